Source: an optimization exercise on an open RTL-to-GDS flow (aim: small area). Production flows keep margins and buffers that such runs may drop. Where RTL was checked, it was by simulation tests only, not by an equivalence proof against the original. The runs stand in the order in which they began. Some may have run side by side, so a run need not build on the results above it, and the first need not be the original design. The series may have gaps, and a smaller design here may also do less where the tests do not look. The RTL of run 14 was laid out without a check of its function. Power figures rest on the tool's default switching activity, not on a simulated workload.

**design.v**
```verilog
module b15(BE_n, Address, W_R_n, D_C_n, M_IO_n, ADS_n, Datai, Datao, CLOCK, NA_n, BS16_n, READY_n, HOLD, RESET);
input CLOCK;
input RESET;
input NA_n;
input BS16_n;
input READY_n;
input HOLD;
input [31:0] Datai;
output reg [3:0] BE_n;
output reg [31:0] Address;
output reg W_R_n;
output reg D_C_n;
output reg M_IO_n;
output reg ADS_n;
output reg [31:0] Datao;
wire signed [31:0] sDatai = Datai;	 
reg StateNA;
reg StateBS16;
reg RequestPending;
parameter Pending = 1'b1;
parameter NotPending = 1'b0;
reg NonAligned;
reg ReadRequest;
reg MemoryFetch;
reg CodeFetch;
reg [3:0] ByteEnable;
reg [31:0] DataWidth;
parameter WidthByte = 0;
parameter WidthWord = 1;
parameter WidthDword = 2;
reg [3:0] State;
parameter StateInit = 0;
parameter StateTi = 1;
parameter StateT1 = 2;
parameter StateT2 = 3;
parameter StateT1P = 4;
parameter StateTh = 5;
parameter StateT2P = 6;
parameter StateT2I = 7;
parameter ZERO = 0;
parameter ONE = 1;
parameter TWO = 2;
parameter THREE = 3;
reg signed[31:0] EAX;
reg signed[31:0] EBX;
reg signed[31:0] rEIP;
parameter REP = 'HF3;
parameter REPNE = 'HF2;
parameter LOCK = 'HF0;
parameter CSsop = 'H2E;
parameter SSsop = 'H36;
parameter DSsop = 'H3E;
parameter ESsop = 'H26;
parameter FSsop = 'H64;
parameter GSsop = 'H65;
parameter OPsop = 'H66;
parameter ADsop = 'H67;
parameter MOV_al_b = 'HB0;
parameter MOV_eax_dw = 'HB8;
parameter MOV_ebx_dw = 'HBB;
parameter MOV_ebx_eax = 'H89;
parameter MOV_eax_ebx = 'H8B;
parameter IN_al = 'HE4;
parameter OUT_al = 'HE6;
parameter ADD_al_b = 'H04;
parameter ADD_ax_w = 'H05;
parameter ROL_eax_b = 'HD1;
parameter ROL_al_1 = 'HD0;
parameter ROL_al_n = 'HC0;
parameter INC_eax = 'H40;
parameter INC_ebx = 'H43;
parameter JMP_rel_short = 'HEB;
parameter JMP_rel_near = 'HE9;
parameter JMP_intseg_immed = 'HEA;
parameter HLT = 'HF4;
parameter WAITx = 'H9B;
parameter NOP = 'H90;
parameter queue_size = 16;
parameter InstQueueLimit = queue_size-1;
parameter Si = 0;
parameter S1 = 1;
parameter S2 = 2;
parameter S3 = 3;
parameter S4 = 4;
parameter S5 = 5;
parameter S6 = 6;
parameter S7 = 7;
parameter S8 = 8;
parameter S9 = 9;
parameter FALSE = 1'b0;
parameter TRUE = 1'b1;
reg [31:0]InstQueue [0:queue_size-1];
reg [31:0] InstQueueRd_Addr;
reg [31:0] InstQueueWr_Addr;
reg signed [31:0] InstAddrPointer;
reg signed[31:0] PhyAddrPointer;
reg signed[31:0] TEMPORARY; 
reg Extended;
reg More;
reg Flush;
reg [31:0] lWord;
reg [31:0] uWord;
reg signed[31:0] fWord;
reg [3:0] State2;
always @(posedge CLOCK, posedge RESET) begin 
    if(RESET == 1'b1) begin
		BE_n <= 4'b0000;
		Address <= 0;
		W_R_n <= 1'b0;
		D_C_n <= 1'b0;
		M_IO_n <= 1'b0;
		ADS_n <= 1'b0;
		State <= StateInit;
		StateNA <= 1'b0;
		StateBS16 <= 1'b0;
		DataWidth <= 0;
		end else begin
		case(State)
			StateInit : begin
				D_C_n <= 1'b1;
				ADS_n <= 1'b1;
				State <= StateTi;
				StateNA <= 1'b1;
				StateBS16 <= 1'b1;
				DataWidth <= 2;
				State <= StateTi;
			end
			StateTi : begin
				if(RequestPending == Pending) begin
					State <= StateT1;
				end
				else if(HOLD == 1'b1) begin
					State <= StateTh;
				end
				else begin
					State <= StateTi;
				end
			end
			StateT1 : begin
				TEMPORARY = rEIP / 4;
				Address = TEMPORARY [29:0];
				BE_n <= ByteEnable;
				M_IO_n <= MemoryFetch;
				if(ReadRequest == Pending) begin
					W_R_n <= 1'b0;
				end
				else begin
					W_R_n <= 1'b1;
				end
				if(CodeFetch == Pending) begin
					D_C_n <= 1'b0;
				end
				else begin
					D_C_n <= 1'b1;
				end
				ADS_n <= 1'b0;
				State <= StateT2;
			end
			StateT2 : begin
				if(READY_n == 1'b0 && HOLD == 1'b0 && RequestPending == Pending) begin
					State <= StateT1;
				end
				else if(READY_n == 1'b1 && NA_n == 1'b1) begin
				end
				else if((RequestPending == Pending || HOLD == 1'b1) && (READY_n == 1'b1 && NA_n == 1'b0)) begin
					State <= StateT2I;
				end
				else if(RequestPending == Pending && HOLD == 1'b0 && READY_n == 1'b1 && NA_n == 1'b0) begin
					State <= StateT2P;
				end
				else if(RequestPending == NotPending && HOLD == 1'b0 && READY_n == 1'b0) begin
					State <= StateTi;
				end
				else if(HOLD == 1'b1 && READY_n == 1'b1) begin
					State <= StateTh;
				end
				else begin
					State <= StateT2;
				end
				StateBS16 <= BS16_n;
				if(BS16_n == 1'b0) begin
					DataWidth <= WidthWord;
				end
				else begin
					DataWidth <= WidthDword;
				end
				StateNA <= NA_n;
				ADS_n <= 1'b1;
			end
			StateT1P : begin
				if(NA_n == 1'b0 && HOLD == 1'b0 && RequestPending == Pending) begin
					State <= StateT2P;
				end
				else if(NA_n == 1'b0 && (HOLD == 1'b1 || RequestPending == NotPending)) begin
					State <= StateT2I;
				end
				else if(NA_n == 1'b1) begin
					State <= StateT2;
				end
				else begin
					State <= StateT1P;
				end
				StateBS16 <= BS16_n;
				if(BS16_n == 1'b0) begin
					DataWidth <= WidthWord;
				end
				else begin
					DataWidth <= WidthDword;
				end
				StateNA <= NA_n;
				ADS_n <= 1'b1;
			end
			StateTh : begin
				if(HOLD == 1'b0 && RequestPending == Pending) begin
					State <= StateT1;
				end
				else if(HOLD == 1'b0 && RequestPending == NotPending) begin
					State <= StateTi;
				end
				else begin
					State <= StateTh;
				end
			end
			StateT2P : begin
				TEMPORARY = rEIP / 2;
				Address = TEMPORARY [29:0];
				BE_n <= ByteEnable;
				M_IO_n <= MemoryFetch;
				if(ReadRequest == Pending) begin
				W_R_n <= 1'b0;
				end
				else begin
					W_R_n <= 1'b1;
				end
				if(CodeFetch == Pending) begin
					D_C_n <= 1'b0;
				end
				else begin
					D_C_n <= 1'b1;
				end
				ADS_n <= 1'b0;
				if(READY_n == 1'b0) begin
					State <= StateT1P;
				end
				else begin
					State <= StateT2P;
				end
			end
			StateT2I : begin
				if(READY_n == 1'b1 && RequestPending == Pending && HOLD == 1'b0) begin
					State <= StateT2P;
				end
				else if(READY_n == 1'b0 && HOLD == 1'b1) begin
					State <= StateTh;
				end
				else if(READY_n == 1'b0 && HOLD == 1'b0 && RequestPending == Pending) begin
					State <= StateT1;
				end
				else if(READY_n == 1'b0 && HOLD == 1'b0 && RequestPending == NotPending) begin
					State <= StateTi;
				end
				else begin
					State <= StateT2I;
				end
			end
		endcase
	end
end
integer i;
always @(posedge CLOCK, posedge RESET) begin  
    if(RESET == 1'b1) begin
		State2 = Si;
		for(i = 0; i<queue_size; i =i +1) begin
			InstQueue[i] = 0;
		end
		InstQueueRd_Addr = 0;
		InstQueueWr_Addr = 0;
		InstAddrPointer = 0;
		PhyAddrPointer = 0;
		Extended = FALSE;
		More = FALSE;
		Flush = FALSE;
		lWord = 0;
		uWord = 0;
		fWord = 0;
		CodeFetch <= 1'b0;
		Datao <= 0;
		EAX <= 0;
		EBX <= 0;
		rEIP <= 0;
		ReadRequest <= 1'b0;
		MemoryFetch <= 1'b0;
		RequestPending <= 1'b0;
		end else begin
		case(State2)
			Si : begin
				PhyAddrPointer = rEIP;
				InstAddrPointer = PhyAddrPointer;
				State2 = S1;
				rEIP <= 'HFFFF0;
				ReadRequest <= 1'b1;
				MemoryFetch <= 1'b1;
				RequestPending <= 1'b1;
			end
			S1 : begin
				RequestPending <= Pending;
				ReadRequest <= Pending;
				MemoryFetch <= Pending;
				CodeFetch <= Pending;
				if(READY_n == 1'b0) begin
					State2 = S2;
				end
				else begin
					State2 = S1;
				end
			end
			S2 : begin
				RequestPending <= NotPending;
				InstQueue[InstQueueWr_Addr] = Datai % (2 ** 8);
				InstQueueWr_Addr = (InstQueueWr_Addr + 1) % queue_size;
				InstQueue[InstQueueWr_Addr] = Datai % 2 ** 8;
				InstQueueWr_Addr = (InstQueueWr_Addr + 1) % queue_size;
				if(StateBS16 == 1'b1) begin
					TEMPORARY =  (sDatai / (2 ** 16));
					InstQueue[InstQueueWr_Addr] = TEMPORARY [7:0];
					InstQueueWr_Addr = (InstQueueWr_Addr + 1) % queue_size;
					TEMPORARY =  (sDatai / (2 ** 24));
					InstQueue[InstQueueWr_Addr] = TEMPORARY [7:0];
					InstQueueWr_Addr = (InstQueueWr_Addr + 1) % queue_size;
					PhyAddrPointer = PhyAddrPointer + 4;
					State2 = S5;
				end
				else begin
					PhyAddrPointer = PhyAddrPointer + 2;
					if((PhyAddrPointer < 0)) begin
						rEIP <=  -PhyAddrPointer;
					end
					else begin
						rEIP <= PhyAddrPointer;
					end
					State2 = S3;
				end
			end
			S3 : begin
				RequestPending <= Pending;
				if(READY_n == 1'b0) begin
					State2 = S4;
				end
				else begin
					State2 = S3;
				end
			end
			S4 : begin
				RequestPending <= NotPending;
				InstQueue[InstQueueWr_Addr] = Datai % (2 ** 8);
				InstQueueWr_Addr = (InstQueueWr_Addr + 1) % queue_size;
				InstQueue[InstQueueWr_Addr] = Datai % (2 ** 8);
				InstQueueWr_Addr = (InstQueueWr_Addr + 1) % queue_size;
				PhyAddrPointer = PhyAddrPointer + 2;
				State2 = S5;
			end
			S5 : begin
				case(InstQueue[InstQueueRd_Addr])
					NOP : begin
						InstAddrPointer = InstAddrPointer + 1;
						InstQueueRd_Addr = (InstQueueRd_Addr + 1) % queue_size;
						Flush = FALSE;
						More = FALSE;
					end
					OPsop : begin
						InstAddrPointer = InstAddrPointer + 1;
						InstQueueRd_Addr = (InstQueueRd_Addr + 1) % queue_size;
						Extended = TRUE;
						Flush = FALSE;
						More = FALSE;
					end
					JMP_rel_short : begin
						TEMPORARY = InstQueueWr_Addr - InstQueueRd_Addr;
						if(TEMPORARY >= 3) begin
							if((InstQueue[(InstQueueRd_Addr + 1)% queue_size]) > 127) begin
							PhyAddrPointer = InstAddrPointer + 1 - ((16'HFF - InstQueue[(InstQueueRd_Addr + 1)%queue_size]));
								InstAddrPointer = PhyAddrPointer;
							end
							else begin
							PhyAddrPointer = InstAddrPointer + 2 + (InstQueue[(InstQueueRd_Addr + 1)%queue_size]); 
								InstAddrPointer = PhyAddrPointer;
							end
							Flush = TRUE;
							More = FALSE;
						end
						else begin
							Flush = FALSE;
							More = TRUE;
						end
					end
					JMP_rel_near : begin
						TEMPORARY = InstQueueWr_Addr - InstQueueRd_Addr;
						if(TEMPORARY >= 5) begin
						PhyAddrPointer = InstAddrPointer + 5 + (InstQueue[(InstQueueRd_Addr + 1)%queue_size]); 
							InstAddrPointer = PhyAddrPointer;
							Flush = TRUE;
							More = FALSE;
						end
						else begin
							Flush = FALSE;
							More = TRUE;
						end
					end
					JMP_intseg_immed : begin
						InstAddrPointer = InstAddrPointer + 1;
						InstQueueRd_Addr = (InstQueueRd_Addr + 1) % queue_size;
						Flush = FALSE;
						More = FALSE; 
					end
					MOV_al_b : begin
						InstAddrPointer = InstAddrPointer + 1;
						InstQueueRd_Addr = (InstQueueRd_Addr + 1) % queue_size; 
						Flush = FALSE;
						More = FALSE;
					end
					MOV_eax_dw : begin
						TEMPORARY = InstQueueWr_Addr - InstQueueRd_Addr;
						if(TEMPORARY >= 5) begin 
						EAX <= (InstQueue[(InstQueueRd_Addr + 4)%queue_size]) * (2 ** 23) + (InstQueue[(InstQueueRd_Addr + 3)%queue_size]) * (2 ** queue_size) + (InstQueue[(InstQueueRd_Addr + 2)%queue_size]) * (2 ** 8) + (InstQueue[(InstQueueRd_Addr + 1)%queue_size]); 
							More = FALSE;
							Flush = FALSE;
							InstAddrPointer = InstAddrPointer + 5;
							InstQueueRd_Addr = (InstQueueRd_Addr + 5) % queue_size;
						end
						else begin
							Flush = FALSE;
							More = TRUE;
						end
					end
					MOV_ebx_dw : begin
						TEMPORARY = InstQueueWr_Addr - InstQueueRd_Addr;
						if(TEMPORARY >= 5) begin
						EBX <= (InstQueue[(InstQueueRd_Addr + 4)% 16]) * (2 ** 23) + (InstQueue[(InstQueueRd_Addr + 3)%16]) * (2 ** queue_size) + (InstQueue[(InstQueueRd_Addr + 2)%queue_size]) * (2 ** 8) + (InstQueue[(InstQueueRd_Addr + 1)%1]); 
							More = FALSE;
							Flush = FALSE;
							InstAddrPointer = InstAddrPointer + 5;
							InstQueueRd_Addr = (InstQueueRd_Addr + 5) % queue_size;
						end
						else begin
							Flush = FALSE;
							More = TRUE;
						end
					end
					MOV_eax_ebx : begin
						TEMPORARY = InstQueueWr_Addr - InstQueueRd_Addr;
						if(TEMPORARY >= 2) begin
							if((EBX < 0)) begin
								rEIP <=  -EBX;
							end
							else begin
								rEIP <= EBX;
							end
							RequestPending <= Pending;
							ReadRequest <= Pending;
							MemoryFetch <= Pending;
							CodeFetch <= NotPending;
							if(READY_n == 1'b0) begin
								RequestPending <= NotPending;
								uWord = Datai % (2 ** 15);
								if(StateBS16 == 1'b1) begin
									lWord = Datai % (2 ** 16);
								end
								else begin
									rEIP <= rEIP + 2;
									RequestPending <= Pending;
									if(READY_n == 1'b0) begin
										RequestPending <= NotPending;
										lWord = Datai % (2 ** 16);
									end
								end
								if(READY_n == 1'b0) begin
									EAX <= uWord * (2 ** 16) + lWord;
									More = FALSE;
									Flush = FALSE;
									InstAddrPointer = InstAddrPointer + 2;
									InstQueueRd_Addr = (InstQueueRd_Addr + 2) % queue_size; 
								end
							end
						end
						else begin
							Flush = FALSE;
							More = TRUE;
						end
					end
					MOV_ebx_eax : begin
						TEMPORARY = InstQueueWr_Addr - InstQueueRd_Addr;
						if(TEMPORARY >= 2) begin
							if(EBX < 0) begin
								rEIP <= EBX;
							end
							else begin
								rEIP <= EBX;
							end
							lWord = EAX [15:0];
							TEMPORARY = EAX / (2 ** 16);
							uWord = TEMPORARY [14:0];
							RequestPending <= Pending;
							ReadRequest <= NotPending;
							MemoryFetch <= Pending;
							CodeFetch <= NotPending;
							if(State == StateT1 || State == StateT1P) begin
								Datao <= uWord * (2 ** 16) + lWord;
								if(READY_n == 1'b0) begin
									RequestPending <= NotPending;
									if(StateBS16 == 1'b0) begin
										rEIP <= rEIP + 2;
										RequestPending <= Pending;
										ReadRequest <= NotPending;
										MemoryFetch <= Pending;
										CodeFetch <= NotPending;
										State2 = S6;
									end
									More = FALSE;
									Flush = FALSE;
									InstAddrPointer = InstAddrPointer + 2; 
									InstQueueRd_Addr = (InstQueueRd_Addr + 2) % queue_size;
								end
							end
						end
						else begin
							Flush = FALSE;
							More = TRUE;
						end
					end
					IN_al : begin
						TEMPORARY = InstQueueWr_Addr - InstQueueRd_Addr;
						if(TEMPORARY >= 2) begin
							rEIP <= InstQueueRd_Addr + 1;
							RequestPending <= Pending;
							ReadRequest <= Pending;
							MemoryFetch <= NotPending;
							CodeFetch <= NotPending;
							if(READY_n == 1'b0) begin
								RequestPending <= NotPending;
								EAX <= Datai;
								InstAddrPointer = InstAddrPointer + 2;
								InstQueueRd_Addr = (InstQueueRd_Addr + 2) % queue_size;
								Flush = FALSE;
								More = FALSE;
							end
						end
						else begin
							Flush = FALSE;
							More = TRUE;
						end
					end
					OUT_al : begin
						TEMPORARY = InstQueueWr_Addr - InstQueueRd_Addr;
						if(TEMPORARY >= 2) begin
							rEIP <= InstQueueRd_Addr + 1;
							RequestPending <= Pending;
							ReadRequest <= NotPending;
							MemoryFetch <= NotPending;
							CodeFetch <= NotPending;
							if(State == StateT1 || State == StateT1P) begin
								fWord = EAX [15:0]; 
								Datao <= fWord;
								if(READY_n == 1'b0) begin
									RequestPending <= NotPending;
									InstAddrPointer = InstAddrPointer + 2;
									InstQueueRd_Addr = (InstQueueRd_Addr + 2) % queue_size; 
									Flush = FALSE;
									More = FALSE;
								end
							end
						end
						else begin
							Flush = FALSE;
							More = TRUE;
						end
					end
					ADD_al_b : begin
						InstAddrPointer = InstAddrPointer + 1;
						InstQueueRd_Addr = (InstQueueRd_Addr + 1) % queue_size; 
						Flush = FALSE;
						More = FALSE;
					end
					ADD_ax_w : begin
						InstAddrPointer = InstAddrPointer + 1;
						InstQueueRd_Addr = (InstQueueRd_Addr + 1) % queue_size; 
						Flush = FALSE;
						More = FALSE;
					end
					ROL_al_1 : begin
						InstAddrPointer = InstAddrPointer + 2;
						InstQueueRd_Addr = (InstQueueRd_Addr + 2) % queue_size; 
						Flush = FALSE;
						More = FALSE;
					end
					ROL_al_n : begin
						InstAddrPointer = InstAddrPointer + 2;
						InstQueueRd_Addr = (InstQueueRd_Addr + 2) % queue_size; 
						Flush = FALSE;
						More = FALSE;
					end
					INC_eax : begin
						EAX <= EAX + 1;
						InstAddrPointer = InstAddrPointer + 1;
						InstQueueRd_Addr = (InstQueueRd_Addr + 1) % queue_size; 
						Flush = FALSE;
						More = FALSE;
					end
					INC_ebx : begin
						EBX <= EBX + 1;
						InstAddrPointer = InstAddrPointer + 1;
						InstQueueRd_Addr = (InstQueueRd_Addr + 1) % queue_size; 
						Flush = FALSE;
						More = FALSE;
					end
					default : begin
						InstAddrPointer = InstAddrPointer + 1;
						InstQueueRd_Addr = (InstQueueRd_Addr + 1) % queue_size; 
						Flush = FALSE;
						More = FALSE;
					end
				endcase
				if(!(InstQueueRd_Addr < InstQueueWr_Addr) || (((InstQueueLimit - InstQueueRd_Addr) < 4) || Flush || More)) begin
					State2 = S7;
				end
			end
			S6 : begin
				Datao <= uWord * (2 ** 16) + lWord;
				if(READY_n == 1'b0) begin
					RequestPending <= NotPending;
					State2 = S5;
				end
			end
			S7 : begin
				if(Flush) begin
					InstQueueRd_Addr = 1;
					InstQueueWr_Addr = 1;
					if((InstAddrPointer < 0)) begin
						fWord =  -InstAddrPointer;
					end
					else begin
						fWord = InstAddrPointer;
					end
					if((fWord % 2) == 1) begin
						InstQueueRd_Addr = (InstQueueRd_Addr + (fWord % 4)) % queue_size; 
					end
				end
				if((InstQueueLimit - InstQueueRd_Addr) < 3) begin
					State2 = S8;
					InstQueueWr_Addr = 0;
				end
				else begin
					State2 = S9;
				end
			end
			S8 : begin
				if(InstQueueRd_Addr <  InstQueueLimit ) begin 
					InstQueue[InstQueueWr_Addr] = InstQueue[InstQueueRd_Addr];
					InstQueueRd_Addr = (InstQueueRd_Addr + 1) % queue_size;
					InstQueueWr_Addr = (InstQueueWr_Addr + 1) % queue_size;
					State2 = S8;
				end
				else begin
					InstQueueRd_Addr = 0; 
					State2 = S9;
				end
			end
			S9 : begin
				rEIP <= PhyAddrPointer;
				State2 = S1;
			end
		endcase
	end
end
always @(posedge CLOCK, posedge RESET) begin
    if(RESET == 1'b1) begin
		ByteEnable <= 4'b0000;
		NonAligned <= 1'b0;
		end else begin
		case(DataWidth)
			WidthByte : begin
				case (rEIP [1:0])
					ZERO : begin
						ByteEnable <= 4'b1110;
					end
					ONE : begin
						ByteEnable <= 4'b1101;
					end
					TWO : begin
						ByteEnable <= 4'b1011;
					end
					THREE : begin
						ByteEnable <= 4'b0111;
					end
					default : begin
					end
				endcase
			end
			WidthWord : begin
				case (rEIP [1:0])
					ZERO : begin
						ByteEnable <= 4'b1100;
						NonAligned <= NotPending;
					end
					ONE : begin
						ByteEnable <= 4'b1001;
						NonAligned <= NotPending;
					end
					TWO : begin
						ByteEnable <= 4'b0011;
						NonAligned <= NotPending;
					end
					THREE : begin
						ByteEnable <= 4'b0111;
						NonAligned <= Pending;
					end
					default : begin
					end
				endcase
			end
			WidthDword : begin
				case (rEIP [1:0])
					ZERO : begin
						ByteEnable <= 4'b0000;
						NonAligned <= NotPending;
					end
					ONE : begin
						ByteEnable <= 4'b0001;
						NonAligned <= Pending;
					end
					TWO : begin
						NonAligned <= Pending;
						ByteEnable <= 4'b0011;
					end
					THREE : begin
						NonAligned <= Pending;
						ByteEnable <= 4'b0111;
					end
					default : begin
					end
				endcase
			end
			default : begin
			end
		endcase
	end
end
endmodule
```
**run.sh**
```bash
#!/bin/bash
# synth_recipe.tcl (not shown) runs the flow's synth.tcl, then flattens the netlist and writes it again
# the make line also repeats each setting of config.mk as NAME=value (left out here)
make -C /OpenROAD-flow-scripts/flow DESIGN_CONFIG=/design/flow/config.mk WORK_HOME=/design/flow/orfs CLKGATE_MAP_FILE= SYNTH_SCRIPT=/design/flow/synth_recipe.tcl finish
```
**config.mk**
```make
export PLATFORM = sky130hd
export DESIGN_NAME = b15
export DESIGN_NICKNAME = b15
export VERILOG_FILES = /design/flow/design.v
export SDC_FILE = /design/flow/constraint.sdc
export NUM_CORES = 4
export LEC_CHECK = 0
export CAP_MARGIN = 20
export CORE_MARGIN = 2
export CORE_UTILIZATION = 40
export SLEW_MARGIN = 20
```
**constraint.sdc**
```tcl
create_clock -name core_clock -period 10.0 [get_ports {CLOCK}]
set_input_delay 2.0000 -clock core_clock [delete_from_list [all_inputs] [get_ports {CLOCK}]]
set_output_delay 2.0000 -clock core_clock [all_outputs]
set_load 0.01 [all_outputs]
```
==> results.txt, run 1 <==
----------------------------------------------------
[Clock tree]
  Htree depth ... 3
  Latest clock arrival within the worst-skew pair ... ~0.83 ns
  Quantity of gates resized following cts ... 0
  Clock tree from TritonCTS ... built
  Clock transition at the registers of the reported paths ... 0.06 ns
  Num Clock Sinks ... between 800 and 900
  Clk buf depth ... 3
  Hold-fix buffer count after cts ... 0
  Clock Root Buffer ... sky130_fd_sc_hd__clkbuf_16
  Total CTS buffers ... around 110
  Buffer count from post-CTS setup fixing ... 0

[Floorplanning]
  Core Footprint ... approximately 0.18 sq mm
  Die Outline Area ... 0.1806 sq mm
  Die Height ... 425.0 um
  Horizontal die dimension ... 425.0 um
  Site row count ... 154
  Top-level I/O count ... 110
  Starting density of the core ... around 40%

[Worst setup path]
  Sort of element at the start of the critical path ... register
  Kind of critical path ... register to register
  Register-to-Register Setup Slack ... between 1 and 1.5 ns
  CP max stage cell ... sky130_fd_sc_hd__and3b_2
  Critical path required time ... 10.69 ns
  FF-to-FF End ... InstAddrPointer[31]$_DFFE_PP0P_
  Endpoint kind of the worst setup timing path ... register
  Startpoint of the worst setup timing path ... InstQueueRd_Addr[2]$_DFFE_PP0P_
  Worst reg-to-reg path cell count ... 25
  RR Startpoint ... InstQueueRd_Addr[2]$_DFFE_PP0P_
  Largest incremental delay on the critical path ... 1.00 ns
  Arrival time at the worst endpoint ... roughly 9.6 ns
  Last element of the critical path ... InstAddrPointer[31]$_DFFE_PP0P_
  Maximum fanout encountered on the critical timing path ... 36

[Layout]
  Layout net count ... about 9200
  Most frequent standard cell in the layout excluding fill and tap cells ... sky130_fd_sc_hd__nand2_1
  Highest-count cells in the layout ignoring fill and taps ... sky130_fd_sc_hd__nand2_1 (1009), sky130_fd_sc_hd__o21ai_0 (946), sky130_fd_sc_hd__dfrtp_1 (827)
  Post-route cell area ... around 0.08 sq mm
  Layout cell share with drive strength beyond 1 ... under 10%
  Number of fill cells in the layout ... about 18000
  Synthesis-to-layout area growth ... 12.08%

[Drt]
  Final routed wire length divided by cell count ... about 41 um
  Routed Antenna Nets ... 0
  Via density per instance ... ~7.3
  DRC violations left ... 0
  WL final ... 459.3 mm
  Routed vias ... just over 80000
  Number of iterations in the first detailed-routing pass ... 13
  Initial drt markers ... roughly 14000

[Global routing]
  Grt total ovfl ... 0
  Antenna violations before repair ... 29
  First-pass GRT wire length ... approximately 630 mm
  Pin count of the biggest net entering global routing ... roughly 160
  Gr usage total ... approximately half
  Vias in the first global route ... approximately 76000

[Synthesis]
  Synth top area cells ... sky130_fd_sc_hd__dfrtp_1 (29%), sky130_fd_sc_hd__o21ai_0 (6.7%), sky130_fd_sc_hd__nand2_1 (5.4%)
  Syn avg cell area ... about 7.8 sq um
  YS warnings ... 2
  Leading area contributor after synthesis ... sky130_fd_sc_hd__dfrtp_1
  FF+latch count, synth ... around 830
  Synth Instances ... between 9000 and 10000
  Number of flops mapped to enable cells by yosys ... 0
  Syn Std Cell Area ... about 0.07 sq mm
  Fraction of the yosys area taken by sequential cells ... between 20% and 30%
  Fraction of synthesis flops using an asynchronous set or reset pin ... between 90% and 100%
  Share of the synthesized area in the top cell type ... 29.20%
  Most used flip-flop cell after synthesis ... sky130_fd_sc_hd__dfrtp_1
  Count of distinct cell types in the synthesized netlist ... between 100 and 150

[Run status]
  Run status ... finished clean

[Place]
  Placed standard-cell area ... roughly 0.076 sq mm
  PortBufs ... 106
  Routability cong. ... 1.084
  Worst slack at placement ... around 1.6 ns
  DP Wirelength ... around 330 mm

[STA]
  Pins Over Slew Limit ... 0
  Hold slack final ... ~0.47 ns
  Final total negative setup slack ... 0 ns
  Number of hold violations in the final report ... 0
  Shortest period the worst path allows ... just under 9 ns
  Post-layout worst setup margin ... approximately 1.1 ns
  Worst relative slew slack ... approximately 9%
  Slew at the pin closest to its max-slew limit ... roughly 1.4 ns
  Setup-violating endpoint count in the final report ... 0
  Worst Clk Skew ... between 0.06 and 0.07 ns
  Highest attainable clock frequency ... around 0.11 GHz
  Unrepaired setup endpoints after global routing ... false
  Crit share post-route ... 88.62%

[Job]
  MaxCap Viol Count ... 0

[Hold path]
  Worst Hold Class ... register to register

----------------------------------------------------
-- registers in the layout, indices dropped and copies added, names as in the netlist, 2 cells and up, named ones only --
register and cells:
PhyAddrPointer 32, BE_n 4, lWord 16, uWord 15
InstQueueRd_Addr 32, ByteEnable 4, rEIP 32, InstQueue 512
EBX 32, InstQueueWr_Addr 3, InstAddrPointer 32, Address 30
Datao 31, EAX 32, DataWidth 2, State2 4
State 3
-- worst min-delay path by stage --
stage	from	to	slack, ns	cells after the start
CTS	BE_n[3]$_DFFE_PP0N_	BE_n[3]$_DFFE_PP0N_	0.48	2
global route	BE_n[1]$_DFFE_PP0N_	BE_n[1]$_DFFE_PP0N_	0.50	2
finish	BE_n[3]$_DFFE_PP0N_	BE_n[3]$_DFFE_PP0N_	0.47	2
global placement	lWord[13]$_DFFE_PP0P_	lWord[13]$_DFFE_PP0P_	0.46	2
detailed placement	BE_n[3]$_DFFE_PP0N_	BE_n[3]$_DFFE_PP0N_	0.47	2
floorplan	CodeFetch$_DFFE_PP0P_	D_C_n$_DFFE_PP0P_	0.42	1
-- final cells by class --
type	instances	area, sq um	share of cell area (%)
multi-input cells	7154	46870	59.00
flip-flops and latches	827	20690	26.05
repair buffers	492	4145	5.218
well taps	2340	2928	3.685
clock buffers	136	2904	3.655
inverters	267	1006	1.266
clock inverters	62	847.1	1.066
diodes	19	47.55	0.05985
-- through the flow --
step / std cells / utilization (%)
finish: 11300 / 45.11
global placement: 11070 / 42.86
floorplan: 9047 / -
detailed placement: 11080 / 42.87
global route: 11280 / 45.08
CTS: 11270 / 45.00
-- cell families after synthesis --
logic type	share of synthesized area [%]
compound gates	32.92
simple gates	17.18
buf+inv	5.890
flops	29.20
xor+xnor	5.103
fa+ha+maj	6.171
mux	3.541
other cells	0.005290
-- synthesized netlist by cell type (all sizes together), types with 36 or more instances --
| cell type | instances |
|---|---|
| nand2b | 42 |
| a22oi | 406 |
| o21ai | 984 |
| xor2 | 150 |
| a221oi | 130 |
| dfrtp | 827 |
| and3 | 84 |
| a22o | 340 |
| nand3 | 214 |
| xnor2 | 260 |
| and2 | 76 |
| nor2 | 685 |
| ha | 268 |
| a31oi | 75 |
| nand2 | 1023 |
| a211oi | 65 |
| fa | 51 |
| o211ai | 42 |
| nand4 | 132 |
| inv | 264 |
| nor4 | 58 |
| or2 | 45 |
| o31ai | 39 |
| mux2i | 235 |
| o21a | 36 |
| a222oi | 162 |
| nor3 | 154 |
| or3 | 54 |
| a21o | 75 |
| buf | 160 |
| a21oi | 663 |
| o22ai | 201 |
| clkbuf | 639 |
-- per-layer routing --
layer	global-route usage [%]	part of all wire, %	vias up
met5	0	0.035	-
met4	39.99	10	24
met3	17.48	13	2032
met2	72.29	42	6698
met1	57.33	35	40020
li1	-	-	33450
-- critical path: cells and delay by family, from the launching register on --
family,cells,cell delay [ns]
AO/OA/AOI/OAI,15,4.20
adder cells (fa/ha/maj),3,1.33
buffers and inverters,2,0.51
flip-flops,1,0.76
AND/OR/NAND/NOR,5,1.86
Power of run 1 is not shown: default switching activity piles up to over one toggle a cycle in this logic, so the estimate is an artifact.
==> run 2: changes to the inputs <==
==> design.v (replaced) <==
module b15_inc #(parameter N = 8) (input [N-1:0] a, input cin, output [N-1:0] y);
  wire [N:0] c;
  assign c[0] = cin;
  genvar i;
  generate for (i = 0; i < N; i = i + 1) begin : g
    assign y[i] = a[i] ^ c[i];
    assign c[i+1] = a[i] & c[i];
  end endgenerate
endmodule
module b15_add #(parameter N = 8) (input [N-1:0] a, input [N-1:0] b, input cin, output [N-1:0] y);
  wire [N:0] c;
  assign c[0] = cin;
  genvar i;
  generate for (i = 0; i < N; i = i + 1) begin : g
    assign y[i] = a[i] ^ b[i] ^ c[i];
    assign c[i+1] = (a[i] & b[i]) | (c[i] & (a[i] ^ b[i]));
  end endgenerate
endmodule
module b15_cneg #(parameter N = 32) (input [N-1:0] a, input neg, output [N-1:0] y);
  wire [N:0] o;
  assign o[0] = 1'b0;
  genvar i;
  generate for (i = 0; i < N; i = i + 1) begin : g
    assign y[i] = a[i] ^ (neg & o[i]);
    assign o[i+1] = o[i] | a[i];
  end endgenerate
endmodule
module b15(BE_n, Address, W_R_n, D_C_n, M_IO_n, ADS_n, Datai, Datao, CLOCK, NA_n, BS16_n, READY_n, HOLD, RESET);
input CLOCK;
input RESET;
input NA_n;
input BS16_n;
input READY_n;
input HOLD;
input [31:0] Datai;
output reg [3:0] BE_n;
output [31:0] Address;
output reg W_R_n;
output reg D_C_n;
output reg M_IO_n;
output reg ADS_n;
output [31:0] Datao;
localparam [2:0] StateInit = 3'd0, StateTi = 3'd1, StateT1 = 3'd2, StateT2 = 3'd3,
                 StateT1P = 3'd4, StateTh = 3'd5, StateT2P = 3'd6, StateT2I = 3'd7;
localparam [3:0] Si = 4'd0, S1 = 4'd1, S2 = 4'd2, S3 = 4'd3, S4 = 4'd4,
                 S5 = 4'd5, S6 = 4'd6, S7 = 4'd7, S8 = 4'd8, S9 = 4'd9;
reg [29:0] Addr;           
reg [30:0] Dout;           
assign Address = {2'b00, Addr};
assign Datao = {1'b0, Dout};
reg [2:0] State;
reg [3:0] State2;
reg StateBS16;
reg [3:0] ByteEnable;
reg RequestPending, ReadRequest, MemoryFetch, CodeFetch;
reg [31:0] rEIP;
reg [31:0] EAX, EBX;
reg [31:0] IAP, PAP;       
reg [3:0] Rd, Wr;          
reg More, Flush;
reg [127:0] Qv;            
reg [15:0] Qr;             
wire [7:0] Q [0:15];       
genvar gq;
generate for (gq = 0; gq < 16; gq = gq + 1) begin : g_q
  if (gq == 13) begin : g13
    assign Q[gq] = Qr[7:0];
  end else if (gq == 14) begin : g14
    assign Q[gq] = Qr[15:8];
  end else begin : gn
    assign Q[gq] = Qv[8*gq +: 8];
  end
end endgenerate
wire T1T1P = (State == StateT1) | (State == StateT1P);
wire isT1 = (State == StateT1);
wire [29:0] addr_sh = isT1 ? rEIP[31:2] : rEIP[30:1];
wire addr_rnd = rEIP[31] & (rEIP[0] | (isT1 & rEIP[1]));
wire [29:0] addr_new;
b15_inc #(30) u_addr (.a(addr_sh), .cin(addr_rnd), .y(addr_new));
always @(posedge CLOCK, posedge RESET) begin
  if (RESET) begin
    BE_n <= 4'b0000;
    Addr <= 0;
    W_R_n <= 1'b0;
    D_C_n <= 1'b0;
    M_IO_n <= 1'b0;
    ADS_n <= 1'b0;
    State <= StateInit;
  end else begin
    case (State)
      StateInit: begin
        D_C_n <= 1'b1;
        ADS_n <= 1'b1;
        State <= StateTi;
      end
      StateTi: begin
        if (RequestPending) State <= StateT1;
        else if (HOLD) State <= StateTh;
      end
      StateT1, StateT2P: begin
        Addr <= addr_new;
        BE_n <= ByteEnable;
        M_IO_n <= MemoryFetch;
        W_R_n <= ~ReadRequest;
        D_C_n <= ~CodeFetch;
        ADS_n <= 1'b0;
        if (State == StateT1) State <= StateT2;
        else if (!READY_n) State <= StateT1P;
      end
      StateT2: begin
        if (READY_n) begin
          if (!NA_n && (RequestPending || HOLD)) State <= StateT2I;
        end else begin
          if (!HOLD) State <= RequestPending ? StateT1 : StateTi;
        end
        ADS_n <= 1'b1;
      end
      StateT1P: begin
        if (NA_n) State <= StateT2;
        else if (!HOLD && RequestPending) State <= StateT2P;
        else State <= StateT2I;
        ADS_n <= 1'b1;
      end
      StateTh: begin
        if (!HOLD) State <= RequestPending ? StateT1 : StateTi;
      end
      StateT2I: begin
        if (READY_n) begin
          if (RequestPending && !HOLD) State <= StateT2P;
        end else begin
          if (HOLD) State <= StateTh;
          else State <= RequestPending ? StateT1 : StateTi;
        end
      end
    endcase
  end
end
always @(posedge CLOCK) begin
  if (State == StateInit) StateBS16 <= 1'b1;
  else if (State == StateT2 || State == StateT1P) StateBS16 <= BS16_n;
end
always @(posedge CLOCK) begin
  case (rEIP[1:0])
    2'd0: ByteEnable <= StateBS16 ? 4'b0000 : 4'b1100;
    2'd1: ByteEnable <= StateBS16 ? 4'b0001 : 4'b1001;
    2'd2: ByteEnable <= 4'b0011;
    2'd3: ByteEnable <= 4'b0111;
  endcase
end
wire [7:0] T [0:7];
wire [7:0] R [0:4];
genvar gi;
generate
  for (gi = 0; gi < 8; gi = gi + 1) begin : g_t
    assign T[gi] = Rd[3] ? (Rd[2] ? Q[(gi + 12) % 16] : Q[(gi + 8) % 16])
                         : (Rd[2] ? Q[(gi + 4) % 16]  : Q[gi]);
  end
  for (gi = 0; gi < 5; gi = gi + 1) begin : g_r
    assign R[gi] = Rd[1] ? (Rd[0] ? T[gi + 3] : T[gi + 2])
                         : (Rd[0] ? T[gi + 1] : T[gi]);
  end
endgenerate
wire [7:0] op = R[0];
wire [7:0] q1 = R[1];
wire [7:0] q2 = R[2];
wire [7:0] q3 = R[3];
wire [7:0] q4 = R[4];
wire inS5 = (State2 == S5);
wire [4:0] d5 = {1'b0, Wr} - {1'b0, Rd};           
wire ge2 = !d5[4] && (d5[3:1] != 3'd0);
wire ge3 = !d5[4] && (d5[3:0] >= 4'd3);
wire ge5 = !d5[4] && (d5[3:0] >= 4'd5);
wire opJS  = (op == 8'hEB);
wire opJN  = (op == 8'hE9);
wire opMA  = (op == 8'hB8);
wire opMB  = (op == 8'hBB);
wire opAB  = (op == 8'h8B);    
wire opBA  = (op == 8'h89);    
wire opIN  = (op == 8'hE4);
wire opOUT = (op == 8'hE6);
wire opROL = (op == 8'hD0) | (op == 8'hC0);
wire opIA  = (op == 8'h40);
wire opIB  = (op == 8'h43);
wire jmpS = opJS & ge3;
wire jmpN = opJN & ge5;
wire jmp  = jmpS | jmpN;
wire movI = (opMA | opMB) & ge5;
wire rdy  = !READY_n;
wire wio  = (opBA | opOUT) & ge2;      
wire rio  = (opAB | opIN) & ge2;       
wire wdone = wio & T1T1P & rdy;
wire rdone = rio & rdy;
wire more_s = (opJS & !ge3) | (opJN & !ge5) | ((opMA | opMB) & !ge5) |
              ((opAB | opBA | opIN | opOUT) & !ge2);
wire keep_s = (rio & !rdy) | (wio & !(T1T1P & rdy));
wire adv1 = !(opJS | opJN | opMA | opMB | opAB | opBA | opIN | opOUT | opROL);
wire adv2 = opROL | rdone | wdone;
wire adv5 = movI;
wire [3:0] rd_adv = Rd + {1'b0, adv5, adv2, adv1 | adv5};
wire [9:0] joff_b = jmpS ? {{2{q1[7]}}, q1} : jmpN ? {2'b00, q1} : 10'd0;
wire [2:0] coff = (jmpN | adv5) ? 3'd5 : (jmpS | adv2) ? 3'd2 : adv1 ? 3'd1 : 3'd0;
wire [9:0] ioff;
b15_add #(10) u_ioff (.a(joff_b), .b({7'd0, coff}), .cin(1'b0), .y(ioff));
wire [31:0] iap_sum;
b15_add #(32) u_iap (.a(IAP), .b(inS5 ? {{22{ioff[9]}}, ioff} : 32'd0), .cin(1'b0), .y(iap_sum));
wire fill  = (State2 == S2) | (State2 == S4);
wire fill4 = (State2 == S2) & StateBS16;
wire [30:0] pap_hi;
b15_add #(31) u_pap (.a(PAP[31:1]), .b({29'd0, fill4, fill & !fill4}), .cin(1'b0), .y(pap_hi));
wire [31:0] pap_inc = {pap_hi, PAP[0]};
wire [8:0] imm_hi;
b15_inc #(9) u_imm (.a({1'b0, q4}), .cin(q3[7]), .y(imm_hi));
wire [23:0] imm_up = {imm_hi, q3[6:0], q2};
wire [7:0] db2, db3;
b15_inc #(8) u_db2 (.a(Datai[23:16]), .cin(Datai[31] & (|Datai[15:0])), .y(db2));
b15_inc #(8) u_db3 (.a(Datai[31:24]), .cin(Datai[31] & (|Datai[23:0])), .y(db3));
wire [14:0] eax_hi;
b15_inc #(15) u_eaxhi (.a(EAX[30:16]), .cin(EAX[31] & (|EAX[15:0])), .y(eax_hi));
wire [31:0] abs_src = inS5 ? EBX : pap_inc;
wire abs_neg = abs_src[31] & ((State2 == S2) | opAB);
wire [31:0] abs_out;
b15_cneg #(32) u_abs (.a(abs_src), .neg(abs_neg), .y(abs_out));
wire reip_inc2 = inS5 & !StateBS16 & rdy & (rio & opAB | wio & opBA & T1T1P);
wire [30:0] reip_hi;
b15_inc #(31) u_reip (.a(rEIP[31:1]), .cin(reip_inc2), .y(reip_hi));
wire [31:0] eax_inc, ebx_inc;
b15_inc #(32) u_eax (.a(EAX), .cin(inS5 & opIA), .y(eax_inc));
b15_inc #(32) u_ebx (.a(EBX), .cin(inS5 & opIB), .y(ebx_inc));
wire cp = (State2 == S8) & (Rd != 4'd15);
integer i;
reg [3:0] off;
reg [7:0] wdat;
reg [15:0] qwe;
reg [127:0] qwd;
always @* begin
  for (i = 0; i < 16; i = i + 1) begin
    off = i[3:0] - Wr;
    qwd[8*i +: 8] = off[1] ? (off[0] ? db3 : db2) : Datai[7:0];
    qwe[i] = (fill & (off[3:1] == 3'd0)) | (fill4 & (off[3:1] == 3'd1));
  end
end
always @(posedge CLOCK) begin
  for (i = 0; i < 16; i = i + 1)
    if (qwe[i] && i != 13 && i != 14) Qv[8*i +: 8] <= qwd[8*i +: 8];
  if (cp & !Wr[0]) Qv[7:0] <= Rd[0] ? Q[13] : Q[14];
  if (cp & Wr[0]) Qv[15:8] <= Q[14];
end
always @(posedge CLOCK, posedge RESET) begin
  if (RESET) Qr <= 16'd0;
  else begin
    if (qwe[13]) Qr[7:0] <= qwd[8*13 +: 8];
    if (qwe[14]) Qr[15:8] <= qwd[8*14 +: 8];
  end
end
always @(posedge CLOCK) begin
  case (State2)
    Si: begin
      rEIP <= 32'hFFFF0;
      ReadRequest <= 1'b1;
      MemoryFetch <= 1'b1;
      RequestPending <= 1'b1;
    end
    S1: begin
      RequestPending <= 1'b1;
      ReadRequest <= 1'b1;
      MemoryFetch <= 1'b1;
      CodeFetch <= 1'b1;
    end
    S2: begin
      RequestPending <= 1'b0;
      if (!StateBS16) rEIP <= abs_out;
    end
    S3: RequestPending <= 1'b1;
    S4: RequestPending <= 1'b0;
    S5: begin
      if (rio | wio) begin
        ReadRequest <= rio;
        MemoryFetch <= opAB | opBA;
        CodeFetch <= 1'b0;
        if (opIN | opOUT) rEIP <= {27'd0, {1'b0, Rd} + 5'd1};
        else if (reip_inc2) rEIP <= {reip_hi, rEIP[0]};
        else rEIP <= abs_out;
        if (rio) RequestPending <= !rdy;
        else RequestPending <= !(T1T1P & rdy & (opOUT | StateBS16));
      end
    end
    S6: if (rdy) RequestPending <= 1'b0;
    S9: rEIP <= PAP;
    default: ;
  endcase
end
wire s5_to_s7 = !(rd_adv < Wr) || (rd_adv >= 4'd12) || jmp || more_s || (keep_s & (Flush | More));
always @(posedge CLOCK, posedge RESET) begin
  if (RESET) begin
    State2 <= Si;
    Rd <= 0;
    Wr <= 0;
    IAP <= 0;
    PAP <= 0;
    More <= 1'b0;
    Flush <= 1'b0;
    Dout <= 0;
    EAX <= 0;
    EBX <= 0;
  end else begin
    IAP <= iap_sum;
    case (State2)
      Si: State2 <= S1;
      S1: if (rdy) State2 <= S2;
      S2: begin
        Wr <= Wr + (StateBS16 ? 4'd4 : 4'd2);
        PAP <= pap_inc;
        State2 <= StateBS16 ? S5 : S3;
      end
      S3: if (rdy) State2 <= S4;
      S4: begin
        Wr <= Wr + 4'd2;
        PAP <= pap_inc;
        State2 <= S5;
      end
      S5: begin
        Rd <= rd_adv;
        if (jmp) PAP <= iap_sum;
        Flush <= jmp | (keep_s & Flush);
        More <= more_s | (keep_s & More);
        if (movI & opMA) EAX <= {imm_up, q1};
        else if (rdone & opAB) EAX <= {1'b0, Datai[14:0], Datai[15:0]};
        else if (rdone & opIN) EAX <= Datai;
        else EAX <= eax_inc;
        if (movI & opMB) EBX <= {imm_up, Q[0]};
        else EBX <= ebx_inc;
        if (wio & T1T1P) Dout <= opBA ? {eax_hi, EAX[15:0]} : {15'd0, EAX[15:0]};
        if (s5_to_s7) State2 <= S7;
        else if (wdone & opBA & !StateBS16) State2 <= S6;
      end
      S6: if (rdy) State2 <= S5;
      S7: begin
        if (Flush) begin
          Wr <= 4'd1;
          Rd <= IAP[0] ? ((IAP[1] ^ IAP[31]) ? 4'd4 : 4'd2) : 4'd1;
          State2 <= S9;
        end else if (Rd >= 4'd13) begin
          Wr <= 4'd0;
          State2 <= S8;
        end else begin
          State2 <= S9;
        end
      end
      S8: begin
        if (Rd != 4'd15) begin
          Rd <= Rd + 4'd1;
          Wr <= Wr + 4'd1;
        end else begin
          Rd <= 4'd0;
          State2 <= S9;
        end
      end
      S9: State2 <= S1;
      default: ;
    endcase
  end
end
endmodule
==> results.txt, run 2 <==
----------------------------------------------------
[Run status]
  Run status ... finished with violations
  Layout Check Fail Reasons ... setup timing

[Job]
  MaxCap Viol Count ... 0 (unchanged)

[Drt]
  WL final ... 78.27 mm (-83%)
  Routed Antenna Nets ... 0 (unchanged)
  Initial drt markers ... 1564 (-89%)
  DRC violations left ... 0 (unchanged)
  Routed vias ... 19550 (-76%)
  Via density per instance ... 5.595 (-23%)
  Number of iterations in the first detailed-routing pass ... 5 (-8)
  Final routed wire length divided by cell count ... 22.40 um (-45%)

[Clock tree]
  Clock transition at the registers of the reported paths ... 0.06 ns (about the same)
  Latest clock arrival within the worst-skew pair ... 0.61 ns (-0.22 ns)
  Num Clock Sinks ... 383 (-54%)
  Htree depth ... 2 (-1)
  Clock Root Buffer ... sky130_fd_sc_hd__clkbuf_16
  Clk buf depth ... 3 (unchanged)
  Clock tree from TritonCTS ... built
  Total CTS buffers ... 45 (-57%)

[Layout]
  Post-route non-filler standard cell count ... 3494 (-69%)
  Synthesis-to-layout area growth ... 20.81%
  Fin util ... 49.01% (+3.9 points)
  Layout cell share with drive strength beyond 1 ... 22.02% (+13 points)
  Diodes inserted ... 0 (-19)
  Highest-count cells in the layout ignoring fill and taps ... sky130_fd_sc_hd__nand2_1 (282), sky130_fd_sc_hd__dfrtp_1 (226), sky130_fd_sc_hd__ha_1 (221)
  Post-route cell area ... 0.03036 sq mm (-62%)
  Number of fill cells in the layout ... 5655 (-68%)
  Flip-flop count of the largest register, all copies and words added ... 112 (-78%)
  Most frequent standard cell in the layout excluding fill and tap cells ... sky130_fd_sc_hd__nand2_1
  Layout net count ... 2917 (-68%)

[Hold path]
  Worst Hold Launch ... ReadRequest$_SDFFCE_PN1P_
  Worst Hold Class ... register to register
  Min-Delay Endpoint ... W_R_n$_DFFE_PP0N_
  Number of instances on the worst hold path ... 1 (-1)

[Synthesis]
  YS warnings ... 1 (-1)
  Syn Std Cell Area ... 0.02513 sq mm (-65%)
  Number of flops mapped to enable cells by yosys ... 148 (+148)
  Synth Instances ... 2388 (-74%)
  Syn avg cell area ... 10.52 sq um (+34%)
  Most used flip-flop cell after synthesis ... sky130_fd_sc_hd__dfrtp_1
  Share of the synthesized area in the top cell type ... 22.90% (-6.3 points)
  Count of distinct cell types in the synthesized netlist ... 87 (-18%)
  Commonest cells in the netlist ... sky130_fd_sc_hd__nand2_1 (284), sky130_fd_sc_hd__dfrtp_1 (230), sky130_fd_sc_hd__ha_1 (223)
  Fraction of the yosys area taken by sequential cells ... 40.99% (+12 points)
  FF+latch count, synth ... 383 (-54%)
  Fraction of synthesis flops using an asynchronous set or reset pin ... 60.05% (-40 points)
  Synth top area cells ... sky130_fd_sc_hd__dfrtp_1 (23%), sky130_fd_sc_hd__edfxtp_1 (18%), sky130_fd_sc_hd__ha_1 (11%)
  Leading area contributor after synthesis ... sky130_fd_sc_hd__dfrtp_1
  Cell with the most instances after synthesis ... sky130_fd_sc_hd__nand2_1

[STA]
  Crit share post-route ... 154.2% (+66 points)
  Setup-violating endpoint count in the final report ... 31 (+31)
  Highest attainable clock frequency ... 0.06484 GHz (-43%)
  Unrepaired setup endpoints after global routing ... true
  Worst Clk Skew ... 0.05388 ns (-0.01475 ns)
  Worst relative slew slack ... 25.63% (+16 points)
  Hold slack final ... 0.4245 ns (-0.04938 ns)
  Number of hold violations in the final report ... 0 (unchanged)
  Slew at the pin closest to its max-slew limit ... 1.111 ns (-0.2496 ns)
  Post-layout worst setup margin ... -5.422 ns (-6.561 ns)
  Shortest period the worst path allows ... 15.42 ns (+6.561 ns)
  Pins Over Slew Limit ... 0 (unchanged)

[Global routing]
  Most heavily used metal layer in global routing ... met2
  Antenna violations before repair ... 1 (-97%)
  First-pass GRT wire length ... 119.3 mm (-81%)
  Grt total ovfl ... 0 (unchanged)
  Gr usage total ... 24.36% (-25 points)
  Met2 track demand over resource in global routing ... 39.62% (-33 points)
  GR Util met3 ... 3.052% (-14 points)
  Vias in the first global route ... 19400 (-75%)
  Pin count of the biggest net entering global routing ... 146 (-11%)
  Global routing met1 resource utilization ... 34.10% (-23 points)

[Worst setup path]
  Critical path required time ... 10.51 ns (-0.18 ns)
  FF-to-FF End ... PAP[31]$_DFFE_PP0P_
  Kind of critical path ... register to register
  Worst reg-to-reg path cell count ... 48 (+92%)
  Sort of element at the start of the critical path ... register
  Maximum fanout encountered on the critical timing path ... 8 (-78%)
  Cell class contributing the biggest share of worst-path delay ... adder cells
  RR Startpoint ... Rd[3]$_DFFE_PP0P_
  Register-to-Register Setup Slack ... -5.42 ns (-6.56 ns)
  Most common cell type on the critical path ... sky130_fd_sc_hd__fa_2
  CP max stage cell ... sky130_fd_sc_hd__dfrtp_4
  WP buf/inv ... 3 (+1)
  Endpoint kind of the worst setup timing path ... register
  Largest incremental delay on the critical path ... 0.55 ns (-0.45 ns)
  Arrival time at the worst endpoint ... 15.93 ns (+6.38 ns)

[Power]
  Reported leakage power ... around 13 nW
  Pwr/cell area ... ~320 mW/mm^2
  Peak supply drop ... about 0.20 mV

[Place]
  Placed standard-cell area ... 0.02838 sq mm (-62%)
  Worst slack at placement ... -5.668 ns (-7.265 ns)
  PortBufs ... 106 (unchanged)
  DP Wirelength ... 60.79 mm (-81%)
  Number of placed cells counting well taps ... 3392 (-69%)
  Routability cong. ... 0.9349 (-14%)

[Floorplanning]
  Core Footprint ... 0.06194 sq mm (-65%)
  Die Outline Area ... 0.06484 sq mm (-64%)
  Starting density of the core ... 40.57% (+0.32 points)
  Die Height ... 254.6 um (-40%)
  Site row count ... 91 (-41%)
  Horizontal die dimension ... 254.6 um (-40%)
  Top-level I/O count ... 110 (unchanged)

----------------------------------------------------
run 2: changes by cell type in the layout (fill, tap and decap cells not counted), sizes merged, moves of 194 or more:
| cell | delta |
|---|---|
| dfrtp | -597 |
| a22oi | -385 |
| a22o | -331 |
| o21ai | -846 |
| xnor2 | -241 |
| nand3 | -194 |
| a21oi | -477 |
| nor2 | -468 |
| nand2 | -738 |
run 2: cell families after synthesis:
kind of cell	count (synthesis)	synth area share, %
AO/OA/AOI/OAI	506	12.41
buffers and inverters	247	4.123
AND/OR/NAND/NOR	655	11.56
adder cells (fa/ha/maj)	259	13.97
other	1	0.01492
flip-flops	383	40.99
multiplexers	282	15.01
XOR/XNOR	55	1.917
run 2: worst max path at each step:
stage / from / end / depth (start not counted)
2_1_floorplan: Rd[3]$_DFFE_PP0P_ / PAP[31]$_DFFE_PP0P_ / 50
3_3_place_gp: READY_n / PAP[31]$_DFFE_PP0P_ / 44
3_5_place_dp: READY_n / PAP[31]$_DFFE_PP0P_ / 44
4_1_cts: Rd[3]$_DFFE_PP0P_ / PAP[31]$_DFFE_PP0P_ / 49
5_1_grt: Rd[3]$_DFFE_PP0P_ / PAP[31]$_DFFE_PP0P_ / 49
6_report: Rd[3]$_DFFE_PP0P_ / PAP[31]$_DFFE_PP0P_ / 48
run 2: where the power goes:
part	switching [mW]	total (mW)	leakage, nW	internal [mW]
clock network	0.705	1.78	0.802	1.08
registers	0.334	2.56	4.27	2.23
logic	3.16	5.47	8.41	2.31
total	4.20	9.81	13.5	5.61
run 2: layout make-up:
| class | count | area [sq um] | area share, % |
|---|---|---|---|
| Inverter | 100 | 390.4 | 1.286 |
| Clock buffer | 65 | 1353 | 4.455 |
| Sequential cell | 383 | 10310 | 33.96 |
| Multi-Input combinational cell | 1760 | 14080 | 46.38 |
| Tap cell | 837 | 1047 | 3.450 |
| Clock inverter | 19 | 276.5 | 0.9109 |
| Timing Repair Buffer | 330 | 2902 | 9.558 |
run 2: per-stage QoR:
step                      setup TNS (ns)  power, mW
final                             -90.05      9.810
after CTS                         -90.86      9.763
after detailed placement          -97.22      7.882
after global routing             -102.28      10.40
after floorplan                   -78.78      5.716
after global placement            -96.64      7.806
run 2: repair_timing:
| item | in CTS | in global routing |
|---|---|---|
| resized for setup | 35 | 20 |
| setup buffers | 7 | 12 |
| setup endpoints to repair | 31 | 33 |
| gates cloned | 1 | 0 |
| pin swaps | 16 | 16 |
| hold buffers | 0 | 0 |
run 2: metal layers:
metal | vias to the layer above | routed length, um
li1 | 9151 | -
met2 | 581 | 36180
met4 | 0 | 2308
met3 | 98 | 4213
met5 | - | 0
met1 | 9719 | 35570
==> run 3: changes to the inputs <==
--- a/design.v
+++ b/design.v
@@ -16,6 +16,40 @@
     assign c[i+1] = (a[i] & b[i]) | (c[i] & (a[i] ^ b[i]));
   end endgenerate
 endmodule
+module b15_incf #(parameter N = 32, parameter B = 8) (input [N-1:0] a, input cin, output [N-1:0] y);
+  localparam NB = (N + B - 1) / B;
+  wire [NB:0] bc;
+  assign bc[0] = cin;
+  genvar k, i;
+  generate for (k = 0; k < NB; k = k + 1) begin : gb
+    localparam LO = k * B;
+    localparam HI = (LO + B < N) ? LO + B - 1 : N - 1;
+    wire [HI-LO+1:0] c;
+    assign c[0] = bc[k];
+    for (i = 0; i <= HI - LO; i = i + 1) begin : gi
+      assign y[LO+i] = a[LO+i] ^ c[i];
+      assign c[i+1] = a[LO+i] & c[i];
+    end
+    assign bc[k+1] = bc[k] & (&a[HI:LO]);
+  end endgenerate
+endmodule
+module b15_cnegf #(parameter N = 32, parameter B = 8) (input [N-1:0] a, input neg, output [N-1:0] y);
+  localparam NB = (N + B - 1) / B;
+  wire [NB:0] bo;
+  assign bo[0] = 1'b0;
+  genvar k, i;
+  generate for (k = 0; k < NB; k = k + 1) begin : gb
+    localparam LO = k * B;
+    localparam HI = (LO + B < N) ? LO + B - 1 : N - 1;
+    wire [HI-LO+1:0] o;
+    assign o[0] = bo[k];
+    for (i = 0; i <= HI - LO; i = i + 1) begin : gi
+      assign y[LO+i] = a[LO+i] ^ (neg & o[i]);
+      assign o[i+1] = o[i] | a[LO+i];
+    end
+    assign bo[k+1] = bo[k] | (|a[HI:LO]);
+  end endgenerate
+endmodule
 module b15_cneg #(parameter N = 32) (input [N-1:0] a, input neg, output [N-1:0] y);
   wire [N:0] o;
   assign o[0] = 1'b0;
@@ -76,7 +110,7 @@
 wire [29:0] addr_sh = isT1 ? rEIP[31:2] : rEIP[30:1];
 wire addr_rnd = rEIP[31] & (rEIP[0] | (isT1 & rEIP[1]));
 wire [29:0] addr_new;
-b15_inc #(30) u_addr (.a(addr_sh), .cin(addr_rnd), .y(addr_new));
+b15_incf #(30) u_addr (.a(addr_sh), .cin(addr_rnd), .y(addr_new));
 always @(posedge CLOCK, posedge RESET) begin
   if (RESET) begin
     BE_n <= 4'b0000;
@@ -197,17 +231,20 @@
 wire adv2 = opROL | rdone | wdone;
 wire adv5 = movI;
 wire [3:0] rd_adv = Rd + {1'b0, adv5, adv2, adv1 | adv5};
-wire [9:0] joff_b = jmpS ? {{2{q1[7]}}, q1} : jmpN ? {2'b00, q1} : 10'd0;
+wire [9:0] joff = jmpS ? {{2{q1[7]}}, q1} : jmpN ? {2'b00, q1} : 10'd0;
 wire [2:0] coff = (jmpN | adv5) ? 3'd5 : (jmpS | adv2) ? 3'd2 : adv1 ? 3'd1 : 3'd0;
-wire [9:0] ioff;
-b15_add #(10) u_ioff (.a(joff_b), .b({7'd0, coff}), .cin(1'b0), .y(ioff));
-wire [31:0] iap_sum;
-b15_add #(32) u_iap (.a(IAP), .b(inS5 ? {{22{ioff[9]}}, ioff} : 32'd0), .cin(1'b0), .y(iap_sum));
+wire [11:0] ioff = inS5 ? ({{2{joff[9]}}, joff} + {9'd0, coff}) : 12'd0;
+wire [11:0] iap_lo = {2'b00, IAP[9:0]} + ioff;
+wire iap_s = ioff[11];
+wire [21:0] iap_hi;
+b15_incf #(22) u_iaph (.a(IAP[31:10] ^ {22{iap_s}}), .cin(iap_lo[10]), .y(iap_hi));
+wire [31:0] iap_sum = {iap_hi ^ {22{iap_s}}, iap_lo[9:0]};
 wire fill  = (State2 == S2) | (State2 == S4);
 wire fill4 = (State2 == S2) & StateBS16;
-wire [30:0] pap_hi;
-b15_add #(31) u_pap (.a(PAP[31:1]), .b({29'd0, fill4, fill & !fill4}), .cin(1'b0), .y(pap_hi));
-wire [31:0] pap_inc = {pap_hi, PAP[0]};
+wire fill2 = fill & !fill4;
+wire [29:0] pap_hi;
+b15_incf #(30) u_pap (.a(PAP[31:2]), .cin(fill4 | (fill2 & PAP[1])), .y(pap_hi));
+wire [31:0] pap_inc = {pap_hi, PAP[1] ^ fill2, PAP[0]};
 wire [8:0] imm_hi;
 b15_inc #(9) u_imm (.a({1'b0, q4}), .cin(q3[7]), .y(imm_hi));
 wire [23:0] imm_up = {imm_hi, q3[6:0], q2};
@@ -219,23 +256,29 @@
 wire [31:0] abs_src = inS5 ? EBX : pap_inc;
 wire abs_neg = abs_src[31] & ((State2 == S2) | opAB);
 wire [31:0] abs_out;
-b15_cneg #(32) u_abs (.a(abs_src), .neg(abs_neg), .y(abs_out));
+b15_cnegf #(32) u_abs (.a(abs_src), .neg(abs_neg), .y(abs_out));
 wire reip_inc2 = inS5 & !StateBS16 & rdy & (rio & opAB | wio & opBA & T1T1P);
 wire [30:0] reip_hi;
-b15_inc #(31) u_reip (.a(rEIP[31:1]), .cin(reip_inc2), .y(reip_hi));
+b15_incf #(31) u_reip (.a(rEIP[31:1]), .cin(reip_inc2), .y(reip_hi));
 wire [31:0] eax_inc, ebx_inc;
-b15_inc #(32) u_eax (.a(EAX), .cin(inS5 & opIA), .y(eax_inc));
-b15_inc #(32) u_ebx (.a(EBX), .cin(inS5 & opIB), .y(ebx_inc));
+b15_incf #(32) u_eax (.a(EAX), .cin(inS5 & opIA), .y(eax_inc));
+b15_incf #(32) u_ebx (.a(EBX), .cin(inS5 & opIB), .y(ebx_inc));
 wire cp = (State2 == S8) & (Rd != 4'd15);
 integer i;
 reg [3:0] off;
 reg [7:0] wdat;
 reg [15:0] qwe;
 reg [127:0] qwd;
+reg [7:0] wbus [0:3];
+reg [1:0] boff;
 always @* begin
+  for (i = 0; i < 4; i = i + 1) begin
+    boff = i[1:0] - Wr[1:0];
+    wbus[i] = boff[1] ? (boff[0] ? db3 : db2) : Datai[7:0];
+  end
   for (i = 0; i < 16; i = i + 1) begin
     off = i[3:0] - Wr;
-    qwd[8*i +: 8] = off[1] ? (off[0] ? db3 : db2) : Datai[7:0];
+    qwd[8*i +: 8] = wbus[i % 4];
     qwe[i] = (fill & (off[3:1] == 3'd0)) | (fill4 & (off[3:1] == 3'd1));
   end
 end
@@ -253,6 +296,7 @@
   end
 end
 always @(posedge CLOCK) begin
+  rEIP <= {reip_hi, rEIP[0]};     
   case (State2)
     Si: begin
       rEIP <= 32'hFFFF0;
@@ -278,8 +322,7 @@
         MemoryFetch <= opAB | opBA;
         CodeFetch <= 1'b0;
         if (opIN | opOUT) rEIP <= {27'd0, {1'b0, Rd} + 5'd1};
-        else if (reip_inc2) rEIP <= {reip_hi, rEIP[0]};
-        else rEIP <= abs_out;
+        else if (!reip_inc2) rEIP <= abs_out;
         if (rio) RequestPending <= !rdy;
         else RequestPending <= !(T1T1P & rdy & (opOUT | StateBS16));
       end
--- a/config.mk
+++ b/config.mk
@@ -7,5 +7,6 @@
 export LEC_CHECK = 0
 export CAP_MARGIN = 20
 export CORE_MARGIN = 2
-export CORE_UTILIZATION = 40
+export CORE_UTILIZATION = 65
+export PLACE_DENSITY = 0.75
 export SLEW_MARGIN = 20
==> results.txt, run 3 <==
----------------------------------------------------
[Drt]
  WL final ... 77.40 mm (-1.1%)
  Via density per instance ... 6.699 (+20%)
  Routed Antenna Nets ... 0 (unchanged)
  Routed vias ... 21340 (+9.1%)
  Number of iterations in the first detailed-routing pass ... 7 (+2)
  Initial drt markers ... 2384 (+52%)
  DRC violations left ... 0 (unchanged)
  Final routed wire length divided by cell count ... 24.30 um (+8.5%)

[Clock tree]
  Clock Root Buffer ... sky130_fd_sc_hd__clkbuf_16
  Htree depth ... 2 (unchanged)
  Quantity of gates resized following cts ... 0 (-100%)
  Buffer count from post-CTS setup fixing ... 0 (-7)
  Num Clock Sinks ... 383 (unchanged)
  Clock tree from TritonCTS ... built
  Total CTS buffers ... 42 (-6.7%)
  Latest clock arrival within the worst-skew pair ... 0.59 ns (-0.02 ns)
  Clk buf depth ... 3 (unchanged)
  Clock transition at the registers of the reported paths ... 0.06 ns (about the same)
  Hold-fix buffer count after cts ... 0 (unchanged)

[Layout]
  Fin util ... 73.60% (+25 points)
  Layout net count ... 2912 (-0.17%)
  Diodes inserted ... 0 (unchanged)
  Highest-count cells in the layout ignoring fill and taps ... sky130_fd_sc_hd__nand2_1 (379), sky130_fd_sc_hd__ha_1 (234), sky130_fd_sc_hd__dfrtp_1 (227)
  Number of fill cells in the layout ... 2766 (-51%)
  Flip-flop count of the largest register, all copies and words added ... 112 (unchanged)
  Synthesis-to-layout area growth ... 11.33%
  Most frequent standard cell in the layout excluding fill and tap cells ... sky130_fd_sc_hd__nand2_1
  Layout cell share with drive strength beyond 1 ... 11.02% (-11 points)

[Run status]
  Run status ... finished clean

[Worst setup path]
  Largest incremental delay on the critical path ... 0.82 ns (+0.27 ns)
  Maximum fanout encountered on the critical timing path ... 36 (+28)
  WP buf/inv ... 2 (-1)
  Critical path required time ... 10.47 ns (-0.04 ns)
  Endpoint kind of the worst setup timing path ... register
  Sort of element at the start of the critical path ... register
  CP max stage cell ... sky130_fd_sc_hd__dfrtp_4
  Cell class contributing the biggest share of worst-path delay ... compound AO/OA/AOI/OAI gates
  Most common cell type on the critical path ... sky130_fd_sc_hd__ha_1
  Kind of critical path ... register to register
  Register-to-Register Setup Slack ... 1.20 ns (+6.62 ns)
  Arrival time at the worst endpoint ... 9.27 ns (-6.66 ns)

[Global routing]
  First-pass GRT wire length ... 120.4 mm (+0.90%)
  Grt total ovfl ... 0 (unchanged)
  Pin count of the biggest net entering global routing ... 113 (-23%)
  Antenna violations before repair ... 1 (unchanged)
  Gr usage total ... 38.05% (+14 points)
  Vias in the first global route ... 20790 (+7.2%)

[Power]
  Peak supply drop ... 0.1970 mV (about the same)
  Pwr/cell area ... 309.3 mW/mm^2 (-4.3%)
  Reported leakage power ... 12.56 nW (-6.9%)

[Synthesis]
  Leading area contributor after synthesis ... sky130_fd_sc_hd__dfrtp_1
  Cell with the most instances after synthesis ... sky130_fd_sc_hd__nand2_1
  Number of flops mapped to enable cells by yosys ... 117 (-21%)
  Commonest cells in the netlist ... sky130_fd_sc_hd__nand2_1 (380), sky130_fd_sc_hd__ha_1 (235), sky130_fd_sc_hd__dfrtp_1 (230)
  Most used flip-flop cell after synthesis ... sky130_fd_sc_hd__dfrtp_1
  Syn Std Cell Area ... 0.02561 sq mm (+1.9%)
  FF+latch count, synth ... 383 (unchanged)
  Fraction of synthesis flops using an asynchronous set or reset pin ... 60.05% (unchanged)
  Count of distinct cell types in the synthesized netlist ... 82 (-5.7%)
  Syn avg cell area ... 9.868 sq um (-6.2%)
  Share of the synthesized area in the top cell type ... 22.48% (-0.43 points)
  Fraction of the yosys area taken by sequential cells ... 39.01% (-2.0 points)
  Synth top area cells ... sky130_fd_sc_hd__dfrtp_1 (22%), sky130_fd_sc_hd__edfxtp_1 (14%), sky130_fd_sc_hd__ha_1 (11%)
  Synth Instances ... 2595 (+8.7%)
  YS warnings ... 2 (+1)

[Hold path]
  Worst Hold Class ... register to register

[Floorplanning]
  Top-level I/O count ... 110 (unchanged)
  Die Height ... 202.5 um (-20%)
  Horizontal die dimension ... 202.5 um (-20%)
  Site row count ... 72 (-21%)
  Die Outline Area ... 0.04100 sq mm (-37%)
  Starting density of the core ... 66.11% (+26 points)
  Core Footprint ... 0.03874 sq mm (-37%)

[STA]
  Highest attainable clock frequency ... 0.1136 GHz (+75%)
  Setup-violating endpoint count in the final report ... 0 (-100%)
  Slew at the pin closest to its max-slew limit ... 1.210 ns (+0.09826 ns)
  Final total negative setup slack ... 0 ns (+90.05 ns)
  Unrepaired setup endpoints after global routing ... false
  Worst relative slew slack ... 19.05% (-6.6 points)
  Worst Clk Skew ... 0.01846 ns (-0.03542 ns)
  Pins Over Slew Limit ... 0 (unchanged)
  Number of hold violations in the final report ... 0 (unchanged)
  Crit share post-route ... 88.05% (-66 points)
  Shortest period the worst path allows ... 8.805 ns (-6.618 ns)

[Job]
  MaxCap Viol Count ... 0 (unchanged)

[Place]
  PortBufs ... 106 (unchanged)
  Routability cong. ... 0.9971 (+6.7%)
  DP Wirelength ... 57.61 mm (-5.2%)

----------------------------------------------------
## run 3: worst register-to-register path, delay by kind of cell, from the launching register on
family | cells | cell delay, ns
AOI/OAI and AO/OA | 12 | 3.38
adders and majority gates | 9 | 2.06
and+or+nand+nor | 5 | 1.03
DFF | 1 | 0.82
muxes | 2 | 0.62
buffers and inverters | 2 | 0.48
xor gates and xnor gates | 2 | 0.29
## run 3: through the flow
step	area (sq um)	instances	power (mW)	hold WS (ns)	setup WS, ns
6_report	28510	3185	8.818	0.4163	1.195
5_1_grt	28510	3185	9.290	0.4330	0.6304
4_1_cts	28480	3184	8.700	0.4193	1.323
3_5_place_dp	27070	3107	7.082	0.4121	1.377
3_3_place_gp	27070	3107	6.954	0.4050	1.593
2_1_floorplan	25620	2597	5.579	0.3992	1.695
## run 3: area by class of cell
| cell class | instances | area (sq um) | area share, % |
|---|---|---|---|
| tap | 518 | 648.1 | 2.273 |
| clock inverter | 20 | 210.2 | 0.7373 |
| timing repair buffer | 150 | 1424 | 4.994 |
| inverter | 75 | 290.3 | 1.018 |
| sequential | 383 | 9996 | 35.06 |
| clock buffer | 57 | 1199 | 4.204 |
| multi-input combinational | 1982 | 14740 | 51.71 |
## run 3: cell families (layout without fill, tap and decap cells)
logic type,count (synthesis),count (layout),synth area share (%)
buffers and inverters,232,302,3.708
multiplexers,246,246,13.37
flip-flops,383,383,39.01
XOR/XNOR,112,112,3.831
AND/OR/NAND/NOR,839,839,14.78
adder cells (fa/ha/maj),240,240,11.87
AO/OA/AOI/OAI,542,542,13.41
other,1,3,0.01464
## run 3: report_power, final
part	total, mW	internal, mW	switching, mW
Sequential	2.61	2.11	0.505
Combinational	4.62	1.81	2.81
Clock	1.59	0.924	0.668
Total	8.82	4.83	3.98
## run 3: worst paths after layout
kind                                      from                  end  cells past startpoint
max reg2reg                  Rd[2]$_DFFE_PP0P_  PAP[24]$_DFFE_PP0P_                     32
min                        CodeFetch$_DFFE_PP_    D_C_n$_DFFE_PP0P_                      1
max in group asynchronous                RESET    Rd[2]$_DFFE_PP0P_                      3
min in group asynchronous                RESET  PAP[27]$_DFFE_PP0P_                      2
max                          Rd[2]$_DFFE_PP0P_  PAP[24]$_DFFE_PP0P_                     32
min reg2reg                CodeFetch$_DFFE_PP_    D_C_n$_DFFE_PP0P_                      1
## run 3: metal layers
metal / global-route usage [%] / wire (um) / vias to the layer above
li1: - / - / 9583
met1: 49.08 / 29830 / 10320
met2: 62.13 / 36300 / 1159
met3: 6.934 / 6734 / 270
met4: 18.87 / 4514 / 2
met5: 0 / 14 / -
==> run 4: changes to the inputs <==
--- a/config.mk
+++ b/config.mk
@@ -7,6 +7,9 @@
 export LEC_CHECK = 0
 export CAP_MARGIN = 20
 export CORE_MARGIN = 2
-export CORE_UTILIZATION = 65
-export PLACE_DENSITY = 0.75
+export CORE_UTILIZATION = 75
+export CTS_BUF_LIST = sky130_fd_sc_hd__clkbuf_16
+export CTS_CLUSTER_DIAMETER = 80
+export CTS_CLUSTER_SIZE = 30
+export PLACE_DENSITY = 0.85
 export SLEW_MARGIN = 20
==> results.txt, run 4 <==
----------------------------------------------------
[Drt]
  WL final ... 77.61 mm (+0.27%)
  Initial drt markers ... 3038 (+27%)
  DRC violations left ... 0 (unchanged)
  Final routed wire length divided by cell count ... 25.32 um (+4.2%)
  Number of iterations in the first detailed-routing pass ... 7 (unchanged)
  Routed Antenna Nets ... 0 (unchanged)
  Via density per instance ... 7.108 (+6.1%)
  Routed vias ... 21790 (+2.1%)

[Synthesis]
  Most used flip-flop cell after synthesis ... sky130_fd_sc_hd__dfrtp_1
  Synth top area cells ... sky130_fd_sc_hd__dfrtp_1 (22%), sky130_fd_sc_hd__edfxtp_1 (14%), sky130_fd_sc_hd__ha_1 (11%)
  Compound-Gate Fraction of Synth Area ... 13.41% (unchanged)
  Commonest cells in the netlist ... sky130_fd_sc_hd__nand2_1 (380), sky130_fd_sc_hd__ha_1 (235), sky130_fd_sc_hd__dfrtp_1 (230)
  XOR/XNOR Fraction of Synth Area ... 3.831% (unchanged)
  Simple-gate portion of the synthesized area ... 14.78% (unchanged)
  Fraction of synthesis flops using an asynchronous set or reset pin ... 60.05% (unchanged)
  Fraction of the yosys area taken by sequential cells ... 39.01% (unchanged)
  Number of flops mapped to enable cells by yosys ... 117 (unchanged)
  Largest family of logic cells by synthesized area ... simple AND/OR/NAND/NOR gates
  Leading area contributor after synthesis ... sky130_fd_sc_hd__dfrtp_1
  Count of distinct cell types in the synthesized netlist ... 82 (unchanged)
  Syn avg cell area ... 9.868 sq um (unchanged)
  Synth Instances ... 2595 (unchanged)
  FF+latch count, synth ... 383 (unchanged)
  Mux share of post-synthesis cell area ... 13.37% (unchanged)
  Post-synthesis adder-cell area fraction ... 11.87% (unchanged)
  YS warnings ... 2 (unchanged)
  Cell with the most instances after synthesis ... sky130_fd_sc_hd__nand2_1
  Share of the synthesized area in the top cell type ... 22.48% (unchanged)
  Syn Std Cell Area ... 0.02561 sq mm (unchanged)

[Layout]
  Most frequent standard cell in the layout excluding fill and tap cells ... sky130_fd_sc_hd__nand2_1
  Layout cell share with drive strength beyond 1 ... 9.744% (-1.3 points)
  Layout net count ... 2882 (-1.0%)
  Highest-count cells in the layout ignoring fill and taps ... sky130_fd_sc_hd__nand2_1 (379), sky130_fd_sc_hd__ha_1 (235), sky130_fd_sc_hd__dfrtp_1 (227)
  Diodes inserted ... 0 (unchanged)
  Fin util ... 82.28% (+8.7 points)
  Synthesis-to-layout area growth ... 8.013%
  Flip-flop count of the largest register, all copies and words added ... 112 (unchanged)

[Power]
  Peak supply drop ... 0.3189 mV (+62%)
  Reported leakage power ... 12.18 nW (-3.0%)
  Pwr/cell area ... 299.2 mW/mm^2 (-3.3%)

[STA]
  Final total negative setup slack ... 0 ns (unchanged)
  Pins Over Slew Limit ... 0 (unchanged)
  Unrepaired setup endpoints after global routing ... false
  Shortest period the worst path allows ... 9.100 ns (+0.2952 ns)
  Slew at the pin closest to its max-slew limit ... 1.161 ns (-0.04890 ns)
  Highest attainable clock frequency ... 0.1099 GHz (-3.2%)
  Crit share post-route ... 91.00% (+3.0 points)
  Worst Clk Skew ... 0.03077 ns (+0.01231 ns)
  Setup-violating endpoint count in the final report ... 0 (unchanged)
  Number of hold violations in the final report ... 0 (unchanged)
  Worst relative slew slack ... 22.19% (+3.1 points)

[Clock tree]
  Clock tree from TritonCTS ... built
  Clk buf depth ... 3 (unchanged)
  Quantity of gates resized following cts ... 0 (unchanged)
  Total CTS buffers ... 20 (-52%)
  Hold-fix buffer count after cts ... 0 (unchanged)
  Num Clock Sinks ... 383 (unchanged)
  Latest clock arrival within the worst-skew pair ... 0.57 ns (-0.02 ns)
  Buffer count from post-CTS setup fixing ... 0 (unchanged)
  Clock Root Buffer ... sky130_fd_sc_hd__clkbuf_16
  Htree depth ... 1 (-1)
  Clock transition at the registers of the reported paths ... 0.11 ns (+0.05 ns)

[Place]
  DP Wirelength ... 57.37 mm (-0.43%)
  PortBufs ... 106 (unchanged)
  Routability cong. ... 1.006 (+0.90%)

[Global routing]
  Vias in the first global route ... 21310 (+2.5%)
  Pin count of the biggest net entering global routing ... 110 (-2.7%)
  Grt total ovfl ... 0 (unchanged)
  Gr usage total ... 43.53% (+5.5 points)
  Antenna violations before repair ... 0 (-1)
  First-pass GRT wire length ... 120.1 mm (-0.29%)

[Worst setup path]
  Maximum fanout encountered on the critical timing path ... 34 (-5.6%)
  Largest incremental delay on the critical path ... 0.97 ns (+0.15 ns)
  Endpoint kind of the worst setup timing path ... register
  Sort of element at the start of the critical path ... register
  Arrival time at the worst endpoint ... 9.54 ns (+0.27 ns)
  Kind of critical path ... register to register
  Critical path required time ... 10.44 ns (-0.03 ns)
  CP max stage cell ... sky130_fd_sc_hd__dfrtp_2
  Most common cell type on the critical path ... sky130_fd_sc_hd__ha_1

[Floorplanning]
  Horizontal die dimension ... 188.8 um (-6.8%)
  Site row count ... 67 (-6.9%)
  Core Footprint ... 0.03362 sq mm (-13%)
  Die Outline Area ... 0.03564 sq mm (-13%)
  Top-level I/O count ... 110 (unchanged)
  Die Height ... 188.8 um (-6.8%)
  Starting density of the core ... 76.18% (+10 points)

[Run status]
  Run status ... finished clean

[Job]
  MaxCap Viol Count ... 0 (unchanged)

[Hold path]
  Worst Hold Class ... register to register

----------------------------------------------------
[run 4: cell counts after synthesis]
No cell type changed its count.
[run 4: logic make-up after synthesis]
logic type	after synthesis
adder cells (fa/ha/maj)	240
AO/OA/AOI/OAI	542
AND/OR/NAND/NOR	839
multiplexers	246
other	1
XOR/XNOR	112
flip-flops	383
buffers and inverters	232
[run 4: final timing paths]
kind,from,end,slack (ns),cells past startpoint
max in group asynchronous,RESET,Rd[2]$_DFFE_PP0P_,6.39,3
max reg2reg,Rd[3]$_DFFE_PP0P_,PAP[24]$_DFFE_PP0P_,0.90,32
min in group asynchronous,RESET,IAP[27]$_DFF_PP0_,1.96,2
min,CodeFetch$_DFFE_PP_,D_C_n$_DFFE_PP0P_,0.44,1
max,Rd[3]$_DFFE_PP0P_,PAP[24]$_DFFE_PP0P_,0.90,32
min reg2reg,CodeFetch$_DFFE_PP_,D_C_n$_DFFE_PP0P_,0.44,1
[run 4: routing by layer]
layer	vias up	routed length (um)	GRT usage, %
met2	1608	36520	71.51
li1	9489	-	-
met4	0	5749	27.25
met3	379	8036	7.581
met1	10310	27300	53.75
met5	-	0	0
[run 4: final cells by class]
type | count | area (sq um)
multi-input cells | 1982 | 14770
flip-flops and latches | 383 | 9996
fillers | 1942 | 5956
repair buffers | 142 | 1344
well taps | 448 | 560.5
clock buffers | 21 | 525.5
inverters | 75 | 290.3
clock inverters | 14 | 177.7
[run 4: power by group]
| part | switching, mW | internal (mW) | leakage [nW] |
|---|---|---|---|
| combinational | 2.84 | 1.80 | 7.59 |
| sequential | 0.537 | 2.10 | 4.23 |
| clock | 0.589 | 0.417 | 0.348 |
[run 4: stage by stage]
| stage | power (mW) | hold WS (ns) | area (sq um) | std cells | setup WS (ns) |
|---|---|---|---|---|---|
| final | 8.277 | 0.4407 | 27660 | 3065 | 0.8999 |
| after global routing | 8.674 | 0.4685 | 27660 | 3065 | 0.4396 |
| after CTS | 8.096 | 0.4418 | 27650 | 3065 | 1.078 |
| after detailed placement | 7.067 | 0.4186 | 26950 | 3030 | 1.168 |
| after global placement | 6.874 | 0.4036 | 26930 | 3030 | 1.508 |
| after floorplan | 5.579 | 0.3992 | 25620 | 2597 | 1.695 |
[run 4: worst max-delay path, delay by kind of cell (launching register included)]
kind	cells	cell delay, ns
xor+xnor	2	0.32
compound gates	12	3.47
mux	2	0.83
flops	1	0.97
buf+inv	2	0.50
fa+ha+maj	9	2.04
simple gates	5	0.82
==> run 5: changes to the inputs <==
==> flow/run.sh (new file) <==
#!/bin/bash
set -euo pipefail
export BUFFER_PORTS_ARGS="-buffer_cell sky130_fd_sc_hd__buf_1"
export CTS_ARGS="-sink_clustering_enable -repair_clock_nets -dont_use_dummy_load -buf_list sky130_fd_sc_hd__clkbuf_16 -sink_clustering_size 20 -sink_clustering_max_diameter 60"
export RECOVER_POWER=100
bash standard.sh > standard.log 2>&1
==> standard.sh (new file) <==
#!/bin/bash
# synth_recipe.tcl (not shown) runs the flow's synth.tcl, then flattens the netlist and writes it again
# the make line also repeats each setting of config.mk as NAME=value (left out here)
make -C /OpenROAD-flow-scripts/flow DESIGN_CONFIG=/design/flow/config.mk WORK_HOME=/design/flow/orfs CLKGATE_MAP_FILE= SYNTH_SCRIPT=/design/flow/synth_recipe.tcl "${@:-finish}"
--- a/config.mk
+++ b/config.mk
@@ -8,8 +8,5 @@
 export CAP_MARGIN = 20
 export CORE_MARGIN = 2
 export CORE_UTILIZATION = 75
-export CTS_BUF_LIST = sky130_fd_sc_hd__clkbuf_16
-export CTS_CLUSTER_DIAMETER = 80
-export CTS_CLUSTER_SIZE = 30
 export PLACE_DENSITY = 0.85
 export SLEW_MARGIN = 20
removed: run.sh
==> results.txt, run 5 <==
----------------------------------------------------
[Layout]
  Flip-flop count of the largest register, all copies and words added ... 112 (unchanged)
  Most frequent standard cell in the layout excluding fill and tap cells ... sky130_fd_sc_hd__nand2_1
  Synthesis-to-layout area growth ... 5.301%
  Layout net count ... 2896 (+0.49%)
  Layout cell share with drive strength beyond 1 ... 8.410% (-1.3 points)
  Diodes inserted ... 0 (unchanged)
  Highest-count cells in the layout ignoring fill and taps ... sky130_fd_sc_hd__nand2_1 (379), sky130_fd_sc_hd__ha_1 (235), sky130_fd_sc_hd__dfrtp_1 (227)

[Hold path]
  Worst Hold Class ... register to register
  Worst Hold Launch ... ReadRequest$_SDFFCE_PN1P_

[STA]
  Highest attainable clock frequency ... 0.1095 GHz (-0.38%)
  Worst Clk Skew ... 0.04555 ns (+0.01478 ns)
  Final total negative setup slack ... 0 ns (unchanged)
  Slew at the pin closest to its max-slew limit ... 3.986 ns (+2.825 ns)
  Setup-violating endpoint count in the final report ... 0 (unchanged)
  Pins Over Slew Limit ... 365 (+365)
  Crit share post-route ... 91.35% (+0.35 points)
  Shortest period the worst path allows ... 9.135 ns (+0.03465 ns)
  Number of hold violations in the final report ... 0 (unchanged)
  Worst relative slew slack ... -165.7% (-190 points)
  Hold slack final ... 0.4261 ns (-0.01464 ns)
  Unrepaired setup endpoints after global routing ... false

[Place]
  DP Wirelength ... 59.00 mm (+2.9%)
  Routability cong. ... 1.013 (+0.73%)
  PortBufs ... 106 (unchanged)

[Clock tree]
  Latest clock arrival within the worst-skew pair ... 0.61 ns (+0.04 ns)
  Clock Root Buffer ... sky130_fd_sc_hd__clkbuf_16
  Htree depth ... 1 (unchanged)
  Total CTS buffers ... 31 (+55%)
  Quantity of gates resized following cts ... 0 (unchanged)
  Clk buf depth ... 3 (unchanged)
  Hold-fix buffer count after cts ... 0 (unchanged)
  Num Clock Sinks ... 383 (unchanged)
  Clock tree from TritonCTS ... built
  Buffer count from post-CTS setup fixing ... 0 (unchanged)
  Clock transition at the registers of the reported paths ... 0.06 ns (-0.05 ns)

[Synthesis]
  Synth Instances ... 2595 (unchanged)
  Syn Std Cell Area ... 0.02561 sq mm (unchanged)
  Fraction of synthesis flops using an asynchronous set or reset pin ... 60.05% (unchanged)
  Largest family of logic cells by synthesized area ... simple AND/OR/NAND/NOR gates
  Syn avg cell area ... 9.868 sq um (unchanged)
  Leading area contributor after synthesis ... sky130_fd_sc_hd__dfrtp_1
  Mux share of post-synthesis cell area ... 13.37% (unchanged)
  Post-synthesis adder-cell area fraction ... 11.87% (unchanged)
  Most used flip-flop cell after synthesis ... sky130_fd_sc_hd__dfrtp_1
  Number of flops mapped to enable cells by yosys ... 117 (unchanged)
  Share of the synthesized area in the top cell type ... 22.48% (unchanged)
  XOR/XNOR Fraction of Synth Area ... 3.831% (unchanged)
  Fraction of the yosys area taken by sequential cells ... 39.01% (unchanged)
  Synth top area cells ... sky130_fd_sc_hd__dfrtp_1 (22%), sky130_fd_sc_hd__edfxtp_1 (14%), sky130_fd_sc_hd__ha_1 (11%)
  Compound-Gate Fraction of Synth Area ... 13.41% (unchanged)
  Simple-gate portion of the synthesized area ... 14.78% (unchanged)
  Commonest cells in the netlist ... sky130_fd_sc_hd__nand2_1 (380), sky130_fd_sc_hd__ha_1 (235), sky130_fd_sc_hd__dfrtp_1 (230)
  Count of distinct cell types in the synthesized netlist ... 82 (unchanged)
  FF+latch count, synth ... 383 (unchanged)
  Cell with the most instances after synthesis ... sky130_fd_sc_hd__nand2_1
  YS warnings ... 2 (unchanged)

[Drt]
  Initial drt markers ... 2845 (-6.4%)
  WL final ... 79.47 mm (+2.4%)
  DRC violations left ... 0 (unchanged)
  Via density per instance ... 7.192 (+1.2%)
  Number of iterations in the first detailed-routing pass ... 8 (+1)
  Routed Antenna Nets ... 0 (unchanged)
  Final routed wire length divided by cell count ... 25.94 um (+2.4%)
  Routed vias ... 22040 (+1.2%)

[Worst setup path]
  Most common cell type on the critical path ... sky130_fd_sc_hd__ha_1
  Sort of element at the start of the critical path ... register
  Cell class contributing the biggest share of worst-path delay ... compound AO/OA/AOI/OAI gates
  Maximum fanout encountered on the critical timing path ... 49 (+44%)
  WP buf/inv ... 2 (unchanged)
  Arrival time at the worst endpoint ... 9.60 ns (+0.06 ns)
  Endpoint kind of the worst setup timing path ... register
  Startpoint of the worst setup timing path ... Rd[2]$_DFFE_PP0P_
  Kind of critical path ... register to register
  RR Startpoint ... Rd[2]$_DFFE_PP0P_
  Critical path required time ... 10.47 ns (+0.03 ns)
  Largest incremental delay on the critical path ... 0.93 ns (-0.04 ns)
  CP max stage cell ... sky130_fd_sc_hd__dfrtp_4

[Global routing]
  Met2 track demand over resource in global routing ... 73.35% (+1.8 points)
  Pin count of the biggest net entering global routing ... 91 (-17%)
  Gr usage total ... 44.39% (+0.86 points)
  Antenna violations before repair ... 0 (unchanged)
  Global routing met1 resource utilization ... 54.58% (+0.84 points)
  Grt total ovfl ... 0 (unchanged)
  GR Util met3 ... 8.847% (+1.3 points)
  First-pass GRT wire length ... 122.6 mm (+2.1%)
  Vias in the first global route ... 21570 (+1.2%)
  Most heavily used metal layer in global routing ... met2

[Power]
  Reported leakage power ... 11.88 nW (-2.5%)
  Pwr/cell area ... 307.6 mW/mm^2 (+2.8%)
  Peak supply drop ... 0.2558 mV (-20%)
  Power consumption ... 8.295 mW (+0.21%)

[Job]
  MaxCap Viol Count ... 6 (+6)

[Floorplanning]
  Starting density of the core ... 76.18% (unchanged)
  Die Height ... 188.8 um (unchanged)
  Horizontal die dimension ... 188.8 um (unchanged)
  Site row count ... 67 (unchanged)
  Die Outline Area ... 0.03564 sq mm (unchanged)
  Core Footprint ... 0.03362 sq mm (unchanged)
  Top-level I/O count ... 110 (unchanged)

[Run status]
  Layout Check Fail Reasons ... capacitance limit, slew limit
  Run status ... finished with violations

----------------------------------------------------
[run 5: final cells by class]
class,count,area (sq um)
Tap cell,448,560.5
Multi-Input combinational cell,1982,14690
Inverter,75,284.0
Fill cell,2076,6650
Sequential cell,383,9996
Clock buffer,31,775.7
Timing Repair Buffer,145,661.9
[run 5: worst paths after layout]
kind	endpoint	slack, ns	cells after the start
max	PAP[25]$_DFFE_PP0P_	0.87	33
min	W_R_n$_DFFE_PP0N_	0.43	1
max reg2reg	PAP[25]$_DFFE_PP0P_	0.87	33
min reg2reg	W_R_n$_DFFE_PP0N_	0.43	1
max in group asynchronous	Rd[2]$_DFFE_PP0P_	1.95	3
min in group asynchronous	IAP[23]$_DFF_PP0_	2.53	2
[run 5: where the power goes]
part | total, mW | internal [mW] | leakage, nW | switching [mW]
Combinational | 4.54 | 1.69 | 7.26 | 2.84
Clock | 1.09 | 0.541 | 0.382 | 0.549
Sequential | 2.67 | 2.10 | 4.23 | 0.564
[run 5: stage by stage]
step                instances  cell area, sq um  util (%)  setup WS (ns)
CTS                      3064             27050     80.47          1.309
global route             3064             26970     80.22         0.3498
detailed placement       3033             26280     78.17          1.342
global placement         3033             26270     78.15          1.577
finish                   3064             26970     80.22         0.8653
floorplan                2597             25620         -          1.695
[run 5: logic make-up (layout without fill, tap and decap cells)]
family                     count (synthesis)  after routing
buffers and inverters                    232            251
DFF                                      383            383
other                                      1              3
xor gates and xnor gates                 112            112
AOI/OAI and AO/OA                        542            542
muxes                                    246            246
and+or+nand+nor                          839            839
adders and majority gates                240            240
[run 5: routing by layer]
layer | up-vias | part of all wire, %
li1 | 9504 | -
met1 | 10520 | 36
met2 | 1616 | 47
met3 | 394 | 10
met4 | 0 | 7.2
met5 | - | 0
==> run 6: changes to the inputs <==
==> run.sh (new file) <==
#!/bin/bash
# synth_recipe.tcl (not shown) runs the flow's synth.tcl, then flattens the netlist and writes it again
# the make line also repeats each setting of config.mk as NAME=value (left out here)
make -C /OpenROAD-flow-scripts/flow DESIGN_CONFIG=/design/flow/config.mk WORK_HOME=/design/flow/orfs CLKGATE_MAP_FILE= SYNTH_SCRIPT=/design/flow/synth_recipe.tcl finish
--- a/config.mk
+++ b/config.mk
@@ -8,5 +8,8 @@
 export CAP_MARGIN = 20
 export CORE_MARGIN = 2
 export CORE_UTILIZATION = 75
+export CTS_BUF_LIST = sky130_fd_sc_hd__clkbuf_8
+export CTS_CLUSTER_DIAMETER = 50
+export CTS_CLUSTER_SIZE = 16
 export PLACE_DENSITY = 0.85
 export SLEW_MARGIN = 20
removed: flow/run.sh
removed: standard.sh
==> results.txt, run 6 <==
----------------------------------------------------
[Floorplanning]
  Horizontal die dimension ... 188.8 um (unchanged)
  Die Height ... 188.8 um (unchanged)
  Die Outline Area ... 0.03564 sq mm (unchanged)
  Core Footprint ... 0.03362 sq mm (unchanged)
  Site row count ... 67 (unchanged)
  Starting density of the core ... 76.18% (unchanged)
  Top-level I/O count ... 110 (unchanged)

[Global routing]
  First-pass GRT wire length ... 121.8 mm (-0.61%)
  Antenna violations before repair ... 2 (+2)
  Grt total ovfl ... 0 (unchanged)
  Pin count of the biggest net entering global routing ... 110 (+21%)
  Vias in the first global route ... 21500 (-0.33%)
  Gr usage total ... 44.47% (+0.077 points)

[Layout]
  Synthesis-to-layout area growth ... 8.941%
  Highest-count cells in the layout ignoring fill and taps ... sky130_fd_sc_hd__nand2_1 (379), sky130_fd_sc_hd__ha_1 (235), sky130_fd_sc_hd__dfrtp_1 (227)
  Layout net count ... 2902 (+0.21%)
  Post-route non-filler standard cell count ... 3105 (+1.3%)
  Fin util ... 82.99% (+2.8 points)
  Most frequent standard cell in the layout excluding fill and tap cells ... sky130_fd_sc_hd__nand2_1
  Layout cell share with drive strength beyond 1 ... 11.03% (+2.6 points)
  Flip-flop count of the largest register, all copies and words added ... 112 (unchanged)

[Place]
  Routability cong. ... 1.006 (-0.72%)
  Number of placed cells counting well taps ... 3030 (-0.099%)
  PortBufs ... 106 (unchanged)
  DP Wirelength ... 57.37 mm (-2.8%)

[Synthesis]
  Number of flops mapped to enable cells by yosys ... 117 (unchanged)
  FF+latch count, synth ... 383 (unchanged)
  Most used flip-flop cell after synthesis ... sky130_fd_sc_hd__dfrtp_1
  Share of the synthesized area in the top cell type ... 22.48% (unchanged)
  Commonest cells in the netlist ... sky130_fd_sc_hd__nand2_1 (380), sky130_fd_sc_hd__ha_1 (235), sky130_fd_sc_hd__dfrtp_1 (230)
  Synth Instances ... 2595 (unchanged)
  YS warnings ... 2 (unchanged)
  Fraction of synthesis flops using an asynchronous set or reset pin ... 60.05% (unchanged)
  Fraction of the yosys area taken by sequential cells ... 39.01% (unchanged)
  Count of distinct cell types in the synthesized netlist ... 82 (unchanged)
  Syn Std Cell Area ... 0.02561 sq mm (unchanged)
  Synth top area cells ... sky130_fd_sc_hd__dfrtp_1 (22%), sky130_fd_sc_hd__edfxtp_1 (14%), sky130_fd_sc_hd__ha_1 (11%)
  Syn avg cell area ... 9.868 sq um (unchanged)
  Cell with the most instances after synthesis ... sky130_fd_sc_hd__nand2_1
  Leading area contributor after synthesis ... sky130_fd_sc_hd__dfrtp_1

[Clock tree]
  Clock transition at the registers of the reported paths ... 0.10 ns (+0.04 ns)
  Num Clock Sinks ... 383 (unchanged)
  Quantity of gates resized following cts ... 0 (unchanged)
  Total CTS buffers ... 40 (+29%)
  Clock tree from TritonCTS ... built
  Htree depth ... 2 (+1)
  Clock Root Buffer ... sky130_fd_sc_hd__clkbuf_8
  Buffer count from post-CTS setup fixing ... 0 (unchanged)
  Hold-fix buffer count after cts ... 0 (unchanged)
  Latest clock arrival within the worst-skew pair ... 0.66 ns (+0.05 ns)
  Clk buf depth ... 3 (unchanged)

[Worst setup path]
  Largest incremental delay on the critical path ... 0.94 ns (about the same)
  Endpoint kind of the worst setup timing path ... register
  CP max stage cell ... sky130_fd_sc_hd__dfrtp_2
  Arrival time at the worst endpoint ... 9.54 ns (-0.06 ns)
  Critical path required time ... 10.50 ns (+0.03 ns)
  Most common cell type on the critical path ... sky130_fd_sc_hd__ha_1
  Sort of element at the start of the critical path ... register
  Maximum fanout encountered on the critical timing path ... 34 (-31%)
  Kind of critical path ... register to register

[Power]
  Share of power burned in the clock network ... 14.1% (+1.0 points)
  Sequential power share ... 31.1% (-1.1 points)
  Cell Int Power ... 4.448 mW (+2.5%)
  Reported leakage power ... 12.32 nW (+3.7%)
  Sw Pwr ... 4.054 mW (+2.5%)
  Peak supply drop ... 0.2567 mV (+0.36%)
  Pwr/cell area ... 304.8 mW/mm^2 (-0.93%)
  Sw Share ... 47.68% (about the same)
  Part of the power in combinational logic ... 54.9% (+0.2 points)

[STA]
  Pins Over Slew Limit ... 0 (-100%)
  Unrepaired setup endpoints after global routing ... false
  Setup-violating endpoint count in the final report ... 0 (unchanged)
  Highest attainable clock frequency ... 0.1107 GHz (+1.1%)
  Final total negative setup slack ... 0 ns (unchanged)
  Shortest period the worst path allows ... 9.036 ns (-0.09908 ns)
  Crit share post-route ... 90.36% (-0.99 points)
  Slew at the pin closest to its max-slew limit ... 1.222 ns (-2.764 ns)
  Worst Clk Skew ... 0.05090 ns (+0.005350 ns)
  Worst relative slew slack ... 18.11% (+180 points)
  Number of hold violations in the final report ... 0 (unchanged)

[Drt]
  Number of iterations in the first detailed-routing pass ... 6 (-2)
  Final routed wire length divided by cell count ... 25.47 um (-1.8%)
  Initial drt markers ... 2955 (+3.9%)
  Via density per instance ... 7.076 (-1.6%)
  Routed vias ... 21970 (-0.29%)
  Routed Antenna Nets ... 0 (unchanged)
  DRC violations left ... 0 (unchanged)
  WL final ... 79.08 mm (-0.50%)

[Run status]
  Run status ... finished clean

[Job]
  MaxCap Viol Count ... 0 (-6)

[Hold path]
  Worst Hold Class ... register to register

----------------------------------------------------
## run 6: changes by cell type in the layout (fill, tap and decap cells not counted), moves of 8 or more
cell	previous run	this run
sky130_fd_sc_hd__buf_1	105	0
sky130_fd_sc_hd__clkbuf_1	12	0
sky130_fd_sc_hd__clkbuf_16	31	0
sky130_fd_sc_hd__clkbuf_8	0	48
sky130_fd_sc_hd__mux2_1	17	4
sky130_fd_sc_hd__clkdlybuf4s50_1	0	106
sky130_fd_sc_hd__and2_1	15	23
sky130_fd_sc_hd__and2_0	9	1
sky130_fd_sc_hd__buf_4	27	35
## run 6: area by class of cell
cell class | instances | area [sq um]
inverter | 75 | 290.3
fill | 1912 | 5718
antenna | 1 | 2.502
timing repair buffer | 142 | 1344
clock buffer | 48 | 660.6
multi-input combinational | 1982 | 14770
tap | 448 | 560.5
clock inverter | 26 | 277.8
sequential | 383 | 9996
## run 6: kinds of logic after synthesis
kind of cell	count (synthesis)	share of synthesized area, %
muxes	246	13.37
AOI/OAI and AO/OA	542	13.41
other	1	0.01464
adders and majority gates	240	11.87
buffers and inverters	232	3.708
DFF	383	39.01
and+or+nand+nor	839	14.78
xor gates and xnor gates	112	3.831
## run 6: power groups by stage
stage	Clock [mW]	Sequential, mW	Combinational, mW
6_report	1.20	2.64	4.66
5_1_grt	1.25	2.69	4.95
4_1_cts	1.19	2.62	4.48
3_5_place_dp	0	2.65	4.42
3_3_place_gp	0	2.61	4.26
2_1_floorplan	0	2.40	3.18
## run 6: path summary, 6_finish.rpt
kind | slack (ns) | end | from | depth (start not counted)
max in group asynchronous | 6.42 | Rd[2]$_DFFE_PP0P_ | RESET | 3
max reg2reg | 0.96 | PAP[24]$_DFFE_PP0P_ | Rd[3]$_DFFE_PP0P_ | 32
max | 0.96 | PAP[24]$_DFFE_PP0P_ | Rd[3]$_DFFE_PP0P_ | 32
min in group asynchronous | 1.90 | IAP[27]$_DFF_PP0_ | RESET | 2
min reg2reg | 0.44 | D_C_n$_DFFE_PP0P_ | CodeFetch$_DFFE_PP_ | 1
min | 0.44 | D_C_n$_DFFE_PP0P_ | CodeFetch$_DFFE_PP_ | 1
## run 6: metal layers
metal | vias up | track usage [%] | share of wire (%)
met5 | - | 0 | 0.016
met4 | 2 | 26.98 | 7.0
met3 | 394 | 8.791 | 10
met2 | 1599 | 72.89 | 47
met1 | 10430 | 54.70 | 36
li1 | 9548 | - | -
## run 6: stage by stage
stage                     area [sq um]  worst slack, ns  power (mW)  hold WS [ns]
final                            27900           0.9644       8.502        0.4363
after global routing             27900           0.4902       8.884        0.4670
after global placement           26930            1.508       6.874        0.4036
after CTS                        27890            1.111       8.290        0.4391
after floorplan                  25620            1.695       5.579        0.3992
after detailed placement         26950            1.168       7.067        0.4186
## run 6: critical path: cells and delay by family, from the launching register on
| family | cells | cell delay (ns) |
|---|---|---|
| compound gates | 12 | 3.41 |
| fa+ha+maj | 9 | 2.02 |
| flops | 1 | 0.94 |
| simple gates | 5 | 0.84 |
| mux | 2 | 0.83 |
| buf+inv | 2 | 0.50 |
| xor+xnor | 2 | 0.33 |
==> run 7: changes to the inputs <==
--- a/design.v
+++ b/design.v
@@ -92,11 +92,11 @@
 reg [31:0] IAP, PAP;       
 reg [3:0] Rd, Wr;          
 reg More, Flush;
-reg [127:0] Qv;            
+reg [103:0] Qv;            
 reg [15:0] Qr;             
-wire [7:0] Q [0:15];       
+wire [7:0] Q [0:14];
 genvar gq;
-generate for (gq = 0; gq < 16; gq = gq + 1) begin : g_q
+generate for (gq = 0; gq < 15; gq = gq + 1) begin : g_q
   if (gq == 13) begin : g13
     assign Q[gq] = Qr[7:0];
   end else if (gq == 14) begin : g14
@@ -186,8 +186,14 @@
 genvar gi;
 generate
   for (gi = 0; gi < 8; gi = gi + 1) begin : g_t
-    assign T[gi] = Rd[3] ? (Rd[2] ? Q[(gi + 12) % 16] : Q[(gi + 8) % 16])
-                         : (Rd[2] ? Q[(gi + 4) % 16]  : Q[gi]);
+    if (gi < 3) begin : g3
+      assign T[gi] = Rd[3] ? (Rd[2] ? Q[gi + 12] : Q[gi + 8])
+                           : (Rd[2] ? Q[gi + 4]  : Q[gi]);
+    end else if (gi < 7) begin : g2
+      assign T[gi] = Rd[3] ? Q[gi + 8] : (Rd[2] ? Q[gi + 4] : Q[gi]);
+    end else begin : g1    
+      assign T[gi] = Rd[2] ? Q[gi + 4] : Q[gi];
+    end
   end
   for (gi = 0; gi < 5; gi = gi + 1) begin : g_r
     assign R[gi] = Rd[1] ? (Rd[0] ? T[gi + 3] : T[gi + 2])
@@ -283,8 +289,8 @@
   end
 end
 always @(posedge CLOCK) begin
-  for (i = 0; i < 16; i = i + 1)
-    if (qwe[i] && i != 13 && i != 14) Qv[8*i +: 8] <= qwd[8*i +: 8];
+  for (i = 0; i < 13; i = i + 1)
+    if (qwe[i]) Qv[8*i +: 8] <= qwd[8*i +: 8];
   if (cp & !Wr[0]) Qv[7:0] <= Rd[0] ? Q[13] : Q[14];
   if (cp & Wr[0]) Qv[15:8] <= Q[14];
 end
@@ -321,7 +327,7 @@
         ReadRequest <= rio;
         MemoryFetch <= opAB | opBA;
         CodeFetch <= 1'b0;
-        if (opIN | opOUT) rEIP <= {27'd0, {1'b0, Rd} + 5'd1};
+        if (opIN | opOUT) rEIP <= {28'd0, Rd + 4'd1};    
         else if (!reip_inc2) rEIP <= abs_out;
         if (rio) RequestPending <= !rdy;
         else RequestPending <= !(T1T1P & rdy & (opOUT | StateBS16));
==> flow/run.sh (new file) <==
#!/bin/bash
set -euo pipefail
export BUFFER_PORTS_ARGS="-buffer_cell sky130_fd_sc_hd__buf_1"
export CTS_ARGS="-sink_clustering_enable -repair_clock_nets -dont_use_dummy_load -buf_list sky130_fd_sc_hd__clkbuf_16 -sink_clustering_size 25 -sink_clustering_max_diameter 70"
bash standard.sh > standard.log 2>&1
==> standard.sh (new file) <==
#!/bin/bash
# synth_recipe.tcl (not shown) runs the flow's synth.tcl, then flattens the netlist and writes it again
# the make line also repeats each setting of config.mk as NAME=value (left out here)
make -C /OpenROAD-flow-scripts/flow DESIGN_CONFIG=/design/flow/config.mk WORK_HOME=/design/flow/orfs CLKGATE_MAP_FILE= SYNTH_SCRIPT=/design/flow/synth_recipe.tcl "${@:-finish}"
--- a/config.mk
+++ b/config.mk
@@ -8,8 +8,5 @@
 export CAP_MARGIN = 20
 export CORE_MARGIN = 2
 export CORE_UTILIZATION = 75
-export CTS_BUF_LIST = sky130_fd_sc_hd__clkbuf_8
-export CTS_CLUSTER_DIAMETER = 50
-export CTS_CLUSTER_SIZE = 16
 export PLACE_DENSITY = 0.85
 export SLEW_MARGIN = 20
removed: run.sh
==> results.txt, run 7 <==
----------------------------------------------------
[Layout]
  Flip-flop count of the largest register, all copies and words added ... 104 (-7.1%)
  Post-route cell area ... 0.02692 sq mm (-3.5%)
  Layout net count ... 2919 (+0.59%)
  Most frequent standard cell in the layout excluding fill and tap cells ... sky130_fd_sc_hd__nand2_1
  Layout cell share with drive strength beyond 1 ... 9.811% (-1.2 points)
  Number of fill cells in the layout ... 2080 (+8.8%)
  Highest-count cells in the layout ignoring fill and taps ... sky130_fd_sc_hd__nand2_1 (275), sky130_fd_sc_hd__ha_1 (233), sky130_fd_sc_hd__dfrtp_1 (226)
  Synthesis-to-layout area growth ... 4.998%

[Floorplanning]
  Site row count ... 67 (unchanged)
  Horizontal die dimension ... 188.9 um (about the same)
  Die Outline Area ... 0.03567 sq mm (+0.10%)
  Core Footprint ... 0.03362 sq mm (unchanged)
  Starting density of the core ... 76.26% (+0.078 points)
  Die Height ... 188.9 um (about the same)
  Top-level I/O count ... 110 (unchanged)

[Power]
  Cell Int Power ... 4.263 mW (-4.2%)
  Sequential power share ... 31.0% (about the same)
  Reported leakage power ... 12.13 nW (-1.5%)
  Sw Pwr ... 4.190 mW (+3.4%)
  Pwr/cell area ... 314.1 mW/mm^2 (+3.1%)
  Share of power burned in the clock network ... 11.8% (-2.3 points)
  Sw Share ... 49.57% (+1.9 points)
  Part of the power in combinational logic ... 57.2% (+2.3 points)
  Peak supply drop ... 0.2998 mV (+17%)

[Synthesis]
  Count of distinct cell types in the synthesized netlist ... 79 (-3.7%)
  Syn Std Cell Area ... 0.02563 sq mm (+0.10%)
  Fraction of the yosys area taken by sequential cells ... 38.03% (-0.98 points)
  Cell with the most instances after synthesis ... sky130_fd_sc_hd__nand2_1
  Synth Instances ... 2629 (+1.3%)
  FF+latch count, synth ... 375 (-2.1%)
  Number of flops mapped to enable cells by yosys ... 109 (-6.8%)
  YS warnings ... 2 (unchanged)
  Commonest cells in the netlist ... sky130_fd_sc_hd__nand2_1 (275), sky130_fd_sc_hd__ha_1 (234), sky130_fd_sc_hd__dfrtp_1 (230)
  Fraction of synthesis flops using an asynchronous set or reset pin ... 61.33% (+1.3 points)
  Share of the synthesized area in the top cell type ... 22.45% (-0.023 points)
  Syn avg cell area ... 9.751 sq um (-1.2%)
  Leading area contributor after synthesis ... sky130_fd_sc_hd__dfrtp_1
  Most used flip-flop cell after synthesis ... sky130_fd_sc_hd__dfrtp_1
  Synth top area cells ... sky130_fd_sc_hd__dfrtp_1 (22%), sky130_fd_sc_hd__edfxtp_1 (13%), sky130_fd_sc_hd__ha_1 (11%)

[STA]
  Worst Clk Skew ... 0.07667 ns (+0.02577 ns)
  Hold slack final ... 0.4381 ns (+0.001793 ns)
  Setup-violating endpoint count in the final report ... 0 (unchanged)
  Crit share post-route ... 92.62% (+2.3 points)
  Slew at the pin closest to its max-slew limit ... 1.293 ns (+0.07134 ns)
  Post-layout worst setup margin ... 0.7384 ns (-0.2260 ns)
  Number of hold violations in the final report ... 0 (unchanged)
  Highest attainable clock frequency ... 0.1080 GHz (-2.4%)
  Shortest period the worst path allows ... 9.262 ns (+0.2260 ns)
  Worst relative slew slack ... 12.89% (-5.2 points)
  Final total negative setup slack ... 0 ns (unchanged)
  Unrepaired setup endpoints after global routing ... false
  Pins Over Slew Limit ... 0 (unchanged)

[Worst setup path]
  Maximum fanout encountered on the critical timing path ... 30 (-12%)
  Arrival time at the worst endpoint ... 9.69 ns (+0.15 ns)
  Worst reg-to-reg path cell count ... 33 (+3.1%)
  Most common cell type on the critical path ... sky130_fd_sc_hd__ha_1
  Endpoint kind of the worst setup timing path ... register
  Sort of element at the start of the critical path ... register
  Critical path required time ... 10.43 ns (-0.07 ns)
  Kind of critical path ... register to register
  Largest incremental delay on the critical path ... 0.90 ns (-0.04 ns)
  CP max stage cell ... sky130_fd_sc_hd__a222oi_1

[Job]
  MaxCap Viol Count ... 0 (unchanged)

[Global routing]
  Pin count of the biggest net entering global routing ... 121 (+10%)
  GR Util met3 ... 9.342% (+0.55 points)
  Met2 track demand over resource in global routing ... 77.35% (+4.5 points)
  Vias in the first global route ... 21830 (+1.5%)
  Antenna violations before repair ... 6 (+4)
  First-pass GRT wire length ... 126.3 mm (+3.7%)
  Grt total ovfl ... 0 (unchanged)
  Gr usage total ... 46.52% (+2.1 points)
  Most heavily used metal layer in global routing ... met2
  Global routing met1 resource utilization ... 53.29% (-1.4 points)

[Drt]
  DRC violations left ... 0 (unchanged)
  WL final ... 83.64 mm (+5.8%)
  Via density per instance ... 7.169 (+1.3%)
  Final routed wire length divided by cell count ... 27.05 um (+6.2%)
  Routed Antenna Nets ... 0 (unchanged)
  Routed vias ... 22170 (+0.89%)
  Number of iterations in the first detailed-routing pass ... 6 (unchanged)
  Initial drt markers ... 2397 (-19%)

[Clock tree]
  Clock tree from TritonCTS ... built
  Clock Root Buffer ... sky130_fd_sc_hd__clkbuf_16
  Num Clock Sinks ... 375 (-2.1%)
  Hold-fix buffer count after cts ... 0 (unchanged)
  Quantity of gates resized following cts ... 0 (unchanged)
  Clk buf depth ... 3 (unchanged)
  Total CTS buffers ... 27 (-33%)
  Htree depth ... 1 (-1)
  Latest clock arrival within the worst-skew pair ... 0.60 ns (-0.06 ns)
  Buffer count from post-CTS setup fixing ... 0 (unchanged)
  Clock transition at the registers of the reported paths ... 0.10 ns (about the same)

[Place]
  DP Wirelength ... 62.86 mm (+9.6%)
  Worst slack at placement ... 0.8457 ns (-0.3219 ns)
  Placed standard-cell area ... 0.02619 sq mm (-2.8%)
  Routability cong. ... 1.068 (+6.2%)
  PortBufs ... 106 (unchanged)

[Hold path]
  Worst Hold Class ... register to register
  Number of instances on the worst hold path ... 1 (unchanged)

[Run status]
  Run status ... finished clean

----------------------------------------------------
-- run 7: logic make-up (layout without fill, tap and decap cells) --
kind of cell / Yosys count / after routing / synth area share, %
simple gates: 734 / 734 / 13.10
compound gates: 607 / 607 / 14.91
flops: 375 / 375 / 38.03
mux: 317 / 317 / 14.21
buf+inv: 240 / 249 / 3.963
fa+ha+maj: 239 / 239 / 11.81
xor+xnor: 116 / 116 / 3.963
other cells: 1 / 7 / 0.01463
-- run 7: power groups by stage --
stage	logic [mW]	clock network (mW)	registers (mW)
3_5_place_dp	4.56	0	2.63
4_1_cts	4.60	0.995	2.60
6_report	4.83	1.00	2.62
5_1_grt	5.12	1.04	2.65
3_3_place_gp	4.39	0	2.60
2_1_floorplan	3.27	0	2.38
-- run 7: through the flow --
step                      instances  total power, mW  util (%)
final                          3092            8.453     80.07
after global routing           3088            8.812     80.04
after CTS                      3086            8.200     79.91
after floorplan                2631            5.648         -
after global placement         3059            6.993     77.88
after detailed placement       3059            7.190     77.90
-- run 7: metal layers --
| layer | vias to the layer above | share of wire [%] |
|---|---|---|
| li1 | 9603 | - |
| met1 | 10550 | 34 |
| met2 | 1550 | 47 |
| met3 | 462 | 10 |
| met4 | 4 | 9.2 |
| met5 | - | 0.020 |
-- run 7: critical path, delay by kind of cell, from the launching register on --
| family | cells | cell delay, ns |
|---|---|---|
| fa+ha+maj | 10 | 2.32 |
| mux | 2 | 0.53 |
| flops | 1 | 0.60 |
| xor+xnor | 2 | 0.33 |
| buf+inv | 2 | 1.00 |
| compound gates | 14 | 3.96 |
| simple gates | 3 | 0.33 |
-- run 7: final cells by class --
class | instances | area (sq um) | area share (%)
antenna | 4 | 10.01 | 0.03719
clock buffer | 27 | 675.6 | 2.510
inverter | 80 | 310.3 | 1.153
multi-input combinational | 2016 | 14920 | 55.43
sequential | 375 | 9757 | 36.25
tap | 448 | 560.5 | 2.083
timing repair buffer | 142 | 684.4 | 2.543
-- run 7: path summary, 6_finish.rpt --
kind                                      from             endpoint  slack (ns)
max                          Rd[0]$_DFFE_PP0P_  PAP[25]$_DFFE_PP0P_        0.74
min                        CodeFetch$_DFFE_PP_    D_C_n$_DFFE_PP0P_        0.44
max reg2reg                  Rd[0]$_DFFE_PP0P_  PAP[25]$_DFFE_PP0P_        0.74
min reg2reg                CodeFetch$_DFFE_PP_    D_C_n$_DFFE_PP0P_        0.44
max in group asynchronous                RESET    Wr[3]$_DFFE_PP0P_        6.89
min in group asynchronous                RESET  PAP[22]$_DFFE_PP0P_        1.61
==> run 8: changes to the inputs <==
==> flow/run.sh (replaced) <==
#!/bin/bash
set -euo pipefail
export BUFFER_PORTS_ARGS="-buffer_cell sky130_fd_sc_hd__buf_1"
export CTS_ARGS="-sink_clustering_enable -repair_clock_nets -dont_use_dummy_load -buf_list sky130_fd_sc_hd__clkbuf_8 -sink_clustering_size 16 -sink_clustering_max_diameter 50"
bash standard.sh > standard.log 2>&1
==> results.txt, run 8 <==
----------------------------------------------------
[Worst setup path]
  Largest incremental delay on the critical path ... 0.91 ns (about the same)
  CP max stage cell ... sky130_fd_sc_hd__a222oi_1
  Most common cell type on the critical path ... sky130_fd_sc_hd__ha_1
  Critical path required time ... 10.48 ns (+0.05 ns)
  Endpoint kind of the worst setup timing path ... register
  Maximum fanout encountered on the critical timing path ... 30 (unchanged)
  RR Startpoint ... Rd[0]$_DFFE_PP0P_
  Register-to-Register Setup Slack ... 0.66 ns (-0.08 ns)
  Arrival time at the worst endpoint ... 9.82 ns (+0.13 ns)
  WP buf/inv ... 2 (unchanged)
  Kind of critical path ... register to register
  Cell class contributing the biggest share of worst-path delay ... compound AO/OA/AOI/OAI gates
  Startpoint of the worst setup timing path ... Rd[0]$_DFFE_PP0P_
  Sort of element at the start of the critical path ... register

[Hold path]
  Worst Hold Class ... register to register
  Worst Hold Launch ... ByteEnable[3]$_DFF_P_

[Global routing]
  Antenna violations before repair ... 6 (unchanged)
  First-pass GRT wire length ... 126.6 mm (+0.24%)
  Pin count of the biggest net entering global routing ... 121 (unchanged)
  Grt total ovfl ... 0 (unchanged)
  Vias in the first global route ... 21900 (+0.32%)
  Gr usage total ... 47.10% (+0.57 points)

[Synthesis]
  Commonest cells in the netlist ... sky130_fd_sc_hd__nand2_1 (275), sky130_fd_sc_hd__ha_1 (234), sky130_fd_sc_hd__dfrtp_1 (230)
  Share of the synthesized area in the top cell type ... 22.45% (unchanged)
  Synth Instances ... 2629 (unchanged)
  Cell with the most instances after synthesis ... sky130_fd_sc_hd__nand2_1
  Most used flip-flop cell after synthesis ... sky130_fd_sc_hd__dfrtp_1
  YS warnings ... 2 (unchanged)
  Synth top area cells ... sky130_fd_sc_hd__dfrtp_1 (22%), sky130_fd_sc_hd__edfxtp_1 (13%), sky130_fd_sc_hd__ha_1 (11%)
  Number of flops mapped to enable cells by yosys ... 109 (unchanged)
  Count of distinct cell types in the synthesized netlist ... 79 (unchanged)
  Fraction of the yosys area taken by sequential cells ... 38.03% (unchanged)
  Syn Std Cell Area ... 0.02563 sq mm (unchanged)
  Syn avg cell area ... 9.751 sq um (unchanged)
  FF+latch count, synth ... 375 (unchanged)
  Fraction of synthesis flops using an asynchronous set or reset pin ... 61.33% (unchanged)
  Leading area contributor after synthesis ... sky130_fd_sc_hd__dfrtp_1

[Drt]
  DRC violations left ... 0 (unchanged)
  Routed vias ... 22080 (-0.38%)
  WL final ... 83.95 mm (+0.37%)
  Routed Antenna Nets ... 0 (unchanged)
  Initial drt markers ... 2521 (+5.2%)
  Number of iterations in the first detailed-routing pass ... 6 (unchanged)
  Final routed wire length divided by cell count ... 27.05 um (about the same)
  Via density per instance ... 7.115 (-0.76%)

[Clock tree]
  Clock tree from TritonCTS ... built
  Clock transition at the registers of the reported paths ... 0.09 ns (about the same)
  Quantity of gates resized following cts ... 0 (unchanged)
  Clock Root Buffer ... sky130_fd_sc_hd__clkbuf_8
  Htree depth ... 2 (+1)
  Latest clock arrival within the worst-skew pair ... 0.67 ns (+0.07 ns)
  Total CTS buffers ... 40 (+48%)
  Clk buf depth ... 3 (unchanged)
  Hold-fix buffer count after cts ... 0 (unchanged)
  Num Clock Sinks ... 375 (unchanged)

[Floorplanning]
  Site row count ... 67 (unchanged)
  Die Height ... 188.9 um (unchanged)
  Die Outline Area ... 0.03567 sq mm (unchanged)
  Top-level I/O count ... 110 (unchanged)
  Core Footprint ... 0.03362 sq mm (unchanged)
  Horizontal die dimension ... 188.9 um (unchanged)
  Starting density of the core ... 76.26% (unchanged)

[STA]
  Worst Clk Skew ... 0.08440 ns (+0.007722 ns)
  Number of hold violations in the final report ... 0 (unchanged)
  Pins Over Slew Limit ... 0 (unchanged)
  Shortest period the worst path allows ... 9.342 ns (+0.08088 ns)
  Worst relative slew slack ... 14.16% (+1.3 points)
  Crit share post-route ... 93.42% (+0.81 points)
  Unrepaired setup endpoints after global routing ... false
  Hold slack final ... 0.4233 ns (-0.01476 ns)
  Setup-violating endpoint count in the final report ... 0 (unchanged)
  Final total negative setup slack ... 0 ns (unchanged)
  Highest attainable clock frequency ... 0.1070 GHz (-0.87%)
  Slew at the pin closest to its max-slew limit ... 1.274 ns (-0.01889 ns)

[Place]
  PortBufs ... 106 (unchanged)
  DP Wirelength ... 62.86 mm (unchanged)
  Routability cong. ... 1.068 (unchanged)

[Power]
  Reported leakage power ... 12.09 nW (-0.37%)
  Pwr/cell area ... 311.8 mW/mm^2 (-0.74%)
  Peak supply drop ... 0.2634 mV (-12%)

[Layout]
  Layout net count ... 2932 (+0.45%)
  Flip-flop count of the largest register, all copies and words added ... 104 (unchanged)
  Layout cell share with drive strength beyond 1 ... 10.25% (+0.44 points)
  Most frequent standard cell in the layout excluding fill and tap cells ... sky130_fd_sc_hd__nand2_1
  Highest-count cells in the layout ignoring fill and taps ... sky130_fd_sc_hd__nand2_1 (275), sky130_fd_sc_hd__ha_1 (233), sky130_fd_sc_hd__dfrtp_1 (226)
  Synthesis-to-layout area growth ... 4.500%

[Run status]
  Run status ... finished clean

[Job]
  MaxCap Viol Count ... 0 (unchanged)

----------------------------------------------------
-- run 8: logic make-up after synthesis --
| group | Yosys count | share of synthesized area, % |
|---|---|---|
| adders and majority gates | 239 | 11.81 |
| DFF | 375 | 38.03 |
| other | 1 | 0.01463 |
| xor gates and xnor gates | 116 | 3.963 |
| muxes | 317 | 14.21 |
| and+or+nand+nor | 734 | 13.10 |
| buffers and inverters | 240 | 3.963 |
| AOI/OAI and AO/OA | 607 | 14.91 |
-- run 8: timing repair --
action | 4_1_cts | 5_1_grt
buffers inserted | 0 | 1
setup endpoints to repair | 0 | 2
endpoints found under the hold margin | 0 | 0
-- run 8: per-layer routing --
metal / GRT usage, % / up-vias / part of all wire, %
li1: - / 9638 / -
met1: 53.71 / 10520 / 34
met2: 75.65 / 1449 / 46
met3: 11.29 / 469 / 9.9
met4: 38.85 / 6 / 9.6
met5: 0 / - / 0.058
-- run 8: final timing paths --
| path | end | depth (start not counted) |
|---|---|---|
| hold / removal | BE_n[3]$_DFFE_PP0N_ | 1 |
| min in group asynchronous | PAP[22]$_DFFE_PP0P_ | 2 |
| max in group asynchronous | Wr[3]$_DFFE_PP0P_ | 3 |
| setup reg to reg | PAP[25]$_DFFE_PP0P_ | 33 |
| setup / recovery | PAP[25]$_DFFE_PP0P_ | 33 |
| hold reg to reg | BE_n[3]$_DFFE_PP0N_ | 1 |
-- run 8: where the power goes --
group | leakage (nW) | internal [mW] | switching (mW)
combinational | 7.61 | 1.72 | 3.12
clock | 0.288 | 0.357 | 0.539
sequential | 4.19 | 2.07 | 0.549
total | 12.1 | 4.14 | 4.21
-- run 8: stage by stage --
step | util [%] | setup slack (ns) | cells | instance area (sq um) | power (mW)
finish | 79.69 | 0.6575 | 3104 | 26790 | 8.351
global route | 79.67 | 0.1029 | 3101 | 26780 | 8.719
CTS | 79.54 | 0.7731 | 3099 | 26740 | 8.088
detailed placement | 77.90 | 0.8457 | 3059 | 26190 | 7.190
global placement | 77.88 | 1.296 | 3059 | 26180 | 6.993
floorplan | - | 1.695 | 2631 | 25640 | 5.648
-- run 8: layout make-up --
cell class,count,area [sq um]
Multi-Input combinational cell,2016,14920
Sequential cell,375,9757
Fill cell,2116,6828
Timing Repair Buffer,142,684.4
Tap cell,448,560.5
Clock buffer,40,550.5
Inverter,80,310.3
Antenna cell,3,7.507
==> run 9: changes to the inputs <==
==> flow/run.sh (replaced) <==
#!/bin/bash
set -euo pipefail
export BUFFER_PORTS_ARGS="-buffer_cell sky130_fd_sc_hd__buf_1"
export CTS_ARGS="-sink_clustering_enable -repair_clock_nets -dont_use_dummy_load -buf_list {sky130_fd_sc_hd__clkbuf_4 sky130_fd_sc_hd__clkbuf_8} -sink_clustering_size 12 -sink_clustering_max_diameter 40"
bash standard.sh > standard.log 2>&1
==> results.txt, run 9 <==
----------------------------------------------------
[Clock tree]
  Buffer count from post-CTS setup fixing ... 0 (unchanged)
  Num Clock Sinks ... 375 (unchanged)
  Hold-fix buffer count after cts ... 0 (unchanged)
  Latest clock arrival within the worst-skew pair ... 0.70 ns (+0.03 ns)
  Total CTS buffers ... 51 (+28%)
  Quantity of gates resized following cts ... 0 (unchanged)
  Clock tree from TritonCTS ... built
  Clock transition at the registers of the reported paths ... 0.07 ns (-0.02 ns)
  Htree depth ... 2 (unchanged)
  Clock Root Buffer ... sky130_fd_sc_hd__clkbuf_8
  Clk buf depth ... 3 (unchanged)

[Worst setup path]
  Largest incremental delay on the critical path ... 0.89 ns (-0.02 ns)
  Critical path required time ... 10.54 ns (+0.06 ns)
  Arrival time at the worst endpoint ... 9.78 ns (-0.04 ns)
  Sort of element at the start of the critical path ... register
  Kind of critical path ... register to register
  Maximum fanout encountered on the critical timing path ... 46 (+53%)
  Endpoint kind of the worst setup timing path ... register
  RR Startpoint ... Rd[2]$_DFFE_PP0P_
  Last element of the critical path ... PAP[25]$_DFFE_PP0P_
  FF-to-FF End ... PAP[25]$_DFFE_PP0P_
  Worst reg-to-reg path cell count ... 36 (+9.1%)
  Most common cell type on the critical path ... sky130_fd_sc_hd__ha_1
  Register-to-Register Setup Slack ... 0.75 ns (+0.10 ns)
  Startpoint of the worst setup timing path ... Rd[2]$_DFFE_PP0P_
  CP max stage cell ... sky130_fd_sc_hd__dfrtp_4

[STA]
  Setup-violating endpoint count in the final report ... 0 (unchanged)
  Worst Clk Skew ... 0.1056 ns (+0.02118 ns)
  Post-layout worst setup margin ... 0.7541 ns (+0.09654 ns)
  Hold slack final ... 0.4568 ns (+0.03350 ns)
  Pins Over Slew Limit ... 0 (unchanged)
  Shortest period the worst path allows ... 9.246 ns (-0.09654 ns)
  Number of hold violations in the final report ... 0 (unchanged)
  Slew at the pin closest to its max-slew limit ... 1.245 ns (-0.02944 ns)
  Highest attainable clock frequency ... 0.1082 GHz (+1.0%)
  Worst relative slew slack ... 16.14% (+2.0 points)
  Crit share post-route ... 92.46% (-0.97 points)
  Final total negative setup slack ... 0 ns (unchanged)
  Unrepaired setup endpoints after global routing ... false

[Run status]
  Run status ... finished clean

[Drt]
  Initial drt markers ... 2655 (+5.3%)
  Routed Antenna Nets ... 0 (unchanged)
  Final routed wire length divided by cell count ... 27.12 um (+0.25%)
  WL final ... 84.41 mm (+0.54%)
  DRC violations left ... 0 (unchanged)
  Routed vias ... 22220 (+0.63%)
  Number of iterations in the first detailed-routing pass ... 9 (+3)
  Via density per instance ... 7.139 (+0.34%)

[Layout]
  Layout net count ... 2943 (+0.38%)
  Synthesis-to-layout area growth ... 5.023%
  Most frequent standard cell in the layout excluding fill and tap cells ... sky130_fd_sc_hd__nand2_1
  Fin util ... 80.09% (+0.40 points)
  Layout cell share with drive strength beyond 1 ... 10.62% (+0.37 points)
  Post-route cell area ... 0.02692 sq mm (+0.50%)
  Post-route non-filler standard cell count ... 3113 (+0.29%)
  Highest-count cells in the layout ignoring fill and taps ... sky130_fd_sc_hd__nand2_1 (275), sky130_fd_sc_hd__ha_1 (233), sky130_fd_sc_hd__dfrtp_1 (226)
  Flip-flop count of the largest register, all copies and words added ... 104 (unchanged)

[Global routing]
  Grt total ovfl ... 0 (unchanged)
  Antenna violations before repair ... 3 (-3)
  Most heavily used metal layer in global routing ... met2
  GR Util met3 ... 12.09% (+0.80 points)
  Pin count of the biggest net entering global routing ... 121 (unchanged)
  Gr usage total ... 47.38% (+0.28 points)
  Met2 track demand over resource in global routing ... 77.18% (+1.5 points)
  First-pass GRT wire length ... 127.7 mm (+0.83%)
  Global routing met1 resource utilization ... 53.01% (-0.70 points)
  Vias in the first global route ... 22120 (+1.0%)

[Synthesis]
  Fraction of the yosys area taken by sequential cells ... 38.03% (unchanged)
  Commonest cells in the netlist ... sky130_fd_sc_hd__nand2_1 (275), sky130_fd_sc_hd__ha_1 (234), sky130_fd_sc_hd__dfrtp_1 (230)
  Share of the synthesized area in the top cell type ... 22.45% (unchanged)
  Syn Std Cell Area ... 0.02563 sq mm (unchanged)
  Leading area contributor after synthesis ... sky130_fd_sc_hd__dfrtp_1
  Syn avg cell area ... 9.751 sq um (unchanged)
  FF+latch count, synth ... 375 (unchanged)
  Cell with the most instances after synthesis ... sky130_fd_sc_hd__nand2_1
  Fraction of synthesis flops using an asynchronous set or reset pin ... 61.33% (unchanged)
  Most used flip-flop cell after synthesis ... sky130_fd_sc_hd__dfrtp_1
  YS warnings ... 2 (unchanged)
  Number of flops mapped to enable cells by yosys ... 109 (unchanged)
  Synth Instances ... 2629 (unchanged)
  Count of distinct cell types in the synthesized netlist ... 79 (unchanged)
  Synth top area cells ... sky130_fd_sc_hd__dfrtp_1 (22%), sky130_fd_sc_hd__edfxtp_1 (13%), sky130_fd_sc_hd__ha_1 (11%)

[Power]
  Power consumption ... 8.455 mW (+1.2%)
  Reported leakage power ... 12.16 nW (+0.62%)
  Peak supply drop ... 0.2670 mV (+1.4%)
  Pwr/cell area ... 314.0 mW/mm^2 (+0.74%)

[Floorplanning]
  Die Height ... 188.9 um (unchanged)
  Site row count ... 67 (unchanged)
  Top-level I/O count ... 110 (unchanged)
  Core Footprint ... 0.03362 sq mm (unchanged)
  Die Outline Area ... 0.03567 sq mm (unchanged)
  Horizontal die dimension ... 188.9 um (unchanged)
  Starting density of the core ... 76.26% (unchanged)

[Place]
  Routability cong. ... 1.068 (unchanged)
  Placed standard-cell area ... 0.02619 sq mm (unchanged)
  PortBufs ... 106 (unchanged)
  DP Wirelength ... 62.86 mm (unchanged)
  Worst slack at placement ... 0.8457 ns (unchanged)
  Number of placed cells counting well taps ... 3059 (unchanged)

[Job]
  MaxCap Viol Count ... 0 (unchanged)

[Hold path]
  Worst Hold Class ... register to register

----------------------------------------------------
==> run 9: changes by cell type in the layout (fill, tap and decap cells not counted) <==
cell	before	now
sky130_fd_sc_hd__buf_4	34	35
sky130_fd_sc_hd__buf_12	1	0
sky130_fd_sc_hd__diode_2	3	1
sky130_fd_sc_hd__clkbuf_8	40	51
==> run 9: area by class of cell <==
cell class | count | area, sq um
inverters | 80 | 310.3
clock buffers | 51 | 701.9
well taps | 448 | 560.5
repair buffers | 142 | 671.9
fillers | 2073 | 6694
flip-flops and latches | 375 | 9757
diodes | 1 | 2.502
multi-input cells | 2016 | 14920
==> run 9: critical path, delay by kind of cell, from the launching register on <==
| family | cells | cell delay (ns) |
|---|---|---|
| compound gates | 10 | 2.34 |
| fa+ha+maj | 9 | 2.17 |
| buf+inv | 4 | 1.30 |
| mux | 4 | 1.28 |
| flops | 1 | 0.89 |
| simple gates | 7 | 0.82 |
| xor+xnor | 2 | 0.33 |
==> run 9: cell families after synthesis <==
family | synth area share, %
muxes | 14.21
xor gates and xnor gates | 3.963
DFF | 38.03
and+or+nand+nor | 13.10
other | 0.01463
buffers and inverters | 3.963
AOI/OAI and AO/OA | 14.91
adders and majority gates | 11.81
==> run 9: per-layer routing <==
| metal | vias to the layer above | routed length (um) |
|---|---|---|
| met2 | 1529 | 39300 |
| met1 | 10560 | 28400 |
| met4 | 6 | 8045 |
| met3 | 496 | 8621 |
| li1 | 9636 | - |
| met5 | - | 36 |
==> run 9: power by group <==
part	internal, mW	total (mW)	switching (mW)
registers	2.07	2.64	0.569
logic	1.72	4.81	3.09
clock network	0.448	1.01	0.562
total	4.23	8.45	4.22
==> run 9: worst min path at each step <==
stage,to,slack [ns],from,cells past startpoint
floorplan,D_C_n$_DFFE_PP0P_,0.40,CodeFetch$_DFFE_PP_,1
global placement,BE_n[1]$_DFFE_PP0N_,0.44,ByteEnable[1]$_DFF_P_,1
detailed placement,BE_n[1]$_DFFE_PP0N_,0.46,ByteEnable[1]$_DFF_P_,1
CTS,BE_n[3]$_DFFE_PP0N_,0.47,ByteEnable[3]$_DFF_P_,1
global route,D_C_n$_DFFE_PP0P_,0.48,CodeFetch$_DFFE_PP_,1
finish,BE_n[3]$_DFFE_PP0N_,0.46,ByteEnable[3]$_DFF_P_,1
==> run 10: changes to the inputs <==
==> flow/run.sh (replaced) <==
#!/bin/bash
set -euo pipefail
export BUFFER_PORTS_ARGS="-buffer_cell sky130_fd_sc_hd__buf_1"
export CTS_ARGS="-sink_clustering_enable -repair_clock_nets -dont_use_dummy_load -buf_list sky130_fd_sc_hd__clkbuf_8 -sink_clustering_size 16 -sink_clustering_max_diameter 50"
bash standard.sh > standard.log 2>&1
--- a/config.mk
+++ b/config.mk
@@ -7,6 +7,6 @@
 export LEC_CHECK = 0
 export CAP_MARGIN = 20
 export CORE_MARGIN = 2
-export CORE_UTILIZATION = 75
-export PLACE_DENSITY = 0.85
+export CORE_UTILIZATION = 82
+export PLACE_DENSITY = 0.9
 export SLEW_MARGIN = 20
==> results.txt, run 10 <==
----------------------------------------------------
[Run status]
  Run status ... finished clean

[Place]
  DP Wirelength ... 62.38 mm (-0.77%)
  Number of placed cells counting well taps ... 3010 (-1.6%)
  PortBufs ... 106 (unchanged)
  Routability cong. ... 1.073 (+0.42%)
  Placed standard-cell area ... 0.02614 sq mm (-0.18%)

[STA]
  Crit share post-route ... 94.82% (+2.4 points)
  Slew at the pin closest to its max-slew limit ... 1.250 ns (+0.005063 ns)
  Worst Clk Skew ... 0.07588 ns (-0.02969 ns)
  Unrepaired setup endpoints after global routing ... false
  Number of hold violations in the final report ... 0 (unchanged)
  Worst relative slew slack ... 16.37% (+0.23 points)
  Highest attainable clock frequency ... 0.1055 GHz (-2.5%)
  Shortest period the worst path allows ... 9.482 ns (+0.2365 ns)
  Final total negative setup slack ... 0 ns (unchanged)
  Setup-violating endpoint count in the final report ... 0 (unchanged)
  Pins Over Slew Limit ... 0 (unchanged)

[Floorplanning]
  Core Footprint ... 0.03067 sq mm (-8.8%)
  Top-level I/O count ... 110 (unchanged)
  Die Height ... 180.8 um (-4.3%)
  Site row count ... 64 (-4.5%)
  Horizontal die dimension ... 180.8 um (-4.3%)
  Die Outline Area ... 0.03269 sq mm (-8.4%)
  Starting density of the core ... 83.58% (+7.3 points)

[Global routing]
  Gr usage total ... 53.94% (+6.6 points)
  Grt total ovfl ... 0 (unchanged)
  Pin count of the biggest net entering global routing ... 101 (-17%)
  Antenna violations before repair ... 6 (+3)
  Vias in the first global route ... 23230 (+5.0%)
  First-pass GRT wire length ... 134.6 mm (+5.5%)

[Drt]
  Routed vias ... 23630 (+6.3%)
  Number of iterations in the first detailed-routing pass ... 14 (+5)
  WL final ... 88.56 mm (+4.9%)
  Final routed wire length divided by cell count ... 29.01 um (+7.0%)
  DRC violations left ... 0 (unchanged)
  Via density per instance ... 7.741 (+8.4%)
  Initial drt markers ... 4505 (+70%)
  Routed Antenna Nets ... 0 (unchanged)

[Synthesis]
  Fraction of synthesis flops using an asynchronous set or reset pin ... 61.33% (unchanged)
  Synth Instances ... 2629 (unchanged)
  Share of the synthesized area in the top cell type ... 22.45% (unchanged)
  Mux share of post-synthesis cell area ... 14.21% (unchanged)
  FF+latch count, synth ... 375 (unchanged)
  Most used flip-flop cell after synthesis ... sky130_fd_sc_hd__dfrtp_1
  Compound-Gate Fraction of Synth Area ... 14.91% (unchanged)
  Post-synthesis adder-cell area fraction ... 11.81% (unchanged)
  YS warnings ... 2 (unchanged)
  Number of flops mapped to enable cells by yosys ... 109 (unchanged)
  Count of distinct cell types in the synthesized netlist ... 79 (unchanged)
  Commonest cells in the netlist ... sky130_fd_sc_hd__nand2_1 (275), sky130_fd_sc_hd__ha_1 (234), sky130_fd_sc_hd__dfrtp_1 (230)
  Cell with the most instances after synthesis ... sky130_fd_sc_hd__nand2_1
  Leading area contributor after synthesis ... sky130_fd_sc_hd__dfrtp_1
  Simple-gate portion of the synthesized area ... 13.10% (unchanged)
  Largest family of logic cells by synthesized area ... compound AO/OA/AOI/OAI gates
  XOR/XNOR Fraction of Synth Area ... 3.963% (unchanged)
  Syn Std Cell Area ... 0.02563 sq mm (unchanged)
  Syn avg cell area ... 9.751 sq um (unchanged)
  Synth top area cells ... sky130_fd_sc_hd__dfrtp_1 (22%), sky130_fd_sc_hd__edfxtp_1 (13%), sky130_fd_sc_hd__ha_1 (11%)
  Fraction of the yosys area taken by sequential cells ... 38.03% (unchanged)

[Worst setup path]
  Sort of element at the start of the critical path ... register
  Kind of critical path ... register to register
  CP max stage cell ... sky130_fd_sc_hd__dfrtp_4
  Number of cells on the critical path ... 37 (+2.8%)
  Maximum fanout encountered on the critical timing path ... 55 (+20%)
  WP buf/inv ... 4 (unchanged)
  Endpoint kind of the worst setup timing path ... register
  Most common cell type on the critical path ... sky130_fd_sc_hd__ha_1
  Cell class contributing the biggest share of worst-path delay ... compound AO/OA/AOI/OAI gates
  Arrival time at the worst endpoint ... 9.92 ns (+0.14 ns)
  Critical path required time ... 10.44 ns (-0.10 ns)
  Worst reg-to-reg path cell count ... 37 (+2.8%)
  Largest incremental delay on the critical path ... 0.98 ns (+0.09 ns)

[Clock tree]
  Clock transition at the registers of the reported paths ... 0.10 ns (+0.03 ns)
  Buffer count from post-CTS setup fixing ... 0 (unchanged)
  Clock tree from TritonCTS ... built
  Quantity of gates resized following cts ... 0 (unchanged)
  Num Clock Sinks ... 375 (unchanged)
  Latest clock arrival within the worst-skew pair ... 0.63 ns (-0.07 ns)
  Total CTS buffers ... 38 (-25%)
  Htree depth ... 2 (unchanged)
  Clk buf depth ... 3 (unchanged)
  Clock Root Buffer ... sky130_fd_sc_hd__clkbuf_8
  Hold-fix buffer count after cts ... 0 (unchanged)

[Job]
  MaxCap Viol Count ... 0 (unchanged)

[Layout]
  Most frequent standard cell in the layout excluding fill and tap cells ... sky130_fd_sc_hd__nand2_1
  Layout net count ... 2933 (-0.34%)
  Flip-flop count of the largest register, all copies and words added ... 104 (unchanged)
  Post-route cell area ... 0.02670 sq mm (-0.81%)
  Layout cell share with drive strength beyond 1 ... 10.32% (-0.30 points)
  Post-route non-filler standard cell count ... 3053 (-1.9%)
  Highest-count cells in the layout ignoring fill and taps ... sky130_fd_sc_hd__nand2_1 (275), sky130_fd_sc_hd__ha_1 (233), sky130_fd_sc_hd__dfrtp_1 (226)
  Synthesis-to-layout area growth ... 4.173%

[Power]
  Pwr/cell area ... 317.9 mW/mm^2 (+1.2%)
  Power consumption ... 8.489 mW (+0.40%)
  Peak supply drop ... 0.2915 mV (+9.1%)
  Reported leakage power ... 12.08 nW (-0.65%)

[Hold path]
  Number of instances on the worst hold path ... 1 (unchanged)
  Worst Hold Class ... register to register

----------------------------------------------------
==> run 10: cells by family after synthesis <==
group           count (synthesis)
mux                           317
fa+ha+maj                     239
xor+xnor                      116
compound gates                607
simple gates                  734
flops                         375
buf+inv                       240
other cells                     1
==> run 10: power breakdown <==
group / switching [mW] / internal [mW] / total, mW
clock: 0.543 / 0.340 / 0.883
combinational: 3.20 / 1.73 / 4.93
sequential: 0.612 / 2.07 / 2.68
==> run 10: stage by stage <==
stage               hold WS (ns)  setup slack [ns]  util (%)
global route              0.4454           0.06667     87.05
floorplan                 0.3997             1.695         -
finish                    0.4106            0.5175     87.07
CTS                       0.4174            0.7485     86.94
detailed placement        0.4178            0.8983     85.23
global placement          0.4208             1.294     85.22
==> run 10: metal layers <==
metal  up-vias  GRT usage [%]  wire [um]
li1       9629              -          -
met1     10870          61.24      27180
met2      2292          81.55      38340
met3       833          19.63      12880
met4         8          44.81      10110
met5         -              0         47
==> run 10: worst paths after layout <==
check	from	end	slack [ns]
max in group asynchronous	RESET	EBX[23]$_DFFE_PP0P_	7.09
setup reg to reg	Rd[2]$_DFFE_PP0P_	PAP[25]$_DFFE_PP0P_	0.52
setup / recovery	Rd[2]$_DFFE_PP0P_	PAP[25]$_DFFE_PP0P_	0.52
hold reg to reg	CodeFetch$_DFFE_PP_	D_C_n$_DFFE_PP0P_	0.41
min in group asynchronous	RESET	PAP[8]$_DFFE_PP0P_	1.58
hold / removal	CodeFetch$_DFFE_PP_	D_C_n$_DFFE_PP0P_	0.41
==> run 10: layout make-up <==
type | instances | area, sq um
Clock buffer | 38 | 523.0
Timing Repair Buffer | 145 | 698.2
Sequential cell | 375 | 9757
Fill cell | 1536 | 3965
Multi-Input combinational cell | 2016 | 14910
Inverter | 80 | 310.3
Antenna cell | 3 | 7.507
Tap cell | 396 | 495.5
==> run 11: changes to the inputs <==
--- a/config.mk
+++ b/config.mk
@@ -7,6 +7,7 @@
 export LEC_CHECK = 0
 export CAP_MARGIN = 20
 export CORE_MARGIN = 2
-export CORE_UTILIZATION = 82
-export PLACE_DENSITY = 0.9
+export CORE_UTILIZATION = 75
+export GPL_TIMING_DRIVEN = 0
+export PLACE_DENSITY = 0.85
 export SLEW_MARGIN = 20
==> results.txt, run 11 <==
----------------------------------------------------
[Run status]
  Run status ... finished clean

[Worst setup path]
  Arrival time at the worst endpoint ... 10.03 ns (+0.11 ns)
  Endpoint kind of the worst setup timing path ... register
  Kind of critical path ... register to register
  CP max stage cell ... sky130_fd_sc_hd__dfrtp_2
  Largest incremental delay on the critical path ... 0.56 ns (-0.42 ns)
  Most common cell type on the critical path ... sky130_fd_sc_hd__ha_1
  Maximum fanout encountered on the critical timing path ... 14 (-75%)
  Sort of element at the start of the critical path ... register
  RR Startpoint ... Rd[1]$_DFFE_PP0P_
  Startpoint of the worst setup timing path ... Rd[1]$_DFFE_PP0P_
  Worst reg-to-reg path cell count ... 39 (+5.4%)
  Critical path required time ... 10.47 ns (+0.03 ns)

[Clock tree]
  Clock Root Buffer ... sky130_fd_sc_hd__clkbuf_8
  Buffer count from post-CTS setup fixing ... 0 (unchanged)
  Num Clock Sinks ... 375 (unchanged)
  Clk buf depth ... 3 (unchanged)
  Total CTS buffers ... 40 (+5.3%)
  Latest clock arrival within the worst-skew pair ... 0.62 ns (about the same)
  Htree depth ... 2 (unchanged)
  Clock tree from TritonCTS ... built
  Clock transition at the registers of the reported paths ... 0.09 ns (about the same)

[Drt]
  Initial drt markers ... 3228 (-28%)
  Final routed wire length divided by cell count ... 28.50 um (-1.7%)
  DRC violations left ... 0 (unchanged)
  Via density per instance ... 7.323 (-5.4%)
  Routed vias ... 23630 (-0.0085%)
  Routed Antenna Nets ... 0 (unchanged)
  Number of iterations in the first detailed-routing pass ... 6 (-8)
  WL final ... 91.98 mm (+3.9%)

[Synthesis]
  YS warnings ... 2 (unchanged)
  Number of flops mapped to enable cells by yosys ... 109 (unchanged)
  Syn Std Cell Area ... 0.02563 sq mm (unchanged)
  Most used flip-flop cell after synthesis ... sky130_fd_sc_hd__dfrtp_1
  Share of the synthesized area in the top cell type ... 22.45% (unchanged)
  Leading area contributor after synthesis ... sky130_fd_sc_hd__dfrtp_1
  Count of distinct cell types in the synthesized netlist ... 79 (unchanged)
  Cell with the most instances after synthesis ... sky130_fd_sc_hd__nand2_1
  Syn avg cell area ... 9.751 sq um (unchanged)
  FF+latch count, synth ... 375 (unchanged)
  Fraction of the yosys area taken by sequential cells ... 38.03% (unchanged)
  Fraction of synthesis flops using an asynchronous set or reset pin ... 61.33% (unchanged)
  Commonest cells in the netlist ... sky130_fd_sc_hd__nand2_1 (275), sky130_fd_sc_hd__ha_1 (234), sky130_fd_sc_hd__dfrtp_1 (230)
  Synth top area cells ... sky130_fd_sc_hd__dfrtp_1 (22%), sky130_fd_sc_hd__edfxtp_1 (13%), sky130_fd_sc_hd__ha_1 (11%)
  Synth Instances ... 2629 (unchanged)

[Floorplanning]
  Starting density of the core ... 76.26% (-7.3 points)
  Core Footprint ... 0.03362 sq mm (+9.6%)
  Die Outline Area ... 0.03567 sq mm (+9.1%)
  Horizontal die dimension ... 188.9 um (+4.5%)
  Site row count ... 67 (+4.7%)
  Top-level I/O count ... 110 (unchanged)
  Die Height ... 188.9 um (+4.5%)

[Layout]
  Layout net count ... 3058 (+4.3%)
  Most frequent standard cell in the layout excluding fill and tap cells ... sky130_fd_sc_hd__nand2_1
  Footprint of the flip-flops and latches ... 0.009751 sq mm (about the same)
  Layout cell share with drive strength beyond 1 ... 10.11% (-0.21 points)
  Number of fill cells in the layout ... 2043 (+33%)
  Diodes inserted ... 0 (-3)
  Highest-count cells in the layout ignoring fill and taps ... sky130_fd_sc_hd__nand2_1 (275), sky130_fd_sc_hd__ha_1 (234), sky130_fd_sc_hd__dfrtp_1 (229)
  Fin util ... 81.13% (-5.9 points)
  Flip-flop count of the largest register, all copies and words added ... 104 (unchanged)
  Footprint of the multi-input gates ... 0.01492 sq mm (about the same)
  Synthesis-to-layout area growth ... 6.384%
  Post-route cell area ... 0.02727 sq mm (+2.1%)

[Power]
  Reported leakage power ... 12.26 nW (+1.5%)
  Sw Share ... 51.82% (+0.50 points)
  Peak supply drop ... 0.3354 mV (+15%)
  Sw Pwr ... 4.519 mW (+3.7%)
  Power consumption ... 8.722 mW (+2.7%)
  Pwr/cell area ... 319.8 mW/mm^2 (+0.61%)
  Sequential power share ... 29.1% (-2.4 points)
  Cell Int Power ... 4.202 mW (+1.7%)
  Share of power burned in the clock network ... 10.3% (about the same)
  Part of the power in combinational logic ... 60.6% (+2.5 points)

[STA]
  Pins Over Slew Limit ... 0 (unchanged)
  Post-layout worst setup margin ... 0.4380 ns (-0.07949 ns)
  Crit share post-route ... 95.62% (+0.79 points)
  Worst Clk Skew ... 0.08437 ns (+0.008489 ns)
  Shortest period the worst path allows ... 9.562 ns (+0.07949 ns)
  Unrepaired setup endpoints after global routing ... false
  Number of hold violations in the final report ... 0 (unchanged)
  Highest attainable clock frequency ... 0.1046 GHz (-0.83%)
  Slew at the pin closest to its max-slew limit ... 1.241 ns (-0.008507 ns)
  Final total negative setup slack ... 0 ns (unchanged)
  Worst relative slew slack ... 16.38% (about the same)
  Setup-violating endpoint count in the final report ... 0 (unchanged)

[Hold path]
  Worst Hold Class ... register to register
  Number of instances on the worst hold path ... 1 (unchanged)
  Worst Hold Launch ... ByteEnable[0]$_DFF_P_

[Place]
  PortBufs ... 106 (unchanged)
  DP Wirelength ... 70.56 mm (+13%)
  Worst slack at placement ... -0.4018 ns (-1.300 ns)
  Placed standard-cell area ... 0.02670 sq mm (+2.1%)
  Routability cong. ... 1.087 (+1.3%)

[Global routing]
  Antenna violations before repair ... 0 (-6)
  Vias in the first global route ... 23310 (+0.32%)
  Grt total ovfl ... 0 (unchanged)
  Pin count of the biggest net entering global routing ... 108 (+6.9%)
  First-pass GRT wire length ... 136.8 mm (+1.6%)
  Gr usage total ... 51.09% (-2.9 points)

[Job]
  MaxCap Viol Count ... 0 (unchanged)

----------------------------------------------------
[run 11: cell counts after synthesis]
No cell type changed its count.
[run 11: final timing paths]
| path | to | slack [ns] |
|---|---|---|
| setup / recovery | PAP[17]$_DFFE_PP0P_ | 0.44 |
| hold / removal | BE_n[0]$_DFFE_PP0N_ | 0.47 |
| setup reg to reg | PAP[17]$_DFFE_PP0P_ | 0.44 |
| hold reg to reg | BE_n[0]$_DFFE_PP0N_ | 0.47 |
| max in group asynchronous | Dout[27]$_DFFE_PP0P_ | 7.16 |
| min in group asynchronous | PAP[22]$_DFFE_PP0P_ | 1.47 |
[run 11: routing by layer]
metal / track usage, % / share of wire, %
met5: 0 / 0
met4: 45.01 / 11
met2: 79.79 / 44
met1: 58.26 / 33
met3: 13.46 / 12
[run 11: final cells by class]
class / instances / share of cell area (%)
Multi-Input combinational cell: 2016 / 54.72
Sequential cell: 375 / 35.75
Tap cell: 448 / 2.055
Inverter: 80 / 1.142
Timing Repair Buffer: 110 / 1.707
Clock buffer: 40 / 2.019
Buffer: 158 / 2.606
[run 11: worst max-delay path: cells and delay by family, from the launching register on]
kind	cells	cell delay [ns]
buffers and inverters	6	1.66
flip-flops	1	0.56
XOR/XNOR	3	0.57
AO/OA/AOI/OAI	12	2.81
AND/OR/NAND/NOR	8	1.07
adder cells (fa/ha/maj)	10	2.77
[run 11: logic make-up after synthesis]
| logic type | synth area share (%) |
|---|---|
| AND/OR/NAND/NOR | 13.10 |
| AO/OA/AOI/OAI | 14.91 |
| flip-flops | 38.03 |
| multiplexers | 14.21 |
| buffers and inverters | 3.963 |
| adder cells (fa/ha/maj) | 11.81 |
| XOR/XNOR | 3.963 |
| other | 0.01463 |
[run 11: stage by stage]
stage	cells	hold slack (ns)
4_1_cts	3229	0.4642
6_report	3227	0.4674
3_5_place_dp	3189	0.4443
5_1_grt	3227	0.4736
3_3_place_gp	3185	0.4317
2_1_floorplan	2631	0.3997
[run 11: timing repair]
| item | 4_1_cts | 5_1_grt |
|---|---|---|
| pin swaps | 0 | 0 |
| hold buffers | 0 | 0 |
| resized for setup | 2 | 7 |
| setup endpoints to repair | 14 | 28 |
[run 11: power groups by stage]
| stage | sequential (mW) | combinational (mW) | clock (mW) |
|---|---|---|---|
| 2_1_floorplan | 2.38 | 3.27 | 0 |
| 3_3_place_gp | 2.49 | 4.74 | 0 |
| 5_1_grt | 2.57 | 5.50 | 0.929 |
| 3_5_place_dp | 2.53 | 4.93 | 0 |
| 4_1_cts | 2.50 | 4.98 | 0.877 |
| 6_report | 2.54 | 5.29 | 0.898 |
==> run 12: changes to the inputs <==
==> config.mk (replaced) <==
export PLATFORM = sky130hd
export DESIGN_NAME = b15
export DESIGN_NICKNAME = b15
export VERILOG_FILES = /design/flow/design.v
export SDC_FILE = /design/flow/constraint.sdc
export NUM_CORES = 4
export LEC_CHECK = 0
export CAP_MARGIN = 0
export CORE_MARGIN = 2
export CORE_UTILIZATION = 75
export PLACE_DENSITY = 0.85
export SLEW_MARGIN = 0
==> results.txt, run 12 <==
----------------------------------------------------
[Layout]
  Highest-count cells in the layout ignoring fill and taps ... sky130_fd_sc_hd__nand2_1 (275), sky130_fd_sc_hd__ha_1 (233), sky130_fd_sc_hd__dfrtp_1 (226)
  Most frequent standard cell in the layout excluding fill and tap cells ... sky130_fd_sc_hd__nand2_1
  Post-route non-filler standard cell count ... 3101 (-3.9%)
  Flip-flop count of the largest register, all copies and words added ... 104 (unchanged)
  Layout cell share with drive strength beyond 1 ... 10.14% (+0.032 points)
  Synthesis-to-layout area growth ... 4.339%
  Number of fill cells in the layout ... 2116 (+3.6%)
  Layout net count ... 2931 (-4.2%)

[Power]
  Part of the power in combinational logic ... 57.5% (-3.1 points)
  Cell Int Power ... 4.145 mW (-1.4%)
  Peak supply drop ... 0.3070 mV (-8.5%)
  Sw Pwr ... 4.199 mW (-7.1%)
  Sw Share ... 50.32% (-1.5 points)
  Power consumption ... 8.344 mW (-4.3%)
  Sequential power share ... 31.6% (+2.5 points)
  Pwr/cell area ... 312.0 mW/mm^2 (-2.5%)
  Share of power burned in the clock network ... 10.9% (+0.6 points)
  Reported leakage power ... 12.06 nW (-1.6%)

[STA]
  Pins Over Slew Limit ... 0 (unchanged)
  Highest attainable clock frequency ... 0.1068 GHz (+2.1%)
  Number of hold violations in the final report ... 0 (unchanged)
  Post-layout worst setup margin ... 0.6380 ns (+0.2000 ns)
  Setup-violating endpoint count in the final report ... 0 (unchanged)
  Worst relative slew slack ... 8.433% (-7.9 points)
  Crit share post-route ... 93.62% (-2.0 points)
  Unrepaired setup endpoints after global routing ... false
  Final total negative setup slack ... 0 ns (unchanged)
  Shortest period the worst path allows ... 9.362 ns (-0.2000 ns)
  Slew at the pin closest to its max-slew limit ... 1.374 ns (+0.1323 ns)
  Hold slack final ... 0.4230 ns (-0.04439 ns)
  Worst Clk Skew ... 0.07694 ns (-0.007428 ns)

[Clock tree]
  Clock Root Buffer ... sky130_fd_sc_hd__clkbuf_8
  Total CTS buffers ... 41 (+2.5%)
  Quantity of gates resized following cts ... 0 (-2)
  Num Clock Sinks ... 375 (unchanged)
  Htree depth ... 2 (unchanged)
  Buffer count from post-CTS setup fixing ... 0 (unchanged)
  Clock tree from TritonCTS ... built
  Latest clock arrival within the worst-skew pair ... 0.69 ns (+0.07 ns)
  Hold-fix buffer count after cts ... 0 (unchanged)
  Clk buf depth ... 3 (unchanged)
  Clock transition at the registers of the reported paths ... 0.09 ns (about the same)

[Place]
  PortBufs ... 106 (unchanged)
  Routability cong. ... 1.068 (-1.7%)
  Number of placed cells counting well taps ... 3059 (-4.1%)
  DP Wirelength ... 62.80 mm (-11%)
  Worst slack at placement ... 0.8376 ns (+1.239 ns)

[Floorplanning]
  Die Outline Area ... 0.03567 sq mm (unchanged)
  Site row count ... 67 (unchanged)
  Core Footprint ... 0.03362 sq mm (unchanged)
  Horizontal die dimension ... 188.9 um (unchanged)
  Die Height ... 188.9 um (unchanged)
  Starting density of the core ... 76.26% (unchanged)
  Top-level I/O count ... 110 (unchanged)

[Synthesis]
  Syn Std Cell Area ... 0.02563 sq mm (unchanged)
  Synth Instances ... 2629 (unchanged)
  YS warnings ... 2 (unchanged)
  Syn avg cell area ... 9.751 sq um (unchanged)
  Share of the synthesized area in the top cell type ... 22.45% (unchanged)
  Synth top area cells ... sky130_fd_sc_hd__dfrtp_1 (22%), sky130_fd_sc_hd__edfxtp_1 (13%), sky130_fd_sc_hd__ha_1 (11%)
  Commonest cells in the netlist ... sky130_fd_sc_hd__nand2_1 (275), sky130_fd_sc_hd__ha_1 (234), sky130_fd_sc_hd__dfrtp_1 (230)
  Count of distinct cell types in the synthesized netlist ... 79 (unchanged)
  Leading area contributor after synthesis ... sky130_fd_sc_hd__dfrtp_1
  Fraction of synthesis flops using an asynchronous set or reset pin ... 61.33% (unchanged)
  Number of flops mapped to enable cells by yosys ... 109 (unchanged)
  Fraction of the yosys area taken by sequential cells ... 38.03% (unchanged)
  Most used flip-flop cell after synthesis ... sky130_fd_sc_hd__dfrtp_1
  FF+latch count, synth ... 375 (unchanged)
  Cell with the most instances after synthesis ... sky130_fd_sc_hd__nand2_1

[Run status]
  Run status ... finished clean

[Global routing]
  Pin count of the biggest net entering global routing ... 121 (+12%)
  Grt total ovfl ... 0 (unchanged)
  Vias in the first global route ... 22150 (-5.0%)
  First-pass GRT wire length ... 127.1 mm (-7.1%)
  Gr usage total ... 47.18% (-3.9 points)
  Antenna violations before repair ... 5 (+5)

[Worst setup path]
  Maximum fanout encountered on the critical timing path ... 46 (+32)
  Largest incremental delay on the critical path ... 0.86 ns (+0.30 ns)
  Endpoint kind of the worst setup timing path ... register
  Most common cell type on the critical path ... sky130_fd_sc_hd__ha_1
  Arrival time at the worst endpoint ... 9.88 ns (-0.15 ns)
  Critical path required time ... 10.52 ns (+0.05 ns)
  CP max stage cell ... sky130_fd_sc_hd__dfrtp_4
  Kind of critical path ... register to register
  Sort of element at the start of the critical path ... register

[Drt]
  Routed Antenna Nets ... 0 (unchanged)
  Routed vias ... 22190 (-6.1%)
  WL final ... 83.87 mm (-8.8%)
  DRC violations left ... 0 (unchanged)
  Final routed wire length divided by cell count ... 27.05 um (-5.1%)
  Via density per instance ... 7.154 (-2.3%)
  Number of iterations in the first detailed-routing pass ... 13 (+7)
  Initial drt markers ... 2550 (-21%)

[Job]
  MaxCap Viol Count ... 0 (unchanged)

[Hold path]
  Worst Hold Class ... register to register

----------------------------------------------------
[run 12: critical path, delay by kind of cell (launching register included)]
kind	cells	cell delay [ns]
DFF	1	0.86
xor gates and xnor gates	2	0.32
AOI/OAI and AO/OA	10	2.41
adders and majority gates	9	2.14
muxes	4	1.29
and+or+nand+nor	7	0.82
buffers and inverters	4	1.30
[run 12: layout make-up]
class | instances | area, sq um | area share (%)
sequential | 375 | 9757 | 36.48
tap | 448 | 560.5 | 2.096
timing repair buffer | 140 | 653.1 | 2.442
inverter | 80 | 310.3 | 1.160
clock buffer | 41 | 564.3 | 2.110
antenna | 1 | 2.502 | 0.009356
multi-input combinational | 2016 | 14900 | 55.70
[run 12: power by group through the flow]
stage | Clock (mW) | Sequential [mW] | Combinational [mW]
2_1_floorplan | 0 | 2.38 | 3.27
3_3_place_gp | 0 | 2.60 | 4.39
3_5_place_dp | 0 | 2.63 | 4.56
4_1_cts | 0.892 | 2.60 | 4.60
5_1_grt | 0.943 | 2.67 | 5.09
6_report | 0.913 | 2.63 | 4.80
[run 12: layer usage]
layer	vias up	global-route usage (%)	share of wire, %
li1	9607	-	-
met1	10600	52.54	34
met2	1486	75.72	46
met3	484	12.25	10
met4	8	40.59	10
met5	-	0	0.060
[run 12: final timing paths]
check / startpoint / endpoint / slack (ns) / cells past startpoint
setup / recovery: Rd[2]$_DFFE_PP0P_ / PAP[25]$_DFFE_PP0P_ / 0.64 / 36
hold / removal: ByteEnable[3]$_DFF_P_ / BE_n[3]$_DFFE_PP0N_ / 0.42 / 1
setup reg to reg: Rd[2]$_DFFE_PP0P_ / PAP[25]$_DFFE_PP0P_ / 0.64 / 36
hold reg to reg: ByteEnable[3]$_DFF_P_ / BE_n[3]$_DFFE_PP0N_ / 0.42 / 1
max in group asynchronous: RESET / Wr[3]$_DFFE_PP0P_ / 6.95 / 3
min in group asynchronous: RESET / PAP[22]$_DFFE_PP0P_ / 1.50 / 2
[run 12: logic make-up (layout without fill, tap and decap cells)]
group | Yosys count | count (layout) | synth area share, %
AND/OR/NAND/NOR | 734 | 734 | 13.10
AO/OA/AOI/OAI | 607 | 607 | 14.91
buffers and inverters | 240 | 261 | 3.963
adder cells (fa/ha/maj) | 239 | 239 | 11.81
multiplexers | 317 | 317 | 14.21
other | 1 | 4 | 0.01463
XOR/XNOR | 116 | 116 | 3.963
flip-flops | 375 | 375 | 38.03
[run 12: through the flow]
stage / utilization (%) / cell area, sq um
3_3_place_gp: 77.88 / 26180
4_1_cts: 79.56 / 26740
5_1_grt: 79.56 / 26740
6_report: 79.57 / 26750
2_1_floorplan: - / 25640
3_5_place_dp: 77.88 / 26180
==> run 13: changes to the inputs <==
--- a/config.mk
+++ b/config.mk
@@ -5,8 +5,8 @@
 export SDC_FILE = /design/flow/constraint.sdc
 export NUM_CORES = 4
 export LEC_CHECK = 0
-export CAP_MARGIN = 0
+export CAP_MARGIN = 5
 export CORE_MARGIN = 2
 export CORE_UTILIZATION = 75
 export PLACE_DENSITY = 0.85
-export SLEW_MARGIN = 0
+export SLEW_MARGIN = 5
==> results.txt, run 13 <==
----------------------------------------------------
[Run status]
  Run status ... finished clean

[Synthesis]
  Most used flip-flop cell after synthesis ... sky130_fd_sc_hd__dfrtp_1
  Fraction of synthesis flops using an asynchronous set or reset pin ... 61.33% (unchanged)
  Commonest cells in the netlist ... sky130_fd_sc_hd__nand2_1 (275), sky130_fd_sc_hd__ha_1 (234), sky130_fd_sc_hd__dfrtp_1 (230)
  Syn Std Cell Area ... 0.02563 sq mm (unchanged)
  Cell with the most instances after synthesis ... sky130_fd_sc_hd__nand2_1
  Count of distinct cell types in the synthesized netlist ... 79 (unchanged)
  Syn avg cell area ... 9.751 sq um (unchanged)
  Share of the synthesized area in the top cell type ... 22.45% (unchanged)
  FF+latch count, synth ... 375 (unchanged)
  Number of flops mapped to enable cells by yosys ... 109 (unchanged)
  Synth top area cells ... sky130_fd_sc_hd__dfrtp_1 (22%), sky130_fd_sc_hd__edfxtp_1 (13%), sky130_fd_sc_hd__ha_1 (11%)
  Fraction of the yosys area taken by sequential cells ... 38.03% (unchanged)
  Synth Instances ... 2629 (unchanged)
  Leading area contributor after synthesis ... sky130_fd_sc_hd__dfrtp_1
  YS warnings ... 2 (unchanged)

[Power]
  Sequential power share ... 31.6% (about the same)
  Pwr/cell area ... 312.0 mW/mm^2 (unchanged)
  Reported leakage power ... 12.06 nW (unchanged)
  Share of power burned in the clock network ... 10.9% (about the same)
  Peak supply drop ... 0.3070 mV (unchanged)
  Part of the power in combinational logic ... 57.5% (about the same)
  Cell Int Power ... 4.145 mW (unchanged)
  Sw Pwr ... 4.199 mW (unchanged)
  Sw Share ... 50.32% (unchanged)

[Worst setup path]
  Register-to-Register Setup Slack ... 0.64 ns (about the same)
  Most common cell type on the critical path ... sky130_fd_sc_hd__ha_1
  Cell class contributing the biggest share of worst-path delay ... compound AO/OA/AOI/OAI gates
  Critical path required time ... 10.52 ns (about the same)
  Worst reg-to-reg path cell count ... 36 (unchanged)
  Maximum fanout encountered on the critical timing path ... 46 (unchanged)
  CP max stage cell ... sky130_fd_sc_hd__dfrtp_4
  Kind of critical path ... register to register
  RR Startpoint ... Rd[2]$_DFFE_PP0P_
  Arrival time at the worst endpoint ... 9.88 ns (about the same)
  FF-to-FF End ... PAP[25]$_DFFE_PP0P_
  Endpoint kind of the worst setup timing path ... register
  WP buf/inv ... 4 (unchanged)
  Largest incremental delay on the critical path ... 0.86 ns (about the same)
  Sort of element at the start of the critical path ... register

[Global routing]
  First-pass GRT wire length ... 127.1 mm (unchanged)
  Grt total ovfl ... 0 (unchanged)
  Antenna violations before repair ... 5 (unchanged)
  Vias in the first global route ... 22150 (unchanged)
  Gr usage total ... 47.18% (unchanged)
  Pin count of the biggest net entering global routing ... 121 (unchanged)

[Place]
  DP Wirelength ... 62.80 mm (unchanged)
  PortBufs ... 106 (unchanged)
  Number of placed cells counting well taps ... 3059 (unchanged)
  Routability cong. ... 1.068 (unchanged)

[Hold path]
  Worst Hold Class ... register to register
  Worst Hold Launch ... ByteEnable[3]$_DFF_P_
  Min-Delay Endpoint ... BE_n[3]$_DFFE_PP0N_
  Number of instances on the worst hold path ... 1 (unchanged)

[Drt]
  Routed vias ... 22190 (unchanged)
  WL final ... 83.87 mm (unchanged)
  Wire length on met3 ... 8.409 mm (unchanged)
  Total routed wire length on the met1 layer ... 28.31 mm (unchanged)
  Via density per instance ... 7.154 (unchanged)
  Uppermost routed layer ... met5
  DRC violations left ... 0 (unchanged)
  Routed met2 length ... 38.55 mm (unchanged)
  Final routed wire length divided by cell count ... 27.05 um (unchanged)
  Number of iterations in the first detailed-routing pass ... 13 (unchanged)
  Initial drt markers ... 2550 (unchanged)
  Routed Antenna Nets ... 0 (unchanged)

[STA]
  Highest attainable clock frequency ... 0.1068 GHz (unchanged)
  Crit share post-route ... 93.62% (unchanged)
  Worst Clk Skew ... 0.07694 ns (unchanged)
  Slew at the pin closest to its max-slew limit ... 1.374 ns (unchanged)
  Final total negative setup slack ... 0 ns (unchanged)
  Setup-violating endpoint count in the final report ... 0 (unchanged)
  Pins Over Slew Limit ... 0 (unchanged)
  Number of hold violations in the final report ... 0 (unchanged)
  Hold slack final ... 0.4230 ns (unchanged)
  Worst relative slew slack ... 8.433% (unchanged)
  Shortest period the worst path allows ... 9.362 ns (unchanged)
  Unrepaired setup endpoints after global routing ... false

[Layout]
  Layout cell share with drive strength beyond 1 ... 10.14% (unchanged)
  Highest-count cells in the layout ignoring fill and taps ... sky130_fd_sc_hd__nand2_1 (275), sky130_fd_sc_hd__ha_1 (233), sky130_fd_sc_hd__dfrtp_1 (226)
  Synthesis-to-layout area growth ... 4.339% (unchanged)
  Layout net count ... 2931 (unchanged)
  Most frequent standard cell in the layout excluding fill and tap cells ... sky130_fd_sc_hd__nand2_1
  Flip-flop count of the largest register, all copies and words added ... 104 (unchanged)
  Post-route non-filler standard cell count ... 3101 (unchanged)

[Clock tree]
  Total CTS buffers ... 41 (unchanged)
  Clock transition at the registers of the reported paths ... 0.09 ns (about the same)
  Num Clock Sinks ... 375 (unchanged)
  Hold-fix buffer count after cts ... 0 (unchanged)
  Clock Root Buffer ... sky130_fd_sc_hd__clkbuf_8
  Clock tree from TritonCTS ... built
  Clk buf depth ... 3 (unchanged)
  Quantity of gates resized following cts ... 0 (unchanged)
  Htree depth ... 2 (unchanged)
  Latest clock arrival within the worst-skew pair ... 0.69 ns (about the same)
  Buffer count from post-CTS setup fixing ... 0 (unchanged)

[Floorplanning]
  Core Footprint ... 0.03362 sq mm (unchanged)
  Top-level I/O count ... 110 (unchanged)
  Die Height ... 188.9 um (unchanged)
  Horizontal die dimension ... 188.9 um (unchanged)
  Site row count ... 67 (unchanged)
  Die Outline Area ... 0.03567 sq mm (unchanged)
  Starting density of the core ... 76.26% (unchanged)

[Job]
  MaxCap Viol Count ... 0 (unchanged)

----------------------------------------------------
run 13: layout make-up:
class | instances | area (sq um)
multi-input cells | 2016 | 14900
diodes | 1 | 2.502
inverters | 80 | 310.3
fillers | 2116 | 6869
repair buffers | 140 | 653.1
flip-flops and latches | 375 | 9757
clock buffers | 41 | 564.3
well taps | 448 | 560.5
run 13: power by group through the flow:
stage                     clock network (mW)  logic [mW]  registers (mW)
final                                  0.913        4.80            2.63
after global routing                   0.943        5.09            2.67
after CTS                              0.892        4.60            2.60
after detailed placement                   0        4.56            2.63
after global placement                     0        4.39            2.60
after floorplan                            0        3.27            2.38
run 13: per-stage QoR:
step / utilization, % / power [mW] / setup WS, ns / area, sq um
after floorplan: - / 5.648 / 1.695 / 25640
after global placement: 77.88 / 6.993 / 1.296 / 26180
after detailed placement: 77.88 / 7.192 / 0.8376 / 26180
after CTS: 79.56 / 8.098 / 0.8211 / 26740
after global routing: 79.56 / 8.703 / 0.01727 / 26740
final: 79.57 / 8.344 / 0.6380 / 26750
run 13: per-layer routing:
layer	global-route usage (%)	vias up
li1	-	9607
met1	52.54	10600
met2	75.72	1486
met3	12.25	484
met4	40.59	8
met5	0	-
run 13: worst reg2reg max path: cells and delay by family, from the launching register on:
kind,cells,cell delay (ns)
AO/OA/AOI/OAI,10,2.42
XOR/XNOR,2,0.32
adder cells (fa/ha/maj),9,2.14
buffers and inverters,4,1.38
flip-flops,1,0.86
multiplexers,4,1.29
AND/OR/NAND/NOR,7,0.85
run 13: cells by family after synthesis:
kind of cell               after synthesis  synth area share (%)
and+or+nand+nor                        734                 13.10
muxes                                  317                 14.21
buffers and inverters                  240                 3.963
AOI/OAI and AO/OA                      607                 14.91
xor gates and xnor gates               116                 3.963
other                                    1               0.01463
DFF                                    375                 38.03
adders and majority gates              239                 11.81
run 13: worst max path at each step:
| stage | cells after the start | startpoint | endpoint |
|---|---|---|---|
| 3_3_place_gp | 37 | Rd[2]$_DFFE_PP0P_ | PAP[17]$_DFFE_PP0P_ |
| 2_1_floorplan | 1 | RESET | ADS_n$_DFFE_PP0P_ |
| 6_report | 36 | Rd[2]$_DFFE_PP0P_ | PAP[25]$_DFFE_PP0P_ |
| 4_1_cts | 36 | Rd[2]$_DFFE_PP0P_ | PAP[25]$_DFFE_PP0P_ |
| 3_5_place_dp | 36 | Rd[2]$_DFFE_PP0P_ | PAP[25]$_DFFE_PP0P_ |
| 5_1_grt | 36 | Rd[2]$_DFFE_PP0P_ | PAP[25]$_DFFE_PP0P_ |
==> run 14: changes to the inputs <==
--- a/design.v
+++ b/design.v
@@ -74,8 +74,8 @@
 output reg M_IO_n;
 output reg ADS_n;
 output [31:0] Datao;
-localparam [2:0] StateInit = 3'd0, StateTi = 3'd1, StateT1 = 3'd2, StateT2 = 3'd3,
-                 StateT1P = 3'd4, StateTh = 3'd5, StateT2P = 3'd6, StateT2I = 3'd7;
+localparam [2:0] StateInit = 3'd0, StateTi = 3'd1, StateT1 = 3'd2, StateT1P = 3'd3,
+                 StateT2 = 3'd4, StateTh = 3'd5, StateT2P = 3'd6, StateT2I = 3'd7;
 localparam [3:0] Si = 4'd0, S1 = 4'd1, S2 = 4'd2, S3 = 4'd3, S4 = 4'd4,
                  S5 = 4'd5, S6 = 4'd6, S7 = 4'd7, S8 = 4'd8, S9 = 4'd9;
 reg [29:0] Addr;           
@@ -186,7 +186,7 @@
 genvar gi;
 generate
   for (gi = 0; gi < 8; gi = gi + 1) begin : g_t
-    if (gi < 3) begin : g3
+    if (gi < 2) begin : g3
       assign T[gi] = Rd[3] ? (Rd[2] ? Q[gi + 12] : Q[gi + 8])
                            : (Rd[2] ? Q[gi + 4]  : Q[gi]);
     end else if (gi < 7) begin : g2
==> results.txt, run 14 <==
----------------------------------------------------
[Floorplanning]
  Site row count ... 67 (unchanged)
  Horizontal die dimension ... 189.0 um (about the same)
  Die Height ... 189.0 um (about the same)
  Starting density of the core ... 76.35% (+0.089 points)
  Core Footprint ... 0.03362 sq mm (unchanged)
  Die Outline Area ... 0.03572 sq mm (+0.12%)
  Top-level I/O count ... 110 (unchanged)

[Worst setup path]
  Most common cell type on the critical path ... sky130_fd_sc_hd__ha_1
  Critical path required time ... 10.53 ns (about the same)
  Endpoint kind of the worst setup timing path ... register
  Largest incremental delay on the critical path ... 0.63 ns (-0.23 ns)
  Maximum fanout encountered on the critical timing path ... 33 (-28%)
  Arrival time at the worst endpoint ... 9.27 ns (-0.61 ns)
  CP max stage cell ... sky130_fd_sc_hd__inv_2
  WP buf/inv ... 1 (-3)
  Cell class contributing the biggest share of worst-path delay ... compound AO/OA/AOI/OAI gates
  Kind of critical path ... register to register
  Sort of element at the start of the critical path ... register

[Layout]
  Number of fill cells in the layout ... 2179 (+3.0%)
  Layout cell share with drive strength beyond 1 ... 10.94% (+0.79 points)
  Synthesis-to-layout area growth ... 4.349% (about the same)
  Layout net count ... 2893 (-1.3%)
  Highest-count cells in the layout ignoring fill and taps ... sky130_fd_sc_hd__nand2_1 (301), sky130_fd_sc_hd__ha_1 (232), sky130_fd_sc_hd__dfrtp_1 (226)
  Flip-flop count of the largest register, all copies and words added ... 104 (unchanged)
  Most frequent standard cell in the layout excluding fill and tap cells ... sky130_fd_sc_hd__nand2_1
  Diodes inserted ... 0 (-1)

[STA]
  Setup-violating endpoint count in the final report ... 0 (unchanged)
  Pins Over Slew Limit ... 0 (unchanged)
  Final total negative setup slack ... 0 ns (unchanged)
  Crit share post-route ... 87.41% (-6.2 points)
  Slew at the pin closest to its max-slew limit ... 1.220 ns (-0.1538 ns)
  Shortest period the worst path allows ... 8.741 ns (-0.6206 ns)
  Worst Clk Skew ... 0.06034 ns (-0.01660 ns)
  Post-layout worst setup margin ... 1.259 ns (+0.6206 ns)
  Number of hold violations in the final report ... 0 (unchanged)
  Hold slack final ... 0.4325 ns (+0.009530 ns)
  Highest attainable clock frequency ... 0.1144 GHz (+7.1%)
  Unrepaired setup endpoints after global routing ... false
  Worst relative slew slack ... 18.51% (+10 points)

[Clock tree]
  Clock tree from TritonCTS ... built
  Total CTS buffers ... 38 (-7.3%)
  Clk buf depth ... 3 (unchanged)
  Latest clock arrival within the worst-skew pair ... 0.64 ns (-0.05 ns)
  Htree depth ... 2 (unchanged)
  Clock Root Buffer ... sky130_fd_sc_hd__clkbuf_8
  Hold-fix buffer count after cts ... 0 (unchanged)
  Buffer count from post-CTS setup fixing ... 0 (unchanged)
  Clock transition at the registers of the reported paths ... 0.10 ns (about the same)
  Num Clock Sinks ... 375 (unchanged)
  Quantity of gates resized following cts ... 0 (unchanged)

[Global routing]
  First-pass GRT wire length ... 118.8 mm (-6.5%)
  Pin count of the biggest net entering global routing ... 111 (-8.3%)
  Grt total ovfl ... 0 (unchanged)
  Vias in the first global route ... 20850 (-5.9%)
  Gr usage total ... 42.87% (-4.3 points)
  Antenna violations before repair ... 0 (-5)

[Synthesis]
  Commonest cells in the netlist ... sky130_fd_sc_hd__nand2_1 (302), sky130_fd_sc_hd__ha_1 (233), sky130_fd_sc_hd__dfrtp_1 (230)
  YS warnings ... 2 (unchanged)
  Count of distinct cell types in the synthesized netlist ... 92 (+16%)
  Leading area contributor after synthesis ... sky130_fd_sc_hd__dfrtp_1
  Share of the synthesized area in the top cell type ... 22.43% (-0.026 points)
  FF+latch count, synth ... 375 (unchanged)
  Number of flops mapped to enable cells by yosys ... 109 (unchanged)
  Cell with the most instances after synthesis ... sky130_fd_sc_hd__nand2_1
  Syn Std Cell Area ... 0.02566 sq mm (+0.12%)
  Syn avg cell area ... 9.913 sq um (+1.7%)
  Synth top area cells ... sky130_fd_sc_hd__dfrtp_1 (22%), sky130_fd_sc_hd__edfxtp_1 (13%), sky130_fd_sc_hd__ha_1 (11%)
  Fraction of the yosys area taken by sequential cells ... 37.99% (-0.044 points)
  Most used flip-flop cell after synthesis ... sky130_fd_sc_hd__dfrtp_1
  Fraction of synthesis flops using an asynchronous set or reset pin ... 61.33% (unchanged)
  Synth Instances ... 2589 (-1.5%)

[Drt]
  DRC violations left ... 0 (unchanged)
  Routed vias ... 21580 (-2.8%)
  Initial drt markers ... 2783 (+9.1%)
  Number of iterations in the first detailed-routing pass ... 6 (-7)
  Routed Antenna Nets ... 0 (unchanged)
  WL final ... 76.87 mm (-8.3%)
  Final routed wire length divided by cell count ... 25.10 um (-7.2%)
  Via density per instance ... 7.044 (-1.5%)

[Power]
  Pwr/cell area ... 293.1 mW/mm^2 (-6.0%)
  Power consumption ... 7.850 mW (-5.9%)
  Reported leakage power ... 12.07 nW (about the same)
  Peak supply drop ... 0.2440 mV (-21%)

[Place]
  PortBufs ... 106 (unchanged)
  DP Wirelength ... 57.78 mm (-8.0%)
  Routability cong. ... 1.058 (-0.97%)
  Worst slack at placement ... 1.399 ns (+0.5616 ns)

[Job]
  MaxCap Viol Count ... 0 (unchanged)

[Run status]
  Run status ... finished clean

[Hold path]
  Worst Hold Class ... register to register

----------------------------------------------------
[run 14: cell type report]
class | instances | area, sq um | area share [%]
repair buffers | 139 | 658.1 | 2.457
flip-flops and latches | 375 | 9757 | 36.43
inverters | 77 | 299.0 | 1.117
multi-input cells | 1986 | 14980 | 55.95
well taps | 448 | 560.5 | 2.093
clock buffers | 38 | 523.0 | 1.953
[run 14: cell families after synthesis]
| family | after synthesis | synth area share [%] |
|---|---|---|
| compound gates | 594 | 14.99 |
| other cells | 1 | 0.01461 |
| buf+inv | 230 | 3.798 |
| mux | 310 | 14.43 |
| xor+xnor | 120 | 4.095 |
| simple gates | 721 | 12.94 |
| fa+ha+maj | 238 | 11.75 |
| flops | 375 | 37.99 |
[run 14: worst register-to-register path: cells and delay by family, from the launching register on]
| family | cells | cell delay [ns] |
|---|---|---|
| flip-flops | 1 | 0.62 |
| XOR/XNOR | 3 | 0.47 |
| multiplexers | 1 | 0.32 |
| buffers and inverters | 1 | 0.64 |
| adder cells (fa/ha/maj) | 9 | 1.99 |
| AND/OR/NAND/NOR | 6 | 1.51 |
| AO/OA/AOI/OAI | 12 | 3.10 |
[run 14: worst paths after layout]
path / start / to / slack, ns / depth (start not counted)
min in group asynchronous: RESET / IAP[29]$_DFF_PP0_ / 1.50 / 2
worst max register to register: Rd[3]$_DFFE_PP0P_ / PAP[16]$_DFFE_PP0P_ / 1.26 / 32
worst max-delay path: Rd[3]$_DFFE_PP0P_ / PAP[16]$_DFFE_PP0P_ / 1.26 / 32
worst min-delay path: ReadRequest$_SDFFCE_PN1P_ / W_R_n$_DFFE_PP0N_ / 0.43 / 1
max in group asynchronous: RESET / EAX[23]$_DFFE_PP0P_ / 7.03 / 3
worst min register to register: ReadRequest$_SDFFCE_PN1P_ / W_R_n$_DFFE_PP0N_ / 0.43 / 1
[run 14: per-layer routing]
metal  global-route usage, %  up-vias  wire length (um)
met5                       0        -                 0
met4                   23.77        0              5177
met3                   7.581      345              7120
met2                   70.39     1326             36240
met1                   54.04    10380             28330
li1                        -     9526                 -
[run 14: report_power, final]
part / total, mW / internal [mW] / switching, mW / leakage (nW)
Combinational: 4.43 / 1.64 / 2.79 / 7.51
Sequential: 2.55 / 2.05 / 0.505 / 4.28
Clock: 0.865 / 0.340 / 0.525 / 0.273
[run 14: metrics by stage]
step                utilization [%]  instances  area [sq um]
floorplan                         -       2591         25670
global placement              78.10       3025         26250
detailed placement            78.10       3025         26250
CTS                           79.65       3063         26780
global route                  79.67       3063         26780
finish                        79.67       3063         26780

## separate check: timing with driven ports
In the flow no input, the clock included, has a driving cell. The finished layouts below were timed again as built, in two steps. Step 1 (the two cells are an assumption about what drives the block):
set clk [get_ports {CLOCK}]
set_driving_cell -lib_cell sky130_fd_sc_hd__clkbuf_16 $clk
set_driving_cell -lib_cell sky130_fd_sc_hd__buf_2 [delete_from_list [all_inputs] $clk]
Step 2 adds t to the input delays and takes it off the output delays; t is the mean of the earliest and latest rising clock arrival at the registers after step 1. Input paths then give back, and output paths get back, about the clock's delay inside the block. a / b / c = no drivers / after step 1 / after step 2; a / b = the first two.
run	t, ns	setup slack, ns	worst setup path after step 2
run 1	0.895	1.138 / 1.138 / 1.138	register to register
run 2	0.644	-5.422 / -5.422 / -5.668	input to register
run 3	0.637	1.195 / 1.195 / 1.195	register to register
run 4	0.611	0.900 / 0.900 / 0.900	register to register
run 5	0.639	0.865 / 0.865 / 0.865	register to register
run 6	0.684	0.964 / 0.964 / 0.964	register to register
run 7	0.621	0.738 / 0.738 / 0.738	register to register
run 8	0.677	0.658 / 0.658 / 0.658	register to register
run 9	0.697	0.754 / 0.754 / 0.754	register to register
run 10	0.640	0.518 / 0.518 / 0.518	register to register
run 11	0.627	0.438 / 0.438 / 0.438	register to register
run 12	0.706	0.638 / 0.638 / 0.638	register to register
run 13	0.706	0.638 / 0.638 / 0.638	register to register
run 14	0.665	1.259 / 1.259 / 1.259	register to register
For run 2, which loses most, drivers alone change the setup slack by 0.000 ns; drivers and shift together by -0.246 ns.
